Source: an optimization exercise on an open RTL-to-GDS flow (aim: small area). Production flows keep margins and buffers that such runs may drop. At most, simulation tests tie the RTL to the original design; equivalence was not proved. The runs stand in the order in which they began. Some may have run side by side, so a run need not build on the results above it, and the first need not be the original design. Some runs may be left out. An edit can pass the tests and still lose a function that they never use. Only the layout flow was run in run 5; the RTL was not checked for function there.

==> design.v <==
module router_fifo(clock, resetn,write_enb,read_enb, soft_reset,data_in,lfd_state,empty,full,data_out);
      input clock,resetn,write_enb,read_enb,soft_reset,lfd_state;
      input [7:0]data_in;
      output empty,full;
      output reg[7:0]data_out;
      integer i;
      reg lfd_state_s;
      reg[8:0]mem[63:0];
      reg [6:0]wr_ptr ;
      reg [6:0]rd_ptr;
      reg [7:0]fifo_cntr;  
always@(posedge clock)
   begin
   if(~resetn)
     begin
       wr_ptr<=7'b0000000;
       rd_ptr<=7'b0000000;
     end
   else if(soft_reset==1'b1)
   begin
       wr_ptr<=7'b0000000;
       rd_ptr<=7'b0000000;
    end
   else
   begin
    if(write_enb && !full)
    wr_ptr<= wr_ptr + 1'b1;
    else
    wr_ptr<=wr_ptr;
   if(read_enb && !empty)
    rd_ptr<=rd_ptr + 1'b1;
   else
    rd_ptr<=rd_ptr;
   end
  end
 always@(posedge clock)
   begin
     if(~resetn) 
     begin
      for(i=0;i<64;i=i+1)
        mem[i]<=9'b0;
      end
     else if(soft_reset==1'b1)
     begin
      for(i=0;i<64;i=i+1)
         mem[i]<=9'b0;
     end
    else 
    begin 
    if(write_enb && !full)
      {mem[wr_ptr[5:0]][8],mem[wr_ptr[5:0]][7:0] }<= {lfd_state_s,data_in};
      end
   end
always@(posedge clock)
  begin
  if(~resetn)
   fifo_cntr<=8'b0;
  else if(soft_reset==1'b1)
   fifo_cntr<=8'b0;
  else if(read_enb && ~empty)
   begin
    if(mem[rd_ptr[5:0]][8] == 1'b1)
      fifo_cntr <= mem[ rd_ptr[5:0]][7:2] + 1'b1;
    else if(fifo_cntr!=0)
      fifo_cntr <= fifo_cntr - 1'b1;
   end
  end 
wire w1= ((fifo_cntr==0) && (data_out!=0)) ? 1'b1 : 1'b0;
always@(posedge clock)
  begin
     if(~resetn)
       data_out<=8'b00000000;
     else if(soft_reset==1'b1)
       data_out<=8'b0; 
     else
      begin
       if(w1)
          data_out<= 8'b0;
       else if(read_enb && !empty)
         data_out<= mem[rd_ptr[5:0]];
      end  
   end      
always@(posedge clock)
begin
if(~resetn)
  lfd_state_s<=0;
else 
  lfd_state_s<=lfd_state;
end
  assign full= (wr_ptr == {~rd_ptr[6],rd_ptr[5:0]}) ? 1'b1 : 1'b0 ;
  assign empty=  (wr_ptr==rd_ptr)?1'b1:1'b0;   
endmodule
module router_FSM(clock, resetn,pkt_valid,parity_done,data_in,soft_reset_0,soft_reset_1,soft_reset_2,
               fifo_full,low_pkt_valid,fifo_empty_0,fifo_empty_1,fifo_empty_2,detect_add,ld_state,
               laf_state,full_state,
                write_enb_reg,rst_int_reg,lfd_state,busy);
 input clock,resetn,pkt_valid,parity_done ,soft_reset_0,soft_reset_1,soft_reset_2,
          fifo_full,low_pkt_valid,fifo_empty_0,fifo_empty_1,fifo_empty_2;
 input [1:0]data_in;
 output detect_add,ld_state,laf_state,full_state,write_enb_reg,rst_int_reg,lfd_state,busy;
parameter DECODE_ADDRESS=3'b000,
          LOAD_FIRST_DATA=3'b001,
          LOAD_DATA=3'b010,
          FIFO_FULL_STATE=3'b011,
          LOAD_AFTER_FULL=3'b100,
          LOAD_PARITY=3'b101,
          CHECK_PARITY_ERROR=3'b110,
          WAIT_TILL_EMPTY=3'b111;
reg [2:0] p_state ,n_state ;
always@(posedge clock)
 begin
 if(~resetn)
     p_state<=DECODE_ADDRESS;
 else if((soft_reset_0 && data_in==2'b00)||(soft_reset_1 && data_in==2'b01)||(soft_reset_2 && data_in==2'b10))
     p_state<=DECODE_ADDRESS;
 else 
     p_state<=n_state;
 end
always@(*)
begin
if(data_in!=2'b11)
begin
case(p_state)
DECODE_ADDRESS: 
 begin
if((pkt_valid && (data_in[1:0]==2'b00) && fifo_empty_0)
  |(pkt_valid && (data_in[1:0]==2'b01) && fifo_empty_1) 
  |(pkt_valid && (data_in[1:0]==2'b10) && fifo_empty_2))
          n_state= LOAD_FIRST_DATA; 
else if((pkt_valid && (data_in[1:0]==2'b00) && (~fifo_empty_0)) 
       |(pkt_valid && (data_in[1:0]==2'b01) && (~fifo_empty_1))
       |(pkt_valid && (data_in[1:0]==2'b10) && (~fifo_empty_2))) 
          n_state= WAIT_TILL_EMPTY; 
else
          n_state= DECODE_ADDRESS; 
end
WAIT_TILL_EMPTY:begin 
    if((data_in[1:0]==2'b00) && (fifo_empty_0) 
       |((data_in[1:0]==2'b01) && (fifo_empty_1)
       |(data_in[1:0]==2'b10) && (fifo_empty_2)))
      n_state=LOAD_FIRST_DATA; 
    else 
    n_state=WAIT_TILL_EMPTY; 
  end 
LOAD_FIRST_DATA: begin 
         n_state= LOAD_DATA; 
         end
LOAD_DATA : begin 
       if(fifo_full)
       n_state= FIFO_FULL_STATE; 
       else if (!fifo_full && !pkt_valid)
       n_state= LOAD_PARITY; 
       else
       n_state= LOAD_DATA; 
   end
FIFO_FULL_STATE: begin 
      if(!fifo_full)
      n_state=LOAD_AFTER_FULL; 
      else
      n_state=FIFO_FULL_STATE; 
     end
LOAD_AFTER_FULL: begin 
      if(!parity_done && !low_pkt_valid)
      n_state=LOAD_DATA; 
      else if(!parity_done && low_pkt_valid)
      n_state=LOAD_PARITY; 
     else if(parity_done)
      n_state=DECODE_ADDRESS; 
      else 
      n_state=LOAD_AFTER_FULL; 
    end
LOAD_PARITY: begin 
     n_state=CHECK_PARITY_ERROR; 
     end
CHECK_PARITY_ERROR: begin 
    if(fifo_full)
    n_state=FIFO_FULL_STATE; 
    else if(!fifo_full)
    n_state=DECODE_ADDRESS; 
    else
    n_state=CHECK_PARITY_ERROR; 
   end
default : n_state=DECODE_ADDRESS; 
endcase
end
else 
begin
	n_state=DECODE_ADDRESS;
end	
end
assign detect_add     = (p_state==DECODE_ADDRESS) ? 1'b1 : 1'b0 ;
assign lfd_state      = (p_state== LOAD_FIRST_DATA) ? 1'b1 : 1'b0 ;
assign ld_state       = (p_state== LOAD_DATA) ? 1'b1 : 1'b0 ;
assign full_state     = (p_state== FIFO_FULL_STATE) ? 1'b1 : 1'b0 ;
assign laf_state      = (p_state== LOAD_AFTER_FULL) ? 1'b1 : 1'b0 ;
assign rst_int_reg    = (p_state== CHECK_PARITY_ERROR) ? 1'b1 : 1'b0 ;
assign write_enb_reg  = (p_state== LOAD_DATA|p_state== LOAD_AFTER_FULL|p_state== LOAD_PARITY) ? 1'b1 : 1'b0 ;
assign busy  = (p_state== LOAD_FIRST_DATA| p_state== LOAD_AFTER_FULL| p_state== FIFO_FULL_STATE| 
                 p_state== LOAD_PARITY| p_state== CHECK_PARITY_ERROR| p_state== WAIT_TILL_EMPTY) ? 1'b1 : 1'b0 ;
endmodule
module router_reg(clock,resetn,pkt_valid,data_in,fifo_full,rst_int_reg,detect_add,ld_state,laf_state,full_state,lfd_state,parity_done,low_pkt_valid,err,dout);
   input clock,resetn,pkt_valid,fifo_full,rst_int_reg,detect_add,ld_state,laf_state,full_state,lfd_state;
   input [7:0]data_in;
   output reg parity_done,low_pkt_valid,err;
   output reg [7:0]dout;
reg [7:0] header_byte, FIFO_full_state_byte,internal_parity,packet_parity;
always@(posedge clock )
begin
if(~resetn)
   dout<=0;
else if(lfd_state)
   dout<=header_byte;
else if(ld_state && ~fifo_full)
   dout<=data_in;
else if(laf_state)
   dout<=FIFO_full_state_byte;
end
always@(posedge clock)
begin
if(~resetn)
   {header_byte,FIFO_full_state_byte}<=0;
else if(pkt_valid && detect_add)
   header_byte<=data_in;
else if(ld_state && fifo_full)
   FIFO_full_state_byte<=data_in;
end
always@(posedge clock)
begin
if(~resetn)
    parity_done<=0;
else 
begin 
if(ld_state && ~fifo_full && ~pkt_valid)
    parity_done<=1'b1;
else if(laf_state && ~parity_done && low_pkt_valid)
    parity_done<=1'b1;
else
   begin
     if(detect_add)
    parity_done<=0;
   end
end
end
always@(posedge clock)
begin
  if(~resetn)
  low_pkt_valid<=0;
  else
     begin
        if(~pkt_valid && ld_state)
         low_pkt_valid<=1'b1;
        else if(rst_int_reg)
         low_pkt_valid<=0;
     end
end
always@(posedge clock)
begin
 if(~resetn)
 packet_parity<=0;
 else if((ld_state && ~pkt_valid && ~fifo_full)|| (laf_state && low_pkt_valid && ~parity_done))
 packet_parity<=data_in;
 else if(~pkt_valid && rst_int_reg)
 packet_parity<=0;
 else 
  begin
   if(detect_add)
   packet_parity<=0;
  end
end
always@(posedge clock)
begin
  if(~resetn)
  internal_parity<=0;
  else if(detect_add)
  internal_parity<=0;
  else if(lfd_state)
  internal_parity<=internal_parity^header_byte;
  else if(ld_state && pkt_valid && ~full_state)
  internal_parity<=internal_parity^data_in;
  else if(~pkt_valid && rst_int_reg)
  internal_parity<=0;
end
always@(posedge clock)
begin
  if(~resetn)
  err<=0;
 else
  begin
   if(parity_done==1'b1 &&(internal_parity!=packet_parity))
   err<=1'b1;
   else
   err<=1'b0;
  end
end
endmodule
module router_synch(clock,resetn, detect_add, data_in,write_enb_reg, read_enb_0,read_enb_1,read_enb_2,empty_0,empty_1,empty_2,
                     full_0,full_1,full_2 ,fifo_full, soft_reset_0 , soft_reset_1, soft_reset_2, valid_out_0 ,valid_out_1, valid_out_2,
                      write_enb);
input clock,resetn, detect_add,write_enb_reg;
input [1:0] data_in; 
input  read_enb_0,read_enb_1,read_enb_2,empty_0,empty_1,empty_2,
                     full_0,full_1,full_2 ;
output reg soft_reset_0 , soft_reset_1, soft_reset_2;
output reg [2:0] write_enb ;
output reg fifo_full;
output  valid_out_0 , valid_out_1, valid_out_2;
reg [1:0] int_add_reg; 
reg [4:0]timer0;
reg [4:0]timer1;
reg [4:0]timer2;
wire w0 = (timer0==5'd29) ? 1'b1: 1'b0;
wire w1 = (timer1==5'd29) ? 1'b1: 1'b0;
wire w2 = (timer2==5'd29) ? 1'b1: 1'b0;
always@(posedge clock)
begin
   if(~resetn)
       int_add_reg<=0;
   else if(detect_add)
     int_add_reg<= data_in;
end
always@(* )
begin
   write_enb<=3'b000;
  if(write_enb_reg)
    begin
    case(int_add_reg)
    2'b00 :  write_enb <= 3'b001;
    2'b01 :  write_enb <= 3'b010;
    2'b10 :  write_enb <= 3'b100;
    default : write_enb <= 3'b000;
    endcase
    end
end
always@(*)
begin
   case(int_add_reg)
   2'b00 :  fifo_full <= full_0;
   2'b01 :  fifo_full <= full_1;
   2'b10 :  fifo_full <= full_2;
   default :  fifo_full <= 0;
   endcase
end
assign valid_out_0=~empty_0;
assign valid_out_1=~empty_1;
assign valid_out_2=~empty_2;
always@(posedge clock)
begin
 if(~resetn)
    begin
    timer0<=0;
    soft_reset_0 <=0;
    end
 else if(valid_out_0)
      begin
        if(!read_enb_0)
         begin
             if(w0)
               begin
               soft_reset_0<=1'b1;
               timer0<=5'd0;
               end
             else 
                begin
                soft_reset_0<=1'b0;
                timer0<= timer0 + 5'd1;
                end
          end
       end
end
always@(posedge clock)
begin
 if(~resetn)
    begin
    timer1<=0;
    soft_reset_1<=0;
    end
 else if(valid_out_1)
      begin
        if(!read_enb_1)
         begin
             if(w1)
               begin
               soft_reset_1<=1'b1;
               timer1<=5'd0;
               end
             else 
                begin
                soft_reset_1<=1'b0;
                timer1<= timer1 + 5'd1;
                end
          end
       end
end
always@(posedge clock)
begin
 if(~resetn)
    begin
    timer2<=0;
    soft_reset_2<=0;
    end
 else if(valid_out_2)
      begin
        if(!read_enb_2)
         begin
             if(w2)
               begin
               soft_reset_2<=1'b1;
               timer2<=5'd0;
               end
             else 
                begin
                soft_reset_2<=1'b0;
                timer2<= timer2 + 5'd1;
                end
          end
       end
end
endmodule
module Router_top(clock,resetn,read_enb_0,read_enb_1,read_enb_2,pkt_valid,data_in,data_out_0,data_out_1,data_out_2,valid_out_0,valid_out_1,valid_out_2,error,busy);
input clock,resetn,read_enb_0,read_enb_1,read_enb_2,pkt_valid;
input [7:0]data_in;
output  [7:0]data_out_0,data_out_1,data_out_2;
output  busy,error,valid_out_0,valid_out_1,valid_out_2;
wire empty0,empty1,empty2;
wire full0,full1,full2;
wire [7:0]d_out;
wire lfd;
wire softr0,softr1,softr2;
wire [2:0]wr_enb;
wire par_dn;
wire f_full;
wire lp_valid;
wire ld;
wire laf;
wire full_s;
wire wr_en_reg;
wire rst_reg;
wire d_add;
router_fifo rtr_fifo1(.clock(clock), .resetn(resetn),.write_enb(wr_enb[0]),.read_enb(read_enb_0), .soft_reset(softr0),.data_in(d_out),.lfd_state(lfd),.empty(empty0)
                                       ,.full(full0),.data_out(data_out_0));
router_fifo rtr_fifo2(.clock(clock), .resetn(resetn),.write_enb(wr_enb[1]),.read_enb(read_enb_1), .soft_reset(softr1),.data_in(d_out),.lfd_state(lfd),.empty(empty1)
                                      ,.full(full1),.data_out(data_out_1));
router_fifo rtr_fifo3(.clock(clock), .resetn(resetn),.write_enb(wr_enb[2]),.read_enb(read_enb_2), .soft_reset(softr2),.data_in(d_out),.lfd_state(lfd),.empty(empty2)
                                        ,.full(full2),.data_out(data_out_2));
router_FSM rtr_fsm(.clock(clock), .resetn(resetn),.pkt_valid(pkt_valid),.parity_done(par_dn),.data_in(data_in[1:0]),.soft_reset_0(softr0),.soft_reset_1(softr1),.soft_reset_2(softr2),
               .fifo_full(f_full),.low_pkt_valid(lp_valid),.fifo_empty_0(empty0),.fifo_empty_1(empty1),.fifo_empty_2(empty2),.detect_add(d_add),.ld_state(ld),
               .laf_state(laf),.full_state(full_s),
                .write_enb_reg(wr_en_reg),.rst_int_reg(rst_reg),.lfd_state(lfd),.busy(busy));
router_reg rtr_reg(.clock(clock),.resetn(resetn),.pkt_valid(pkt_valid),.data_in(data_in),.fifo_full(f_full),.rst_int_reg(rst_reg),.detect_add(d_add),.ld_state(ld),
                 .laf_state(laf),.full_state(full_s),.lfd_state(lfd),.parity_done(par_dn),.low_pkt_valid(lp_valid),.err(error),.dout(d_out));
router_synch rtr_synch(.clock(clock),.resetn(resetn), .detect_add(d_add), .data_in(data_in[1:0]),.write_enb_reg(wr_en_reg), .read_enb_0(read_enb_0),.read_enb_1(read_enb_1),
                      .read_enb_2(read_enb_2),.empty_0(empty0) ,.empty_1(empty1),.empty_2(empty2), .full_0(full0),.full_1(full1),.full_2(full2) ,
                       .fifo_full(f_full), .soft_reset_0(softr0) , .soft_reset_1(softr1), 
                      .soft_reset_2(softr2), .valid_out_0(valid_out_0) ,.valid_out_1(valid_out_1), .valid_out_2(valid_out_2),.write_enb(wr_enb));
endmodule
==> run.sh <==
#!/bin/bash
# synth_recipe.tcl (not shown) runs the flow's synth.tcl, then flattens the netlist and writes it again
# the make line also repeats each setting of config.mk as NAME=value (left out here)
make -C /OpenROAD-flow-scripts/flow DESIGN_CONFIG=/design/flow/config.mk WORK_HOME=/design/flow/orfs CLKGATE_MAP_FILE= SYNTH_SCRIPT=/design/flow/synth_recipe.tcl finish
==> config.mk <==
export PLATFORM = sky130hd
export DESIGN_NAME = Router_top
export DESIGN_NICKNAME = Router_top
export VERILOG_FILES = /design/flow/design.v
export SDC_FILE = /design/flow/constraint.sdc
export NUM_CORES = 4
export LEC_CHECK = 0
export CAP_MARGIN = 20
export CORE_MARGIN = 2
export CORE_UTILIZATION = 40
export SLEW_MARGIN = 20
==> constraint.sdc <==
create_clock -name core_clock -period 10.0 [get_ports {clock}]
set_input_delay 2.0000 -clock core_clock [delete_from_list [all_inputs] [get_ports {clock}]]
set_output_delay 2.0000 -clock core_clock [all_outputs]
set_load 0.01 [all_outputs]
==> out/results.txt, run 1 <==
Outcome: complete, no violations
Post-route minimum period: 5.43 ns
PnR worst setup slack: 4.57 ns
FF+latch count, synth: 1,903
Num CTS Buffers: 200
# hold bufs at CTS: 0
Hold Vio Cnt, Final: 0
Mux share of post-synthesis cell area: 0.141
Seq/Total Area, Yosys: 0.628
Setup CP Type: primary input to flip-flop
CTS tree: built
CTS Sinks: 1,903
Post-synth ARST share: 0
Core Rows: 172
Setup repair after global routing missed its margin: no
GRT met3 Usage: 0.0370
Yosys top cell area share: 0.588
Largest net degree at the start of global routing: 153
Number of buffers added on ports: 42
Slew headroom: 0.209
Total congestion overflow: 0
DR vias: 50,000
Final period util: 0.543
Clock Skews: 0.0667 ns
Die ar.: 224,000 µm²
Post-synth EDFFs: 1,728
XOR/XNOR Fraction of Synth Area: 0.00963
Max-cap viol count: 0
Slew Limit Fails: 0
Synth Area in Simple Gates: 0.163
Clock Tree Buf Depth: 3
CTS HTree Levels: 4
Vias per std cell: 5.48
Core ar.: 220,000 µm²
Global route hottest layer: met2
Crit path DAT: 5.96 ns
DP HPWL: 144 mm
Gp weighted congestion: 0.803
M2 GR Usage: 0.335
Final setup vio count: 0
Synth unique cells: 86
Setup WS pre-CTS: 3.54 ns
Post-CTS Setup Inserts: 0
Fmax: 184 MHz
Cells after Synth: 6,054
CP Capture Type: flip-flop
Vias in the first global route: 50,600
Worst-Margin Slew: 1.18 ns
First-pass GRT wire length: 342 mm
Post-CTS resize count: 0
Remaining antenna violation count: 0
Top_reg_cell synth: edfxtp_1
Post-synth top area cell: edfxtp_1
Root Buffer: clkbuf_16
Synth Area in Adders: 0.00298
Largest family of logic cells by synthesized area: simple AND/OR/NAND/NOR gates
Initial antenna violation count: 11
Share of cells above drive strength 1: 0.177
Initial DRC count: 4,647
Detailed Route WL: 231 mm
Syn Nets: 6,089
Starting Density: 0.402
CTS clk-pin slew, worst paths: 0.06 ns
Top Registers: rtr_fifo1.mem: 576 flops, rtr_fifo2.mem: 576 flops, rtr_fifo3.mem: 576 flops
Synth Area in Compound Gates: 0.0292
Startpoint types: primary input
Top post-synthesis cells by area: edfxtp_1, mux4_2, and2_1
Commonest non-fill, non-tap cell in the layout: and2_1
Chip Height: 474 µm
Routed len/inst: 25.4 µm
Pre-Repair DR Iteration Count: 6
Crit path max fanout: 75
Synthesis-to-layout area growth: 11.7%
M1 GR Usage: 0.279
Min-delay worst type: flip-flop to flip-flop
Critical Path RT: 10.54 ns
Chip width: 474 µm
I/O pins: 43
Mapped Area: 88,200 µm²
Setup_tns: 0 ns
Syn Area/Cell: 14.6 µm²
Final-stage net count: 6,103
YS warnings: 4
Skew-Pair Late Insertion Delay: 0.86 ns
Most frequent cells in the layout: and2_1, edfxtp_1, mux4_2
Tot GR Track Use: 0.206
Detailed-route DRC error count: 0
==> cell families after synthesis <==
family	count (synthesis)
XOR/XNOR	97
AO/OA/AOI/OAI	444
adder cells (fa/ha/maj)	21
AND/OR/NAND/NOR	2489
flip-flops	1903
buffers and inverters	495
multiplexers	605
==> cell usage after synthesis, types with 21 or more instances <==
library cell  count
dfxtp_1         175
a22oi_1          21
a21oi_1          86
nand2_1         182
buf_4            24
mux4_2          507
nand3_1          43
o21ai_0         233
nor2_1          341
edfxtp_1       1728
xnor2_1          30
nand4_1          22
xor2_1           67
clkbuf_1        326
and2_1         1739
inv_1            25
mux2i_1          85
buf_6            25
ha_1             21
buf_2            78
nor2b_1          21
==> critical path, cell delays in order <==
cell and delay [ns]:
clkdlybuf4s50_1 0.98, inv_1 0.22, nor2_4 0.14, buf_4 0.69, nand3_1 0.18, or3b_1 0.57
buf_4 0.28, o21ai_0 0.57, buf_4 0.26
==> through the flow <==
step	hold WS [ns]	util	cell area [µm²]	std cells
after floorplan	0.435	-	88200	6054
after global placement	0.441	0.419	91900	8736
after detailed placement	0.447	0.419	91900	8736
after CTS	0.455	0.449	98500	9109
after global routing	0.482	0.449	98500	9111
final	0.458	0.449	98500	9112
==> metal layers <==
metal | vias to the layer above | share of wire
li1 | 22300 | -
met1 | 25700 | 0.42
met2 | 1603 | 0.48
met5 | - | 0.00020
met3 | 372 | 0.063
met4 | 6 | 0.032
==> path summary, 6_finish.rpt <==
| kind | cells past startpoint | slack [ns] | startpoint | end |
|---|---|---|---|---|
| min reg2reg | 2 | 0.46 | rtr_reg.header_byte[5] | rtr_reg.header_byte[5] |
| max | 9 | 4.57 | resetn | rtr_fifo3.mem[35][0] |
| max reg2reg | 9 | 5.22 | rtr_fifo3.wr_ptr[3] | rtr_fifo3.mem[54][0] |
| min | 2 | 0.46 | rtr_reg.header_byte[5] | rtr_reg.header_byte[5] |
==> area by class of cell <==
cell class	instances	area (µm²)
Clock buffer	261	5340
Multi-Input combinational cell	3656	30500
Inverter	26	97.6
Antenna cell	2	5.00
Sequential cell	1903	55500
Clock inverter	112	1200
Tap cell	2871	3590
Timing Repair Buffer	281	2250
Fill cell	19300	121000
Power of run 1 is not shown: the default activity estimate is doubtful for this run.
==> run 2: changes to the inputs <==
==> design.v (replaced) <==
module router_fifo(clock, resetn, write_enb, read_enb, soft_reset, data_in, lfd_state, empty, data_out);
  input clock, resetn, write_enb, read_enb, soft_reset, lfd_state;
  input [7:0] data_in;
  output empty;
  output reg [7:0] data_out;
  localparam DEPTH = 30;
  reg [8:0] mem [0:DEPTH-1];
  reg [4:0] cnt;
  reg [6:0] fifo_cntr;
  wire rd = read_enb & ~empty;
  wire [4:0] head_idx = cnt - 5'd1;
  wire [8:0] head = mem[head_idx];
  integer i;
  always @(posedge clock)
    if (write_enb) begin
      mem[0] <= {lfd_state, data_in};
      for (i = 1; i < DEPTH; i = i + 1)
        mem[i] <= mem[i-1];
    end
  always @(posedge clock)
    if (~resetn | soft_reset)
      cnt <= 5'd0;
    else if (write_enb & ~rd)
      cnt <= cnt + 5'd1;
    else if (~write_enb & rd)
      cnt <= cnt - 5'd1;
  always @(posedge clock)
    if (~resetn | soft_reset)
      fifo_cntr <= 7'd0;
    else if (rd) begin
      if (head[8])
        fifo_cntr <= {1'b0, head[7:2]} + 7'd1;
      else if (fifo_cntr != 7'd0)
        fifo_cntr <= fifo_cntr - 7'd1;
    end
  always @(posedge clock)
    if (~resetn | soft_reset)
      data_out <= 8'd0;
    else if ((fifo_cntr == 7'd0) && (data_out != 8'd0))
      data_out <= 8'd0;
    else if (rd)
      data_out <= head[7:0];
  assign empty = (cnt == 5'd0);
endmodule
module router_FSM(clock, resetn, pkt_valid, data_in, soft_reset_0, soft_reset_1, soft_reset_2,
                  fifo_empty_0, fifo_empty_1, fifo_empty_2, detect_add, ld_state, lfd_state,
                  write_enb_reg, rst_int_reg, busy);
  input clock, resetn, pkt_valid, soft_reset_0, soft_reset_1, soft_reset_2,
        fifo_empty_0, fifo_empty_1, fifo_empty_2;
  input [1:0] data_in;
  output detect_add, ld_state, lfd_state, write_enb_reg, rst_int_reg, busy;
  parameter DECODE_ADDRESS     = 3'b000,
            LOAD_FIRST_DATA    = 3'b001,
            LOAD_DATA          = 3'b010,
            LOAD_PARITY        = 3'b101,
            CHECK_PARITY_ERROR = 3'b110,
            WAIT_TILL_EMPTY    = 3'b111;
  reg [2:0] p_state, n_state;
  always @(posedge clock)
    if (~resetn)
      p_state <= DECODE_ADDRESS;
    else if ((soft_reset_0 && data_in==2'b00)||(soft_reset_1 && data_in==2'b01)||(soft_reset_2 && data_in==2'b10))
      p_state <= DECODE_ADDRESS;
    else
      p_state <= n_state;
  always @(*) begin
    n_state = DECODE_ADDRESS;
    if (data_in != 2'b11)
      case (p_state)
        DECODE_ADDRESS:
          if ((pkt_valid && (data_in[1:0]==2'b00) && fifo_empty_0)
             |(pkt_valid && (data_in[1:0]==2'b01) && fifo_empty_1)
             |(pkt_valid && (data_in[1:0]==2'b10) && fifo_empty_2))
            n_state = LOAD_FIRST_DATA;
          else if (pkt_valid)
            n_state = WAIT_TILL_EMPTY;
          else
            n_state = DECODE_ADDRESS;
        WAIT_TILL_EMPTY:
          if ((data_in[1:0]==2'b00) && (fifo_empty_0)
             |((data_in[1:0]==2'b01) && (fifo_empty_1)
             |(data_in[1:0]==2'b10) && (fifo_empty_2)))
            n_state = LOAD_FIRST_DATA;
          else
            n_state = WAIT_TILL_EMPTY;
        LOAD_FIRST_DATA:
          n_state = LOAD_DATA;
        LOAD_DATA:
          if (!pkt_valid)
            n_state = LOAD_PARITY;
          else
            n_state = LOAD_DATA;
        LOAD_PARITY:
          n_state = CHECK_PARITY_ERROR;
        default:
          n_state = DECODE_ADDRESS;
      endcase
  end
  assign detect_add    = (p_state == DECODE_ADDRESS);
  assign lfd_state     = (p_state == LOAD_FIRST_DATA);
  assign ld_state      = (p_state == LOAD_DATA);
  assign rst_int_reg   = (p_state == CHECK_PARITY_ERROR);
  assign write_enb_reg = (p_state == LOAD_DATA) | (p_state == LOAD_PARITY);
  assign busy          = ~((p_state == DECODE_ADDRESS) | (p_state == LOAD_DATA));
endmodule
module router_reg(clock, resetn, pkt_valid, data_in, rst_int_reg, detect_add, ld_state, lfd_state, err, dout);
  input clock, resetn, pkt_valid, rst_int_reg, detect_add, ld_state, lfd_state;
  input [7:0] data_in;
  output reg err;
  output reg [7:0] dout;
  reg [7:0] parity_diff;
  reg parity_done;
  always @(posedge clock)
    if (detect_add | ld_state)
      dout <= data_in;
  always @(posedge clock)
    if (detect_add)
      parity_diff <= 8'd0;
    else if (lfd_state)
      parity_diff <= parity_diff ^ dout;
    else if (ld_state)
      parity_diff <= parity_diff ^ data_in;
    else if (~pkt_valid && rst_int_reg)
      parity_diff <= 8'd0;
  always @(posedge clock)
    if (~resetn)
      parity_done <= 1'b0;
    else if (ld_state && ~pkt_valid)
      parity_done <= 1'b1;
    else if (detect_add)
      parity_done <= 1'b0;
  always @(posedge clock)
    if (~resetn)
      err <= 1'b0;
    else
      err <= parity_done && (parity_diff != 8'd0);
endmodule
module router_synch(clock, resetn, detect_add, data_in, write_enb_reg, read_enb_0, read_enb_1, read_enb_2,
                    empty_0, empty_1, empty_2, soft_reset_0, soft_reset_1, soft_reset_2, write_enb);
  input clock, resetn, detect_add, write_enb_reg;
  input [1:0] data_in;
  input read_enb_0, read_enb_1, read_enb_2, empty_0, empty_1, empty_2;
  output reg soft_reset_0, soft_reset_1, soft_reset_2;
  output [2:0] write_enb;
  reg [1:0] int_add_reg;
  reg [4:0] timer0, timer1, timer2;
  always @(posedge clock)
    if (detect_add)
      int_add_reg <= data_in;
  assign write_enb[0] = write_enb_reg & (int_add_reg == 2'b00);
  assign write_enb[1] = write_enb_reg & (int_add_reg == 2'b01);
  assign write_enb[2] = write_enb_reg & (int_add_reg == 2'b10);
  always @(posedge clock)
    if (~resetn) begin
      timer0 <= 5'd0;
      soft_reset_0 <= 1'b0;
    end else if (~empty_0 & ~read_enb_0) begin
      soft_reset_0 <= (timer0 == 5'd29);
      timer0 <= (timer0 == 5'd29) ? 5'd0 : timer0 + 5'd1;
    end
  always @(posedge clock)
    if (~resetn) begin
      timer1 <= 5'd0;
      soft_reset_1 <= 1'b0;
    end else if (~empty_1 & ~read_enb_1) begin
      soft_reset_1 <= (timer1 == 5'd29);
      timer1 <= (timer1 == 5'd29) ? 5'd0 : timer1 + 5'd1;
    end
  always @(posedge clock)
    if (~resetn) begin
      timer2 <= 5'd0;
      soft_reset_2 <= 1'b0;
    end else if (~empty_2 & ~read_enb_2) begin
      soft_reset_2 <= (timer2 == 5'd29);
      timer2 <= (timer2 == 5'd29) ? 5'd0 : timer2 + 5'd1;
    end
endmodule
module Router_top(clock, resetn, read_enb_0, read_enb_1, read_enb_2, pkt_valid, data_in,
                  data_out_0, data_out_1, data_out_2, valid_out_0, valid_out_1, valid_out_2, error, busy);
  input clock, resetn, read_enb_0, read_enb_1, read_enb_2, pkt_valid;
  input [7:0] data_in;
  output [7:0] data_out_0, data_out_1, data_out_2;
  output busy, error, valid_out_0, valid_out_1, valid_out_2;
  wire empty0, empty1, empty2;
  wire [7:0] d_out;
  wire lfd, ld, wr_en_reg, rst_reg, d_add;
  wire softr0, softr1, softr2;
  wire [2:0] wr_enb;
  reg lfd_s;
  always @(posedge clock)
    if (~resetn)
      lfd_s <= 1'b0;
    else
      lfd_s <= lfd;
  router_fifo rtr_fifo1(.clock(clock), .resetn(resetn), .write_enb(wr_enb[0]), .read_enb(read_enb_0),
                        .soft_reset(softr0), .data_in(d_out), .lfd_state(lfd_s), .empty(empty0), .data_out(data_out_0));
  router_fifo rtr_fifo2(.clock(clock), .resetn(resetn), .write_enb(wr_enb[1]), .read_enb(read_enb_1),
                        .soft_reset(softr1), .data_in(d_out), .lfd_state(lfd_s), .empty(empty1), .data_out(data_out_1));
  router_fifo rtr_fifo3(.clock(clock), .resetn(resetn), .write_enb(wr_enb[2]), .read_enb(read_enb_2),
                        .soft_reset(softr2), .data_in(d_out), .lfd_state(lfd_s), .empty(empty2), .data_out(data_out_2));
  router_FSM rtr_fsm(.clock(clock), .resetn(resetn), .pkt_valid(pkt_valid), .data_in(data_in[1:0]),
                     .soft_reset_0(softr0), .soft_reset_1(softr1), .soft_reset_2(softr2),
                     .fifo_empty_0(empty0), .fifo_empty_1(empty1), .fifo_empty_2(empty2),
                     .detect_add(d_add), .ld_state(ld), .lfd_state(lfd),
                     .write_enb_reg(wr_en_reg), .rst_int_reg(rst_reg), .busy(busy));
  router_reg rtr_reg(.clock(clock), .resetn(resetn), .pkt_valid(pkt_valid), .data_in(data_in),
                     .rst_int_reg(rst_reg), .detect_add(d_add), .ld_state(ld), .lfd_state(lfd),
                     .err(error), .dout(d_out));
  router_synch rtr_synch(.clock(clock), .resetn(resetn), .detect_add(d_add), .data_in(data_in[1:0]),
                         .write_enb_reg(wr_en_reg), .read_enb_0(read_enb_0), .read_enb_1(read_enb_1), .read_enb_2(read_enb_2),
                         .empty_0(empty0), .empty_1(empty1), .empty_2(empty2),
                         .soft_reset_0(softr0), .soft_reset_1(softr1), .soft_reset_2(softr2), .write_enb(wr_enb));
  assign valid_out_0 = ~empty0;
  assign valid_out_1 = ~empty1;
  assign valid_out_2 = ~empty2;
endmodule
==> out/results.txt, run 2 <==
Outcome: complete, no violations (unchanged)
Setup_tns: 0 ns (unchanged)
Worst Path Buf+Inv: 4 (was 5)
Cells after Synth: 2,744 (was 6,054)
CP top delay family: buffers and inverters (unchanged)
Chip Height: 313 µm (was 474 µm)
FF+latch count, synth: 912 (was 1,903)
DR vias: 26,400 (was 50,000)
Final-stage net count: 2,849 (was 6,103)
Initial DRC count: 3,704 (was 4,647)
Setup CP Type: flip-flop to primary output (was primary input to flip-flop)
Top post-synthesis cells by area: edfxtp_1, dfxtp_1, a22oi_1 (was edfxtp_1, mux4_2, and2_1)
Fmax: 180 MHz (was 184 MHz)
Final setup vio count: 0 (unchanged)
Mapped Area: 38,200 µm² (was 88,200 µm²)
Most frequent CP cell: inv_1 (was buf_4)
Max-cap viol count: 0 (unchanged)
CTS HTree Levels: 3 (was 4)
Core ar.: 94,900 µm² (was 220,000 µm²)
Core Rows: 113 (was 172)
DP HPWL: 70.3 mm (was 144 mm)
Largest net degree at the start of global routing: 186 (was 153)
CTS clk-pin slew, worst paths: 0.06 ns (about the same)
Startpoint types: flip-flop (was primary input)
Root Buffer: clkbuf_16 (unchanged)
Worst-Margin Slew: 1.16 ns (was 1.18 ns)
Commonest non-fill, non-tap cell in the layout: edfxtp_1 (was and2_1)
Count leader, synth: edfxtp_1 (was and2_1)
Final core utilization: 0.457 (was 0.449)
Synthesis-to-layout area growth: 13.2% (was 11.7%)
Pre-Repair DR Iteration Count: 7 (was 6)
Min-delay worst type: flip-flop to flip-flop (unchanged)
Setup repair after global routing missed its margin: no (unchanged)
Post-CTS Setup Inserts: 0 (unchanged)
Vias in the first global route: 25,100 (was 50,600)
I/O pins: 43 (unchanged)
Hold Vio Cnt, Final: 0 (unchanged)
Final period util: 0.556 (was 0.543)
Share of cells above drive strength 1: 0.100 (was 0.177)
Syn Nets: 2,794 (was 6,089)
Post-CTS resize count: 0 (unchanged)
Top Registers: rtr_fifo1.mem: 270 flops, rtr_fifo2.mem: 270 flops, rtr_fifo3.mem: 270 flops (was rtr_fifo1.mem: 576 flops, rtr_fifo2.mem: 576 flops, rtr_fifo3.mem: 576 flops)
Most frequent cells in the layout: edfxtp_1, nand2_1, a21oi_1 (was and2_1, edfxtp_1, mux4_2)
CTS tree: built (unchanged)
Setup WS pre-CTS: 4.85 ns (was 3.54 ns)
Routed len/inst: 26.8 µm (was 25.4 µm)
Detailed Route WL: 111 mm (was 231 mm)
CTS Sinks: 912 (was 1,903)
Clock Tree Buf Depth: 3 (unchanged)
Clock Skews: 0.0350 ns (was 0.0667 ns)
Syn Area/Cell: 13.9 µm² (was 14.6 µm²)
Detailed-route DRC error count: 0 (unchanged)
Seq/Total Area, Yosys: 0.692 (was 0.628)
Slew Limit Fails: 0 (unchanged)
Crit path DAT: 3.56 ns (was 5.96 ns)
Ant. Diodes: 0 (was 2)
Synth cell count leaders: edfxtp_1, nand2_1, a21oi_1 (was and2_1, edfxtp_1, mux4_2)
Vias per std cell: 6.36 (was 5.48)
Chip width: 313 µm (was 474 µm)
Worst hold slack: 0.435 ns (was 0.458 ns)
Crit path max fanout: 47 (was 75)
Critical Path RT: 8.00 ns (was 10.54 ns)
Remaining antenna violation count: 0 (unchanged)
YS warnings: 6 (was 4)
Gp weighted congestion: 0.957 (was 0.803)
PnR worst setup slack: 4.44 ns (was 4.57 ns)
CP max stage delay: 0.62 ns (was 0.98 ns)
Skew-Pair Late Insertion Delay: 0.68 ns (was 0.86 ns)
Starting Density: 0.403 (was 0.402)
Top_reg_cell synth: edfxtp_1 (unchanged)
Num CTS Buffers: 94 (was 200)
Slew headroom: 0.223 (was 0.209)
Critical path's slowest cell: clkdlybuf4s50_1 (unchanged)
Total congestion overflow: 0 (unchanged)
Number of buffers added on ports: 42 (unchanged)
Crit-path cells: inv_1, ha_2, buf_4, nand2b_1, nor3_1, inv_1, clkdlybuf4s50_1 (was clkdlybuf4s50_1, inv_1, nor2_4, buf_4, nand3_1, or3b_1, buf_4, o21ai_0, buf_4)
Die ar.: 98,100 µm² (was 224,000 µm²)
Synth unique cells: 103 (was 86)
Post-synth ARST share: 0 (unchanged)
Post-synth top area cell: edfxtp_1 (unchanged)
Initial antenna violation count: 1 (was 11)
Post-route minimum period: 5.56 ns (was 5.43 ns)
First-pass GRT wire length: 163 mm (was 342 mm)
Post-synth EDFFs: 820 (was 1,728)
Tot GR Track Use: 0.219 (was 0.206)
# hold bufs at CTS: 0 (unchanged)
CP Capture Type: primary output (was flip-flop)
Yosys top cell area share: 0.644 (was 0.588)
[run 2: per-layer routing]
metal | up-vias | global-route usage | part of all wire
met5 | - | 0 | 0.00012
met4 | 2 | 0.0820 | 0.034
met3 | 273 | 0.0370 | 0.090
met2 | 1538 | 0.336 | 0.46
li1 | 11200 | - | -
met1 | 13400 | 0.312 | 0.42
[run 2: area by class of cell]
type                            instances  area (µm²)
Clock buffer                          123        2520
Clock inverter                         52         563
Fill cell                            8338       51600
Inverter                               48         180
Multi-Input combinational cell       1626       11000
Sequential cell                       912       26500
Tap cell                             1265        1580
Timing Repair Buffer                  117        1000
[run 2: cells by family after synthesis]
| kind of cell | Yosys count | synth area share |
|---|---|---|
| DFF | 912 | 0.692 |
| AOI/OAI and AO/OA | 796 | 0.154 |
| and+or+nand+nor | 700 | 0.0952 |
| buffers and inverters | 206 | 0.0226 |
| muxes | 54 | 0.0155 |
| xor gates and xnor gates | 40 | 0.00916 |
| adders and majority gates | 36 | 0.0118 |
[run 2: metrics by stage]
stage / cell area (µm²) / std cells
floorplan: 38300 / 2744
global placement: 40200 / 3968
detailed placement: 40200 / 3968
CTS: 43300 / 4143
global route: 43300 / 4143
finish: 43300 / 4143
[run 2: final timing paths]
kind	from	to	slack, ns	cells after the start
max	rtr_fifo3.cnt[0]	valid_out_2	4.44	7
min	rtr_fifo1.mem[25][4]	rtr_fifo1.mem[26][4]	0.44	0
max reg2reg	rtr_fifo1.cnt[0]	rtr_fifo1.fifo_cntr[6]	4.92	13
min reg2reg	rtr_fifo1.mem[25][4]	rtr_fifo1.mem[26][4]	0.44	0
[run 2: worst reg2reg max path: stages (launching register included)]
cell and delay, ns:
dfxtp_1 0.61, inv_1 0.17, ha_1 0.53, nor2_1 0.81, o21ai_1 0.33, nand2_1 0.65
mux2i_1 0.14, a21boi_0 0.24, nor4_2 0.09, buf_4 0.21, mux2i_1 0.68, a21oi_1 0.22
o21ai_0 0.21, a31oi_1 0.06
Power of run 2 is not shown: the default activity estimate is doubtful for this run.
==> run 3: changes to the inputs <==
--- a/design.v
+++ b/design.v
@@ -1,21 +1,56 @@
-module router_fifo(clock, resetn, write_enb, read_enb, soft_reset, data_in, lfd_state, empty, data_out);
-  input clock, resetn, write_enb, read_enb, soft_reset, lfd_state;
+module router_line(clock, write_tag, data_in, lfd_state, line_data, line_tag);
+  parameter DEPTH = 30;
+  input clock, lfd_state;
+  input [1:0] write_tag;
   input [7:0] data_in;
+  output [9*DEPTH-1:0] line_data;
+  output [2*DEPTH-1:0] line_tag;
+  reg [8:0] data [0:DEPTH-1];
+  reg [1:0] tag [0:DEPTH-1];
+  integer i;
+  always @(posedge clock) begin
+    data[0] <= {lfd_state, data_in};
+    tag[0] <= write_tag;
+    for (i = 1; i < DEPTH; i = i + 1) begin
+      data[i] <= data[i-1];
+      tag[i] <= tag[i-1];
+    end
+  end
+  genvar g;
+  generate
+    for (g = 0; g < DEPTH; g = g + 1) begin : flat
+      assign line_data[9*g +: 9] = data[g];
+      assign line_tag[2*g +: 2] = tag[g];
+    end
+  endgenerate
+endmodule
+module router_fifo(clock, resetn, write_enb, read_enb, soft_reset, line_data, line_tag, empty, data_out);
+  parameter DEPTH = 30;
+  parameter [1:0] ID = 2'd0;
+  input clock, resetn, write_enb, read_enb, soft_reset;
+  input [9*DEPTH-1:0] line_data;
+  input [2*DEPTH-1:0] line_tag;
   output empty;
   output reg [7:0] data_out;
-  localparam DEPTH = 30;
-  reg [8:0] mem [0:DEPTH-1];
   reg [4:0] cnt;
+  reg [4:0] head_idx;
   reg [6:0] fifo_cntr;
   wire rd = read_enb & ~empty;
-  wire [4:0] head_idx = cnt - 5'd1;
-  wire [8:0] head = mem[head_idx];
-  integer i;
-  always @(posedge clock)
-    if (write_enb) begin
-      mem[0] <= {lfd_state, data_in};
-      for (i = 1; i < DEPTH; i = i + 1)
-        mem[i] <= mem[i-1];
-    end
+  wire [8:0] head = line_data[9*head_idx +: 9];
+  reg [4:0] next_idx;
+  integer j;
+  always @(*) begin
+    next_idx = 5'd0;
+    for (j = 0; j < DEPTH; j = j + 1)
+      if (line_tag[2*j +: 2] == ID && j < head_idx)
+        next_idx = j + 1;
+  end
+  always @(posedge clock)
+    if (empty)
+      head_idx <= 5'd0;
+    else if (rd)
+      head_idx <= next_idx;
+    else
+      head_idx <= head_idx + 5'd1;
   always @(posedge clock)
     if (~resetn | soft_reset)
@@ -137,5 +172,5 @@
 endmodule
 module router_synch(clock, resetn, detect_add, data_in, write_enb_reg, read_enb_0, read_enb_1, read_enb_2,
-                    empty_0, empty_1, empty_2, soft_reset_0, soft_reset_1, soft_reset_2, write_enb);
+                    empty_0, empty_1, empty_2, soft_reset_0, soft_reset_1, soft_reset_2, write_enb, write_tag);
   input clock, resetn, detect_add, write_enb_reg;
   input [1:0] data_in;
@@ -143,4 +178,5 @@
   output reg soft_reset_0, soft_reset_1, soft_reset_2;
   output [2:0] write_enb;
+  output [1:0] write_tag;
   reg [1:0] int_add_reg;
   reg [4:0] timer0, timer1, timer2;
@@ -148,4 +184,5 @@
     if (detect_add)
       int_add_reg <= data_in;
+  assign write_tag = write_enb_reg ? int_add_reg : 2'b11;
   assign write_enb[0] = write_enb_reg & (int_add_reg == 2'b00);
   assign write_enb[1] = write_enb_reg & (int_add_reg == 2'b01);
@@ -187,4 +224,7 @@
   wire softr0, softr1, softr2;
   wire [2:0] wr_enb;
+  wire [1:0] wr_tag;
+  wire [9*30-1:0] line_data;
+  wire [2*30-1:0] line_tag;
   reg lfd_s;
   always @(posedge clock)
@@ -193,10 +233,12 @@
     else
       lfd_s <= lfd;
-  router_fifo rtr_fifo1(.clock(clock), .resetn(resetn), .write_enb(wr_enb[0]), .read_enb(read_enb_0),
-                        .soft_reset(softr0), .data_in(d_out), .lfd_state(lfd_s), .empty(empty0), .data_out(data_out_0));
-  router_fifo rtr_fifo2(.clock(clock), .resetn(resetn), .write_enb(wr_enb[1]), .read_enb(read_enb_1),
-                        .soft_reset(softr1), .data_in(d_out), .lfd_state(lfd_s), .empty(empty1), .data_out(data_out_1));
-  router_fifo rtr_fifo3(.clock(clock), .resetn(resetn), .write_enb(wr_enb[2]), .read_enb(read_enb_2),
-                        .soft_reset(softr2), .data_in(d_out), .lfd_state(lfd_s), .empty(empty2), .data_out(data_out_2));
+  router_line rtr_line(.clock(clock), .write_tag(wr_tag), .data_in(d_out), .lfd_state(lfd_s),
+                       .line_data(line_data), .line_tag(line_tag));
+  router_fifo #(.ID(2'd0)) rtr_fifo1(.clock(clock), .resetn(resetn), .write_enb(wr_enb[0]), .read_enb(read_enb_0),
+                        .soft_reset(softr0), .line_data(line_data), .line_tag(line_tag), .empty(empty0), .data_out(data_out_0));
+  router_fifo #(.ID(2'd1)) rtr_fifo2(.clock(clock), .resetn(resetn), .write_enb(wr_enb[1]), .read_enb(read_enb_1),
+                        .soft_reset(softr1), .line_data(line_data), .line_tag(line_tag), .empty(empty1), .data_out(data_out_1));
+  router_fifo #(.ID(2'd2)) rtr_fifo3(.clock(clock), .resetn(resetn), .write_enb(wr_enb[2]), .read_enb(read_enb_2),
+                        .soft_reset(softr2), .line_data(line_data), .line_tag(line_tag), .empty(empty2), .data_out(data_out_2));
   router_FSM rtr_fsm(.clock(clock), .resetn(resetn), .pkt_valid(pkt_valid), .data_in(data_in[1:0]),
                      .soft_reset_0(softr0), .soft_reset_1(softr1), .soft_reset_2(softr2),
@@ -210,5 +252,6 @@
                          .write_enb_reg(wr_en_reg), .read_enb_0(read_enb_0), .read_enb_1(read_enb_1), .read_enb_2(read_enb_2),
                          .empty_0(empty0), .empty_1(empty1), .empty_2(empty2),
-                         .soft_reset_0(softr0), .soft_reset_1(softr1), .soft_reset_2(softr2), .write_enb(wr_enb));
+                         .soft_reset_0(softr0), .soft_reset_1(softr1), .soft_reset_2(softr2),
+                         .write_enb(wr_enb), .write_tag(wr_tag));
   assign valid_out_0 = ~empty0;
   assign valid_out_1 = ~empty1;
==> out/results.txt, run 3 <==
Pre-Repair DR Iteration Count: 6 (was 7)
CTS tree: built (unchanged)
# hold bufs at CTS: 0 (unchanged)
Routed len/inst: 24.5 µm (was 26.8 µm)
Most frequent cells in the layout: dfxtp_1, nor2_1, mux4_2 (was edfxtp_1, nand2_1, a21oi_1)
Vias per std cell: 6.21 (was 6.36)
Post-synth ARST share: 0 (unchanged)
Share of cells above drive strength 1: 0.176 (was 0.100)
Detailed Route WL: 67.2 mm (was 111 mm)
Worst Path Buf+Inv: 3 (was 4)
Final setup vio count: 0 (unchanged)
Min-delay worst type: flip-flop to flip-flop (unchanged)
Post-synth top area cell: dfxtp_1 (was edfxtp_1)
Synthesis-to-layout area growth: 11.1% (was 13.2%)
Chip Height: 238 µm (was 313 µm)
Die ar.: 56,900 µm² (was 98,100 µm²)
Total congestion overflow: 0 (unchanged)
Clock Skews: 0.0255 ns (was 0.0350 ns)
Setup WS pre-CTS: 4.57 ns (was 4.85 ns)
Core ar.: 54,100 µm² (was 94,900 µm²)
Post-CTS Setup Inserts: 0 (unchanged)
Fmax: 205 MHz (was 180 MHz)
Top Registers: rtr_line.data: 270 flops, rtr_line.tag: 60 flops (was rtr_fifo1.mem: 270 flops, rtr_fifo2.mem: 270 flops, rtr_fifo3.mem: 270 flops)
Top_reg_cell synth: dfxtp_1 (was edfxtp_1)
Remaining antenna violation count: 0 (unchanged)
Largest net degree at the start of global routing: 52 (was 186)
Crit path DAT: 5.39 ns (was 3.56 ns)
Yosys top cell area share: 0.398 (was 0.644)
Syn Area/Cell: 10.9 µm² (was 13.9 µm²)
FF+latch count, synth: 447 (was 912)
Initial DRC count: 1,738 (was 3,704)
First-pass GRT wire length: 103 mm (was 163 mm)
Worst-Margin Slew: 1.28 ns (was 1.16 ns)
Setup_tns: 0 ns (unchanged)
CTS clk-pin slew, worst paths: 0.06 ns (about the same)
Crit-path cells: clkdlybuf4s50_1, and2_1, inv_1, ha_1, inv_1, ha_1, a21o_1, a21oi_1, xnor2_1, or3_1, a21oi_1 (was inv_1, ha_2, buf_4, nand2b_1, nor3_1, inv_1, clkdlybuf4s50_1)
Outcome: complete, no violations (unchanged)
CP top delay family: buffers and inverters (unchanged)
Setup repair after global routing missed its margin: no (unchanged)
Core Rows: 85 (was 113)
Critical path's slowest cell: clkdlybuf4s50_1 (unchanged)
Slew Limit Fails: 0 (unchanged)
Detailed-route DRC error count: 0 (unchanged)
I/O pins: 43 (unchanged)
CTS Sinks: 447 (was 912)
YS warnings: 10 (was 6)
Post-synth EDFFs: 10 (was 820)
Gp weighted congestion: 0.953 (was 0.957)
Final period util: 0.487 (was 0.556)
Initial antenna violation count: 1 (unchanged)
Count leader, synth: dfxtp_1 (was edfxtp_1)
Hold Vio Cnt, Final: 0 (unchanged)
PnR worst setup slack: 5.13 ns (was 4.44 ns)
Post-route minimum period: 4.87 ns (was 5.56 ns)
Ant. Diodes: 0 (unchanged)
Mapped Area: 22,000 µm² (was 38,200 µm²)
Chip width: 238 µm (was 313 µm)
Commonest non-fill, non-tap cell in the layout: dfxtp_1 (was edfxtp_1)
Startpoint types: primary input (was flip-flop)
Setup CP Type: primary input to flip-flop (was flip-flop to primary output)
Tot GR Track Use: 0.236 (was 0.219)
Fill cells: 4,881 (was 8,338)
Slew headroom: 0.141 (was 0.223)
Final-stage net count: 2,054 (was 2,849)
CTS HTree Levels: 2 (was 3)
Number of buffers added on ports: 42 (unchanged)
Top post-synthesis cells by area: dfxtp_1, mux4_2, nor2_1 (was edfxtp_1, dfxtp_1, a22oi_1)
Max reg flops: 270
Synth cell count leaders: dfxtp_1, nor2_1, mux4_2 (was edfxtp_1, nand2_1, a21oi_1)
DR vias: 17,000 (was 26,400)
Top reg by flops: rtr_line.data
Synth unique cells: 102 (was 103)
Root Buffer: clkbuf_16 (unchanged)
Critical Path RT: 10.52 ns (was 8.00 ns)
Syn Nets: 2,059 (was 2,794)
DP HPWL: 46.3 mm (was 70.3 mm)
Crit path max fanout: 18 (was 47)
Post-CTS resize count: 0 (unchanged)
CP Capture Type: flip-flop (was primary output)
Max-cap viol count: 0 (unchanged)
Seq/Total Area, Yosys: 0.411 (was 0.692)
CP max stage delay: 0.76 ns (was 0.62 ns)
Skew-Pair Late Insertion Delay: 0.60 ns (was 0.68 ns)
Cells after Synth: 2,012 (was 2,744)
Vias in the first global route: 16,900 (was 25,100)
Starting Density: 0.406 (was 0.403)
Num CTS Buffers: 49 (was 94)
Clock Tree Buf Depth: 3 (unchanged)
run 3: cell types whose count changed in the layout (fill, tap and decap cells not counted), sizes merged, moves of 62 or more:
cell	delta
nand3	-76
dfxtp	+345
mux4	+172
a32oi	-62
a22o	-64
edfxtp	-810
a22oi	-96
run 3: metal layers:
| metal | global-route usage | routed length, µm |
|---|---|---|
| met1 | 0.313 | 28100 |
| met2 | 0.371 | 30300 |
| met3 | 0.0526 | 5640 |
| met4 | 0.101 | 3080 |
| met5 | 0 | 12 |
run 3: worst reg2reg max path, cell delays in order (launching register included):
cell and delay (ns):
dfxtp_4 0.74, buf_4 0.84, mux4_2 0.66, a32o_1 0.23, a2111oi_2 0.98, a311oi_1 0.32
nand2_1 0.18, xor2_1 0.10, a221oi_2 0.27
run 3: metrics by stage:
stage	instance area [µm²]	cells	utilization	hold WS, ns
6_report	24400	2742	0.451	0.329
4_1_cts	24400	2741	0.451	0.331
3_3_place_gp	22700	2650	0.418	0.321
5_1_grt	24400	2742	0.451	0.338
2_1_floorplan	22000	2012	-	0.310
3_5_place_dp	22700	2651	0.419	0.319
run 3: path summary, 6_finish.rpt:
kind	start	end	slack, ns	cells after the start
setup / recovery	read_enb_0	rtr_fifo1.cnt[4]	5.13	11
hold reg to reg	lfd_s	rtr_line.data[0][8]	0.33	0
hold / removal	lfd_s	rtr_line.data[0][8]	0.33	0
setup reg to reg	rtr_fifo2.head_idx[0]	rtr_fifo2.fifo_cntr[5]	5.59	8
run 3: final cells by class:
type	instances	area [µm²]	area share
clock buffer	64	1420	0.0580
clock inverter	26	339	0.0139
sequential	447	9070	0.371
inverter	50	188	0.00768
tap	696	871	0.0356
timing repair buffer	71	638	0.0261
multi-input combinational	1388	11900	0.487
run 3: cell families after synthesis:
logic type                 synth area share
DFF                                   0.411
buffers and inverters                0.0475
and+or+nand+nor                       0.133
AOI/OAI and AO/OA                     0.145
adders and majority gates            0.0198
xor gates and xnor gates             0.0179
muxes                                 0.225
Power of run 3 is not shown: the default activity estimate is doubtful for this run.
==> run 4: changes to the inputs <==
--- a/design.v
+++ b/design.v
@@ -1,14 +1,15 @@
-module router_line(clock, write_tag, data_in, lfd_state, line_data, line_tag);
+module router_line(clock, write_tag, data_in, line_data, line_tag);
   parameter DEPTH = 30;
-  input clock, lfd_state;
+  input clock;
   input [1:0] write_tag;
   input [7:0] data_in;
   output [9*DEPTH-1:0] line_data;
   output [2*DEPTH-1:0] line_tag;
-  reg [8:0] data [0:DEPTH-1];
+  reg [7:0] data [0:DEPTH-1];
   reg [1:0] tag [0:DEPTH-1];
+  reg last_written;
   integer i;
   always @(posedge clock) begin
-    data[0] <= {lfd_state, data_in};
+    data[0] <= data_in;
     tag[0] <= write_tag;
     for (i = 1; i < DEPTH; i = i + 1) begin
@@ -16,9 +17,14 @@
       tag[i] <= tag[i-1];
     end
+    last_written <= (tag[DEPTH-1] != 2'b11);
   end
   genvar g;
   generate
     for (g = 0; g < DEPTH; g = g + 1) begin : flat
-      assign line_data[9*g +: 9] = data[g];
+      if (g == DEPTH-1) begin : oldest
+        assign line_data[9*g +: 9] = {~last_written, data[g]};
+      end else begin : younger
+        assign line_data[9*g +: 9] = {tag[g+1] == 2'b11, data[g]};
+      end
       assign line_tag[2*g +: 2] = tag[g];
     end
@@ -33,19 +39,30 @@
   output empty;
   output reg [7:0] data_out;
-  reg [4:0] cnt;
+  reg held;
   reg [4:0] head_idx;
-  reg [6:0] fifo_cntr;
-  wire rd = read_enb & ~empty;
-  wire [8:0] head = line_data[9*head_idx +: 9];
+  reg cntr_zero;
+  reg [5:0] cntr_left;
+  wire rd = read_enb & held;
+  reg [8:0] head;
+  integer k;
+  always @(*) begin
+    head = 9'd0;
+    for (k = 0; k < DEPTH; k = k + 1)
+      head = head | (line_data[9*k +: 9] & {9{head_idx == k}});
+  end
   reg [4:0] next_idx;
+  reg found;
   integer j;
   always @(*) begin
     next_idx = 5'd0;
+    found = 1'b0;
     for (j = 0; j < DEPTH; j = j + 1)
-      if (line_tag[2*j +: 2] == ID && j < head_idx)
+      if (line_tag[2*j +: 2] == ID && j < head_idx) begin
         next_idx = j + 1;
-  end
-  always @(posedge clock)
-    if (empty)
+        found = 1'b1;
+      end
+  end
+  always @(posedge clock)
+    if (~held)
       head_idx <= 5'd0;
     else if (rd)
@@ -55,26 +72,30 @@
   always @(posedge clock)
     if (~resetn | soft_reset)
-      cnt <= 5'd0;
-    else if (write_enb & ~rd)
-      cnt <= cnt + 5'd1;
-    else if (~write_enb & rd)
-      cnt <= cnt - 5'd1;
+      held <= 1'b0;
+    else if (~held)
+      held <= write_enb;
+    else if (rd)
+      held <= found | write_enb;
   always @(posedge clock)
     if (~resetn | soft_reset)
-      fifo_cntr <= 7'd0;
+      cntr_zero <= 1'b1;
     else if (rd) begin
-      if (head[8])
-        fifo_cntr <= {1'b0, head[7:2]} + 7'd1;
-      else if (fifo_cntr != 7'd0)
-        fifo_cntr <= fifo_cntr - 7'd1;
+      if (head[8]) begin
+        cntr_zero <= 1'b0;
+        cntr_left <= head[7:2];
+      end else if (~cntr_zero) begin
+        if (cntr_left == 6'd0)
+          cntr_zero <= 1'b1;
+        cntr_left <= cntr_left - 6'd1;
+      end
     end
   always @(posedge clock)
     if (~resetn | soft_reset)
       data_out <= 8'd0;
-    else if ((fifo_cntr == 7'd0) && (data_out != 8'd0))
+    else if (cntr_zero && (data_out != 8'd0))
       data_out <= 8'd0;
     else if (rd)
       data_out <= head[7:0];
-  assign empty = (cnt == 5'd0);
+  assign empty = ~held;
 endmodule
 module router_FSM(clock, resetn, pkt_valid, data_in, soft_reset_0, soft_reset_1, soft_reset_2,
@@ -139,6 +160,6 @@
   assign busy          = ~((p_state == DECODE_ADDRESS) | (p_state == LOAD_DATA));
 endmodule
-module router_reg(clock, resetn, pkt_valid, data_in, rst_int_reg, detect_add, ld_state, lfd_state, err, dout);
-  input clock, resetn, pkt_valid, rst_int_reg, detect_add, ld_state, lfd_state;
+module router_reg(clock, resetn, pkt_valid, data_in, rst_int_reg, detect_add, ld_state, err, dout);
+  input clock, resetn, pkt_valid, rst_int_reg, detect_add, ld_state;
   input [7:0] data_in;
   output reg err;
@@ -150,10 +171,6 @@
       dout <= data_in;
   always @(posedge clock)
-    if (detect_add)
-      parity_diff <= 8'd0;
-    else if (lfd_state)
-      parity_diff <= parity_diff ^ dout;
-    else if (ld_state)
-      parity_diff <= parity_diff ^ data_in;
+    if (detect_add | ld_state)
+      parity_diff <= (detect_add ? 8'd0 : parity_diff) ^ data_in;
     else if (~pkt_valid && rst_int_reg)
       parity_diff <= 8'd0;
@@ -227,11 +244,5 @@
   wire [9*30-1:0] line_data;
   wire [2*30-1:0] line_tag;
-  reg lfd_s;
-  always @(posedge clock)
-    if (~resetn)
-      lfd_s <= 1'b0;
-    else
-      lfd_s <= lfd;
-  router_line rtr_line(.clock(clock), .write_tag(wr_tag), .data_in(d_out), .lfd_state(lfd_s),
+  router_line rtr_line(.clock(clock), .write_tag(wr_tag), .data_in(d_out),
                        .line_data(line_data), .line_tag(line_tag));
   router_fifo #(.ID(2'd0)) rtr_fifo1(.clock(clock), .resetn(resetn), .write_enb(wr_enb[0]), .read_enb(read_enb_0),
@@ -247,5 +258,5 @@
                      .write_enb_reg(wr_en_reg), .rst_int_reg(rst_reg), .busy(busy));
   router_reg rtr_reg(.clock(clock), .resetn(resetn), .pkt_valid(pkt_valid), .data_in(data_in),
-                     .rst_int_reg(rst_reg), .detect_add(d_add), .ld_state(ld), .lfd_state(lfd),
+                     .rst_int_reg(rst_reg), .detect_add(d_add), .ld_state(ld),
                      .err(error), .dout(d_out));
   router_synch rtr_synch(.clock(clock), .resetn(resetn), .detect_add(d_add), .data_in(data_in[1:0]),
--- a/config.mk
+++ b/config.mk
@@ -6,4 +6,5 @@
 export NUM_CORES = 4
 export LEC_CHECK = 0
+export ABC_AREA = 1
 export CAP_MARGIN = 20
 export CORE_MARGIN = 2
==> out/results.txt, run 4 <==
Final period util: 0.452 (was 0.487)
Synth cell count leaders: nand2_1, inv_1, dfxtp_1 (was dfxtp_1, nor2_1, mux4_2)
# hold bufs at CTS: 0 (unchanged)
Pre-Repair DR Iteration Count: 9 (was 6)
Hold Vio Cnt, Final: 0 (unchanged)
Setup CP Type: flip-flop to flip-flop (was primary input to flip-flop)
Routed len/inst: 32.3 µm (was 24.5 µm)
Final setup vio count: 0 (unchanged)
Syn Area/Cell: 7.60 µm² (was 10.9 µm²)
Crit path max fanout: 14 (was 18)
Most frequent cells in the layout: nand2_1, inv_1, dfxtp_1 (was dfxtp_1, nor2_1, mux4_2)
First-pass GRT wire length: 143 mm (was 103 mm)
Cells after Synth: 2,453 (was 2,012)
Top post-synthesis cells by area: dfxtp_1, nand2_1, inv_1 (was dfxtp_1, mux4_2, nor2_1)
Initial antenna violation count: 5 (was 1)
Post-CTS Setup Inserts: 0 (unchanged)
Setup_tns: 0 ns (unchanged)
Critical Path RT: 10.35 ns (was 10.52 ns)
Max-cap viol count: 0 (unchanged)
Clock Skews: 0.0374 ns (was 0.0255 ns)
Min-delay worst type: flip-flop to flip-flop (unchanged)
Mux share of post-synthesis cell area: 0 (was 0.225)
Depth of the worst hold-timing path: 0 (unchanged)
Post-synth EDFFs: 36 (was 10)
Gp weighted congestion: 1.17 (was 0.953)
Synth Area in Adders: 0.0141 (was 0.0198)
Post-CTS resize count: 0 (unchanged)
Largest net degree at the start of global routing: 27 (was 52)
Worst-Margin Slew: 1.22 ns (was 1.28 ns)
Final-stage net count: 2,609 (was 2,054)
Yosys top cell area share: 0.396 (was 0.398)
Mapped Area: 18,700 µm² (was 22,000 µm²)
Setup repair after global routing missed its margin: no (unchanged)
Remaining antenna violation count: 0 (unchanged)
Seq/Total Area, Yosys: 0.454 (was 0.411)
Outcome: complete, no violations (unchanged)
CTS clk-pin slew, worst paths: 0.06 ns (about the same)
Detailed-route DRC error count: 0 (unchanged)
Critical path's slowest cell: a2111oi_0 (was clkdlybuf4s50_1)
DR vias: 20,400 (was 17,000)
Fmax: 221 MHz (was 205 MHz)
CP Capture Type: flip-flop (unchanged)
Core Rows: 79 (was 85)
FF+latch count, synth: 405 (was 447)
Core ar.: 46,300 µm² (was 54,100 µm²)
I/O pins: 43 (unchanged)
Starting Density: 0.403 (was 0.406)
Largest family of logic cells by synthesized area: simple AND/OR/NAND/NOR gates (was multiplexers)
Number of buffers added on ports: 42 (unchanged)
Tot GR Track Use: 0.428 (was 0.236)
DP HPWL: 80.4 mm (was 46.3 mm)
CTS tree: built (unchanged)
Worst reg-to-reg path cell count: 11 (was 8)
CP top delay family: simple AND/OR/NAND/NOR gates (was buffers and inverters)
Hold Path End: rtr_line.data[11][0] (was rtr_line.data[0][8])
CTS Sinks: 405 (was 447)
Final core utilization: 0.467 (was 0.451)
Vias in the first global route: 19,200 (was 16,900)
Chip Height: 220 µm (was 238 µm)
Crit-path cells: nor2_1, inv_1, nor2_1, nand2_1, inv_1, a221oi_1, o21ai_0, a2111oi_0, nand4_1, nand2_1, o21ai_1 (was clkdlybuf4s50_1, and2_1, inv_1, ha_1, inv_1, ha_1, a21o_1, a21oi_1, xnor2_1, or3_1, a21oi_1)
Detailed Route WL: 104 mm (was 67.2 mm)
Die ar.: 48,400 µm² (was 56,900 µm²)
Fill cells: 4,649 (was 4,881)
Synth Area in Compound Gates: 0.199 (was 0.145)
Startpoint types: flip-flop (was primary input)
Slew Limit Fails: 0 (unchanged)
Worst hold slack: 0.341 ns (was 0.329 ns)
Max reg flops: 240 (was 270)
Synthesis-to-layout area growth: 15.9% (was 11.1%)
XOR/XNOR Fraction of Synth Area: 0.00704 (was 0.0179)
Synth unique cells: 59 (was 102)
Share of cells above drive strength 1: 0.0775 (was 0.176)
CTS HTree Levels: 2 (unchanged)
Commonest non-fill, non-tap cell in the layout: nand2_1 (was dfxtp_1)
End of the worst register-to-register path: rtr_fifo3.cntr_left[5] (was rtr_fifo2.fifo_cntr[5])
Crit path DAT: 4.87 ns (was 5.39 ns)
Slew headroom: 0.185 (was 0.141)
Chip width: 220 µm (was 238 µm)
Clock Tree Buf Depth: 3 (unchanged)
Num CTS Buffers: 45 (was 49)
Critical path depth: 11 (unchanged)
Hold wc startpoint: rtr_line.data[10][0] (was lfd_s)
Post-route minimum period: 4.52 ns (was 4.87 ns)
Top_reg_cell synth: dfxtp_1 (unchanged)
Skew-Pair Late Insertion Delay: 0.64 ns (was 0.60 ns)
Worst Path Buf+Inv: 2 (was 3)
Synth Area in Simple Gates: 0.231 (was 0.133)
R2r setup slk: 5.48 ns (was 5.59 ns)
Total congestion overflow: 0 (unchanged)
Count leader, synth: nand2_1 (was dfxtp_1)
Top Registers: rtr_line.data: 240 flops, rtr_line.tag: 60 flops (was rtr_line.data: 270 flops, rtr_line.tag: 60 flops)
Initial DRC count: 3,108 (was 1,738)
Post-synth ARST share: 0 (unchanged)
Top reg by flops: rtr_line.data (unchanged)
Root Buffer: clkbuf_16 (unchanged)
Syn Nets: 2,488 (was 2,059)
Reg-to-reg startpoint: rtr_fifo3.head_idx[4] (was rtr_fifo2.head_idx[0])
Vias per std cell: 6.34 (was 6.21)
CP max stage delay: 0.79 ns (was 0.76 ns)
YS warnings: 9 (was 10)
Post-synth top area cell: dfxtp_1 (unchanged)
-- run 4: kinds of logic (layout without fill, tap and decap cells) --
logic type,count (synthesis),in the layout
and+or+nand+nor,1018,1018
AOI/OAI and AO/OA,535,535
DFF,405,405
buffers and inverters,459,614
adders and majority gates,21,21
other,0,3
xor gates and xnor gates,15,15
-- run 4: area by class of cell --
class                           instances  area (µm²)  area share
Clock inverter                         18         199     0.00920
Antenna cell                            3        7.51    0.000347
Timing Repair Buffer                   97         836      0.0386
Clock buffer                           63        1250      0.0580
Multi-Input combinational cell       1589        8460       0.391
Sequential cell                       405        8470       0.392
Inverter                              436        1640      0.0760
Tap cell                              607         759      0.0351
-- run 4: worst reg2reg max path, cell delays in order (launching register included) --
cell and delay (ns):
dfxtp_1 0.73, nor2_1 0.26, inv_1 0.23, nor2_1 0.07, nand2_1 0.42, inv_1 0.40, a221oi_1 0.35, o21ai_0 0.12
a2111oi_0 0.79, nand4_1 0.59, nand2_1 0.21, o21ai_1 0.10
-- run 4: worst max-delay path by stage --
| stage | from | end | slack, ns |
|---|---|---|---|
| after global routing | rtr_fifo3.head_idx[0] | rtr_fifo3.cntr_left[4] | 5.49 |
| final | rtr_fifo3.head_idx[4] | rtr_fifo3.cntr_left[5] | 5.48 |
| after global placement | read_enb_0 | rtr_fifo1.data_out[1] | 5.29 |
| after floorplan | read_enb_0 | rtr_fifo1.cntr_left[0] | 6.55 |
| after detailed placement | read_enb_0 | rtr_fifo1.data_out[1] | 5.52 |
| after CTS | rtr_fifo2.head_idx[4] | rtr_fifo2.cntr_left[2] | 5.85 |
-- run 4: metrics by stage --
| step | worst slack [ns] | instances | cell area [µm²] |
|---|---|---|---|
| 2_1_floorplan | 6.55 | 2453 | 18700 |
| 3_3_place_gp | 5.29 | 3133 | 20100 |
| 3_5_place_dp | 5.52 | 3134 | 20200 |
| 4_1_cts | 5.85 | 3215 | 21600 |
| 5_1_grt | 5.49 | 3215 | 21600 |
| 6_report | 5.48 | 3218 | 21600 |
-- run 4: layer usage --
metal  wire [µm]  global-route usage
met3       13900               0.165
met4        9860               0.317
met2       42600               0.622
met5          72                   0
met1       37400               0.510
Power of run 4 is not shown: the default activity estimate is doubtful for this run.
==> run 5: changes to the inputs <==
--- a/design.v
+++ b/design.v
@@ -11,5 +11,5 @@
   integer i;
   always @(posedge clock) begin
-    data[0] <= data_in;
+    data[0] <= ~data_in;
     tag[0] <= write_tag;
     for (i = 1; i < DEPTH; i = i + 1) begin
@@ -23,7 +23,7 @@
     for (g = 0; g < DEPTH; g = g + 1) begin : flat
       if (g == DEPTH-1) begin : oldest
-        assign line_data[9*g +: 9] = {~last_written, data[g]};
+        assign line_data[9*g +: 9] = {~last_written, ~data[g]};
       end else begin : younger
-        assign line_data[9*g +: 9] = {tag[g+1] == 2'b11, data[g]};
+        assign line_data[9*g +: 9] = {tag[g+1] == 2'b11, ~data[g]};
       end
       assign line_tag[2*g +: 2] = tag[g];
==> flow/run.sh (new file) <==
#!/bin/bash
# Layout flow: the standard ORFS flow with two changes.
#  - synthesis maps the logic with flow/abc_area.script (area-oriented ABC
#    mapping) instead of ORFS's abc_area.script; the flip-flops and their
#    names are those of the standard synthesis;
#  - CTS runs without dummy loads and with larger sink clusters.
set -euo pipefail
W=$(pwd)
F=$W/flow

# synthesis script: the standard flow's, with the abc override inserted after its first line
{ head -n 1 "$W/synth_recipe.tcl"; cat "$F/synth_pre.tcl"; tail -n +2 "$W/synth_recipe.tcl"; } > "$W/flow_synth.tcl"
sed "s#$W/synth_recipe.tcl#$W/flow_synth.tcl#g" "$W/standard.sh" > "$W/flow_standard.sh"
grep -q flow_synth.tcl "$W/flow_standard.sh"

export FLOW_ABC_SCRIPT=$F/abc_area.script
export CTS_ARGS="-sink_clustering_enable -repair_clock_nets -dont_use_dummy_load -sink_clustering_size 30 -sink_clustering_max_diameter 100"
export BUFFER_PORTS_ARGS="-buffer_cell sky130_fd_sc_hd__buf_1"

bash "$W/flow_standard.sh" finish > "$W/flow_make.log" 2>&1
==> flow/abc_area.script (new file) <==
strash
dc2
&get -n
&dch -f
&nf -a -R 1000
&put
mfs2
strash
&get -n
&dch -f
&nf -a -R 1000
&put
mfs2
strash
&get -n
&dch -f
&nf -a -R 1000
&put
topo
==> flow/synth_pre.tcl (new file) <==
# Run Yosys's abc with an area-oriented mapping script (flow/abc_area.script)
# in place of the script ORFS passes; everything else in the synthesis is the
# standard one, so the registers are the same.
proc abc {args} {
  set i [lsearch -exact $args -script]
  if { $i >= 0 } {
    lset args [expr {$i + 1}] $::env(FLOW_ABC_SCRIPT)
  }
  yosys abc {*}$args
}
==> standard.sh (new file) <==
#!/bin/bash
# synth_recipe.tcl (not shown) runs the flow's synth.tcl, then flattens the netlist and writes it again
# the make line also repeats each setting of config.mk as NAME=value (left out here)
make -C /OpenROAD-flow-scripts/flow DESIGN_CONFIG=/design/flow/config.mk WORK_HOME=/design/flow/orfs CLKGATE_MAP_FILE= SYNTH_SCRIPT=/design/flow/synth_recipe.tcl "${@:-finish}"
--- a/config.mk
+++ b/config.mk
@@ -6,5 +6,4 @@
 export NUM_CORES = 4
 export LEC_CHECK = 0
-export ABC_AREA = 1
 export CAP_MARGIN = 20
 export CORE_MARGIN = 2
removed: run.sh
==> out/results.txt, run 5 <==
Synth unique cells: 49 (was 59)
End of the worst register-to-register path: rtr_fifo3.cntr_left[5] (unchanged)
Skew-Pair Late Insertion Delay: 0.56 ns (was 0.64 ns)
Seq/Total Area, Yosys: 0.510 (was 0.454)
DR vias: 18,200 (was 20,400)
Commonest non-fill, non-tap cell in the layout: dfxtp_1 (was nand2_1)
Final setup vio count: 0 (unchanged)
Post-synth ARST share: 0 (unchanged)
Register area: 8470 µm² (unchanged)
Worst reg-to-reg path cell count: 8 (was 11)
Yosys top cell area share: 0.445 (was 0.396)
Largest net degree at the start of global routing: 31 (was 27)
Slew Limit Fails: 0 (unchanged)
Number of buffers added on ports: 42 (unchanged)
CTS Sinks: 405 (unchanged)
Routed len/inst: 35.3 µm (was 32.3 µm)
Clock Tree Buf Depth: 3 (unchanged)
Gp weighted congestion: 1.11 (was 1.17)
Worst hold slack: 0.390 ns (was 0.341 ns)
Core ar.: 40,900 µm² (was 46,300 µm²)
Root Buffer: clkbuf_16 (unchanged)
Syn Area/Cell: 8.96 µm² (was 7.60 µm²)
Post-synth top area cell: dfxtp_1 (unchanged)
Clock Skews: 0.0189 ns (was 0.0374 ns)
DP HPWL: 57.0 mm (was 80.4 mm)
Core Rows: 74 (was 79)
Total congestion overflow: 0 (unchanged)
Initial antenna violation count: 4 (was 5)
CP startpoint: rtr_fsm.p_state[2] (was rtr_fifo3.head_idx[4])
Vias per std cell: 7.36 (was 6.34)
Hold Path End: rtr_line.data[23][7] (was rtr_line.data[11][0])
Post-synth EDFFs: 36 (unchanged)
Synthesis-to-layout area growth: 9.09% (was 15.9%)
Final-stage net count: 1,979 (was 2,609)
Post-route minimum period: 4.48 ns (was 4.52 ns)
CP Capture Type: primary output (was flip-flop)
Remaining antenna violation count: 0 (unchanged)
Top_reg_cell synth: dfxtp_1 (unchanged)
Startpoint types: flip-flop (unchanged)
Detailed Route WL: 87.4 mm (was 104 mm)
Hold Vio Cnt, Final: 0 (unchanged)
Post-CTS Setup Inserts: 0 (unchanged)
Final period util: 0.448 (was 0.452)
Most frequent cells in the layout: dfxtp_1, o22ai_1, nand2_1 (was nand2_1, inv_1, dfxtp_1)
Chip Height: 208 µm (was 220 µm)
Die ar.: 43,100 µm² (was 48,400 µm²)
CP max stage delay: 0.72 ns (was 0.79 ns)
Top reg by flops: rtr_line.data (unchanged)
Pre-Repair DR Iteration Count: 14 (was 9)
Initial DRC count: 4,123 (was 3,108)
Min-delay worst type: flip-flop to flip-flop (unchanged)
Final core utilization: 0.442 (was 0.467)
Worst-Margin Slew: 1.28 ns (was 1.22 ns)
Synth cell count leaders: dfxtp_1, o22ai_1, nand2_1 (was nand2_1, inv_1, dfxtp_1)
Count leader, synth: dfxtp_1 (was nand2_1)
Crit-path cells: nor2_1, clkinv_1, buf_1 (was nor2_1, inv_1, nor2_1, nand2_1, inv_1, a221oi_1, o21ai_0, a2111oi_0, nand4_1, nand2_1, o21ai_1)
Max reg flops: 240 (unchanged)
CTS HTree Levels: 1 (was 2)
# hold bufs at CTS: 0 (unchanged)
Post-CTS resize count: 0 (unchanged)
Num CTS Buffers: 17 (was 45)
Crit path DAT: 2.48 ns (was 4.87 ns)
Cells after Synth: 1,852 (was 2,453)
Setup CP Type: flip-flop to primary output (was flip-flop to flip-flop)
Detailed-route DRC error count: 0 (unchanged)
Hold wc startpoint: rtr_line.data[22][7] (was rtr_line.data[10][0])
Slew headroom: 0.140 (was 0.185)
Syn Nets: 1,887 (was 2,488)
Setup_tns: 0 ns (unchanged)
FF+latch count, synth: 405 (unchanged)
Tot GR Track Use: 0.390 (was 0.428)
Crit path max fanout: 12 (was 14)
Footprint of the multi-input gates: 8020 µm² (was 8460 µm²)
Critical path's slowest cell: nor2_1 (was a2111oi_0)
Fmax: 223 MHz (was 221 MHz)
Fill cells: 4,012 (was 4,649)
Chip width: 208 µm (was 220 µm)
Max-cap viol count: 0 (unchanged)
Reg-to-reg startpoint: rtr_fifo3.head_idx[4] (unchanged)
Vias in the first global route: 16,700 (was 19,200)
Share of cells above drive strength 1: 0.0268 (was 0.0775)
Setup repair after global routing missed its margin: no (unchanged)
CTS clk-pin slew, worst paths: 0.11 ns (was 0.06 ns)
Outcome: complete, no violations (unchanged)
Starting Density: 0.406 (was 0.403)
Mapped Area: 16,600 µm² (was 18,700 µm²)
Top post-synthesis cells by area: dfxtp_1, o22ai_1, edfxtp_1 (was dfxtp_1, nand2_1, inv_1)
Critical Path RT: 8.00 ns (was 10.35 ns)
CTS tree: built (unchanged)
R2r setup slk: 5.62 ns (was 5.48 ns)
YS warnings: 9 (unchanged)
First-pass GRT wire length: 122 mm (was 143 mm)
I/O pins: 43 (unchanged)
Top Registers: rtr_line.data: 240 flops, rtr_line.tag: 60 flops (unchanged)
Depth of the worst hold-timing path: 0 (unchanged)
run 5: changes by cell type after synthesis, sizes merged, moves of 31 or more:
cell | previous run | this run
a221oi | 78 | 0
inv | 431 | 0
nand2 | 530 | 187
o2111ai | 53 | 1
nor2 | 276 | 175
clkinv | 5 | 36
nor3 | 45 | 108
o21ai | 108 | 70
o22ai | 97 | 362
run 5: kinds of logic (layout without fill, tap and decap cells):
| kind of cell | after synthesis | in the layout | share of synthesized area |
|---|---|---|---|
| XOR/XNOR | 22 | 22 | 0.0116 |
| AO/OA/AOI/OAI | 632 | 632 | 0.242 |
| buffers and inverters | 36 | 126 | 0.00814 |
| adder cells (fa/ha/maj) | 21 | 21 | 0.0158 |
| other | 0 | 2 | 0 |
| multiplexers | 6 | 6 | 0.00362 |
| flip-flops | 405 | 405 | 0.510 |
| AND/OR/NAND/NOR | 730 | 730 | 0.209 |
run 5: area by class of cell:
class,instances,area share
antenna,2,0.000276
inverter,36,0.00746
tap,532,0.0368
clock buffer,17,0.0235
timing repair buffer,73,0.0216
multi-input combinational,1411,0.443
sequential,405,0.468
run 5: stage by stage:
step | instance area, µm² | instances | setup slack [ns]
after global placement | 17700 | 2457 | 5.66
after floorplan | 16600 | 1852 | 6.55
after CTS | 18100 | 2474 | 5.54
after detailed placement | 17700 | 2457 | 5.64
final | 18100 | 2476 | 5.52
after global routing | 18100 | 2474 | 5.37
run 5: worst max path at each step:
stage                       endpoint  slack (ns)  cells after the start
2_1_floorplan  rtr_fifo2.data_out[0]        6.55                      6
3_3_place_gp   rtr_fifo3.data_out[1]        5.66                      8
3_5_place_dp   rtr_fifo3.data_out[1]        5.64                      8
4_1_cts                         busy        5.54                      3
5_1_grt                         busy        5.37                      3
6_report                        busy        5.52                      3
run 5: routing by layer:
layer,wire (µm),up-vias,GRT usage
li1,-,7415,-
met1,31800,8423,0.480
met2,34500,1769,0.548
met3,13500,614,0.176
met4,7610,0,0.250
met5,0,-,0.0211
run 5: critical path: cells and delay by family, from the launching register on:
| family | cells | cell delay (ns) |
|---|---|---|
| flops | 1 | 0.37 |
| simple gates | 1 | 0.72 |
| buf+inv | 2 | 0.83 |
Power of run 5 is not shown: the default activity estimate is doubtful for this run.
==> run 6: changes to the inputs <==
--- a/design.v
+++ b/design.v
@@ -205,4 +205,16 @@
   assign write_enb[1] = write_enb_reg & (int_add_reg == 2'b01);
   assign write_enb[2] = write_enb_reg & (int_add_reg == 2'b10);
+  function [4:0] timer_step(input [4:0] t);
+    timer_step = {t[3:0], ~(t[4] ^ t[2])};
+  endfunction
+  function [4:0] timer_after(input integer n);
+    integer m;
+    begin
+      timer_after = 5'd0;
+      for (m = 0; m < n; m = m + 1)
+        timer_after = timer_step(timer_after);
+    end
+  endfunction
+  localparam [4:0] TIMER_LAST = timer_after(29);
   always @(posedge clock)
     if (~resetn) begin
@@ -210,6 +222,6 @@
       soft_reset_0 <= 1'b0;
     end else if (~empty_0 & ~read_enb_0) begin
-      soft_reset_0 <= (timer0 == 5'd29);
-      timer0 <= (timer0 == 5'd29) ? 5'd0 : timer0 + 5'd1;
+      soft_reset_0 <= (timer0 == TIMER_LAST);
+      timer0 <= (timer0 == TIMER_LAST) ? 5'd0 : timer_step(timer0);
     end
   always @(posedge clock)
@@ -218,6 +230,6 @@
       soft_reset_1 <= 1'b0;
     end else if (~empty_1 & ~read_enb_1) begin
-      soft_reset_1 <= (timer1 == 5'd29);
-      timer1 <= (timer1 == 5'd29) ? 5'd0 : timer1 + 5'd1;
+      soft_reset_1 <= (timer1 == TIMER_LAST);
+      timer1 <= (timer1 == TIMER_LAST) ? 5'd0 : timer_step(timer1);
     end
   always @(posedge clock)
@@ -226,6 +238,6 @@
       soft_reset_2 <= 1'b0;
     end else if (~empty_2 & ~read_enb_2) begin
-      soft_reset_2 <= (timer2 == 5'd29);
-      timer2 <= (timer2 == 5'd29) ? 5'd0 : timer2 + 5'd1;
+      soft_reset_2 <= (timer2 == TIMER_LAST);
+      timer2 <= (timer2 == TIMER_LAST) ? 5'd0 : timer_step(timer2);
     end
 endmodule
--- a/flow/run.sh
+++ b/flow/run.sh
@@ -15,5 +15,5 @@
 
 export FLOW_ABC_SCRIPT=$F/abc_area.script
-export CTS_ARGS="-sink_clustering_enable -repair_clock_nets -dont_use_dummy_load -sink_clustering_size 30 -sink_clustering_max_diameter 100"
+export CTS_ARGS="-sink_clustering_enable -repair_clock_nets -dont_use_dummy_load -sink_clustering_size 24 -sink_clustering_max_diameter 80"
 export BUFFER_PORTS_ARGS="-buffer_cell sky130_fd_sc_hd__buf_1"
 
==> out/results.txt, run 6 <==
Final setup vio count: 0 (unchanged)
CP Capture Type: flip-flop (was primary output)
Detailed-route DRC error count: 0 (unchanged)
Pre-Repair DR Iteration Count: 13 (was 14)
Final period util: 0.451 (was 0.448)
Total congestion overflow: 0 (unchanged)
Crit path DAT: 4.82 ns (was 2.48 ns)
Count leader, synth: dfxtp_1 (unchanged)
Hold Vio Cnt, Final: 0 (unchanged)
Yosys top cell area share: 0.447 (was 0.445)
Detailed Route WL: 86.2 mm (was 87.4 mm)
Remaining antenna violation count: 0 (unchanged)
Max-cap viol count: 0 (unchanged)
Top Registers: rtr_line.data: 240 flops, rtr_line.tag: 60 flops (unchanged)
Num CTS Buffers: 26 (was 17)
Cells after Synth: 1,849 (was 1,852)
Synth unique cells: 50 (was 49)
YS warnings: 9 (unchanged)
Fmax: 222 MHz (was 223 MHz)
Syn Area/Cell: 8.93 µm² (was 8.96 µm²)
DR vias: 18,500 (was 18,200)
Min-delay worst type: flip-flop to flip-flop (unchanged)
Top_reg_cell synth: dfxtp_1 (unchanged)
Skew-Pair Late Insertion Delay: 0.60 ns (was 0.56 ns)
DP HPWL: 56.6 mm (was 57.0 mm)
CTS tree: built (unchanged)
R2r setup slk: 5.49 ns (was 5.62 ns)
Vias in the first global route: 17,000 (was 16,700)
Initial antenna violation count: 2 (was 4)
Tot GR Track Use: 0.385 (was 0.390)
Commonest non-fill, non-tap cell in the layout: dfxtp_1 (unchanged)
Setup CP Type: flip-flop to flip-flop (was flip-flop to primary output)
Synthesis-to-layout area growth: 10.4% (was 9.09%)
Post-synth ARST share: 0 (unchanged)
Vias per std cell: 7.44 (was 7.36)
Most frequent cells in the layout: dfxtp_1, o22ai_1, nor2_1 (was dfxtp_1, o22ai_1, nand2_1)
Post-route minimum period: 4.51 ns (was 4.48 ns)
Slew Limit Fails: 0 (unchanged)
CP max stage delay: 0.95 ns (was 0.72 ns)
Final-stage net count: 1,977 (was 1,979)
CTS HTree Levels: 1 (unchanged)
Critical path's slowest cell: nand3_1 (was nor2_1)
Root Buffer: clkbuf_16 (unchanged)
Slew headroom: 0.135 (was 0.140)
Initial DRC count: 4,206 (was 4,123)
Chip width: 207 µm (was 208 µm)
Chip Height: 207 µm (was 208 µm)
Max reg flops: 240 (unchanged)
Seq/Total Area, Yosys: 0.513 (was 0.510)
Syn Nets: 1,878 (was 1,887)
Outcome: complete, no violations (unchanged)
Setup_tns: 0 ns (unchanged)
First-pass GRT wire length: 121 mm (was 122 mm)
Share of cells above drive strength 1: 0.0298 (was 0.0268)
Core ar.: 40,800 µm² (was 40,900 µm²)
Critical Path RT: 10.32 ns (was 8.00 ns)
Post-CTS Setup Inserts: 0 (unchanged)
Mapped Area: 16,500 µm² (was 16,600 µm²)
Die ar.: 42,900 µm² (was 43,100 µm²)
Clock Tree Buf Depth: 3 (unchanged)
CTS clk-pin slew, worst paths: 0.09 ns (was 0.11 ns)
Core Rows: 74 (unchanged)
Largest net degree at the start of global routing: 31 (unchanged)
FF+latch count, synth: 405 (unchanged)
Routed len/inst: 34.8 µm (was 35.3 µm)
Number of buffers added on ports: 42 (unchanged)
CTS Sinks: 405 (unchanged)
Worst-Margin Slew: 1.29 ns (was 1.28 ns)
# hold bufs at CTS: 0 (unchanged)
Post-synth EDFFs: 36 (unchanged)
Crit path max fanout: 24 (was 12)
Post-CTS resize count: 0 (unchanged)
Top reg by flops: rtr_line.data (unchanged)
Gp weighted congestion: 1.09 (was 1.11)
Top post-synthesis cells by area: dfxtp_1, o22ai_1, edfxtp_1 (unchanged)
Clock Skews: 0.0629 ns (was 0.0189 ns)
Crit-path cells: nor2_1, nand3_1, o22ai_1, nor4_1, nand4_1, nor3_1, o21ai_0 (was nor2_1, clkinv_1, buf_1)
Startpoint types: flip-flop (unchanged)
Starting Density: 0.404 (was 0.406)
Synth cell count leaders: dfxtp_1, o22ai_1, nor2_1 (was dfxtp_1, o22ai_1, nand2_1)
Fill cells: 3,975 (was 4,012)
I/O pins: 43 (unchanged)
Setup repair after global routing missed its margin: no (unchanged)
Post-synth top area cell: dfxtp_1 (unchanged)
run 6: path summary, 6_finish.rpt:
check,end,cells past startpoint,from
max,rtr_fifo1.cntr_left[5],7,rtr_fifo1.head_idx[4]
min,rtr_line.data[3][3],0,rtr_line.data[2][3]
max reg2reg,rtr_fifo1.cntr_left[5],7,rtr_fifo1.head_idx[4]
min reg2reg,rtr_line.data[3][3],0,rtr_line.data[2][3]
run 6: metal layers:
metal | wire [µm] | part of all wire | track usage | up-vias
met4 | 7670 | 0.089 | 0.231 | 2
met5 | 13 | 0.00015 | 0 | -
met1 | 30700 | 0.36 | 0.470 | 8558
li1 | - | - | - | 7415
met3 | 14000 | 0.16 | 0.192 | 629
met2 | 33800 | 0.39 | 0.541 | 1855
run 6: cell type report:
type	instances	area [µm²]	area share
Sequential cell	405	8470	0.465
Multi-Input combinational cell	1416	7960	0.437
Tap cell	532	666	0.0365
Clock buffer	26	651	0.0357
Timing Repair Buffer	71	375	0.0206
Inverter	28	105	0.00577
Antenna cell	2	5.00	0.000275
run 6: cells by family after synthesis:
group                    Yosys count  synth area share
flip-flops                       405             0.513
AND/OR/NAND/NOR                  754             0.218
adder cells (fa/ha/maj)           15            0.0114
XOR/XNOR                          15           0.00796
multiplexers                       6           0.00364
buffers and inverters             28           0.00637
AO/OA/AOI/OAI                    626             0.239
run 6: per-stage QoR:
| stage | std cells | instance area [µm²] | setup WS (ns) | utilization | hold slack, ns |
|---|---|---|---|---|---|
| finish | 2480 | 18200 | 5.49 | 0.446 | 0.357 |
| global route | 2478 | 18200 | 5.36 | 0.446 | 0.349 |
| global placement | 2452 | 17600 | 5.77 | 0.430 | 0.377 |
| detailed placement | 2452 | 17600 | 5.77 | 0.430 | 0.377 |
| floorplan | 1849 | 16500 | 6.53 | - | 0.361 |
| CTS | 2478 | 18200 | 5.54 | 0.446 | 0.353 |
run 6: worst max-delay path, delay by kind of cell (launching register included):
| family | cells | cell delay, ns |
|---|---|---|
| flip-flops | 1 | 0.83 |
| AND/OR/NAND/NOR | 5 | 3.00 |
| AO/OA/AOI/OAI | 2 | 0.41 |
Power of run 6 is not shown: the default activity estimate is doubtful for this run.
==> run 7: changes to the inputs <==
--- a/design.v
+++ b/design.v
@@ -5,17 +5,18 @@
   input [7:0] data_in;
   output [9*DEPTH-1:0] line_data;
-  output [2*DEPTH-1:0] line_tag;
-  reg [7:0] data [0:DEPTH-1];
-  reg [1:0] tag [0:DEPTH-1];
-  reg last_written;
+  output [2*DEPTH-3:0] line_tag;
+  reg [7:0] data [0:DEPTH-1];           
+  reg [1:0] tag [0:DEPTH-2];
+  reg oldest_written, last_written;
   integer i;
   always @(posedge clock) begin
     data[0] <= ~data_in;
     tag[0] <= write_tag;
-    for (i = 1; i < DEPTH; i = i + 1) begin
+    for (i = 1; i < DEPTH; i = i + 1)
       data[i] <= data[i-1];
+    for (i = 1; i < DEPTH-1; i = i + 1)
       tag[i] <= tag[i-1];
-    end
-    last_written <= (tag[DEPTH-1] != 2'b11);
+    oldest_written <= (tag[DEPTH-2] != 2'b11);
+    last_written <= oldest_written;
   end
   genvar g;
@@ -24,7 +25,11 @@
       if (g == DEPTH-1) begin : oldest
         assign line_data[9*g +: 9] = {~last_written, ~data[g]};
+      end else if (g == DEPTH-2) begin : second
+        assign line_data[9*g +: 9] = {~oldest_written, ~data[g]};
       end else begin : younger
         assign line_data[9*g +: 9] = {tag[g+1] == 2'b11, ~data[g]};
       end
+    end
+    for (g = 0; g < DEPTH-1; g = g + 1) begin : tags
       assign line_tag[2*g +: 2] = tag[g];
     end
@@ -36,5 +41,5 @@
   input clock, resetn, write_enb, read_enb, soft_reset;
   input [9*DEPTH-1:0] line_data;
-  input [2*DEPTH-1:0] line_tag;
+  input [2*DEPTH-3:0] line_tag;
   output empty;
   output reg [7:0] data_out;
@@ -57,5 +62,5 @@
     next_idx = 5'd0;
     found = 1'b0;
-    for (j = 0; j < DEPTH; j = j + 1)
+    for (j = 0; j < DEPTH-1; j = j + 1)
       if (line_tag[2*j +: 2] == ID && j < head_idx) begin
         next_idx = j + 1;
@@ -255,5 +260,5 @@
   wire [1:0] wr_tag;
   wire [9*30-1:0] line_data;
-  wire [2*30-1:0] line_tag;
+  wire [2*30-3:0] line_tag;
   router_line rtr_line(.clock(clock), .write_tag(wr_tag), .data_in(d_out),
                        .line_data(line_data), .line_tag(line_tag));
--- a/flow/abc_area.script
+++ b/flow/abc_area.script
@@ -17,3 +17,9 @@
 &nf -a -R 1000
 &put
+mfs2
+strash
+&get -n
+&dch -f
+&nf -a -R 1000
+&put
 topo
--- a/config.mk
+++ b/config.mk
@@ -6,6 +6,7 @@
 export NUM_CORES = 4
 export LEC_CHECK = 0
-export CAP_MARGIN = 20
+export CAP_MARGIN = 10
 export CORE_MARGIN = 2
 export CORE_UTILIZATION = 40
-export SLEW_MARGIN = 20
+export GPL_TIMING_DRIVEN = 0
+export SLEW_MARGIN = 10
==> out/results.txt, run 7 <==
Outcome: complete, no violations (unchanged)
Gp weighted congestion: 1.02 (was 1.09)
Die ar.: 42,600 µm² (was 42,900 µm²)
CP max stage delay: 1.04 ns (was 0.95 ns)
Root Buffer: clkbuf_16 (unchanged)
FF+latch count, synth: 404 (was 405)
Post-CTS Setup Inserts: 0 (unchanged)
Initial antenna violation count: 2 (unchanged)
Vias in the first global route: 16,400 (was 17,000)
Setup_tns: 0 ns (unchanged)
Post-CTS resize count: 0 (unchanged)
Top Registers: rtr_line.data: 240 flops, rtr_line.tag: 58 flops (was rtr_line.data: 240 flops, rtr_line.tag: 60 flops)
Mapped Area: 16,400 µm² (was 16,500 µm²)
# hold bufs at CTS: 0 (unchanged)
CP top delay family: simple AND/OR/NAND/NOR gates (unchanged)
I/O pins: 43 (unchanged)
Worst Path Buf+Inv: 2 (was 0)
Number of buffers added on ports: 42 (unchanged)
Max reg flops: 240 (unchanged)
DP HPWL: 55.3 mm (was 56.6 mm)
Post-synth ARST share: 0 (unchanged)
Count leader, synth: dfxtp_1 (unchanged)
Final instance area: 18,000 µm² (was 18,200 µm²)
Synth unique cells: 46 (was 50)
Startpoint types: flip-flop (unchanged)
Routed len/inst: 34.4 µm (was 34.8 µm)
Top_reg_cell synth: dfxtp_1 (unchanged)
Post-synth top area cell: dfxtp_1 (unchanged)
GRT met3 Usage: 0.166 (was 0.192)
Pre-Repair DR Iteration Count: 12 (was 13)
Slew headroom: 0.0577 (was 0.135)
CTS Sinks: 404 (was 405)
Chip width: 206 µm (was 207 µm)
CTS clk-pin slew, worst paths: 0.07 ns (was 0.09 ns)
Reg-to-reg startpoint: rtr_fifo1.head_idx[3] (was rtr_fifo1.head_idx[4])
Most frequent cells in the layout: dfxtp_1, o22ai_1, nand2_1 (was dfxtp_1, o22ai_1, nor2_1)
Fill cells: 4,014 (was 3,975)
Chip Height: 206 µm (was 207 µm)
Footprint of the multi-input gates: 7860 µm² (was 7960 µm²)
M2 GR Usage: 0.538 (was 0.541)
Slew Limit Fails: 0 (unchanged)
Largest net degree at the start of global routing: 32 (was 31)
Placed instance area: 17,300 µm² (was 17,600 µm²)
Syn Area/Cell: 8.91 µm² (was 8.93 µm²)
Most frequent CP cell: buf_4
Global route hottest layer: met2 (unchanged)
Tot GR Track Use: 0.386 (was 0.385)
Yosys top cell area share: 0.450 (was 0.447)
Post-synth EDFFs: 36 (unchanged)
Hold Vio Cnt, Final: 0 (unchanged)
Top post-synthesis cells by area: dfxtp_1, o22ai_1, edfxtp_1 (unchanged)
Min-delay worst type: flip-flop to flip-flop (unchanged)
Total congestion overflow: 0 (unchanged)
Final setup vio count: 0 (unchanged)
Max-cap viol count: 0 (unchanged)
Crit path DAT: 5.06 ns (was 4.82 ns)
Setup CP Type: flip-flop to flip-flop (unchanged)
Commonest non-fill, non-tap cell in the layout: dfxtp_1 (unchanged)
Crit path max fanout: 23 (was 24)
Synthesis-to-layout area growth: 9.65% (was 10.4%)
DR vias: 17,900 (was 18,500)
Starting Density: 0.403 (was 0.404)
Detailed Route WL: 84.3 mm (was 86.2 mm)
Worst hold slack: 0.358 ns (was 0.357 ns)
Num CTS Buffers: 27 (was 26)
CTS HTree Levels: 1 (unchanged)
Skew-Pair Late Insertion Delay: 0.61 ns (was 0.60 ns)
Initial DRC count: 3,812 (was 4,206)
Synth cell count leaders: dfxtp_1, o22ai_1, nand2_1 (was dfxtp_1, o22ai_1, nor2_1)
Top reg by flops: rtr_line.data (unchanged)
PnR worst setup slack: 5.14 ns (was 5.49 ns)
Core ar.: 40,600 µm² (was 40,800 µm²)
Critical path's slowest cell: nand4b_1 (was nand3_1)
Final period util: 0.486 (was 0.451)
CP Capture Type: flip-flop (unchanged)
Remaining antenna violation count: 0 (unchanged)
Seq/Total Area, Yosys: 0.516 (was 0.513)
Cells after Synth: 1,838 (was 1,849)
Critical Path RT: 10.20 ns (was 10.32 ns)
CTS tree: built (unchanged)
CP startpoint: rtr_fifo1.head_idx[3] (was rtr_fifo1.head_idx[4])
Final-stage net count: 1,946 (was 1,977)
Fmax: 206 MHz (was 222 MHz)
Crit-path cells: nor2b_1, nand4b_1, o22ai_1, nor4_1, nand2_1, nor4_2, buf_4, buf_4, a211oi_1 (was nor2_1, nand3_1, o22ai_1, nor4_1, nand4_1, nor3_1, o21ai_0)
First-pass GRT wire length: 117 mm (was 121 mm)
Syn Nets: 1,870 (was 1,878)
Detailed-route DRC error count: 0 (unchanged)
Share of cells above drive strength 1: 0.0199 (was 0.0298)
Worst-Margin Slew: 1.40 ns (was 1.29 ns)
YS warnings: 9 (unchanged)
M1 GR Usage: 0.490 (was 0.470)
Setup WS pre-CTS: 5.47 ns (was 5.77 ns)
Vias per std cell: 7.33 (was 7.44)
Clock Skews: 0.0739 ns (was 0.0629 ns)
Hold wc startpoint: rtr_line.data[27][0] (was rtr_line.data[2][3])
Setup repair after global routing missed its margin: no (unchanged)
Post-route minimum period: 4.86 ns (was 4.51 ns)
Clock Tree Buf Depth: 3 (unchanged)
Register area: 8450 µm² (was 8470 µm²)
Core Rows: 74 (unchanged)
## run 7: changes by cell type after synthesis, sizes merged, moves of 4 or more
cell,change
nand2,+27
or4,-5
a21oi,+22
nand4,+6
a211oi,-11
nand3b,-6
o22a,-4
and2,-7
a31oi,+4
nand3,-26
nor2,-33
o221ai,+8
o21ai,+20
## run 7: per-stage QoR
| step | util | instances |
|---|---|---|
| 2_1_floorplan | - | 1838 |
| 3_5_place_dp | 0.425 | 2417 |
| 3_3_place_gp | 0.423 | 2412 |
| 6_report | 0.442 | 2447 |
| 4_1_cts | 0.442 | 2444 |
| 5_1_grt | 0.442 | 2444 |
## run 7: path summary, 6_finish.rpt
path              depth (start not counted)                endpoint  slack [ns]
hold / removal                            0    rtr_line.data[28][0]        0.36
setup reg to reg                          9  rtr_fifo1.cntr_left[3]        5.14
setup / recovery                          9  rtr_fifo1.cntr_left[3]        5.14
hold reg to reg                           0    rtr_line.data[28][0]        0.36
## run 7: final cells by class
class	instances	share of cell area
inverters	29	0.00606
multi-input cells	1405	0.438
clock buffers	27	0.0376
flip-flops and latches	404	0.470
repair buffers	47	0.0109
well taps	532	0.0371
diodes	3	0.000418
## run 7: routing by layer
layer,wire length [µm],part of all wire,up-vias
li1,-,-,7345
met1,31300,0.37,8362
met2,33300,0.39,1710
met3,12800,0.15,523
met4,6900,0.082,0
met5,0,0,-
## run 7: cell families after synthesis
| family | after synthesis | synth area share |
|---|---|---|
| DFF | 404 | 0.516 |
| buffers and inverters | 29 | 0.00664 |
| adders and majority gates | 18 | 0.0137 |
| xor gates and xnor gates | 15 | 0.00802 |
| AOI/OAI and AO/OA | 655 | 0.247 |
| and+or+nand+nor | 711 | 0.205 |
| muxes | 6 | 0.00367 |
Power of run 7 is not shown: the default activity estimate is doubtful for this run.
==> run 8: changes to the inputs <==
--- a/flow/run.sh
+++ b/flow/run.sh
@@ -15,5 +15,5 @@
 
 export FLOW_ABC_SCRIPT=$F/abc_area.script
-export CTS_ARGS="-sink_clustering_enable -repair_clock_nets -dont_use_dummy_load -sink_clustering_size 24 -sink_clustering_max_diameter 80"
+export CTS_ARGS="-sink_clustering_enable -repair_clock_nets -dont_use_dummy_load -sink_clustering_size 30 -sink_clustering_max_diameter 60"
 export BUFFER_PORTS_ARGS="-buffer_cell sky130_fd_sc_hd__buf_1"
 
==> out/results.txt, run 8 <==
Num CTS Buffers: 34 (was 27)
Final period util: 0.481 (was 0.486)
Max-cap viol count: 0 (unchanged)
Top reg by flops: rtr_line.data (unchanged)
DR vias: 17,800 (was 17,900)
Crit-path cells: clkinv_1, ha_1, nor2b_1, nand2_1, o22ai_1, nor3_1, nand2_1, nor3_1, o2111ai_1, nor3_1, o21ai_0 (was nor2b_1, nand4b_1, o22ai_1, nor4_1, nand2_1, nor4_2, buf_4, buf_4, a211oi_1)
Post-route minimum period: 4.81 ns (was 4.86 ns)
Core Rows: 74 (unchanged)
CP max stage delay: 0.89 ns (was 1.04 ns)
Vias per std cell: 7.28 (was 7.33)
CTS clk-pin slew, worst paths: 0.09 ns (was 0.07 ns)
# hold bufs at CTS: 0 (unchanged)
Total congestion overflow: 0 (unchanged)
CP startpoint: rtr_fifo1.head_idx[0] (was rtr_fifo1.head_idx[3])
Fmax: 208 MHz (was 206 MHz)
GRT met3 Usage: 0.180 (was 0.166)
Synth Area in Compound Gates: 0.247 (unchanged)
Post-synth top area cell: dfxtp_1 (unchanged)
Setup repair after global routing missed its margin: no (unchanged)
YS warnings: 9 (unchanged)
Count leader, synth: dfxtp_1 (unchanged)
Worst-Margin Slew: 1.38 ns (was 1.40 ns)
Outcome: complete, no violations (unchanged)
Top post-synthesis cells by area: dfxtp_1, o22ai_1, edfxtp_1 (unchanged)
Depth of the worst hold-timing path: 0 (unchanged)
Reg-to-reg startpoint: rtr_fifo1.head_idx[0] (was rtr_fifo1.head_idx[3])
Slew Limit Fails: 0 (unchanged)
Die ar.: 42,600 µm² (unchanged)
Final-stage net count: 1,953 (was 1,946)
Register area: 8450 µm² (unchanged)
Setup CP Type: flip-flop to flip-flop (unchanged)
Core ar.: 40,600 µm² (unchanged)
Detailed-route DRC error count: 0 (unchanged)
M2 GR Usage: 0.540 (was 0.538)
DP HPWL: 55.3 mm (unchanged)
Setup WS pre-CTS: 5.47 ns (unchanged)
CTS Sinks: 404 (unchanged)
Crit path DAT: 5.12 ns (was 5.06 ns)
Post-synth ARST share: 0 (unchanged)
Skew-Pair Late Insertion Delay: 0.58 ns (was 0.61 ns)
Pre-Repair DR Iteration Count: 13 (was 12)
Synth Area in Adders: 0.0137 (unchanged)
Seq/Total Area, Yosys: 0.516 (unchanged)
CTS HTree Levels: 2 (was 1)
Min-delay worst type: flip-flop to flip-flop (unchanged)
Syn Nets: 1,870 (unchanged)
FF+latch count, synth: 404 (unchanged)
XOR/XNOR Fraction of Synth Area: 0.00802 (unchanged)
Global route hottest layer: met2 (unchanged)
Synth unique cells: 46 (unchanged)
Top_reg_cell synth: dfxtp_1 (unchanged)
Share of cells above drive strength 1: 0.0234 (was 0.0199)
Startpoint types: flip-flop (unchanged)
Largest family of logic cells by synthesized area: compound AO/OA/AOI/OAI gates (unchanged)
Detailed Route WL: 84.5 mm (was 84.3 mm)
Cells after Synth: 1,838 (unchanged)
First-pass GRT wire length: 117 mm (about the same)
Final setup vio count: 0 (unchanged)
I/O pins: 43 (unchanged)
Post-synth EDFFs: 36 (unchanged)
Synth cell count leaders: dfxtp_1, o22ai_1, nand2_1 (unchanged)
Hold Vio Cnt, Final: 0 (unchanged)
Number of buffers added on ports: 42 (unchanged)
Post-CTS Setup Inserts: 0 (unchanged)
Max reg flops: 240 (unchanged)
R2r setup slk: 5.19 ns (was 5.14 ns)
Chip width: 206 µm (unchanged)
Starting Density: 0.403 (unchanged)
Mapped Area: 16,400 µm² (unchanged)
Post-CTS resize count: 0 (unchanged)
Commonest non-fill, non-tap cell in the layout: dfxtp_1 (unchanged)
Mux share of post-synthesis cell area: 0.00367 (unchanged)
M1 GR Usage: 0.480 (was 0.490)
Critical path's slowest cell: dfxtp_1 (was nand4b_1)
Remaining antenna violation count: 0 (unchanged)
Setup_tns: 0 ns (unchanged)
Yosys top cell area share: 0.450 (unchanged)
PnR worst setup slack: 5.19 ns (was 5.14 ns)
Routed len/inst: 34.5 µm (was 34.4 µm)
Syn Area/Cell: 8.91 µm² (unchanged)
Synthesis-to-layout area growth: 10.7% (was 9.65%)
Synth Area in Simple Gates: 0.205 (unchanged)
Clock Skews: 0.0742 ns (was 0.0739 ns)
Final core utilization: 0.446 (was 0.442)
Initial DRC count: 3,768 (was 3,812)
Crit path max fanout: 21 (was 23)
End of the worst register-to-register path: rtr_fifo1.cntr_left[5] (was rtr_fifo1.cntr_left[3])
Hold Path End: rtr_line.data[7][6] (was rtr_line.data[28][0])
Most frequent cells in the layout: dfxtp_1, o22ai_1, nand2_1 (unchanged)
Fill cells: 3,990 (was 4,014)
Worst reg-to-reg path cell count: 11 (was 9)
Tot GR Track Use: 0.389 (was 0.386)
Clock Tree Buf Depth: 3 (unchanged)
Footprint of the multi-input gates: 7860 µm² (unchanged)
Most frequent CP cell: nor3_1 (was buf_4)
Placed cells: 2,417 (unchanged)
Largest net degree at the start of global routing: 32 (unchanged)
Initial antenna violation count: 2 (unchanged)
Gp weighted congestion: 1.02 (unchanged)
CP Capture Type: flip-flop (unchanged)
Top Registers: rtr_line.data: 240 flops, rtr_line.tag: 58 flops (unchanged)
Chip Height: 206 µm (unchanged)
Critical Path RT: 10.30 ns (was 10.20 ns)
Final non-filler cell total: 2,452 (was 2,447)
Hold wc startpoint: rtr_line.data[6][6] (was rtr_line.data[27][0])
CTS tree: built (unchanged)
Root Buffer: clkbuf_16 (unchanged)
Vias in the first global route: 16,500 (was 16,400)
Slew headroom: 0.0749 (was 0.0577)
-- run 8: changes by cell type in the layout (fill, tap and decap cells not counted), sizes merged --
cell,previous run,this run
diode,3,1
clkbuf,27,34
-- run 8: per-stage QoR --
step,instance area (µm²),hold WS (ns)
2_1_floorplan,16400,0.360
3_3_place_gp,17200,0.372
3_5_place_dp,17300,0.372
4_1_cts,18100,0.364
5_1_grt,18100,0.370
6_report,18100,0.367
-- run 8: worst max-delay path by stage --
| stage | end | slack [ns] | depth (start not counted) |
|---|---|---|---|
| 2_1_floorplan | rtr_fifo1.cntr_left[0] | 6.32 | 9 |
| 3_3_place_gp | rtr_fifo1.cntr_left[3] | 4.13 | 9 |
| 3_5_place_dp | rtr_fifo1.cntr_left[3] | 5.47 | 9 |
| 4_1_cts | busy | 5.45 | 3 |
| 5_1_grt | rtr_fifo2.head_idx[0] | 5.05 | 23 |
| 6_report | rtr_fifo1.cntr_left[5] | 5.19 | 11 |
-- run 8: critical path, delay by kind of cell (launching register included) --
kind	cells	cell delay (ns)
buffers and inverters	1	0.39
and+or+nand+nor	6	2.35
AOI/OAI and AO/OA	3	0.51
adders and majority gates	1	0.37
DFF	1	0.89
-- run 8: routing by layer --
metal  share of wire  up-vias
met1            0.37     8369
met5         0.00071        -
met4           0.082        4
met2            0.40     1643
li1                -     7335
met3            0.15      494
-- run 8: layout make-up --
type                       count  area share
antenna                        1    0.000138
inverter                      29     0.00600
tap                          532      0.0367
clock buffer                  34      0.0469
sequential                   404       0.466
timing repair buffer          47      0.0108
multi-input combinational   1405       0.434
-- run 8: logic make-up (layout without fill, tap and decap cells) --
group / count (synthesis) / count (layout)
AND/OR/NAND/NOR: 711 / 711
AO/OA/AOI/OAI: 655 / 655
flip-flops: 404 / 404
buffers and inverters: 29 / 110
adder cells (fa/ha/maj): 18 / 18
XOR/XNOR: 15 / 15
multiplexers: 6 / 6
other: 0 / 1
Power of run 8 is not shown: the default activity estimate is doubtful for this run.
==> run 9: changes to the inputs <==
--- a/flow/run.sh
+++ b/flow/run.sh
@@ -15,5 +15,5 @@
 
 export FLOW_ABC_SCRIPT=$F/abc_area.script
-export CTS_ARGS="-sink_clustering_enable -repair_clock_nets -dont_use_dummy_load -sink_clustering_size 30 -sink_clustering_max_diameter 60"
+export CTS_ARGS="-sink_clustering_enable -repair_clock_nets -dont_use_dummy_load -sink_clustering_size 40 -sink_clustering_max_diameter 70"
 export BUFFER_PORTS_ARGS="-buffer_cell sky130_fd_sc_hd__buf_1"
 
==> out/results.txt, run 9 <==
Starting Density: 0.403 (unchanged)
Worst-Margin Slew: 1.41 ns (was 1.38 ns)
Pre-Repair DR Iteration Count: 11 (was 13)
Clock Tree Buf Depth: 3 (unchanged)
CP Capture Type: flip-flop (unchanged)
Critical Path RT: 10.25 ns (was 10.30 ns)
Post-CTS resize count: 0 (unchanged)
Top Registers: rtr_line.data: 240 flops, rtr_line.tag: 58 flops (unchanged)
Post-synth EDFFs: 36 (unchanged)
DR vias: 17,800 (about the same)
Top reg by flops: rtr_line.data (unchanged)
DP HPWL: 55.3 mm (unchanged)
Synth cell count leaders: dfxtp_1, o22ai_1, nand2_1 (unchanged)
Total congestion overflow: 0 (unchanged)
Yosys top cell area share: 0.450 (unchanged)
Reg-to-reg startpoint: rtr_fifo1.head_idx[3] (was rtr_fifo1.head_idx[0])
Placed instance area: 17,300 µm² (unchanged)
Critical path capture point: rtr_fifo1.cntr_left[1] (was rtr_fifo1.cntr_left[5])
Core Rows: 74 (unchanged)
Crit-path cells: nor2b_1, nand4b_1, o22ai_1, nor4_1, nand2_1, nor4_2, buf_4, buf_4, a211oi_1 (was clkinv_1, ha_1, nor2b_1, nand2_1, o22ai_1, nor3_1, nand2_1, nor3_1, o2111ai_1, nor3_1, o21ai_0)
CTS clk-pin slew, worst paths: 0.10 ns (was 0.09 ns)
Tot GR Track Use: 0.385 (was 0.389)
Worst Path Buf+Inv: 2 (was 1)
Synthesis-to-layout area growth: 9.62% (was 10.7%)
Final setup vio count: 0 (unchanged)
Count leader, synth: dfxtp_1 (unchanged)
# hold bufs at CTS: 0 (unchanged)
Share of cells above drive strength 1: 0.0199 (was 0.0234)
Initial DRC count: 3,853 (was 3,768)
Chip width: 206 µm (unchanged)
Startpoint types: flip-flop (unchanged)
Gp weighted congestion: 1.02 (unchanged)
Setup CP Type: flip-flop to flip-flop (unchanged)
Post-CTS Setup Inserts: 0 (unchanged)
Most frequent cells in the layout: dfxtp_1, o22ai_1, nand2_1 (unchanged)
FF+latch count, synth: 404 (unchanged)
Clock Skews: 0.0898 ns (was 0.0742 ns)
Number of buffers added on ports: 42 (unchanged)
Critical path's slowest cell: nand4b_1 (was dfxtp_1)
Final core utilization: 0.442 (was 0.446)
CTS tree: built (unchanged)
CP startpoint: rtr_fifo1.head_idx[3] (was rtr_fifo1.head_idx[0])
Outcome: complete, no violations (unchanged)
I/O pins: 43 (unchanged)
Largest net degree at the start of global routing: 32 (unchanged)
Crit path max fanout: 23 (was 21)
Post-route minimum period: 4.81 ns (about the same)
End of the worst register-to-register path: rtr_fifo1.cntr_left[1] (was rtr_fifo1.cntr_left[5])
CP top delay family: simple AND/OR/NAND/NOR gates (unchanged)
Syn Area/Cell: 8.91 µm² (unchanged)
Num CTS Buffers: 27 (was 34)
Remaining antenna violation count: 0 (unchanged)
CP max stage delay: 1.01 ns (was 0.89 ns)
Worst reg-to-reg path cell count: 9 (was 11)
Detailed Route WL: 84.0 mm (was 84.5 mm)
Slew headroom: 0.0515 (was 0.0749)
Skew-Pair Late Insertion Delay: 0.62 ns (was 0.58 ns)
CTS HTree Levels: 1 (was 2)
Syn Nets: 1,870 (unchanged)
Core ar.: 40,600 µm² (unchanged)
CTS Sinks: 404 (unchanged)
Commonest non-fill, non-tap cell in the layout: dfxtp_1 (unchanged)
Top_reg_cell synth: dfxtp_1 (unchanged)
Post-synth ARST share: 0 (unchanged)
Slew Limit Fails: 0 (unchanged)
Cells after Synth: 1,838 (unchanged)
Setup_tns: 0 ns (unchanged)
Hold Vio Cnt, Final: 0 (unchanged)
Min-delay worst type: flip-flop to flip-flop (unchanged)
Top post-synthesis cells by area: dfxtp_1, o22ai_1, edfxtp_1 (unchanged)
Max reg flops: 240 (unchanged)
Setup repair after global routing missed its margin: no (unchanged)
Max-cap viol count: 0 (unchanged)
Root Buffer: clkbuf_16 (unchanged)
Fmax: 208 MHz (about the same)
Synth unique cells: 46 (unchanged)
Critical path depth: 9 (was 11)
Seq/Total Area, Yosys: 0.516 (unchanged)
Initial antenna violation count: 1 (was 2)
Chip Height: 206 µm (unchanged)
First-pass GRT wire length: 117 mm (about the same)
Vias per std cell: 7.29 (was 7.28)
Post-synth top area cell: dfxtp_1 (unchanged)
Final instance area: 18,000 µm² (was 18,100 µm²)
Final-stage net count: 1,946 (was 1,953)
Routed len/inst: 34.3 µm (was 34.5 µm)
Detailed-route DRC error count: 0 (unchanged)
Final non-filler cell total: 2,445 (was 2,452)
Mapped Area: 16,400 µm² (unchanged)
Most frequent CP cell: buf_4 (was nor3_1)
Final period util: 0.481 (about the same)
R2r setup slk: 5.19 ns (about the same)
Placed cells: 2,417 (unchanged)
Crit path DAT: 5.06 ns (was 5.12 ns)
Vias in the first global route: 16,400 (was 16,500)
YS warnings: 9 (unchanged)
Die ar.: 42,600 µm² (unchanged)
## run 9: cell counts after synthesis
No cell type changed its count.
## run 9: layout make-up
cell class	count	area [µm²]
diodes	1	2.50
clock buffers	27	676
fillers	4017	22700
inverters	29	109
multi-input cells	1405	7860
flip-flops and latches	404	8450
well taps	532	666
repair buffers	47	196
## run 9: worst min-delay path by stage
stage,slack [ns],end,cells after the start,start
5_1_grt,0.36,rtr_line.data[9][7],0,rtr_line.data[8][7]
2_1_floorplan,0.36,rtr_line.tag[1][0],0,rtr_line.tag[0][0]
4_1_cts,0.36,rtr_line.data[24][7],0,rtr_line.data[23][7]
3_5_place_dp,0.37,rtr_line.data[15][0],0,rtr_line.data[14][0]
6_report,0.36,rtr_line.data[28][0],0,rtr_line.data[27][0]
3_3_place_gp,0.37,rtr_line.data[7][6],0,rtr_line.data[6][6]
## run 9: logic make-up after synthesis
logic type	count (synthesis)	share of synthesized area
XOR/XNOR	15	0.00802
AND/OR/NAND/NOR	711	0.205
flip-flops	404	0.516
buffers and inverters	29	0.00664
AO/OA/AOI/OAI	655	0.247
multiplexers	6	0.00367
adder cells (fa/ha/maj)	18	0.0137
## run 9: per-stage QoR
stage               hold slack [ns]  setup slack [ns]
floorplan                     0.360              6.32
global placement              0.372              4.13
detailed placement            0.372              5.47
CTS                           0.361              5.46
global route                  0.357              5.10
finish                        0.356              5.19
## run 9: per-layer routing
metal,wire (µm),up-vias,track usage
met5,72,-,0.00119
met4,6990,5,0.216
met3,12300,511,0.167
met2,33200,1614,0.546
met1,31400,8358,0.486
li1,-,7335,-
Power of run 9 is not shown: the default activity estimate is doubtful for this run.
==> run 10: changes to the inputs <==
--- a/flow/run.sh
+++ b/flow/run.sh
@@ -15,5 +15,5 @@
 
 export FLOW_ABC_SCRIPT=$F/abc_area.script
-export CTS_ARGS="-sink_clustering_enable -repair_clock_nets -dont_use_dummy_load -sink_clustering_size 40 -sink_clustering_max_diameter 70"
+export CTS_ARGS="-sink_clustering_enable -repair_clock_nets -dont_use_dummy_load -sink_clustering_size 26 -sink_clustering_max_diameter 100"
 export BUFFER_PORTS_ARGS="-buffer_cell sky130_fd_sc_hd__buf_1"
 
==> out/results.txt, run 10 <==
Chip width: 206 µm (unchanged)
Top_reg_cell synth: dfxtp_1 (unchanged)
Top Registers: rtr_line.data: 240 flops, rtr_line.tag: 58 flops (unchanged)
Largest family of logic cells by synthesized area: compound AO/OA/AOI/OAI gates (unchanged)
Mapped Area: 16,400 µm² (unchanged)
Count leader, synth: dfxtp_1 (unchanged)
Starting Density: 0.403 (unchanged)
Worst Path Buf+Inv: 2 (unchanged)
Critical Path RT: 10.18 ns (was 10.25 ns)
Core ar.: 40,600 µm² (unchanged)
Chip Height: 206 µm (unchanged)
Vias per std cell: 7.31 (was 7.29)
Synth Area in Adders: 0.0137 (unchanged)
Crit-path cells: nor2b_1, nand4b_1, o22ai_1, nor4_1, nand2_1, nor4_2, buf_4, buf_4, a211oi_1 (unchanged)
YS warnings: 9 (unchanged)
Initial antenna violation count: 3 (was 1)
Top post-synthesis cells by area: dfxtp_1, o22ai_1, edfxtp_1 (unchanged)
Synth cell count leaders: dfxtp_1, o22ai_1, nand2_1 (unchanged)
Post-CTS resize count: 0 (unchanged)
Fill cells: 4,045 (was 4,017)
Synth Area in Compound Gates: 0.247 (unchanged)
Pre-Repair DR Iteration Count: 15 (was 11)
Yosys top cell area share: 0.450 (unchanged)
Initial DRC count: 3,922 (was 3,853)
CTS HTree Levels: 1 (unchanged)
Post-synth EDFFs: 36 (unchanged)
Synth Area in Simple Gates: 0.205 (unchanged)
Root Buffer: clkbuf_16 (unchanged)
Slew Limit Fails: 0 (unchanged)
Crit path max fanout: 23 (unchanged)
Mux share of post-synthesis cell area: 0.00367 (unchanged)
Die ar.: 42,600 µm² (unchanged)
Routed len/inst: 34.6 µm (was 34.3 µm)
Slew headroom: 0.0608 (was 0.0515)
CP Capture Type: flip-flop (unchanged)
Final-stage net count: 1,938 (was 1,946)
Syn Nets: 1,870 (unchanged)
DR vias: 17,800 (about the same)
Num CTS Buffers: 19 (was 27)
Tot GR Track Use: 0.386 (was 0.385)
Vias in the first global route: 16,300 (was 16,400)
Gp weighted congestion: 1.02 (unchanged)
Post-synth top area cell: dfxtp_1 (unchanged)
Skew-Pair Late Insertion Delay: 0.58 ns (was 0.62 ns)
Syn Area/Cell: 8.91 µm² (unchanged)
Min-delay worst type: flip-flop to flip-flop (unchanged)
Clock Tree Buf Depth: 3 (unchanged)
Post-route minimum period: 4.92 ns (was 4.81 ns)
Max reg flops: 240 (unchanged)
FF+latch count, synth: 404 (unchanged)
CP max stage delay: 1.00 ns (was 1.01 ns)
Critical path's slowest cell: nand4b_1 (unchanged)
Max-cap viol count: 0 (unchanged)
Setup CP Type: flip-flop to flip-flop (unchanged)
Synthesis-to-layout area growth: 8.41% (was 9.62%)
XOR/XNOR Fraction of Synth Area: 0.00802 (unchanged)
# hold bufs at CTS: 0 (unchanged)
Critical path depth: 9 (unchanged)
CP top delay family: simple AND/OR/NAND/NOR gates (unchanged)
Final period util: 0.492 (was 0.481)
Clock Skews: 0.0370 ns (was 0.0898 ns)
Most frequent CP cell: buf_4 (unchanged)
Depth of the worst hold-timing path: 0 (unchanged)
Core Rows: 74 (unchanged)
Remaining antenna violation count: 0 (unchanged)
Post-CTS Setup Inserts: 0 (unchanged)
CTS clk-pin slew, worst paths: 0.11 ns (was 0.10 ns)
Post-synth ARST share: 0 (unchanged)
Seq/Total Area, Yosys: 0.516 (unchanged)
First-pass GRT wire length: 117 mm (about the same)
CTS tree: built (unchanged)
Setup_tns: 0 ns (unchanged)
Fmax: 203 MHz (was 208 MHz)
Detailed Route WL: 84.2 mm (was 84.0 mm)
CTS Sinks: 404 (unchanged)
Startpoint types: flip-flop (unchanged)
Share of cells above drive strength 1: 0.0158 (was 0.0199)
Detailed-route DRC error count: 0 (unchanged)
Final setup vio count: 0 (unchanged)
Worst reg-to-reg path cell count: 9 (unchanged)
Setup repair after global routing missed its margin: no (unchanged)
Hold Vio Cnt, Final: 0 (unchanged)
Synth unique cells: 46 (unchanged)
Worst-Margin Slew: 1.40 ns (was 1.41 ns)
Most frequent cells in the layout: dfxtp_1, o22ai_1, nand2_1 (unchanged)
Number of buffers added on ports: 42 (unchanged)
Crit path DAT: 5.10 ns (was 5.06 ns)
Top reg by flops: rtr_line.data (unchanged)
Cells after Synth: 1,838 (unchanged)
Largest net degree at the start of global routing: 32 (unchanged)
Outcome: complete, no violations (unchanged)
Commonest non-fill, non-tap cell in the layout: dfxtp_1 (unchanged)
Total congestion overflow: 0 (unchanged)
DP HPWL: 55.3 mm (unchanged)
I/O pins: 43 (unchanged)
-- run 10: cell counts after synthesis --
No cell type changed its count.
-- run 10: path summary, 6_finish.rpt --
| kind | slack, ns | startpoint | to |
|---|---|---|---|
| worst max-delay path | 5.08 | rtr_fifo1.head_idx[3] | rtr_fifo1.cntr_left[2] |
| worst min-delay path | 0.37 | rtr_line.data[14][0] | rtr_line.data[15][0] |
| worst max register to register | 5.08 | rtr_fifo1.head_idx[3] | rtr_fifo1.cntr_left[2] |
| worst min register to register | 0.37 | rtr_line.data[14][0] | rtr_line.data[15][0] |
-- run 10: per-layer routing --
metal  global-route usage  routed length, µm
met3                0.173              12600
met4                0.218               6600
met5              0.00714                104
met2                0.544              33600
met1                0.487              31300
-- run 10: layout make-up --
cell class | instances | area, µm² | share of cell area
Sequential cell | 404 | 8450 | 0.476
Multi-Input combinational cell | 1405 | 7860 | 0.443
Tap cell | 532 | 666 | 0.0375
Clock buffer | 19 | 475 | 0.0268
Timing Repair Buffer | 47 | 196 | 0.0111
Inverter | 29 | 109 | 0.00613
Antenna cell | 2 | 5.00 | 0.000282
-- run 10: kinds of logic (layout without fill, tap and decap cells) --
| kind of cell | after synthesis | in the layout |
|---|---|---|
| other cells | 0 | 2 |
| xor+xnor | 15 | 15 |
| flops | 404 | 404 |
| buf+inv | 29 | 95 |
| mux | 6 | 6 |
| simple gates | 711 | 711 |
| fa+ha+maj | 18 | 18 |
| compound gates | 655 | 655 |
-- run 10: worst reg2reg max path, delay by kind of cell, from the launching register on --
family | cells | cell delay, ns
AOI/OAI and AO/OA | 2 | 1.36
buffers and inverters | 2 | 0.35
DFF | 1 | 0.91
and+or+nand+nor | 5 | 1.92
-- run 10: metrics by stage --
step,hold WS (ns),utilization,area [µm²],setup WS (ns),cells
floorplan,0.360,-,16400,6.32,1838
global placement,0.372,0.423,17200,4.13,2412
detailed placement,0.372,0.425,17300,5.47,2417
CTS,0.365,0.437,17700,5.44,2436
global route,0.382,0.437,17800,5.01,2436
finish,0.366,0.437,17800,5.08,2438
Power of run 10 is not shown: the default activity estimate is doubtful for this run.
==> run 11: changes to the inputs <==
--- a/flow/run.sh
+++ b/flow/run.sh
@@ -15,5 +15,5 @@
 
 export FLOW_ABC_SCRIPT=$F/abc_area.script
-export CTS_ARGS="-sink_clustering_enable -repair_clock_nets -dont_use_dummy_load -sink_clustering_size 26 -sink_clustering_max_diameter 100"
+export CTS_ARGS="-sink_clustering_enable -repair_clock_nets -dont_use_dummy_load -sink_clustering_size 30 -sink_clustering_max_diameter 85"
 export BUFFER_PORTS_ARGS="-buffer_cell sky130_fd_sc_hd__buf_1"
 
==> out/results.txt, run 11 <==
Crit-path cells: clkinv_1, ha_1, nor2b_1, nand2_1, o22ai_1, nor3_1, nand2_1, nor3_1, o2111ai_1, nor3_1, o21ai_0 (was nor2b_1, nand4b_1, o22ai_1, nor4_1, nand2_1, nor4_2, buf_4, buf_4, a211oi_1)
Synth Area in Compound Gates: 0.247 (unchanged)
Initial DRC count: 4,093 (was 3,922)
Chip Height: 206 µm (unchanged)
CTS Sinks: 404 (unchanged)
Placed instance area: 17,300 µm² (unchanged)
R2r setup slk: 5.17 ns (was 5.08 ns)
XOR/XNOR Fraction of Synth Area: 0.00802 (unchanged)
Critical path's slowest cell: dfxtp_1 (was nand4b_1)
Count leader, synth: dfxtp_1 (unchanged)
Most frequent CP cell: nor3_1 (was buf_4)
Skew-Pair Late Insertion Delay: 0.59 ns (was 0.58 ns)
Min-delay worst type: flip-flop to flip-flop (unchanged)
Pre-Repair DR Iteration Count: 11 (was 15)
Worst-Margin Slew: 1.34 ns (was 1.40 ns)
Mapped Area: 16,400 µm² (unchanged)
Reg-to-reg startpoint: rtr_fifo1.head_idx[0] (was rtr_fifo1.head_idx[3])
Final-stage net count: 1,942 (was 1,938)
Syn Nets: 1,870 (unchanged)
Setup_tns: 0 ns (unchanged)
Remaining antenna violation count: 0 (unchanged)
Placed cells: 2,417 (unchanged)
Post-synth EDFFs: 36 (unchanged)
Top post-synthesis cells by area: dfxtp_1, o22ai_1, edfxtp_1 (unchanged)
Tot GR Track Use: 0.386 (about the same)
Outcome: complete, no violations (unchanged)
Setup CP Type: flip-flop to flip-flop (unchanged)
CP top delay family: simple AND/OR/NAND/NOR gates (unchanged)
Starting Density: 0.403 (unchanged)
Top Registers: rtr_line.data: 240 flops, rtr_line.tag: 58 flops (unchanged)
Final non-filler cell total: 2,441 (was 2,438)
Final instance area: 17,900 µm² (was 17,800 µm²)
Synthesis-to-layout area growth: 9.00% (was 8.41%)
Crit path max fanout: 21 (was 23)
Vias in the first global route: 16,400 (was 16,300)
Hold Path End: rtr_line.data[26][3] (was rtr_line.data[15][0])
Seq/Total Area, Yosys: 0.516 (unchanged)
Post-route minimum period: 4.83 ns (was 4.92 ns)
Number of buffers added on ports: 42 (unchanged)
First-pass GRT wire length: 117 mm (about the same)
Yosys top cell area share: 0.450 (unchanged)
Root Buffer: clkbuf_16 (unchanged)
Final setup vio count: 0 (unchanged)
Post-synth ARST share: 0 (unchanged)
Synth Area in Adders: 0.0137 (unchanged)
Worst Path Buf+Inv: 1 (was 2)
Synth Area in Simple Gates: 0.205 (unchanged)
Share of cells above drive strength 1: 0.0178 (was 0.0158)
CP startpoint: rtr_fifo1.head_idx[0] (was rtr_fifo1.head_idx[3])
DP HPWL: 55.3 mm (unchanged)
Post-CTS resize count: 0 (unchanged)
# hold bufs at CTS: 0 (unchanged)
Depth of the worst hold-timing path: 0 (unchanged)
Gp weighted congestion: 1.02 (unchanged)
DR vias: 17,900 (was 17,800)
I/O pins: 43 (unchanged)
Num CTS Buffers: 23 (was 19)
Top reg by flops: rtr_line.data (unchanged)
Most frequent cells in the layout: dfxtp_1, o22ai_1, nand2_1 (unchanged)
YS warnings: 9 (unchanged)
Clock Tree Buf Depth: 3 (unchanged)
CP max stage delay: 0.89 ns (was 1.00 ns)
Commonest non-fill, non-tap cell in the layout: dfxtp_1 (unchanged)
Die ar.: 42,600 µm² (unchanged)
Post-synth top area cell: dfxtp_1 (unchanged)
Syn Area/Cell: 8.91 µm² (unchanged)
Mux share of post-synthesis cell area: 0.00367 (unchanged)
Initial antenna violation count: 2 (was 3)
Post-CTS Setup Inserts: 0 (unchanged)
Synth cell count leaders: dfxtp_1, o22ai_1, nand2_1 (unchanged)
FF+latch count, synth: 404 (unchanged)
Max reg flops: 240 (unchanged)
CTS HTree Levels: 1 (unchanged)
Setup repair after global routing missed its margin: no (unchanged)
Routed len/inst: 34.5 µm (was 34.6 µm)
Fmax: 207 MHz (was 203 MHz)
Detailed-route DRC error count: 0 (unchanged)
Total congestion overflow: 0 (unchanged)
CTS tree: built (unchanged)
End of the worst register-to-register path: rtr_fifo1.cntr_left[5] (was rtr_fifo1.cntr_left[2])
CTS clk-pin slew, worst paths: 0.11 ns (about the same)
CP Capture Type: flip-flop (unchanged)
Hold Vio Cnt, Final: 0 (unchanged)
Max-cap viol count: 0 (unchanged)
Worst reg-to-reg path cell count: 11 (was 9)
Largest family of logic cells by synthesized area: compound AO/OA/AOI/OAI gates (unchanged)
Crit path DAT: 5.13 ns (was 5.10 ns)
Synth unique cells: 46 (unchanged)
Top_reg_cell synth: dfxtp_1 (unchanged)
Clock Skews: 0.0864 ns (was 0.0370 ns)
Hold wc startpoint: rtr_line.data[25][3] (was rtr_line.data[14][0])
Core ar.: 40,600 µm² (unchanged)
Critical Path RT: 10.31 ns (was 10.18 ns)
Largest net degree at the start of global routing: 32 (unchanged)
Vias per std cell: 7.34 (was 7.31)
Detailed Route WL: 84.3 mm (was 84.2 mm)
Slew headroom: 0.100 (was 0.0608)
Startpoint types: flip-flop (unchanged)
Final period util: 0.483 (was 0.492)
Slew Limit Fails: 0 (unchanged)
Cells after Synth: 1,838 (unchanged)
Core Rows: 74 (unchanged)
Chip width: 206 µm (unchanged)
run 11: cell count changes in the layout (fill, tap and decap cells not counted), sizes merged:
cell	change
diode	-1
clkbuf	+4
run 11: through the flow:
| step | hold slack, ns | utilization | setup WS, ns |
|---|---|---|---|
| after floorplan | 0.360 | - | 6.32 |
| after global placement | 0.372 | 0.423 | 4.13 |
| after detailed placement | 0.372 | 0.425 | 5.47 |
| after CTS | 0.331 | 0.439 | 5.45 |
| after global routing | 0.334 | 0.439 | 5.05 |
| final | 0.337 | 0.439 | 5.17 |
run 11: area by class of cell:
cell class | count | area [µm²]
repair buffers | 47 | 196
diodes | 1 | 2.50
clock buffers | 23 | 576
fillers | 4027 | 22800
flip-flops and latches | 404 | 8450
well taps | 532 | 666
multi-input cells | 1405 | 7860
inverters | 29 | 109
run 11: worst max path at each step:
stage | cells past startpoint | end
after global placement | 9 | rtr_fifo1.cntr_left[3]
after global routing | 23 | rtr_fifo2.head_idx[0]
after CTS | 3 | busy
after detailed placement | 9 | rtr_fifo1.cntr_left[3]
after floorplan | 9 | rtr_fifo1.cntr_left[0]
final | 11 | rtr_fifo1.cntr_left[5]
run 11: metal layers:
metal,up-vias,part of all wire,GRT usage
met4,0,0.079,0.224
met3,476,0.15,0.169
met2,1638,0.39,0.540
met5,-,0,0.00714
met1,8470,0.38,0.488
li1,7327,-,-
run 11: kinds of logic (layout without fill, tap and decap cells):
kind of cell	Yosys count	after routing
other	0	1
and+or+nand+nor	711	711
xor gates and xnor gates	15	15
AOI/OAI and AO/OA	655	655
DFF	404	404
adders and majority gates	18	18
buffers and inverters	29	99
muxes	6	6
Power of run 11 is not shown: the default activity estimate is doubtful for this run.
==> run 12: changes to the inputs <==
--- a/flow/run.sh
+++ b/flow/run.sh
@@ -1,8 +1,11 @@
 #!/bin/bash
-# Layout flow: the standard ORFS flow with two changes.
+# Layout flow: the standard ORFS flow (standard.sh) with three changes.
 #  - synthesis maps the logic with flow/abc_area.script (area-oriented ABC
 #    mapping) instead of ORFS's abc_area.script; the flip-flops and their
 #    names are those of the standard synthesis;
-#  - CTS runs without dummy loads and with larger sink clusters.
+#  - CTS runs without dummy loads and with larger sink clusters;
+#  - every input and output port still gets a buffer, of the smallest kind.
+# All of make's output goes to flow_make.log; ORFS keeps each step's log
+# under orfs/logs/.
 set -euo pipefail
 W=$(pwd)
@@ -15,5 +18,5 @@
 
 export FLOW_ABC_SCRIPT=$F/abc_area.script
-export CTS_ARGS="-sink_clustering_enable -repair_clock_nets -dont_use_dummy_load -sink_clustering_size 30 -sink_clustering_max_diameter 85"
+export CTS_ARGS="-sink_clustering_enable -repair_clock_nets -dont_use_dummy_load -sink_clustering_size 26 -sink_clustering_max_diameter 100"
 export BUFFER_PORTS_ARGS="-buffer_cell sky130_fd_sc_hd__buf_1"
 
==> out/results.txt, run 12 <==
Mapped Area: 16,400 µm² (unchanged)
Crit path DAT: 5.10 ns (was 5.13 ns)
YS warnings: 9 (unchanged)
Post-CTS Setup Inserts: 0 (unchanged)
Top reg by flops: rtr_line.data (unchanged)
Root Buffer: clkbuf_16 (unchanged)
Detailed-route DRC error count: 0 (unchanged)
CTS HTree Levels: 1 (unchanged)
Syn Nets: 1,870 (unchanged)
Commonest non-fill, non-tap cell in the layout: dfxtp_1 (unchanged)
Post-CTS resize count: 0 (unchanged)
Setup_tns: 0 ns (unchanged)
Most frequent cells in the layout: dfxtp_1, o22ai_1, nand2_1 (unchanged)
Post-synth top area cell: dfxtp_1 (unchanged)
Most frequent CP cell: buf_4 (was nor3_1)
Chip Height: 206 µm (unchanged)
I/O pins: 43 (unchanged)
Max reg flops: 240 (unchanged)
Synthesis-to-layout area growth: 8.41% (was 9.00%)
Share of cells above drive strength 1: 0.0158 (was 0.0178)
Max-cap viol count: 0 (unchanged)
Synth unique cells: 46 (unchanged)
CTS tree: built (unchanged)
Startpoint types: flip-flop (unchanged)
# hold bufs at CTS: 0 (unchanged)
First-pass GRT wire length: 117 mm (about the same)
Min-delay worst type: flip-flop to flip-flop (unchanged)
Fmax: 203 MHz (was 207 MHz)
Seq/Total Area, Yosys: 0.516 (unchanged)
Outcome: complete, no violations (unchanged)
Vias per std cell: 7.31 (was 7.34)
Post-synth EDFFs: 36 (unchanged)
DR vias: 17,800 (was 17,900)
Crit path max fanout: 23 (was 21)
Tot GR Track Use: 0.386 (about the same)
Critical path's slowest cell: nand4b_1 (was dfxtp_1)
CP Capture Type: flip-flop (unchanged)
Syn Area/Cell: 8.91 µm² (unchanged)
Remaining antenna violation count: 0 (unchanged)
Final period util: 0.492 (was 0.483)
DP HPWL: 55.3 mm (unchanged)
Initial antenna violation count: 3 (was 2)
Final setup vio count: 0 (unchanged)
Cells after Synth: 1,838 (unchanged)
Largest net degree at the start of global routing: 32 (unchanged)
Worst-Margin Slew: 1.40 ns (was 1.34 ns)
Hold Vio Cnt, Final: 0 (unchanged)
Critical Path RT: 10.18 ns (was 10.31 ns)
CTS Sinks: 404 (unchanged)
CTS clk-pin slew, worst paths: 0.11 ns (about the same)
Crit-path cells: nor2b_1, nand4b_1, o22ai_1, nor4_1, nand2_1, nor4_2, buf_4, buf_4, a211oi_1 (was clkinv_1, ha_1, nor2b_1, nand2_1, o22ai_1, nor3_1, nand2_1, nor3_1, o2111ai_1, nor3_1, o21ai_0)
Chip width: 206 µm (unchanged)
Initial DRC count: 3,922 (was 4,093)
Starting Density: 0.403 (unchanged)
Core ar.: 40,600 µm² (unchanged)
Count leader, synth: dfxtp_1 (unchanged)
Number of buffers added on ports: 42 (unchanged)
Slew headroom: 0.0608 (was 0.100)
Top Registers: rtr_line.data: 240 flops, rtr_line.tag: 58 flops (unchanged)
Detailed Route WL: 84.2 mm (was 84.3 mm)
Yosys top cell area share: 0.450 (unchanged)
Clock Skews: 0.0370 ns (was 0.0864 ns)
Core Rows: 74 (unchanged)
CP max stage delay: 1.00 ns (was 0.89 ns)
Gp weighted congestion: 1.02 (unchanged)
Slew Limit Fails: 0 (unchanged)
FF+latch count, synth: 404 (unchanged)
Pre-Repair DR Iteration Count: 15 (was 11)
Vias in the first global route: 16,300 (was 16,400)
Setup CP Type: flip-flop to flip-flop (unchanged)
Die ar.: 42,600 µm² (unchanged)
Routed len/inst: 34.6 µm (was 34.5 µm)
Top_reg_cell synth: dfxtp_1 (unchanged)
Setup repair after global routing missed its margin: no (unchanged)
Top post-synthesis cells by area: dfxtp_1, o22ai_1, edfxtp_1 (unchanged)
Final-stage net count: 1,938 (was 1,942)
Post-route minimum period: 4.92 ns (was 4.83 ns)
Num CTS Buffers: 19 (was 23)
Clock Tree Buf Depth: 3 (unchanged)
Total congestion overflow: 0 (unchanged)
Post-synth ARST share: 0 (unchanged)
Skew-Pair Late Insertion Delay: 0.58 ns (was 0.59 ns)
Synth cell count leaders: dfxtp_1, o22ai_1, nand2_1 (unchanged)
[run 12: changes by cell type in the layout (fill, tap and decap cells not counted), sizes merged]
| cell | delta |
|---|---|
| clkbuf | -4 |
| diode | +1 |
[run 12: kinds of logic (layout without fill, tap and decap cells)]
kind of cell / after synthesis / in the layout / synth area share
xor+xnor: 15 / 15 / 0.00802
other cells: 0 / 2 / 0
buf+inv: 29 / 95 / 0.00664
flops: 404 / 404 / 0.516
fa+ha+maj: 18 / 18 / 0.0137
mux: 6 / 6 / 0.00367
simple gates: 711 / 711 / 0.205
compound gates: 655 / 655 / 0.247
[run 12: metal layers]
metal  routed length, µm  GRT usage
met4                6600      0.218
met5                 104    0.00714
met2               33600      0.544
met3               12600      0.173
met1               31300      0.487
[run 12: area by class of cell]
type / instances / area, µm²
flip-flops and latches: 404 / 8450
repair buffers: 47 / 196
multi-input cells: 1405 / 7860
diodes: 2 / 5.00
clock buffers: 19 / 475
fillers: 4045 / 22900
inverters: 29 / 109
well taps: 532 / 666
[run 12: final timing paths]
kind                               from                      to  slack, ns  cells past startpoint
setup / recovery  rtr_fifo1.head_idx[3]  rtr_fifo1.cntr_left[2]       5.08                      9
hold / removal     rtr_line.data[14][0]    rtr_line.data[15][0]       0.37                      0
setup reg to reg  rtr_fifo1.head_idx[3]  rtr_fifo1.cntr_left[2]       5.08                      9
hold reg to reg    rtr_line.data[14][0]    rtr_line.data[15][0]       0.37                      0
[run 12: worst max-delay path, delay by kind of cell, from the launching register on]
kind,cells,cell delay [ns]
AO/OA/AOI/OAI,2,1.36
buffers and inverters,2,0.34
flip-flops,1,0.91
AND/OR/NAND/NOR,5,1.91
[run 12: through the flow]
step | instances | util | hold WS, ns | cell area [µm²] | worst slack (ns)
final | 2438 | 0.437 | 0.366 | 17800 | 5.08
after global routing | 2436 | 0.437 | 0.382 | 17800 | 5.01
after CTS | 2436 | 0.437 | 0.365 | 17700 | 5.44
after detailed placement | 2417 | 0.425 | 0.372 | 17300 | 5.47
after global placement | 2412 | 0.423 | 0.372 | 17200 | 4.13
after floorplan | 1838 | - | 0.360 | 16400 | 6.32
Power of run 12 is not shown: the default activity estimate is doubtful for this run.
==> run 13: changes to the inputs <==
--- a/flow/run.sh
+++ b/flow/run.sh
@@ -18,5 +18,5 @@
 
 export FLOW_ABC_SCRIPT=$F/abc_area.script
-export CTS_ARGS="-sink_clustering_enable -repair_clock_nets -dont_use_dummy_load -sink_clustering_size 26 -sink_clustering_max_diameter 100"
+export CTS_ARGS="-sink_clustering_enable -repair_clock_nets -dont_use_dummy_load -sink_clustering_size 24 -sink_clustering_max_diameter 80"
 export BUFFER_PORTS_ARGS="-buffer_cell sky130_fd_sc_hd__buf_1"
 
==> out/results.txt, run 13 <==
Outcome: complete, no violations (unchanged)
YS warnings: 9 (unchanged)
Hold wc startpoint: rtr_line.data[27][0] (was rtr_line.data[14][0])
Clock Tree Buf Depth: 3 (unchanged)
Setup CP Type: flip-flop to flip-flop (unchanged)
Mapped Area: 16,400 µm² (unchanged)
Core ar.: 40,600 µm² (unchanged)
Top reg by flops: rtr_line.data (unchanged)
Seq/Total Area, Yosys: 0.516 (unchanged)
Pre-Repair DR Iteration Count: 12 (was 15)
Setup_tns: 0 ns (unchanged)
Cells after Synth: 1,838 (unchanged)
Top post-synthesis cells by area: dfxtp_1, o22ai_1, edfxtp_1 (unchanged)
DP HPWL: 55.3 mm (unchanged)
Post-synth ARST share: 0 (unchanged)
CTS clk-pin slew, worst paths: 0.07 ns (was 0.11 ns)
Remaining antenna violation count: 0 (unchanged)
I/O pins: 43 (unchanged)
Post-CTS resize count: 0 (unchanged)
Top_reg_cell synth: dfxtp_1 (unchanged)
Setup repair after global routing missed its margin: no (unchanged)
Synthesis-to-layout area growth: 9.65% (was 8.41%)
CTS Sinks: 404 (unchanged)
Post-synth top area cell: dfxtp_1 (unchanged)
Hold Vio Cnt, Final: 0 (unchanged)
Commonest non-fill, non-tap cell in the layout: dfxtp_1 (unchanged)
Routed len/inst: 34.4 µm (was 34.6 µm)
Chip Height: 206 µm (unchanged)
CTS HTree Levels: 1 (unchanged)
Fmax: 206 MHz (was 203 MHz)
Slew Limit Fails: 0 (unchanged)
Clock Skews: 0.0739 ns (was 0.0370 ns)
Reg-to-reg startpoint: rtr_fifo1.head_idx[3] (unchanged)
Vias in the first global route: 16,400 (was 16,300)
Number of buffers added on ports: 42 (unchanged)
Worst-Margin Slew: 1.40 ns (about the same)
Total congestion overflow: 0 (unchanged)
Post-synth EDFFs: 36 (unchanged)
Crit path max fanout: 23 (unchanged)
CP Capture Type: flip-flop (unchanged)
R2r setup slk: 5.14 ns (was 5.08 ns)
Yosys top cell area share: 0.450 (unchanged)
FF+latch count, synth: 404 (unchanged)
Num CTS Buffers: 27 (was 19)
Slew headroom: 0.0577 (was 0.0608)
Vias per std cell: 7.33 (was 7.31)
Final setup vio count: 0 (unchanged)
First-pass GRT wire length: 117 mm (about the same)
DR vias: 17,900 (was 17,800)
Detailed-route DRC error count: 0 (unchanged)
Hold Path End: rtr_line.data[28][0] (was rtr_line.data[15][0])
Final period util: 0.486 (was 0.492)
Top Registers: rtr_line.data: 240 flops, rtr_line.tag: 58 flops (unchanged)
Startpoint types: flip-flop (unchanged)
Synth unique cells: 46 (unchanged)
Die ar.: 42,600 µm² (unchanged)
Synth cell count leaders: dfxtp_1, o22ai_1, nand2_1 (unchanged)
Chip width: 206 µm (unchanged)
Worst hold slack: 0.358 ns (was 0.366 ns)
Post-route minimum period: 4.86 ns (was 4.92 ns)
CTS tree: built (unchanged)
Crit path DAT: 5.06 ns (was 5.10 ns)
# hold bufs at CTS: 0 (unchanged)
Skew-Pair Late Insertion Delay: 0.61 ns (was 0.58 ns)
Most frequent cells in the layout: dfxtp_1, o22ai_1, nand2_1 (unchanged)
Syn Nets: 1,870 (unchanged)
Initial DRC count: 3,812 (was 3,922)
Starting Density: 0.403 (unchanged)
Final-stage net count: 1,946 (was 1,938)
Tot GR Track Use: 0.386 (about the same)
Syn Area/Cell: 8.91 µm² (unchanged)
Largest net degree at the start of global routing: 32 (unchanged)
Depth of the worst hold-timing path: 0 (unchanged)
Core Rows: 74 (unchanged)
Post-CTS Setup Inserts: 0 (unchanged)
Initial antenna violation count: 2 (was 3)
Gp weighted congestion: 1.02 (unchanged)
Root Buffer: clkbuf_16 (unchanged)
Max-cap viol count: 0 (unchanged)
Detailed Route WL: 84.3 mm (was 84.2 mm)
Min-delay worst type: flip-flop to flip-flop (unchanged)
Critical Path RT: 10.20 ns (was 10.18 ns)
End of the worst register-to-register path: rtr_fifo1.cntr_left[3] (was rtr_fifo1.cntr_left[2])
Final core utilization: 0.442 (was 0.437)
Share of cells above drive strength 1: 0.0199 (was 0.0158)
Count leader, synth: dfxtp_1 (unchanged)
Worst reg-to-reg path cell count: 9 (unchanged)
Max reg flops: 240 (unchanged)
-- run 13: stage by stage --
step	setup WS [ns]	instance area [µm²]	std cells
after global placement	4.13	17200	2412
final	5.14	18000	2447
after global routing	5.08	18000	2444
after floorplan	6.32	16400	1838
after CTS	5.43	17900	2444
after detailed placement	5.47	17300	2417
-- run 13: cell families after synthesis --
kind of cell | Yosys count | share of synthesized area
flip-flops | 404 | 0.516
XOR/XNOR | 15 | 0.00802
multiplexers | 6 | 0.00367
buffers and inverters | 29 | 0.00664
AO/OA/AOI/OAI | 655 | 0.247
AND/OR/NAND/NOR | 711 | 0.205
adder cells (fa/ha/maj) | 18 | 0.0137
-- run 13: cell type report --
type / count / area, µm²
inverter: 29 / 109
multi-input combinational: 1405 / 7860
clock buffer: 27 / 676
tap: 532 / 666
fill: 4014 / 22700
timing repair buffer: 47 / 196
antenna: 3 / 7.51
sequential: 404 / 8450
-- run 13: worst max-delay path, stage by stage, from the launching register on --
cell and delay (ns):
dfxtp_1 0.89, nor2b_1 0.64, nand4b_1 1.04, o22ai_1 0.52, nor4_1 0.11, nand2_1 0.11
nor4_2 0.05, buf_4 0.19, buf_4 0.16, a211oi_1 0.78
-- run 13: worst max-delay path by stage --
| stage | to | startpoint | cells after the start | slack (ns) |
|---|---|---|---|---|
| after floorplan | rtr_fifo1.cntr_left[0] | rtr_fifo1.head_idx[0] | 9 | 6.32 |
| after global placement | rtr_fifo1.cntr_left[3] | rtr_fifo1.head_idx[0] | 9 | 4.13 |
| after detailed placement | rtr_fifo1.cntr_left[3] | rtr_fifo1.head_idx[0] | 9 | 5.47 |
| after CTS | busy | rtr_fsm.p_state[2] | 3 | 5.43 |
| after global routing | rtr_fifo2.head_idx[0] | rtr_fifo2.head_idx[1] | 23 | 5.08 |
| final | rtr_fifo1.cntr_left[3] | rtr_fifo1.head_idx[3] | 9 | 5.14 |
-- run 13: metal layers --
layer | wire length, µm | part of all wire | track usage
met2 | 33300 | 0.39 | 0.538
met1 | 31300 | 0.37 | 0.490
met3 | 12800 | 0.15 | 0.166
met4 | 6900 | 0.082 | 0.230
met5 | 0 | 0 | 0.00714
Power of run 13 is not shown: the default activity estimate is doubtful for this run.
==> run 14: changes to the inputs <==
--- a/flow/run.sh
+++ b/flow/run.sh
@@ -18,5 +18,5 @@
 
 export FLOW_ABC_SCRIPT=$F/abc_area.script
-export CTS_ARGS="-sink_clustering_enable -repair_clock_nets -dont_use_dummy_load -sink_clustering_size 24 -sink_clustering_max_diameter 80"
+export CTS_ARGS="-sink_clustering_enable -repair_clock_nets -dont_use_dummy_load -sink_clustering_size 26 -sink_clustering_max_diameter 100"
 export BUFFER_PORTS_ARGS="-buffer_cell sky130_fd_sc_hd__buf_1"
 
--- a/config.mk
+++ b/config.mk
@@ -8,5 +8,5 @@
 export CAP_MARGIN = 10
 export CORE_MARGIN = 2
-export CORE_UTILIZATION = 40
+export CORE_UTILIZATION = 50
 export GPL_TIMING_DRIVEN = 0
 export SLEW_MARGIN = 10
==> out/results.txt, run 14 <==
Vias per std cell: 7.68 (was 7.33)
Setup repair after global routing missed its margin: no (unchanged)
Critical Path RT: 10.19 ns (was 10.20 ns)
Seq/Total Area, Yosys: 0.516 (unchanged)
Initial antenna violation count: 1 (was 2)
Tot GR Track Use: 0.467 (was 0.386)
Commonest non-fill, non-tap cell in the layout: dfxtp_1 (unchanged)
Largest net degree at the start of global routing: 32 (unchanged)
Largest family of logic cells by synthesized area: compound AO/OA/AOI/OAI gates (unchanged)
Core ar.: 32,400 µm² (was 40,600 µm²)
Number of buffers added on ports: 42 (unchanged)
Num CTS Buffers: 19 (was 27)
CP max stage delay: 1.03 ns (was 1.04 ns)
Crit path DAT: 5.26 ns (was 5.06 ns)
DR vias: 18,000 (was 17,900)
Die ar.: 34,200 µm² (was 42,600 µm²)
Synth Area in Adders: 0.0137 (unchanged)
Synth Area in Simple Gates: 0.205 (unchanged)
DP HPWL: 53.0 mm (was 55.3 mm)
Synthesis-to-layout area growth: 7.55% (was 9.65%)
I/O pins: 43 (unchanged)
Final-stage net count: 1,936 (was 1,946)
Detailed Route WL: 81.7 mm (was 84.3 mm)
Max reg flops: 240 (unchanged)
Synth unique cells: 46 (unchanged)
XOR/XNOR Fraction of Synth Area: 0.00802 (unchanged)
CP top delay family: simple AND/OR/NAND/NOR gates (unchanged)
Count leader, synth: dfxtp_1 (unchanged)
Remaining antenna violation count: 0 (unchanged)
Hold Vio Cnt, Final: 0 (unchanged)
Crit-path cells: nor2b_1, nand4_1, o22ai_1, nor4_1, nand2_1, nor4_2, buf_4, a211oi_1 (was nor2b_1, nand4b_1, o22ai_1, nor4_1, nand2_1, nor4_2, buf_4, buf_4, a211oi_1)
Chip Height: 185 µm (was 206 µm)
Core Rows: 66 (was 74)
Min-delay worst type: flip-flop to flip-flop (unchanged)
Final period util: 0.506 (was 0.486)
Routed len/inst: 34.8 µm (was 34.4 µm)
Critical path's slowest cell: nand4_1 (was nand4b_1)
Top Registers: rtr_line.data: 240 flops, rtr_line.tag: 58 flops (unchanged)
Post-CTS resize count: 0 (unchanged)
Skew-Pair Late Insertion Delay: 0.57 ns (was 0.61 ns)
CTS clk-pin slew, worst paths: 0.11 ns (was 0.07 ns)
Final setup vio count: 0 (unchanged)
Mux share of post-synthesis cell area: 0.00367 (unchanged)
Synth Area in Compound Gates: 0.247 (unchanged)
Gp weighted congestion: 1.06 (was 1.02)
Worst-Margin Slew: 1.37 ns (was 1.40 ns)
Fmax: 198 MHz (was 206 MHz)
Starting Density: 0.506 (was 0.403)
Post-route minimum period: 5.06 ns (was 4.86 ns)
Setup CP Type: flip-flop to flip-flop (unchanged)
Most frequent cells in the layout: dfxtp_1, o22ai_1, nand2_1 (unchanged)
Crit path max fanout: 23 (unchanged)
Slew Limit Fails: 0 (unchanged)
Chip width: 185 µm (was 206 µm)
Clock Tree Buf Depth: 3 (unchanged)
Root Buffer: clkbuf_16 (unchanged)
CP Capture Type: flip-flop (unchanged)
R2r setup slk: 4.94 ns (was 5.14 ns)
Share of cells above drive strength 1: 0.0137 (was 0.0199)
Outcome: complete, no violations (unchanged)
CTS tree: built (unchanged)
FF+latch count, synth: 404 (unchanged)
Detailed-route DRC error count: 0 (unchanged)
Startpoint types: flip-flop (unchanged)
Top_reg_cell synth: dfxtp_1 (unchanged)
Cells after Synth: 1,838 (unchanged)
Vias in the first global route: 16,800 (was 16,400)
Post-synth EDFFs: 36 (unchanged)
# hold bufs at CTS: 0 (unchanged)
Worst Path Buf+Inv: 1 (was 2)
Post-CTS Setup Inserts: 0 (unchanged)
Top reg by flops: rtr_line.data (unchanged)
Max-cap viol count: 0 (unchanged)
Yosys top cell area share: 0.450 (unchanged)
CTS HTree Levels: 1 (unchanged)
Syn Area/Cell: 8.91 µm² (unchanged)
Total congestion overflow: 0 (unchanged)
Placed cells: 2,325 (was 2,417)
Clock Skews: 0.0401 ns (was 0.0739 ns)
Setup_tns: 0 ns (unchanged)
Syn Nets: 1,870 (unchanged)
Post-synth top area cell: dfxtp_1 (unchanged)
Post-synth ARST share: 0 (unchanged)
Synth cell count leaders: dfxtp_1, o22ai_1, nand2_1 (unchanged)
YS warnings: 9 (unchanged)
Pre-Repair DR Iteration Count: 9 (was 12)
Initial DRC count: 3,678 (was 3,812)
Mapped Area: 16,400 µm² (unchanged)
Slew headroom: 0.0799 (was 0.0577)
Final non-filler cell total: 2,345 (was 2,447)
First-pass GRT wire length: 114 mm (was 117 mm)
CTS Sinks: 404 (unchanged)
Top post-synthesis cells by area: dfxtp_1, o22ai_1, edfxtp_1 (unchanged)
## run 14: cell counts after synthesis
Identical to the previous run, type by type.
## run 14: cell families (layout without fill, tap and decap cells)
| kind of cell | count (synthesis) | count (layout) |
|---|---|---|
| compound gates | 655 | 655 |
| buf+inv | 29 | 93 |
| flops | 404 | 404 |
| other cells | 0 | 1 |
| fa+ha+maj | 18 | 18 |
| simple gates | 711 | 711 |
| mux | 6 | 6 |
| xor+xnor | 15 | 15 |
## run 14: final timing paths
path / from / to / cells past startpoint
hold / removal: rtr_line.tag[21][1] / rtr_line.tag[22][1] / 0
setup reg to reg: rtr_fifo1.head_idx[3] / rtr_fifo1.cntr_left[1] / 8
hold reg to reg: rtr_line.tag[21][1] / rtr_line.tag[22][1] / 0
setup / recovery: rtr_fifo1.head_idx[3] / rtr_fifo1.cntr_left[1] / 8
## run 14: worst register-to-register path: stages (launching register included)
cell and delay, ns:
dfxtp_1 0.94, nor2b_1 0.81, nand4_1 1.03, o22ai_1 0.55, nor4_1 0.11, nand2_1 0.12
nor4_2 0.12, buf_4 0.21, a211oi_1 0.84
## run 14: final cells by class
class	count	area, µm²
Inverter	29	109
Timing Repair Buffer	45	184
Clock buffer	19	475
Sequential cell	404	8450
Fill cell	3015	14800
Antenna cell	1	2.50
Multi-Input combinational cell	1405	7850
Tap cell	442	553
## run 14: metrics by stage
| stage | util | setup WS (ns) | hold slack (ns) | area [µm²] |
|---|---|---|---|---|
| after floorplan | - | 6.32 | 0.360 | 16400 |
| after global placement | 0.528 | 4.08 | 0.373 | 17100 |
| after detailed placement | 0.530 | 5.22 | 0.377 | 17100 |
| after CTS | 0.544 | 5.18 | 0.376 | 17600 |
| after global routing | 0.544 | 4.73 | 0.385 | 17600 |
| final | 0.544 | 4.94 | 0.376 | 17600 |
## run 14: routing by layer
metal,wire (µm),vias up,GRT usage
met4,8040,2,0.327
met5,12,-,0.0119
met3,13600,604,0.230
li1,-,7324,-
met1,28200,8293,0.555
met2,31800,1796,0.653
Power of run 14 is not shown: the default activity estimate is doubtful for this run.

re-timing with driven ports:
No port has a modelled driver above. Below, the same layouts with a new extraction and two added sets of constraints.
Step 1 sets driving cells, clkbuf_16 on the clock port and buf_2 on the other inputs (assumed; they add their load-dependent delay and slew).
Step 2 times the ports against the registers' clock, not the clock port: input delays grow and output delays shrink by t, the midpoint of the rising clock arrivals with the driver on.
Three values: no drivers, after step 1, after step 2; two values: the first two.
run	shift t [ns]	setup WS [ns]	worst setup path at the end
run 1	0.927	4.574 / 4.493 / 3.713	input to register
run 2	0.730	4.438 / 4.370 / 4.858	input to register
run 3	0.647	5.134 / 5.170 / 4.523	input to register
run 4	0.677	5.480 / 5.480 / 5.346	input to register
run 5	0.609	5.522 / 5.460 / 5.567	input to register
run 6	0.634	5.493 / 5.490 / 5.493	register to register
run 7	0.625	5.140 / 5.140 / 5.140	register to register
run 8	0.603	5.187 / 5.187 / 5.187	register to register
run 9	0.627	5.193 / 5.193 / 5.193	register to register
run 10	0.619	5.078 / 5.078 / 5.078	register to register
run 11	0.610	5.174 / 5.174 / 5.174	register to register
run 12	0.619	5.078 / 5.078 / 5.078	register to register
run 13	0.625	5.140 / 5.140 / 5.140	register to register
run 14	0.612	4.938 / 4.938 / 4.938	register to register
After both steps every run listed still meets setup and hold. The setup slack of run 1, which loses most, moves by -0.081 ns with the drivers and by -0.861 ns with both steps.
